Context: an optimization exercise on an open-source flow, tuned for small area, a short achievable clock period and few clock cycles per item. The choices shown serve that exercise and are no tape-out recipe. In this exercise RTL edits were held to simulation tests only and were not proved equivalent to the original. Runs are listed by start time; runs that overlapped did not see each other's results, and the first one shown may already differ from the original design. Some runs may be left out. An edit can pass the tests and still lose a function that they never use.

--- design.v ---
module ALU #(parameter W = 32) (
    input  [W-1:0] x,
    input  [W-1:0] y,
    input          ci,
    output [W-1:0] s,
    output         co
);
    wire [W:0] c;
    assign c[0] = ci;
    genvar j;
    generate for (j = 0; j < W; j = j + 1) begin : g
        assign s[j]   = x[j] ^ y[j] ^ c[j];
        assign c[j+1] = (x[j] & y[j]) | (c[j] & (x[j] ^ y[j]));
    end endgenerate
    assign co = c[W];
endmodule
module alu_unit (
    input             clk,
    input             rst,
    input             in_valid,
    output            in_ready,
    input      [3:0]  op,
    input      [31:0] a,
    input      [31:0] b,
    output            out_valid,
    output     [63:0] result
);
    localparam OP_AND = 4'd0, OP_OR = 4'd1, OP_ADD = 4'd2, OP_SUB = 4'd3,
               OP_NEG = 4'd4, OP_NOT = 4'd5, OP_SHL = 4'd6, OP_SHR = 4'd7,
               OP_ROL = 4'd8, OP_ROR = 4'd9, OP_MUL = 4'd10, OP_DIV = 4'd11;
    localparam ST_IDLE = 3'd0, ST_FIRST = 3'd1, ST_MUL = 3'd2, ST_DALIGN = 3'd3,
               ST_DITER = 3'd4, ST_DFIXR = 3'd5, ST_DFIXQ = 3'd6;
    reg [31:0] ra, rb;
    reg [3:0]  rop;
    reg [2:0]  st;
    reg [5:0]  cnt;
    reg        rdy, ov;
    reg [63:0] rr;
    reg        bprev, sgn_a, sgn_q, sgn_b;
    assign in_ready  = rdy;
    assign out_valid = ov;
    assign result    = rr;
    wire accept = in_valid & rdy & ~rst;
    wire first  = (st == ST_FIRST);
    wire is_mul = first & (rop == OP_MUL);
    wire is_div = first & (rop == OP_DIV);
    wire inv_a = first ? ra[31] : 1'b0;
    wire inv_b = first ? rb[31] : 1'b1;
    wire [31:0] a1 = ra ^ {32{inv_a}};
    wire [31:0] b1 = rb ^ {32{inv_b}};
    reg  [5:0] clz_a, clz_b;
    integer k;
    always @(*) begin
        clz_a = 6'd32;
        for (k = 0; k < 32; k = k + 1)
            if (a1[k]) clz_a = 6'd31 - k[5:0];
        clz_b = 6'd32;
        for (k = 0; k < 32; k = k + 1)
            if (b1[k]) clz_b = 6'd31 - k[5:0];
    end
    wire [6:0] nq0 = {1'b0, clz_b} - {1'b0, clz_a} + {6'd0, inv_a} + 7'd1;
    wire       nq_le0 = nq0[6] | (nq0 == 7'd0);
    wire [6:0] nq = (!nq0[6] && nq0 > 7'd32) ? 7'd32 : nq0;
    wire       b_zero = (rb == 32'd0);
    wire in_diter = (st == ST_DITER);
    wire [31:0] rprime = {rr[62:32], rr[31]};
    reg  [31:0] ax, ay;
    reg         acin;
    always @(*) begin
        ax = 32'd0; ay = ~rb; acin = 1'b1;
        case (st)
            ST_DITER:  begin ax = rprime; ay = rb;        acin = ~sgn_b; end
            ST_DFIXR:  begin ay = ~rr[63:32]; end
            ST_DFIXQ:  begin ay = ~rr[31:0]; end
            default: begin
                if (rop == OP_DIV)      begin ay = ~ra; end
                else if (rop == OP_ADD) begin ax = ra; ay = rb; acin = 1'b0; end
                else if (rop == OP_SUB) begin ax = ra; end
            end
        endcase
    end
    wire [31:0] asum;
    wire        aco;
    ALU #(32) add0 (.x(ax), .y(ay), .ci(acin), .s(asum), .co(aco));
    wire       sh_div = (rop == OP_DIV);
    wire [4:0] amt    = sh_div ? nq[4:0] : rb[4:0];
    wire       rneg   = sh_div | (rop == OP_ROR) | (rop == OP_SHR);
    wire [4:0] rot    = rneg ? (5'd0 - amt) : amt;
    wire [63:0] rot2  = {ra, ra} << rot;
    wire [31:0] rotv  = rot2[63:32];
    wire [5:0] mk     = ((rop == OP_SHR) && (rb[4:0] == 5'd0)) ? 6'd32 : {1'b0, rot};
    wire [31:0] m     = 32'hFFFFFFFF << mk;
    reg  [31:0] sh_lo, sh_hi;
    always @(*) begin
        sh_lo = 32'd0; sh_hi = 32'd0;
        case (rop)
            OP_SHL: if (rb[31:6] == 26'd0) begin
                        if (rb[5]) sh_hi = rotv & m;
                        else begin sh_lo = rotv & m; sh_hi = rotv & ~m; end
                    end
            OP_SHR: if (rb[31:5] == 27'd0) sh_lo = rotv & ~m;
            OP_ROL, OP_ROR: sh_lo = rotv;
            default: begin sh_lo = rotv & m; sh_hi = rotv & ~m; end
        endcase
    end
    wire [31:0] mult = first ? ra : rr[31:0];
    wire [31:0] acc  = first ? 32'd0 : rr[63:32];
    wire [8:0]  mb   = {mult[7:0], first ? 1'b0 : bprev};
    wire [32:0] mext = {rb[31], rb};
    function [39:0] booth_row;
        input [2:0]  bits;    
        input [32:0] m;
        reg one, two;
        reg [32:0] mag;
        begin
            one = bits[1] ^ bits[0];
            two = (bits[2] & ~bits[1] & ~bits[0]) | (~bits[2] & bits[1] & bits[0]);
            mag = ({33{one}} & m) | ({33{two}} & {m[31:0], 1'b0});
            booth_row = {{7{mag[32] ^ bits[2]}}, mag ^ {33{bits[2]}}};
        end
    endfunction
    wire [39:0] pp0 = booth_row(mb[2:0], mext);
    wire [39:0] pp1 = booth_row(mb[4:2], mext) << 2;
    wire [39:0] pp2 = booth_row(mb[6:4], mext) << 4;
    wire [39:0] pp3 = booth_row(mb[8:6], mext) << 6;
    wire [3:0]  pneg = {mb[8], mb[6], mb[4], mb[2]};
    wire [39:0] accx = {{8{acc[31]}}, acc};
    wire [39:0] negv = {33'd0, pneg[3], 1'b0, pneg[2], 1'b0, pneg[1], 1'b0, pneg[0]};
    wire [39:0] s1 = accx ^ pp0 ^ pp1;
    wire [39:0] c1 = ((accx & pp0) | (accx & pp1) | (pp0 & pp1)) << 1;
    wire [39:0] s2 = pp2 ^ pp3 ^ negv;
    wire [39:0] c2 = ((pp2 & pp3) | (pp2 & negv) | (pp3 & negv)) << 1;
    wire [39:0] s3 = s1 ^ c1 ^ s2;
    wire [39:0] c3 = ((s1 & c1) | (s1 & s2) | (c1 & s2)) << 1;
    wire [39:0] s4 = s3 ^ c3 ^ c2;
    wire [39:0] c4 = ((s3 & c3) | (s3 & c2) | (c3 & c2)) << 1;
    wire [39:0] msum;
    wire        mco;
    ALU #(40) add1 (.x(s4), .y(c4), .ci(1'b0), .s(msum), .co(mco));
    reg [2:0]  st_n;
    reg [5:0]  cnt_n;
    reg        fin;         
    reg [63:0] rr_n;
    reg [31:0] ra_n, rb_n;
    reg        sa_n, sq_n, sb_n;
    always @(*) begin
        st_n = st; cnt_n = cnt; fin = 1'b0; rr_n = rr;
        ra_n = ra; rb_n = rb;
        sa_n = sgn_a; sq_n = sgn_q; sb_n = sgn_b;
        case (st)
            ST_FIRST: begin
                fin = 1'b1;
                case (rop)
                    OP_AND: rr_n = {32'd0, ra & rb};
                    OP_OR:  rr_n = {32'd0, ra | rb};
                    OP_ADD: rr_n = {31'd0, aco, asum};
                    OP_SUB, OP_NEG: rr_n = {{32{~aco}}, asum};
                    OP_NOT: rr_n = {32'd0, ~rb};
                    OP_SHL, OP_SHR, OP_ROL, OP_ROR: rr_n = {sh_hi, sh_lo};
                    OP_MUL: begin
                        fin = 1'b0;
                        rr_n = {msum[39:8], msum[7:0], mult[31:8]};
                        st_n = ST_MUL; cnt_n = 6'd3;
                    end
                    OP_DIV: begin
                        sa_n = ra[31]; sb_n = rb[31]; sq_n = ra[31] ^ rb[31];
                        if (b_zero)      rr_n = {ra, 32'hFFFFFFFF};
                        else if (nq_le0) rr_n = {ra, 32'd0};
                        else begin
                            fin = 1'b0;
                            rb_n = rb ^ {32{~rb[31]}};
                            cnt_n = nq[5:0];
                            if (ra[31]) begin
                                ra_n = asum;
                                st_n = ST_DALIGN;
                            end else begin
                                rr_n = {sh_hi, sh_lo};
                                st_n = ST_DITER;
                            end
                        end
                    end
                    default: rr_n = 64'd0;
                endcase
            end
            ST_MUL: begin
                rr_n = {msum[39:8], msum[7:0], mult[31:8]};
                cnt_n = cnt - 6'd1;
                if (cnt == 6'd1) fin = 1'b1;
            end
            ST_DALIGN: begin
                cnt_n = nq[5:0];
                if (nq_le0) begin
                    rr_n = {ra, 32'd0};
                    st_n = ST_DFIXR;
                end else begin
                    rr_n = {sh_hi, sh_lo};
                    st_n = ST_DITER;
                end
            end
            ST_DITER: begin
                rr_n = {aco ? asum : rprime, rr[30:0], aco};
                cnt_n = cnt - 6'd1;
                if (cnt == 6'd1) begin
                    if (sgn_a)      st_n = ST_DFIXR;
                    else if (sgn_q) st_n = ST_DFIXQ;
                    else            fin = 1'b1;
                end
            end
            ST_DFIXR: begin
                rr_n = {asum, rr[31:0]};
                if (sgn_q) st_n = ST_DFIXQ;
                else       fin = 1'b1;
            end
            ST_DFIXQ: begin
                rr_n = {rr[63:32], asum};
                fin = 1'b1;
            end
            default: ;
        endcase
        if (fin) st_n = ST_IDLE;
        if (accept) st_n = ST_FIRST;
    end
    reg rdy_n;
    always @(*) begin
        case (st_n)
            ST_IDLE:   rdy_n = 1'b1;
            ST_FIRST:  rdy_n = accept ? ((op != OP_MUL) && (op != OP_DIV))
                                      : ((rop != OP_MUL) && (rop != OP_DIV));
            ST_MUL:    rdy_n = (cnt_n == 6'd1);
            ST_DITER:  rdy_n = (cnt_n == 6'd1) && !sa_n && !sq_n;
            ST_DFIXR:  rdy_n = !sq_n;
            ST_DFIXQ:  rdy_n = 1'b1;
            default:   rdy_n = 1'b0;
        endcase
    end
    always @(posedge clk) begin
        if (rst) begin
            st  <= ST_IDLE;
            rdy <= 1'b1;
            ov  <= 1'b0;
        end else begin
            st  <= st_n;
            rdy <= rdy_n;
            ov  <= fin;
        end
        if (accept) begin
            rop <= op;
            ra  <= a;
            rb  <= b;
        end else begin
            ra  <= ra_n;
            rb  <= rb_n;
        end
        rr    <= rr_n;
        cnt   <= cnt_n;
        bprev <= mult[7];
        sgn_a <= sa_n;
        sgn_q <= sq_n;
        sgn_b <= sb_n;
    end
endmodule
--- run.sh ---
#!/bin/bash
# synth_recipe.tcl (not shown) runs the flow's synth.tcl, then flattens the netlist and writes it again
# the make line also repeats each setting of config.mk as NAME=value (left out here)
make -C /OpenROAD-flow-scripts/flow DESIGN_CONFIG=/design/flow/config.mk WORK_HOME=/design/flow/orfs CLKGATE_MAP_FILE= SYNTH_SCRIPT=/design/flow/synth_recipe.tcl finish
--- config.mk ---
export PLATFORM = sky130hd
export DESIGN_NAME = alu_unit
export DESIGN_NICKNAME = alu_unit
export VERILOG_FILES = /design/flow/design.v
export SDC_FILE = /design/flow/constraint.sdc
export NUM_CORES = 4
export LEC_CHECK = 0
export CAP_MARGIN = 20
export CORE_MARGIN = 2
export CORE_UTILIZATION = 40
export SLEW_MARGIN = 20
--- constraint.sdc ---
create_clock -name core_clock -period 85.0 [get_ports {clk}]
set_input_delay 17.0000 -clock core_clock [delete_from_list [all_inputs] [get_ports {clk}]]
set_output_delay 17.0000 -clock core_clock [all_outputs]
set_load 0.01 [all_outputs]
==> results.cfg, run 1 <==
[cts]
cts_buffers = 17
cts_root_buf = clkbuf_16
clkTransAtPathRegs_ns = 0.08
post_cts_buffers = 0
cts_htree_levels = 4
cts.sinks = 147
cts_max_path_buffers = 2
cts_hold_buf = 0
post_cts_resized = 0
cts_tree = done
clock_latency_ns = 0.53

[place]
placed_cells = 4143
gp_congestion = 1.15
portBuffers = 136
dp_hpwl_um = 97500
placement.cell_area_mm2 = 0.0281

[global_route]
antenna_found_initial = 7
grt_usage_pct = 40.2
grt-ovfl-total = 0
grt_pass1_wl_um = 197000
grt_pass1_vias = 26900
grt_max_degree = 63

[yosys]
synthesis.nets = 3725
synth_edf_count = 133
synth_ff_type = edfxtp_1
synthArstFlopShare_pct = 0
ys_top_cells_by_area = edfxtp_1 (15%), fa_1 (13%), a21oi_1 (6.1%), nand2_1 (5.9%), o21ai_0 (5.2%)
synthCells = 3422
ys_seq_area_share_pct = 16.4
yosysTopAreaCell = edfxtp_1
synth_top_area_share_pct = 15.3
ys_ff_latch = 147
avgSynthCellArea_um2 = 7.63
post-synth-top-count-cell = nand2_1
synth_cell_types = 93
synth_commonest_cells = nand2_1 (408), a21oi_1 (318), clkbuf_1 (313), nor2_1 (305), o21ai_0 (273)
synth_area_mm2 = 0.0261
yosys_warnings = 1

[setup_path]
critPathMaxFanout = 57
startpoint_type = flip-flop
r2r_slack_ns = 62.31
arrival_ns = 22.95
required_ns = 85.25
crit_type = reg -> reg
r2r-start = st[0]$_SDFF_PP0_
cp_top_family = adder cells
cp_slowest_cell = dfxtp_4
reg2regPathDepth = 54
reg2reg_to = rr[63]$_DFFE_PP_
slowest_delay_ns = 0.86
crit_buf_inv = 2
cp_common_cell = fa_1
end_kind = flip-flop

[final_layout]
post-route-util_pct = 44.5
final_cells = 4180
final_nets = 3610
synthToLayoutAreaGrowth_pct = 9.90
drive_above_1_share_pct = 9.28
fin_area_mm2 = 0.0287
fill_cells = 6575

[timing]
period_needed_ns = 22.69
fin_crit_sh_pct = 26.7
fin_setup_tns_ns = 0
finalSetupViolations = 0
rsz0062_at_grt = no
tightest_slew_ns = 1.22
relSlewSlack_pct = 18.4
fmax_ghz = 0.0441
fin_skew_ns = 0.0234
finalHoldViolations = 0
drv_slew = 0

[worst_hold_path]
hold_class = reg -> reg
min_to = sgn_a$_DFF_P_
holdPathStages = 1
min_from = sgn_a$_DFF_P_

[detailed_routing]
drcViolationCount = 0
drt_pass1_iterations = 10
drt_iter0_markers = 5315
ant_nets = 0
drt-total-wl_um = 138000
wire_per_inst_um = 33.0
vias_per_cell = 7.00
vias = 29300

[floorplanning]
ios = 137
die_y_um = 259
die_w_um = 259
initial_core_util_pct = 40.5
coreArea_mm2 = 0.0645
rows = 93
dieArea_mm2 = 0.0673

[job]
drv_cap = 0

[outcome]
status = no timing/DRC/antenna violations
[state kept, by name (all words and copies together) (netlist names)]
signal and count:
sgn_a 1, sgn_b 1, rb 32, rr 64
sgn_q 1, st 3, rdy 1, ra 32
bprev 1, ov 1, cnt 6, rop 4
[layout make-up]
cell class | instances | area [um2] | area share [%]
multi-input cells | 2766 | 20000 | 69.9
diodes | 5 | 12.5 | 0.0436
well taps | 855 | 1070 | 3.73
repair buffers | 256 | 2260 | 7.89
inverters | 119 | 447 | 1.56
flip-flops and latches | 147 | 4290 | 14.9
clock buffers | 18 | 429 | 1.50
clock inverters | 14 | 126 | 0.441
[layout by cell type, fill, tap and decap left out, types with 19 or more instances in the layout]
master and instances:
fa_1 172, nor3_1 70, mux2i_1 111, inv_1 106, ha_1 60, o221ai_1 26
o22ai_1 45, a221oi_1 79, a22oi_1 105, a22o_1 34, and3_1 19, xor2_1 41
a21oi_1 314, a2111oi_0 36, edfxtp_1 133, buf_4 120, a211oi_1 67, nand2_1 408
o31ai_1 23, mux2_2 56, a31oi_1 25, nor2_1 294, and2_1 19, nand3_1 79
o21ai_0 271, a222oi_1 31, clkdlybuf4s50_1 136, xnor2_1 106
[per-layer routing]
metal / GRT usage, % / vias up / part of all wire (%)
met1: 50.5 / 14100 / 37
met5: 0 / - / 0.029
li1: - / 12300 / -
met4: 24.9 / 8 / 7.8
met3: 15.9 / 562 / 15
met2: 57.4 / 2357 / 41
[metrics by stage]
stage	setup slack, ns	hold WS (ns)
3_3_place_gp	62.34	0.522
2_1_floorplan	63.86	0.487
4_1_cts	62.27	0.548
3_5_place_dp	62.29	0.536
5_1_grt	61.43	0.575
6_report	62.31	0.555
[logic make-up (layout without fill, tap and decap cells)]
group	count (synthesis)	after routing	synth area share, %
AO/OA/AOI/OAI	1189	1189	29.9
AND/OR/NAND/NOR	1012	1012	17.0
buffers and inverters	509	407	7.65
adder cells (fa/ha/maj)	233	233	16.1
multiplexers	185	185	7.99
XOR/XNOR	147	147	4.93
flip-flops	147	147	16.4
other	0	5	0
[worst reg2reg max path, delay by kind of cell (launching register included)]
kind	cells	cell delay [ns]
adder cells (fa/ha/maj)	39	17.54
AND/OR/NAND/NOR	4	1.56
flip-flops	1	0.86
buffers and inverters	2	0.59
AO/OA/AOI/OAI	6	1.43
XOR/XNOR	3	0.47
[worst max-delay path by stage]
stage               cells past startpoint              from          endpoint  slack [ns]
detailed placement                     54  st[0]$_SDFF_PP0_  rr[63]$_DFFE_PP_       62.29
global route                           54  st[0]$_SDFF_PP0_  rr[63]$_DFFE_PP_       61.43
global placement                       54  st[0]$_SDFF_PP0_  rr[63]$_DFFE_PP_       62.34
floorplan                              56  st[2]$_SDFF_PP0_  rr[63]$_DFFE_PP_       63.86
CTS                                    54  st[0]$_SDFF_PP0_  rr[63]$_DFFE_PP_       62.27
finish                                 54  st[0]$_SDFF_PP0_  rr[63]$_DFFE_PP_       62.31
Testbench counts, summed over its fixed seeds: cycles 40,837, items 24,000.
Power of run 1 is not shown: the default activity estimate is doubtful for this run.
==> run 2: changes to the inputs <==
==> design.v (replaced) <==
module ALU #(parameter W = 32) (
    input  [W-1:0] x,
    input  [W-1:0] y,
    input          ci,
    output [W-1:0] s,
    output         co
);
    wire [W:0] c;
    assign c[0] = ci;
    genvar j;
    generate for (j = 0; j < W; j = j + 1) begin : g
        assign s[j]   = x[j] ^ y[j] ^ c[j];
        assign c[j+1] = (x[j] & y[j]) | (c[j] & (x[j] ^ y[j]));
    end endgenerate
    assign co = c[W];
endmodule
module alu_unit (
    input             clk,
    input             rst,
    input             in_valid,
    output            in_ready,
    input      [3:0]  op,
    input      [31:0] a,
    input      [31:0] b,
    output            out_valid,
    output     [63:0] result
);
    localparam OP_AND = 4'd0, OP_OR = 4'd1, OP_ADD = 4'd2, OP_SUB = 4'd3,
               OP_NEG = 4'd4, OP_NOT = 4'd5, OP_SHL = 4'd6, OP_SHR = 4'd7,
               OP_ROL = 4'd8, OP_ROR = 4'd9, OP_MUL = 4'd10, OP_DIV = 4'd11;
    reg [31:0] ra, rb;
    reg [63:0] rr;
    reg [5:0]  cnt;
    reg        rdy, ov;
    reg        bprev, sgn_a, sgn_q;
    reg s_first, s_mul, s_dalign, s_diter, s_dfixr, s_dfixq;
    reg f_and, f_or, f_not, f_add, f_subneg, f_shl, f_shr, f_rot, f_rneg,
        f_mul, f_div;
    reg xs_acc, xs_rp, xs_a, xs_lo, xinv, xsgn_a, mm_mul, mm_p1, mm_m1,
        m_signed, m_first;
    assign in_ready  = rdy;
    assign out_valid = ov;
    assign result    = rr;
    wire accept = in_valid & rdy & ~rst;
    function [5:0] lzc32;
        input [31:0] x;
        reg [1:0] c2 [0:15]; reg z2 [0:15];
        reg [2:0] c4 [0:7];  reg z4 [0:7];
        reg [3:0] c8 [0:3];  reg z8 [0:3];
        reg [4:0] c16 [0:1]; reg z16 [0:1];
        integer i;
        begin
            for (i = 0; i < 16; i = i + 1) begin
                z2[i] = ~(x[2*i+1] | x[2*i]);
                c2[i] = {1'b0, ~x[2*i+1]};
            end
            for (i = 0; i < 8; i = i + 1) begin
                z4[i] = z2[2*i+1] & z2[2*i];
                c4[i] = z2[2*i+1] ? {1'b1, c2[2*i][0:0]} : {1'b0, c2[2*i+1][0:0]};
            end
            for (i = 0; i < 4; i = i + 1) begin
                z8[i] = z4[2*i+1] & z4[2*i];
                c8[i] = z4[2*i+1] ? {1'b1, c4[2*i][1:0]} : {1'b0, c4[2*i+1][1:0]};
            end
            for (i = 0; i < 2; i = i + 1) begin
                z16[i] = z8[2*i+1] & z8[2*i];
                c16[i] = z8[2*i+1] ? {1'b1, c8[2*i][2:0]} : {1'b0, c8[2*i+1][2:0]};
            end
            lzc32 = (z16[1] & z16[0]) ? 6'd32 :
                    z16[1] ? {2'b01, c16[0][3:0]} : {2'b00, c16[1][3:0]};
        end
    endfunction
    wire inv_a = s_first & ra[31];
    wire [5:0] clz_a = lzc32(ra ^ {32{inv_a}});
    wire [5:0] clz_b = lzc32(rb ^ {32{rb[31]}});
    wire [6:0] nq0 = {1'b0, clz_b} - {1'b0, clz_a} + {6'd0, inv_a} + 7'd1;
    wire       nq_le0 = nq0[6] | (nq0 == 7'd0);
    wire [5:0] nq = (!nq0[6] && nq0 > 7'd32) ? 6'd32 : nq0[5:0];
    wire       b_zero = (rb == 32'd0);
    wire       d_quick = f_div & (b_zero | nq_le0);    
    wire       d_abs   = f_div & ~d_quick & ra[31];    
    wire       d_go    = f_div & ~d_quick & ~ra[31];   
    wire [31:0] rprime = {rr[62:32], rr[31]};
    wire [32:0] xop = (({33{xs_acc}} & {rr[63], rr[63:32]})
                     | ({33{xs_rp}}  & {1'b0, rprime})
                     | ({33{xs_a}}   & {ra[31] & xsgn_a, ra})
                     | ({33{xs_lo}}  & {1'b0, rr[31:0]})) ^ {33{xinv}};
    wire        cin = xinv;
    wire [31:0] mult = m_first ? ra : rr[31:0];
    wire [8:0]  mb = mm_mul ? {mult[7:0], bprev & ~m_first} : {{8{mm_m1}}, mm_p1};
    wire [32:0] mext = {rb[31] & m_signed, rb};
    function [33:0] booth_row;
        input [2:0]  bits;    
        input [32:0] m;
        reg one, two;
        reg [33:0] mag;
        begin
            one = bits[1] ^ bits[0];
            two = (bits[2] & ~bits[1] & ~bits[0]) | (~bits[2] & bits[1] & bits[0]);
            mag = ({34{one}} & {m[32], m}) | ({34{two}} & {m, 1'b0});
            booth_row = mag ^ {34{bits[2]}};
        end
    endfunction
    wire [33:0] pp0 = booth_row(mb[2:0], mext);
    wire [33:0] pp1 = booth_row(mb[4:2], mext);
    wire [33:0] pp2 = booth_row(mb[6:4], mext);
    wire [33:0] pp3 = booth_row(mb[8:6], mext);
    wire [3:0]  pneg = {mb[8], mb[6], mb[4], mb[2]};
    wire [39:0] msum;
    wire t0_s = xop[4] ^ pp0[4];
    wire t0_c = xop[4] & pp0[4];
    wire t1_s = xop[5] ^ pp0[5];
    wire t1_c = xop[5] & pp0[5];
    wire t2_s = xop[6] ^ pp0[6] ^ pp1[4];
    wire t2_c = (xop[6] & pp0[6]) | (xop[6] & pp1[4]) | (pp0[6] & pp1[4]);
    wire t3_s = pp2[2] ^ pp3[0];
    wire t3_c = pp2[2] & pp3[0];
    wire t4_s = xop[7] ^ pp0[7] ^ pp1[5];
    wire t4_c = (xop[7] & pp0[7]) | (xop[7] & pp1[5]) | (pp0[7] & pp1[5]);
    wire t5_s = pp2[3] ^ pp3[1];
    wire t5_c = pp2[3] & pp3[1];
    wire t6_s = xop[8] ^ pp0[8] ^ pp1[6];
    wire t6_c = (xop[8] & pp0[8]) | (xop[8] & pp1[6]) | (pp0[8] & pp1[6]);
    wire t7_s = pp2[4] ^ pp3[2];
    wire t7_c = pp2[4] & pp3[2];
    wire t8_s = xop[9] ^ pp0[9] ^ pp1[7];
    wire t8_c = (xop[9] & pp0[9]) | (xop[9] & pp1[7]) | (pp0[9] & pp1[7]);
    wire t9_s = pp2[5] ^ pp3[3];
    wire t9_c = pp2[5] & pp3[3];
    wire t10_s = xop[10] ^ pp0[10] ^ pp1[8];
    wire t10_c = (xop[10] & pp0[10]) | (xop[10] & pp1[8]) | (pp0[10] & pp1[8]);
    wire t11_s = pp2[6] ^ pp3[4];
    wire t11_c = pp2[6] & pp3[4];
    wire t12_s = xop[11] ^ pp0[11] ^ pp1[9];
    wire t12_c = (xop[11] & pp0[11]) | (xop[11] & pp1[9]) | (pp0[11] & pp1[9]);
    wire t13_s = pp2[7] ^ pp3[5];
    wire t13_c = pp2[7] & pp3[5];
    wire t14_s = xop[12] ^ pp0[12] ^ pp1[10];
    wire t14_c = (xop[12] & pp0[12]) | (xop[12] & pp1[10]) | (pp0[12] & pp1[10]);
    wire t15_s = pp2[8] ^ pp3[6];
    wire t15_c = pp2[8] & pp3[6];
    wire t16_s = xop[13] ^ pp0[13] ^ pp1[11];
    wire t16_c = (xop[13] & pp0[13]) | (xop[13] & pp1[11]) | (pp0[13] & pp1[11]);
    wire t17_s = pp2[9] ^ pp3[7];
    wire t17_c = pp2[9] & pp3[7];
    wire t18_s = xop[14] ^ pp0[14] ^ pp1[12];
    wire t18_c = (xop[14] & pp0[14]) | (xop[14] & pp1[12]) | (pp0[14] & pp1[12]);
    wire t19_s = pp2[10] ^ pp3[8];
    wire t19_c = pp2[10] & pp3[8];
    wire t20_s = xop[15] ^ pp0[15] ^ pp1[13];
    wire t20_c = (xop[15] & pp0[15]) | (xop[15] & pp1[13]) | (pp0[15] & pp1[13]);
    wire t21_s = pp2[11] ^ pp3[9];
    wire t21_c = pp2[11] & pp3[9];
    wire t22_s = xop[16] ^ pp0[16] ^ pp1[14];
    wire t22_c = (xop[16] & pp0[16]) | (xop[16] & pp1[14]) | (pp0[16] & pp1[14]);
    wire t23_s = pp2[12] ^ pp3[10];
    wire t23_c = pp2[12] & pp3[10];
    wire t24_s = xop[17] ^ pp0[17] ^ pp1[15];
    wire t24_c = (xop[17] & pp0[17]) | (xop[17] & pp1[15]) | (pp0[17] & pp1[15]);
    wire t25_s = pp2[13] ^ pp3[11];
    wire t25_c = pp2[13] & pp3[11];
    wire t26_s = xop[18] ^ pp0[18] ^ pp1[16];
    wire t26_c = (xop[18] & pp0[18]) | (xop[18] & pp1[16]) | (pp0[18] & pp1[16]);
    wire t27_s = pp2[14] ^ pp3[12];
    wire t27_c = pp2[14] & pp3[12];
    wire t28_s = xop[19] ^ pp0[19] ^ pp1[17];
    wire t28_c = (xop[19] & pp0[19]) | (xop[19] & pp1[17]) | (pp0[19] & pp1[17]);
    wire t29_s = pp2[15] ^ pp3[13];
    wire t29_c = pp2[15] & pp3[13];
    wire t30_s = xop[20] ^ pp0[20] ^ pp1[18];
    wire t30_c = (xop[20] & pp0[20]) | (xop[20] & pp1[18]) | (pp0[20] & pp1[18]);
    wire t31_s = pp2[16] ^ pp3[14];
    wire t31_c = pp2[16] & pp3[14];
    wire t32_s = xop[21] ^ pp0[21] ^ pp1[19];
    wire t32_c = (xop[21] & pp0[21]) | (xop[21] & pp1[19]) | (pp0[21] & pp1[19]);
    wire t33_s = pp2[17] ^ pp3[15];
    wire t33_c = pp2[17] & pp3[15];
    wire t34_s = xop[22] ^ pp0[22] ^ pp1[20];
    wire t34_c = (xop[22] & pp0[22]) | (xop[22] & pp1[20]) | (pp0[22] & pp1[20]);
    wire t35_s = pp2[18] ^ pp3[16];
    wire t35_c = pp2[18] & pp3[16];
    wire t36_s = xop[23] ^ pp0[23] ^ pp1[21];
    wire t36_c = (xop[23] & pp0[23]) | (xop[23] & pp1[21]) | (pp0[23] & pp1[21]);
    wire t37_s = pp2[19] ^ pp3[17];
    wire t37_c = pp2[19] & pp3[17];
    wire t38_s = xop[24] ^ pp0[24] ^ pp1[22];
    wire t38_c = (xop[24] & pp0[24]) | (xop[24] & pp1[22]) | (pp0[24] & pp1[22]);
    wire t39_s = pp2[20] ^ pp3[18];
    wire t39_c = pp2[20] & pp3[18];
    wire t40_s = xop[25] ^ pp0[25] ^ pp1[23];
    wire t40_c = (xop[25] & pp0[25]) | (xop[25] & pp1[23]) | (pp0[25] & pp1[23]);
    wire t41_s = pp2[21] ^ pp3[19];
    wire t41_c = pp2[21] & pp3[19];
    wire t42_s = xop[26] ^ pp0[26] ^ pp1[24];
    wire t42_c = (xop[26] & pp0[26]) | (xop[26] & pp1[24]) | (pp0[26] & pp1[24]);
    wire t43_s = pp2[22] ^ pp3[20];
    wire t43_c = pp2[22] & pp3[20];
    wire t44_s = xop[27] ^ pp0[27] ^ pp1[25];
    wire t44_c = (xop[27] & pp0[27]) | (xop[27] & pp1[25]) | (pp0[27] & pp1[25]);
    wire t45_s = pp2[23] ^ pp3[21];
    wire t45_c = pp2[23] & pp3[21];
    wire t46_s = xop[28] ^ pp0[28] ^ pp1[26];
    wire t46_c = (xop[28] & pp0[28]) | (xop[28] & pp1[26]) | (pp0[28] & pp1[26]);
    wire t47_s = pp2[24] ^ pp3[22];
    wire t47_c = pp2[24] & pp3[22];
    wire t48_s = xop[29] ^ pp0[29] ^ pp1[27];
    wire t48_c = (xop[29] & pp0[29]) | (xop[29] & pp1[27]) | (pp0[29] & pp1[27]);
    wire t49_s = pp2[25] ^ pp3[23];
    wire t49_c = pp2[25] & pp3[23];
    wire t50_s = xop[30] ^ pp0[30] ^ pp1[28];
    wire t50_c = (xop[30] & pp0[30]) | (xop[30] & pp1[28]) | (pp0[30] & pp1[28]);
    wire t51_s = pp2[26] ^ pp3[24];
    wire t51_c = pp2[26] & pp3[24];
    wire t52_s = xop[31] ^ pp0[31] ^ pp1[29];
    wire t52_c = (xop[31] & pp0[31]) | (xop[31] & pp1[29]) | (pp0[31] & pp1[29]);
    wire t53_s = pp2[27] ^ pp3[25];
    wire t53_c = pp2[27] & pp3[25];
    wire t54_s = ~xop[32] ^ pp0[32] ^ pp1[30];
    wire t54_c = (~xop[32] & pp0[32]) | (~xop[32] & pp1[30]) | (pp0[32] & pp1[30]);
    wire t55_s = pp2[28] ^ pp3[26] ^ 1'b1;
    wire t55_c = (pp2[28] & pp3[26]) | (pp2[28] & 1'b1) | (pp3[26] & 1'b1);
    wire t56_s = ~pp0[33] ^ pp1[31] ^ pp2[29];
    wire t56_c = (~pp0[33] & pp1[31]) | (~pp0[33] & pp2[29]) | (pp1[31] & pp2[29]);
    wire t57_s = pp1[32] ^ pp2[30];
    wire t57_c = pp1[32] & pp2[30];
    wire t58_s = xop[0] ^ pp0[0];
    wire t58_c = xop[0] & pp0[0];
    wire t59_s = xop[2] ^ pp0[2];
    wire t59_c = xop[2] & pp0[2];
    wire t60_s = xop[3] ^ pp0[3];
    wire t60_c = xop[3] & pp0[3];
    wire t61_s = pp1[2] ^ pp2[0] ^ pneg[2];
    wire t61_c = (pp1[2] & pp2[0]) | (pp1[2] & pneg[2]) | (pp2[0] & pneg[2]);
    wire t62_s = pp1[3] ^ pp2[1] ^ t1_s;
    wire t62_c = (pp1[3] & pp2[1]) | (pp1[3] & t1_s) | (pp2[1] & t1_s);
    wire t63_s = pneg[3] ^ t2_s ^ t3_s;
    wire t63_c = (pneg[3] & t2_s) | (pneg[3] & t3_s) | (t2_s & t3_s);
    wire t64_s = t4_s ^ t5_s ^ t2_c;
    wire t64_c = (t4_s & t5_s) | (t4_s & t2_c) | (t5_s & t2_c);
    wire t65_s = t6_s ^ t7_s ^ t4_c;
    wire t65_c = (t6_s & t7_s) | (t6_s & t4_c) | (t7_s & t4_c);
    wire t66_s = t8_s ^ t9_s ^ t6_c;
    wire t66_c = (t8_s & t9_s) | (t8_s & t6_c) | (t9_s & t6_c);
    wire t67_s = t10_s ^ t11_s ^ t8_c;
    wire t67_c = (t10_s & t11_s) | (t10_s & t8_c) | (t11_s & t8_c);
    wire t68_s = t12_s ^ t13_s ^ t10_c;
    wire t68_c = (t12_s & t13_s) | (t12_s & t10_c) | (t13_s & t10_c);
    wire t69_s = t14_s ^ t15_s ^ t12_c;
    wire t69_c = (t14_s & t15_s) | (t14_s & t12_c) | (t15_s & t12_c);
    wire t70_s = t16_s ^ t17_s ^ t14_c;
    wire t70_c = (t16_s & t17_s) | (t16_s & t14_c) | (t17_s & t14_c);
    wire t71_s = t18_s ^ t19_s ^ t16_c;
    wire t71_c = (t18_s & t19_s) | (t18_s & t16_c) | (t19_s & t16_c);
    wire t72_s = t20_s ^ t21_s ^ t18_c;
    wire t72_c = (t20_s & t21_s) | (t20_s & t18_c) | (t21_s & t18_c);
    wire t73_s = t22_s ^ t23_s ^ t20_c;
    wire t73_c = (t22_s & t23_s) | (t22_s & t20_c) | (t23_s & t20_c);
    wire t74_s = t24_s ^ t25_s ^ t22_c;
    wire t74_c = (t24_s & t25_s) | (t24_s & t22_c) | (t25_s & t22_c);
    wire t75_s = t26_s ^ t27_s ^ t24_c;
    wire t75_c = (t26_s & t27_s) | (t26_s & t24_c) | (t27_s & t24_c);
    wire t76_s = t28_s ^ t29_s ^ t26_c;
    wire t76_c = (t28_s & t29_s) | (t28_s & t26_c) | (t29_s & t26_c);
    wire t77_s = t30_s ^ t31_s ^ t28_c;
    wire t77_c = (t30_s & t31_s) | (t30_s & t28_c) | (t31_s & t28_c);
    wire t78_s = t32_s ^ t33_s ^ t30_c;
    wire t78_c = (t32_s & t33_s) | (t32_s & t30_c) | (t33_s & t30_c);
    wire t79_s = t34_s ^ t35_s ^ t32_c;
    wire t79_c = (t34_s & t35_s) | (t34_s & t32_c) | (t35_s & t32_c);
    wire t80_s = t36_s ^ t37_s ^ t34_c;
    wire t80_c = (t36_s & t37_s) | (t36_s & t34_c) | (t37_s & t34_c);
    wire t81_s = t38_s ^ t39_s ^ t36_c;
    wire t81_c = (t38_s & t39_s) | (t38_s & t36_c) | (t39_s & t36_c);
    wire t82_s = t40_s ^ t41_s ^ t38_c;
    wire t82_c = (t40_s & t41_s) | (t40_s & t38_c) | (t41_s & t38_c);
    wire t83_s = t42_s ^ t43_s ^ t40_c;
    wire t83_c = (t42_s & t43_s) | (t42_s & t40_c) | (t43_s & t40_c);
    wire t84_s = t44_s ^ t45_s ^ t42_c;
    wire t84_c = (t44_s & t45_s) | (t44_s & t42_c) | (t45_s & t42_c);
    wire t85_s = t46_s ^ t47_s ^ t44_c;
    wire t85_c = (t46_s & t47_s) | (t46_s & t44_c) | (t47_s & t44_c);
    wire t86_s = t48_s ^ t49_s ^ t46_c;
    wire t86_c = (t48_s & t49_s) | (t48_s & t46_c) | (t49_s & t46_c);
    wire t87_s = t50_s ^ t51_s ^ t48_c;
    wire t87_c = (t50_s & t51_s) | (t50_s & t48_c) | (t51_s & t48_c);
    wire t88_s = t52_s ^ t53_s ^ t50_c;
    wire t88_c = (t52_s & t53_s) | (t52_s & t50_c) | (t53_s & t50_c);
    wire t89_s = t54_s ^ t55_s ^ t52_c;
    wire t89_c = (t54_s & t55_s) | (t54_s & t52_c) | (t55_s & t52_c);
    wire t90_s = pp3[27] ^ t56_s ^ t54_c;
    wire t90_c = (pp3[27] & t56_s) | (pp3[27] & t54_c) | (t56_s & t54_c);
    wire t91_s = pp3[28] ^ 1'b1 ^ t57_s;
    wire t91_c = (pp3[28] & 1'b1) | (pp3[28] & t57_s) | (1'b1 & t57_s);
    wire t92_s = ~pp1[33] ^ pp2[31] ^ pp3[29];
    wire t92_c = (~pp1[33] & pp2[31]) | (~pp1[33] & pp3[29]) | (pp2[31] & pp3[29]);
    wire t93_s = pp2[32] ^ pp3[30];
    wire t93_c = pp2[32] & pp3[30];
    wire t94_s = pneg[0] ^ cin;
    wire t94_c = pneg[0] & cin;
    wire t95_s = xop[1] ^ pp0[1] ^ t58_c;
    wire t95_c = (xop[1] & pp0[1]) | (xop[1] & t58_c) | (pp0[1] & t58_c);
    wire t96_s = pp1[0] ^ pneg[1] ^ t59_s;
    wire t96_c = (pp1[0] & pneg[1]) | (pp1[0] & t59_s) | (pneg[1] & t59_s);
    wire t97_s = pp1[1] ^ t60_s ^ t59_c;
    wire t97_c = (pp1[1] & t60_s) | (pp1[1] & t59_c) | (t60_s & t59_c);
    wire t98_s = t0_s ^ t61_s ^ t60_c;
    wire t98_c = (t0_s & t61_s) | (t0_s & t60_c) | (t61_s & t60_c);
    wire t99_s = t0_c ^ t62_s ^ t61_c;
    wire t99_c = (t0_c & t62_s) | (t0_c & t61_c) | (t62_s & t61_c);
    wire t100_s = t1_c ^ t63_s ^ t62_c;
    wire t100_c = (t1_c & t63_s) | (t1_c & t62_c) | (t63_s & t62_c);
    wire t101_s = t3_c ^ t64_s ^ t63_c;
    wire t101_c = (t3_c & t64_s) | (t3_c & t63_c) | (t64_s & t63_c);
    wire t102_s = t5_c ^ t65_s ^ t64_c;
    wire t102_c = (t5_c & t65_s) | (t5_c & t64_c) | (t65_s & t64_c);
    wire t103_s = t7_c ^ t66_s ^ t65_c;
    wire t103_c = (t7_c & t66_s) | (t7_c & t65_c) | (t66_s & t65_c);
    wire t104_s = t9_c ^ t67_s ^ t66_c;
    wire t104_c = (t9_c & t67_s) | (t9_c & t66_c) | (t67_s & t66_c);
    wire t105_s = t11_c ^ t68_s ^ t67_c;
    wire t105_c = (t11_c & t68_s) | (t11_c & t67_c) | (t68_s & t67_c);
    wire t106_s = t13_c ^ t69_s ^ t68_c;
    wire t106_c = (t13_c & t69_s) | (t13_c & t68_c) | (t69_s & t68_c);
    wire t107_s = t15_c ^ t70_s ^ t69_c;
    wire t107_c = (t15_c & t70_s) | (t15_c & t69_c) | (t70_s & t69_c);
    wire t108_s = t17_c ^ t71_s ^ t70_c;
    wire t108_c = (t17_c & t71_s) | (t17_c & t70_c) | (t71_s & t70_c);
    wire t109_s = t19_c ^ t72_s ^ t71_c;
    wire t109_c = (t19_c & t72_s) | (t19_c & t71_c) | (t72_s & t71_c);
    wire t110_s = t21_c ^ t73_s ^ t72_c;
    wire t110_c = (t21_c & t73_s) | (t21_c & t72_c) | (t73_s & t72_c);
    wire t111_s = t23_c ^ t74_s ^ t73_c;
    wire t111_c = (t23_c & t74_s) | (t23_c & t73_c) | (t74_s & t73_c);
    wire t112_s = t25_c ^ t75_s ^ t74_c;
    wire t112_c = (t25_c & t75_s) | (t25_c & t74_c) | (t75_s & t74_c);
    wire t113_s = t27_c ^ t76_s ^ t75_c;
    wire t113_c = (t27_c & t76_s) | (t27_c & t75_c) | (t76_s & t75_c);
    wire t114_s = t29_c ^ t77_s ^ t76_c;
    wire t114_c = (t29_c & t77_s) | (t29_c & t76_c) | (t77_s & t76_c);
    wire t115_s = t31_c ^ t78_s ^ t77_c;
    wire t115_c = (t31_c & t78_s) | (t31_c & t77_c) | (t78_s & t77_c);
    wire t116_s = t33_c ^ t79_s ^ t78_c;
    wire t116_c = (t33_c & t79_s) | (t33_c & t78_c) | (t79_s & t78_c);
    wire t117_s = t35_c ^ t80_s ^ t79_c;
    wire t117_c = (t35_c & t80_s) | (t35_c & t79_c) | (t80_s & t79_c);
    wire t118_s = t37_c ^ t81_s ^ t80_c;
    wire t118_c = (t37_c & t81_s) | (t37_c & t80_c) | (t81_s & t80_c);
    wire t119_s = t39_c ^ t82_s ^ t81_c;
    wire t119_c = (t39_c & t82_s) | (t39_c & t81_c) | (t82_s & t81_c);
    wire t120_s = t41_c ^ t83_s ^ t82_c;
    wire t120_c = (t41_c & t83_s) | (t41_c & t82_c) | (t83_s & t82_c);
    wire t121_s = t43_c ^ t84_s ^ t83_c;
    wire t121_c = (t43_c & t84_s) | (t43_c & t83_c) | (t84_s & t83_c);
    wire t122_s = t45_c ^ t85_s ^ t84_c;
    wire t122_c = (t45_c & t85_s) | (t45_c & t84_c) | (t85_s & t84_c);
    wire t123_s = t47_c ^ t86_s ^ t85_c;
    wire t123_c = (t47_c & t86_s) | (t47_c & t85_c) | (t86_s & t85_c);
    wire t124_s = t49_c ^ t87_s ^ t86_c;
    wire t124_c = (t49_c & t87_s) | (t49_c & t86_c) | (t87_s & t86_c);
    wire t125_s = t51_c ^ t88_s ^ t87_c;
    wire t125_c = (t51_c & t88_s) | (t51_c & t87_c) | (t88_s & t87_c);
    wire t126_s = t53_c ^ t89_s ^ t88_c;
    wire t126_c = (t53_c & t89_s) | (t53_c & t88_c) | (t89_s & t88_c);
    wire t127_s = t55_c ^ t90_s ^ t89_c;
    wire t127_c = (t55_c & t90_s) | (t55_c & t89_c) | (t90_s & t89_c);
    wire t128_s = t56_c ^ t91_s ^ t90_c;
    wire t128_c = (t56_c & t91_s) | (t56_c & t90_c) | (t91_s & t90_c);
    wire t129_s = t57_c ^ t92_s ^ t91_c;
    wire t129_c = (t57_c & t92_s) | (t57_c & t91_c) | (t92_s & t91_c);
    wire t130_s = 1'b1 ^ t93_s ^ t92_c;
    wire t130_c = (1'b1 & t93_s) | (1'b1 & t92_c) | (t93_s & t92_c);
    wire t131_s = ~pp2[33] ^ pp3[31] ^ t93_c;
    wire t131_c = (~pp2[33] & pp3[31]) | (~pp2[33] & t93_c) | (pp3[31] & t93_c);
    wire t132_s = pp3[32] ^ 1'b1;
    wire t132_c = pp3[32] & 1'b1;
    wire [39:0] csa_a = {~pp3[33], t132_s, t131_s, t130_s, t129_s, t128_s, t127_s, t126_s, t125_s, t124_s, t123_s, t122_s, t121_s, t120_s, t119_s, t118_s, t117_s, t116_s, t115_s, t114_s, t113_s, t112_s, t111_s, t110_s, t109_s, t108_s, t107_s, t106_s, t105_s, t104_s, t103_s, t102_s, t101_s, t100_s, t99_s, t98_s, t97_s, t96_s, t95_s, t58_s};
    wire [39:0] csa_b = {t132_c, t131_c, t130_c, t129_c, t128_c, t127_c, t126_c, t125_c, t124_c, t123_c, t122_c, t121_c, t120_c, t119_c, t118_c, t117_c, t116_c, t115_c, t114_c, t113_c, t112_c, t111_c, t110_c, t109_c, t108_c, t107_c, t106_c, t105_c, t104_c, t103_c, t102_c, t101_c, t100_c, t99_c, t98_c, t97_c, t96_c, t95_c, t94_c, t94_s};
    wire [24:0] rc;
    assign rc[0] = 1'b0;
    genvar gj;
    generate for (gj = 0; gj < 24; gj = gj + 1) begin : g_cpa
        assign msum[gj] = csa_a[gj] ^ csa_b[gj] ^ rc[gj];
        assign rc[gj+1] = (csa_a[gj] & csa_b[gj]) | (rc[gj] & (csa_a[gj] ^ csa_b[gj]));
    end endgenerate
    wire [40-24:0] hsum = {csa_a[39:24], 1'b1} + {csa_b[39:24], rc[24]};
    assign msum[39:24] = hsum[40-24:1];
    wire       sh_div = f_div | s_dalign;
    wire [4:0] amt  = sh_div ? nq[4:0] : rb[4:0];
    wire [4:0] rot  = (sh_div | f_rneg) ? (5'd0 - amt) : amt;
    wire [31:0] r1 = rot[0] ? {ra[30:0], ra[31]}    : ra;
    wire [31:0] r2 = rot[1] ? {r1[29:0], r1[31:30]} : r1;
    wire [31:0] r3 = rot[2] ? {r2[27:0], r2[31:28]} : r2;
    wire [31:0] r4 = rot[3] ? {r3[23:0], r3[31:24]} : r3;
    wire [31:0] rotv = rot[4] ? {r4[15:0], r4[31:16]} : r4;
    wire       mk32 = f_shr && (rb[4:0] == 5'd0);
    reg  [31:0] m;
    integer mj;
    always @(*)
        for (mj = 0; mj < 32; mj = mj + 1)
            m[mj] = !mk32 && (mj[4:0] >= rot);
    wire shl_ok = (rb[31:6] == 26'd0);
    wire shr_ok = (rb[31:5] == 27'd0);
    wire lo_m  = (f_shl & shl_ok & ~rb[5]) | sh_div;         
    wire lo_nm = f_shr & shr_ok;                             
    wire hi_nm = (f_shl & shl_ok & ~rb[5]) | sh_div;         
    wire hi_m  = f_shl & shl_ok & rb[5];                     
    wire [31:0] sh_lo = rotv & (({32{lo_m}} & m) | ({32{lo_nm}} & ~m) | {32{f_rot}});
    wire [31:0] sh_hi = rotv & (({32{hi_nm}} & ~m) | ({32{hi_m}} & m));
    wire qbit = ~msum[32];
    wire t_shift = f_shl | f_shr | f_rot | d_go | (s_dalign & ~nq_le0);
    wire t_mul   = f_mul | s_mul;
    wire t_ra    = d_quick | (s_dalign & nq_le0);    
    wire [63:0] rr_n =
          ({64{f_and}}    & {32'd0, ra & rb})
        | ({64{f_or}}     & {32'd0, ra | rb})
        | ({64{f_not}}    & {32'd0, ~rb})
        | ({64{f_add}}    & {31'd0, msum[32:0]})
        | ({64{f_subneg}} & {{32{msum[32]}}, msum[31:0]})
        | ({64{t_shift}}  & {sh_hi, sh_lo})
        | ({64{t_mul}}    & {msum[39:8], msum[7:0], mult[31:8]})
        | ({64{t_ra}}     & {ra, {32{b_zero & f_div}}})
        | ({64{s_diter}}  & {qbit ? msum[31:0] : rprime, rr[30:0], qbit})
        | ({64{s_dfixr}}  & {msum[31:0], rr[31:0]})
        | ({64{s_dfixq}}  & {rr[63:32], msum[31:0]});
    wire last_mul  = (cnt == 6'd1);
    wire first_end = s_first & ~f_mul & ~(f_div & ~d_quick);
    wire fin = first_end | (s_mul & last_mul)
             | (s_diter & last_mul & ~sgn_a & ~sgn_q)
             | (s_dfixr & ~sgn_q) | s_dfixq;
    wire sa_n = f_div ? ra[31] : sgn_a;
    wire sq_n = f_div ? (ra[31] ^ rb[31]) : sgn_q;
    wire n_mul    = (s_first & f_mul) | (s_mul & ~last_mul);
    wire n_dalign = d_abs;
    wire n_diter  = d_go | (s_dalign & ~nq_le0) | (s_diter & ~last_mul);
    wire n_dfixr  = (s_dalign & nq_le0) | (s_diter & last_mul & sgn_a);
    wire n_dfixq  = (s_diter & last_mul & ~sgn_a & sgn_q) | (s_dfixr & sgn_q);
    wire [5:0] cnt_n = (f_mul) ? 6'd3 :
                       (d_go | s_dalign) ? nq : cnt - 6'd1;
    wire busy_n = (n_mul & (cnt_n != 6'd1)) | n_dalign
                | (n_diter & ~((cnt_n == 6'd1) & ~sa_n & ~sq_n))
                | (n_dfixr & sq_n);
    wire op_multi = (op == OP_MUL) || (op == OP_DIV);
    always @(posedge clk) begin
        if (rst) begin
            rdy <= 1'b1; ov <= 1'b0;
            s_first <= 1'b0; s_mul <= 1'b0; s_dalign <= 1'b0;
            s_diter <= 1'b0; s_dfixr <= 1'b0; s_dfixq <= 1'b0;
        end else begin
            rdy <= accept ? ~op_multi : ~busy_n;
            ov  <= fin;
            s_first  <= accept;
            s_mul    <= n_mul;
            s_dalign <= n_dalign;
            s_diter  <= n_diter;
            s_dfixr  <= n_dfixr;
            s_dfixq  <= n_dfixq;
        end
        f_and    <= accept & (op == OP_AND);
        f_or     <= accept & (op == OP_OR);
        f_not    <= accept & (op == OP_NOT);
        f_add    <= accept & (op == OP_ADD);
        f_subneg <= accept & ((op == OP_SUB) | (op == OP_NEG));
        f_shl    <= accept & (op == OP_SHL);
        f_shr    <= accept & (op == OP_SHR);
        f_rot    <= accept & ((op == OP_ROL) | (op == OP_ROR));
        f_rneg   <= accept & ((op == OP_ROR) | (op == OP_SHR));
        f_mul    <= accept & (op == OP_MUL);
        f_div    <= accept & (op == OP_DIV);
        xs_acc   <= n_mul | n_dfixr;
        xs_rp    <= n_diter;
        xs_a     <= accept & ((op == OP_ADD) | (op == OP_SUB) | (op == OP_DIV));
        xs_lo    <= n_dfixq;
        xinv     <= (accept & (op == OP_DIV)) | n_dfixr | n_dfixq;
        xsgn_a   <= accept & (op == OP_DIV);
        mm_mul   <= (accept & (op == OP_MUL)) | n_mul;
        mm_p1    <= (accept & (op == OP_ADD)) | (n_diter & rb[31]);
        mm_m1    <= (accept & ((op == OP_SUB) | (op == OP_NEG))) | (n_diter & ~rb[31]);
        m_signed <= (accept & ((op == OP_MUL) | (op == OP_DIV))) | n_mul | n_diter;
        m_first  <= accept & (op == OP_MUL);
        if (rdy) begin
            ra <= a;
            rb <= b;
        end else if (d_abs) begin
            ra <= msum[31:0];
        end
        rr    <= rr_n;
        cnt   <= cnt_n;
        bprev <= mult[7];
        sgn_a <= sa_n;
        sgn_q <= sq_n;
    end
endmodule
==> results.cfg, run 2 <==
[cts]
cts_tree = done
cts_max_path_buffers = 2
clkTransAtPathRegs_ns = 0.08
cts.sinks = 165
cts_htree_levels = 4
cts_root_buf = clkbuf_16
clock_latency_ns = 0.52
post_cts_buffers = 0
cts_buffers = 17
cts_hold_buf = 0
post_cts_resized = 0

[global_route]
antenna_found_initial = 8
grt_pass1_wl_um = 155000
grt_pass1_vias = 21800
grt_max_degree = 71
grt-ovfl-total = 0
grt_usage_pct = 37.9

[yosys]
synth_fa_ha_area_share_pct = 15.1
synthMuxAreaShare_pct = 9.12
synthArstFlopShare_pct = 0
yosys_warnings = 17
synth_simple_gate_area_share_pct = 13.4
yosysTopAreaCell = fa_1
ys_ff_latch = 165
synth_commonest_cells = clkbuf_1 (238), nand2_1 (224), nor2_1 (202), inv_1 (181), a21oi_1 (169)
avgSynthCellArea_um2 = 8.02
synthCells = 2699
synth_cell_types = 94
synth_area_mm2 = 0.0217
synthXorXnorAreaFrac_pct = 6.59
ys_top_cells_by_area = fa_1 (11%), dfxtp_1 (9.3%), edfxtp_1 (8.9%), mux2i_1 (5.4%), a22oi_1 (4.3%)
post-synth-top-count-cell = clkbuf_1
synth_top_area_share_pct = 11.0
synth_edf_count = 64
synthesis.nets = 2960
ys_seq_area_share_pct = 18.2
synth_compound_area_share_pct = 29.5
synth_ff_type = dfxtp_1
synth_top_family_by_area = compound AO/OA/AOI/OAI gates

[place]
placement.cell_area_mm2 = 0.0236
dp_hpwl_um = 78000
gp_congestion = 1.02
portBuffers = 136
placed_cells = 3347
pre_cts_slack_ns = 66.11

[final_layout]
final_common_cell = nand2_1
fill_cells = 5297
final_cell_mix = nand2_1 (224), nor2_1 (198), inv_1 (181)
drive_above_1_share_pct = 9.02
final_cells = 3380
fin_area_mm2 = 0.0242
multi_input_area_mm2 = 0.0161
final_nets = 2931
reg_top3 = rr: 64 flops, ra: 32 flops, rb: 32 flops
ff_latch_area_mm2 = 0.00395
top_register = rr
synthToLayoutAreaGrowth_pct = 11.6
largest_reg_flops = 64

[detailed_routing]
ant_nets = 0
drt-total-wl_um = 108000
wl_met2_um = 45000
drcViolationCount = 0
vias_per_cell = 6.89
vias = 23300
drt_iter0_markers = 4028
dr.max_layer_used = met5
drt_pass1_iterations = 13
met3_length_um = 13400
wl_met1_um = 43100
wire_per_inst_um = 32.0

[setup_path]
startpoint_type = flip-flop
path_cells = clkdlybuf4s50_1
end_kind = output port
critPathMaxFanout = 6
crit_type = reg -> out
cp_slowest_cell = clkdlybuf4s50_1
crit_buf_inv = 1
arrival_ns = 1.78
cp_top_family = buffers and inverters
slowest_delay_ns = 0.64
required_ns = 68.00

[timing]
period_needed_ns = 18.78
fin_skew_ns = 0.0196
finalHoldViolations = 0
drv_slew = 0
tightest_slew_ns = 1.28
relSlewSlack_pct = 14.5
rsz0062_at_grt = no
fin_crit_sh_pct = 22.1
finalWorstSetupSlack_ns = 66.22
fin_setup_tns_ns = 0
finalSetupViolations = 0
fmax_ghz = 0.0532

[job]
drv_cap = 0

[worst_hold_path]
hold_class = reg -> reg

[floorplanning]
die_w_um = 237
coreArea_mm2 = 0.0537
initial_core_util_pct = 40.3
ios = 137
dieArea_mm2 = 0.0560
die_y_um = 237
rows = 85

[outcome]
status = no timing/DRC/antenna violations
-- run 2: cell count changes in the layout (fill, tap and decap cells not counted), sizes merged, moves of 39 or more --
cell	before	now
inv	117	191
nor2	306	202
a211oi	68	27
a21oi	323	169
fa	172	119
o21ai	288	168
a222oi	31	70
dfxtp	14	101
edfxtp	133	64
nand2	410	225
-- run 2: kinds of logic (layout without fill, tap and decap cells) --
family,after synthesis,in the layout
AOI/OAI and AO/OA,900,900
and+or+nand+nor,643,643
buffers and inverters,453,437
adders and majority gates,190,190
muxes,186,186
DFF,165,165
xor gates and xnor gates,162,162
other,0,1
-- run 2: metal layers --
metal	up-vias	track usage, %
li1	9882	-
met1	11300	50.1
met2	1727	55.5
met3	336	11.3
met4	12	20.2
met5	-	0
-- run 2: final cells by class --
type,count,share of cell area (%)
clock inverter,13,0.549
multi-input combinational,2081,66.5
timing repair buffer,221,8.30
antenna,1,0.0104
tap,696,3.60
sequential,165,16.4
clock buffer,19,1.83
inverter,184,2.86
-- run 2: through the flow --
step                      util (%)  hold WS (ns)
after detailed placement      43.9         0.517
after global placement        43.9         0.504
final                         45.0         0.551
after global routing          45.0         0.579
after CTS                     45.0         0.529
after floorplan                  -         0.471
-- run 2: worst paths after layout --
| path | start | to | slack (ns) | cells after the start |
|---|---|---|---|---|
| setup / recovery | rr[31]$_DFF_P_ | result[31] | 66.22 | 1 |
| hold / removal | sgn_q$_DFF_P_ | xs_lo$_DFF_P_ | 0.55 | 2 |
| setup reg to reg | f_mul$_DFF_P_ | rr[59]$_DFF_P_ | 67.25 | 47 |
| hold reg to reg | sgn_q$_DFF_P_ | xs_lo$_DFF_P_ | 0.55 | 2 |
Testbench counts for the RTL of run 2, summed over its fixed seeds: cycles 40,837, items 24,000.
Power of run 2 is not shown: the default activity estimate is doubtful for this run.
==> run 3: changes to the inputs <==
==> flow/run.sh (new file) <==
#!/bin/bash
set -euo pipefail
export BUFFER_PORTS_ARGS="-buffer_cell sky130_fd_sc_hd__buf_2"
bash standard.sh synth > synth.log 2>&1
bash standard.sh floorplan > floorplan.log 2>&1
bash standard.sh place > place.log 2>&1
bash standard.sh cts > cts.log 2>&1
bash standard.sh route > route.log 2>&1
bash standard.sh finish > finish.log 2>&1
==> standard.sh (new file) <==
#!/bin/bash
# synth_recipe.tcl (not shown) runs the flow's synth.tcl, then flattens the netlist and writes it again
# the make line also repeats each setting of config.mk as NAME=value (left out here)
make -C /OpenROAD-flow-scripts/flow DESIGN_CONFIG=/design/flow/config.mk WORK_HOME=/design/flow/orfs CLKGATE_MAP_FILE= SYNTH_SCRIPT=/design/flow/synth_recipe.tcl "${@:-finish}"
removed: run.sh
==> results.cfg, run 3 <==
[outcome]
status = no timing/DRC/antenna violations

[global_route]
grt-ovfl-total = 0
grt_max_degree = 70
grt_pass1_vias = 21400
grt_usage_pct = 36.9
antenna_found_initial = 8
grt_pass1_wl_um = 152000

[cts]
post_cts_resized = 0
clock_latency_ns = 0.50
clkTransAtPathRegs_ns = 0.08
cts_max_path_buffers = 2
cts_buffers = 17
cts_tree = done
cts_root_buf = clkbuf_16
cts_htree_levels = 4
cts_hold_buf = 0
cts.sinks = 165
post_cts_buffers = 0

[yosys]
synth_cell_types = 94
synthCells = 2699
synth_edf_count = 64
ys_seq_area_share_pct = 18.2
yosysTopAreaCell = fa_1
synthesis.nets = 2960
ys_ff_latch = 165
ys_top_cells_by_area = fa_1 (11%), dfxtp_1 (9.3%), edfxtp_1 (8.9%), mux2i_1 (5.4%), a22oi_1 (4.3%)
synth_top_area_share_pct = 11.0
avgSynthCellArea_um2 = 8.02
synth_area_mm2 = 0.0217
synth_commonest_cells = clkbuf_1 (238), nand2_1 (224), nor2_1 (202), inv_1 (181), a21oi_1 (169)
synth_ff_type = dfxtp_1
post-synth-top-count-cell = clkbuf_1
yosys_warnings = 17
synthArstFlopShare_pct = 0

[setup_path]
startpoint_type = flip-flop
required_ns = 68.00
cp_top_family = flip-flops
startpoint = rr[31]$_DFF_P_
r2r-start = f_mul$_DFF_P_
path_cells = buf_2
crit_buf_inv = 1
cp_slowest_cell = dfxtp_1
crit_type = reg -> out
critPathMaxFanout = 6
end_kind = output port
slowest_delay_ns = 0.65
arrival_ns = 1.39

[timing]
period_needed_ns = 18.39
fin_hold_ws_ns = 0.561
fin_crit_sh_pct = 21.6
fin_setup_tns_ns = 0
fmax_ghz = 0.0544
drv_slew = 0
finalHoldViolations = 0
rsz0062_at_grt = no
tightest_slew_ns = 1.20
relSlewSlack_pct = 20.1
fin_skew_ns = 0.0135
finalSetupViolations = 0

[job]
drv_cap = 0

[floorplanning]
die_y_um = 237
ios = 137
die_w_um = 237
dieArea_mm2 = 0.0560
rows = 85
coreArea_mm2 = 0.0537
initial_core_util_pct = 40.3

[detailed_routing]
drcViolationCount = 0
wire_per_inst_um = 31.2
drt_iter0_markers = 3811
drt-total-wl_um = 106000
vias = 23100
vias_per_cell = 6.84
ant_nets = 0
drt_pass1_iterations = 10

[final_layout]
synthToLayoutAreaGrowth_pct = 8.67
drive_above_1_share_pct = 14.1
reg_top3 = rr: 64 flops, ra: 32 flops, rb: 32 flops
post-route-util_pct = 43.8
final_cell_mix = nand2_1 (224), nor2_1 (198), inv_1 (181)
top_register = rr
final_common_cell = nand2_1
final_nets = 2933
largest_reg_flops = 64
final_cells = 3382

[worst_hold_path]
hold_class = reg -> reg
min_from = sgn_a$_DFF_P_

[place]
placed_cells = 3347
gp_congestion = 1.01
portBuffers = 136
dp_hpwl_um = 77000
-- run 3: cell counts after synthesis --
Identical to the previous run, type by type.
-- run 3: cells by family after synthesis --
kind of cell    Yosys count  synth area share [%]
compound gates          900                  29.5
flops                   165                  18.2
fa+ha+maj               190                  15.1
mux                     186                  9.12
buf+inv                 453                  8.06
simple gates            643                  13.4
xor+xnor                162                  6.59
-- run 3: per-stage QoR --
step	cell area, um2	setup slack, ns
6_report	23500	66.61
5_1_grt	23500	66.66
4_1_cts	23500	66.69
3_5_place_dp	22900	66.59
3_3_place_gp	22900	66.64
2_1_floorplan	21700	66.63
-- run 3: final cells by class --
cell class                      count  area, um2
Fill cell                        5331      30200
Multi-Input combinational cell   2081      16100
Sequential cell                   165       3950
Timing Repair Buffer              223       1340
Tap cell                          696        871
Inverter                          184        691
Clock buffer                       20        458
Clock inverter                     12        143
Antenna cell                        1       2.50
-- run 3: worst paths after layout --
| kind | to | slack (ns) | cells after the start |
|---|---|---|---|
| min | sgn_a$_DFF_P_ | 0.56 | 2 |
| max | result[31] | 66.61 | 1 |
| min reg2reg | sgn_a$_DFF_P_ | 0.56 | 2 |
| max reg2reg | rr[52]$_DFF_P_ | 67.75 | 47 |
-- run 3: metal layers --
metal / up-vias / global-route usage (%) / share of wire [%]
li1: 9899 / - / -
met5: - / 0 / 0.065
met3: 297 / 11.2 / 13
met1: 11200 / 50.0 / 40
met2: 1712 / 51.8 / 40
met4: 10 / 21.1 / 6.3
Power of run 3 is not shown: the default activity estimate is doubtful for this run.
==> run 4: changes to the inputs <==
--- a/config.mk
+++ b/config.mk
@@ -5,7 +5,8 @@
 export SDC_FILE = /design/flow/constraint.sdc
 export NUM_CORES = 4
 export LEC_CHECK = 0
-export CAP_MARGIN = 20
+export ABC_AREA = 1
+export CAP_MARGIN = 0
 export CORE_MARGIN = 2
 export CORE_UTILIZATION = 40
-export SLEW_MARGIN = 20
+export SLEW_MARGIN = 0
==> results.cfg, run 4 <==
[cts]
clock_latency_ns = 0.51
cts_hold_buf = 0
cts_buffers = 17
cts_tree = done
cts_htree_levels = 4
clkTransAtPathRegs_ns = 0.08
cts_max_path_buffers = 2
post_cts_buffers = 0
post_cts_resized = 0
cts.sinks = 165
cts_root_buf = clkbuf_16

[detailed_routing]
vias = 24900
drt_iter0_markers = 3934
drt_pass1_iterations = 8
vias_per_cell = 6.40
drcViolationCount = 0
wire_per_inst_um = 30.8
ant_nets = 0
drt-total-wl_um = 120000

[floorplanning]
initial_core_util_pct = 40.4
rows = 84
ios = 137
dieArea_mm2 = 0.0548
die_w_um = 234
coreArea_mm2 = 0.0524
die_y_um = 234

[setup_path]
cp_slowest_cell = dfxtp_4
cp_top_family = flip-flops
path_cells = buf_2
crit_type = reg -> out
startpoint_type = flip-flop
crit_buf_inv = 1
arrival_ns = 1.37
critPathMaxFanout = 34
required_ns = 68.00
end_kind = output port
slowest_delay_ns = 0.63

[timing]
finalHoldViolations = 0
fin_setup_tns_ns = 0
period_needed_ns = 18.37
drv_slew = 0
fmax_ghz = 0.0544
finalSetupViolations = 0
fin_skew_ns = 0.0167
tightest_slew_ns = 1.18
fin_crit_sh_pct = 21.6
finalWorstSetupSlack_ns = 66.63
rsz0062_at_grt = no
relSlewSlack_pct = 19.2

[final_layout]
reg_top3 = rr: 64 flops, ra: 32 flops, rb: 32 flops
final_common_cell = nand2_1
final_cell_mix = nand2_1 (743), inv_1 (374), o22ai_1 (232)
final_nets = 3441
synthToLayoutAreaGrowth_pct = 8.52
drive_above_1_share_pct = 8.64
ff_latch_area_mm2 = 0.00395
top_register = rr
multi_input_area_mm2 = 0.0149
largest_reg_flops = 64
fill_cells = 5595

[worst_hold_path]
hold_class = reg -> reg

[yosys]
ys_ff_latch = 165
synth_ff_type = dfxtp_1
post-synth-top-count-cell = nand2_1
yosysTopAreaCell = nand2_1
ys_top_cells_by_area = nand2_1 (13%), fa_1 (11%), dfxtp_1 (9.5%), edfxtp_1 (9.1%), xor2_1 (8.0%)
synthCells = 3162
avgSynthCellArea_um2 = 6.70
synth_commonest_cells = nand2_1 (744), inv_1 (374), o22ai_1 (233), nand3_1 (216), xor2_1 (194)
synthesis.nets = 3423
synth_edf_count = 64
synthArstFlopShare_pct = 0
synth_area_mm2 = 0.0212
yosys_warnings = 17
synth_cell_types = 57
ys_seq_area_share_pct = 18.6
synth_top_area_share_pct = 13.2

[place]
dp_hpwl_um = 92700
portBuffers = 136
pre_cts_slack_ns = 66.95
gp_congestion = 1.05

[outcome]
status = no timing/DRC/antenna violations

[global_route]
grt_max_degree = 67
antenna_found_initial = 10
grt_pass1_wl_um = 165000
grt_pass1_vias = 22600
grt-ovfl-total = 0
grt_usage_pct = 42.9

[job]
drv_cap = 0
==> run 4: cell count changes in the layout (fill, tap and decap cells not counted), moves of 48 or more <==
cell | previous run | this run
nand2_1 | 224 | 743
inv_1 | 181 | 374
o22ai_1 | 43 | 232
nand3_1 | 58 | 216
xor2_1 | 69 | 194
a22oi_1 | 125 | 11
mux2i_1 | 115 | 1
xnor2_1 | 89 | 7
a222oi_1 | 70 | 0
mux2_2 | 66 | 0
a221oi_1 | 83 | 35
==> run 4: kinds of logic after synthesis <==
group,share of synthesized area (%)
AO/OA/AOI/OAI,21.3
buffers and inverters,11.2
XOR/XNOR,8.31
multiplexers,0.0473
flip-flops,18.6
adder cells (fa/ha/maj),15.4
AND/OR/NAND/NOR,25.1
==> run 4: cell type report <==
type	count	area share (%)
multi-input combinational	2393	64.9
sequential	165	17.2
inverter	409	6.68
timing repair buffer	194	4.86
tap	688	3.75
clock buffer	19	1.94
clock inverter	13	0.680
antenna	3	0.0327
==> run 4: metal layers <==
layer	vias up	part of all wire, %	global-route usage [%]
met4	6	7.2	26.9
li1	10700	-	-
met3	378	12	11.5
met5	-	0.18	1.70
met1	11900	39	56.5
met2	1845	41	62.0
==> run 4: final timing paths <==
check / from / slack [ns] / depth (start not counted) / end
max reg2reg: ra[1]$_DFFE_PP_ / 67.50 / 48 / rr[43]$_DFF_P_
min reg2reg: sgn_q$_DFF_P_ / 0.52 / 2 / xs_lo$_DFF_P_
min: sgn_q$_DFF_P_ / 0.52 / 2 / xs_lo$_DFF_P_
max: rdy$_SDFF_PP1_ / 66.63 / 1 / in_ready
==> run 4: per-stage QoR <==
step,util (%),hold WS [ns],cell area [um2],std cells
global placement,42.7,0.496,22400,3849
floorplan,-,0.450,21200,3162
finish,43.8,0.516,23000,3884
CTS,43.8,0.513,23000,3881
global route,43.8,0.534,23000,3881
detailed placement,42.7,0.499,22400,3849
==> run 4: worst reg2reg max path: cells and delay by family, from the launching register on <==
| kind | cells | cell delay, ns |
|---|---|---|
| flops | 1 | 0.76 |
| simple gates | 12 | 1.63 |
| fa+ha+maj | 24 | 11.18 |
| compound gates | 3 | 0.74 |
| buf+inv | 8 | 2.86 |
| xor+xnor | 1 | 0.20 |
Power of run 4 is not shown: the default activity estimate is doubtful for this run.
==> run 5: changes to the inputs <==
--- a/design.v
+++ b/design.v
@@ -410,18 +410,29 @@
     wire t_shift = f_shl | f_shr | f_rot | d_go | (s_dalign & ~nq_le0);
     wire t_mul   = f_mul | s_mul;
     wire t_ra    = d_quick | (s_dalign & nq_le0);    
-    wire [63:0] rr_n =
-          ({64{f_and}}    & {32'd0, ra & rb})
-        | ({64{f_or}}     & {32'd0, ra | rb})
-        | ({64{f_not}}    & {32'd0, ~rb})
-        | ({64{f_add}}    & {31'd0, msum[32:0]})
-        | ({64{f_subneg}} & {{32{msum[32]}}, msum[31:0]})
-        | ({64{t_shift}}  & {sh_hi, sh_lo})
-        | ({64{t_mul}}    & {msum[39:8], msum[7:0], mult[31:8]})
-        | ({64{t_ra}}     & {ra, {32{b_zero & f_div}}})
-        | ({64{s_diter}}  & {qbit ? msum[31:0] : rprime, rr[30:0], qbit})
-        | ({64{s_dfixr}}  & {msum[31:0], rr[31:0]})
-        | ({64{s_dfixq}}  & {rr[63:32], msum[31:0]});
+    wire l_sum  = f_add | f_subneg | s_dfixq;
+    wire h_msum = s_dfixr | (s_diter & qbit);
+    wire h_rp   = s_diter & ~qbit;
+    wire [31:0] rr_lo_n =
+          ({32{f_and}}   & (ra & rb))
+        | ({32{f_or}}    & (ra | rb))
+        | ({32{f_not}}   & ~rb)
+        | ({32{l_sum}}   & msum[31:0])
+        | ({32{t_shift}} & sh_lo)
+        | ({32{t_mul}}   & {msum[7:0], mult[31:8]})
+        | ({32{t_ra & b_zero & f_div}})
+        | ({32{s_diter}} & {rr[30:0], qbit})
+        | ({32{s_dfixr}} & rr[31:0]);
+    wire [31:0] rr_hi_n =
+          ({32{f_add}}    & {31'd0, msum[32]})
+        | ({32{f_subneg}} & {32{msum[32]}})
+        | ({32{t_shift}}  & sh_hi)
+        | ({32{t_mul}}    & msum[39:8])
+        | ({32{t_ra}}     & ra)
+        | ({32{h_msum}}   & msum[31:0])
+        | ({32{h_rp}}     & rprime)
+        | ({32{s_dfixq}}  & rr[63:32]);
+    wire [63:0] rr_n = {rr_hi_n, rr_lo_n};
     wire last_mul  = (cnt == 6'd1);
     wire first_end = s_first & ~f_mul & ~(f_div & ~d_quick);
     wire fin = first_end | (s_mul & last_mul)
@@ -477,12 +488,8 @@
         mm_m1    <= (accept & ((op == OP_SUB) | (op == OP_NEG))) | (n_diter & ~rb[31]);
         m_signed <= (accept & ((op == OP_MUL) | (op == OP_DIV))) | n_mul | n_diter;
         m_first  <= accept & (op == OP_MUL);
-        if (rdy) begin
-            ra <= a;
-            rb <= b;
-        end else if (d_abs) begin
-            ra <= msum[31:0];
-        end
+        ra <= rdy ? a : msum[31:0];
+        if (rdy) rb <= b;
         rr    <= rr_n;
         cnt   <= cnt_n;
         bprev <= mult[7];
==> flow/run.sh (replaced) <==
#!/bin/bash
# The standard layout (standard synthesis and ORFS steps unchanged) with
# two differences: the port buffers are buf_2 cells instead of the default
# delay buffer, and after the floorplan the flip-flops that drive the result
# port get the next drive strength of the same cell (dfxtp_1 -> dfxtp_2).
set -euo pipefail
export BUFFER_PORTS_ARGS="-buffer_cell sky130_fd_sc_hd__buf_2"
RES=orfs/results/${FLOW_PLATFORM}/alu_unit/base
bash standard.sh synth > synth.log 2>&1
bash standard.sh floorplan > floorplan.log 2>&1
cat > upsize.tcl <<EOS
read_liberty $FLOW_HOME/platforms/$FLOW_PLATFORM/lib/sky130_fd_sc_hd__tt_025C_1v80.lib
read_db $RES/2_floorplan.odb
set n 0
foreach inst [get_cells rr*] {
  set m [get_property \$inst ref_name]
  if {\$m eq "sky130_fd_sc_hd__dfxtp_1"} {
    replace_cell \$inst sky130_fd_sc_hd__dfxtp_2
    incr n
  }
}
puts "upsized \$n result flip-flops"
write_db $RES/2_floorplan.odb
EOS
openroad -no_init -exit upsize.tcl > upsize.log 2>&1
bash standard.sh place > place.log 2>&1
bash standard.sh cts > cts.log 2>&1
bash standard.sh route > route.log 2>&1
bash standard.sh finish > finish.log 2>&1
==> results.cfg, run 5 <==
[detailed_routing]
drt-total-wl_um = 103000
vias_per_cell = 6.24
ant_nets = 0
drcViolationCount = 0
wire_per_inst_um = 27.0
drt_pass1_iterations = 7
vias = 23800
drt_iter0_markers = 3387

[global_route]
antenna_found_initial = 3
grt_pass1_vias = 22200
grt_max_degree = 62
grt_usage_pct = 37.9
grt-ovfl-total = 0
grt_pass1_wl_um = 148000

[setup_path]
crit_buf_inv = 1
cp_slowest_cell = dfxtp_4
end_kind = output port
path_cells = buf_2
crit_type = reg -> out
worst-path-stages = 1
reg2regPathDepth = 49
r2r-start = f_mul$_DFF_P_
critPathMaxFanout = 49
r2r_slack_ns = 68.98
arrival_ns = 1.51
reg2reg_to = rr[63]$_DFF_P_
startpoint_type = flip-flop
required_ns = 68.00
slowest_delay_ns = 0.76
cp_top_family = flip-flops

[floorplanning]
die_y_um = 231
rows = 83
coreArea_mm2 = 0.0512
initial_core_util_pct = 40.3
ios = 137
die_w_um = 231
dieArea_mm2 = 0.0535

[cts]
clkTransAtPathRegs_ns = 0.08
post_cts_resized = 0
cts_root_buf = clkbuf_16
cts_hold_buf = 0
cts.sinks = 165
cts_buffers = 17
post_cts_buffers = 0
clock_latency_ns = 0.50
cts_max_path_buffers = 2
cts_tree = done
cts_htree_levels = 4

[worst_hold_path]
min_to = sgn_a$_DFF_P_
min_from = sgn_a$_DFF_P_
holdPathStages = 2
hold_class = reg -> reg

[yosys]
post-synth-top-count-cell = nand2_1
synth_edf_count = 32
ys_ff_latch = 165
ys_seq_area_share_pct = 17.5
synthArstFlopShare_pct = 0
synth_top_area_share_pct = 12.9
synthesis.nets = 3379
ys_top_cells_by_area = dfxtp_1 (13%), nand2_1 (13%), fa_1 (12%), xor2_1 (8.2%), inv_1 (6.8%)
yosys_warnings = 17
synth_cell_types = 55
synthCells = 3118
synth_area_mm2 = 0.0207
avgSynthCellArea_um2 = 6.62
synth_ff_type = dfxtp_1
yosysTopAreaCell = dfxtp_1
synth_commonest_cells = nand2_1 (709), inv_1 (373), nor2_1 (225), nand3_1 (214)

[final_layout]
final_nets = 3385
reg_top3 = rr: 64 flops, ra: 32 flops, rb: 32 flops
fin_area_mm2 = 0.0224
synthToLayoutAreaGrowth_pct = 8.50
final_cell_mix = nand2_1 (709), inv_1 (373), nor2_1 (220)
largest_reg_flops = 64
fill_cells = 5386
final_common_cell = nand2_1
final_cells = 3819
drive_above_1_share_pct = 10.6
top_register = rr

[timing]
drv_slew = 0
fin_skew_ns = 0.0223
finalHoldViolations = 0
finalSetupViolations = 0
fin_crit_sh_pct = 21.8
fin_setup_tns_ns = 0
finalWorstSetupSlack_ns = 66.49
period_needed_ns = 18.51
tightest_slew_ns = 1.22
fmax_ghz = 0.0540
rsz0062_at_grt = no
relSlewSlack_pct = 18.3

[place]
placement.cell_area_mm2 = 0.0218
placed_cells = 3785
dp_hpwl_um = 79500
portBuffers = 136
gp_congestion = 1.05
pre_cts_slack_ns = 66.77

[outcome]
status = no timing/DRC/antenna violations

[job]
drv_cap = 0
run 5: cell types whose count changed after synthesis, moves of 24 or more:
| cell | change |
|---|---|
| dfxtp_1 | +32 |
| nand2_1 | -35 |
| nor4_1 | -27 |
| edfxtp_1 | -32 |
| o22ai_1 | -40 |
| a221oi_1 | +24 |
| nor2_1 | +35 |
run 5: area by class of cell:
class / count / area [um2] / share of cell area (%)
timing repair buffer: 181 / 1020 / 4.54
multi-input combinational: 2352 / 14700 / 65.6
antenna: 2 / 5.00 / 0.0223
clock inverter: 15 / 175 / 0.782
tap: 680 / 851 / 3.80
clock buffer: 17 / 425 / 1.90
inverter: 407 / 1530 / 6.82
sequential: 165 / 3710 / 16.5
run 5: stage by stage:
stage,util [%],hold WS [ns]
floorplan,-,0.450
global placement,42.6,0.500
detailed placement,42.6,0.503
CTS,43.8,0.521
global route,43.8,0.561
finish,43.8,0.536
run 5: cells by family after synthesis:
family                     share of synthesized area, %
AOI/OAI and AO/OA                                  21.5
DFF                                                17.5
and+or+nand+nor                                    25.0
muxes                                             0.212
xor gates and xnor gates                           8.40
buffers and inverters                              11.5
adders and majority gates                          15.8
run 5: worst max-delay path by stage:
stage                   start           end  slack, ns
3_5_place_dp              rst  xinv$_DFF_P_      66.77
4_1_cts        rdy$_SDFF_PP1_      in_ready      66.49
2_1_floorplan  rdy$_SDFF_PP1_      in_ready      66.95
6_report       rdy$_SDFF_PP1_      in_ready      66.49
5_1_grt        rdy$_SDFF_PP1_      in_ready      66.47
3_3_place_gp              rst  xs_a$_DFF_P_      66.78
run 5: metal layers:
metal  GRT usage (%)  share of wire (%)  wire length [um]
met5               0                  0                 0
met4            24.0                7.0              7200
met3            9.42                 12             12300
met2            56.4                 43             43900
met1            49.0                 38             39600
Power of run 5 is not shown: the default activity estimate is doubtful for this run.
==> run 6: changes to the inputs <==
--- a/design.v
+++ b/design.v
@@ -385,27 +385,26 @@
     wire [40-24:0] hsum = {csa_a[39:24], 1'b1} + {csa_b[39:24], rc[24]};
     assign msum[39:24] = hsum[40-24:1];
     wire       sh_div = f_div | s_dalign;
-    wire [4:0] amt  = sh_div ? nq[4:0] : rb[4:0];
-    wire [4:0] rot  = (sh_div | f_rneg) ? (5'd0 - amt) : amt;
-    wire [31:0] r1 = rot[0] ? {ra[30:0], ra[31]}    : ra;
-    wire [31:0] r2 = rot[1] ? {r1[29:0], r1[31:30]} : r1;
-    wire [31:0] r3 = rot[2] ? {r2[27:0], r2[31:28]} : r2;
-    wire [31:0] r4 = rot[3] ? {r3[23:0], r3[31:24]} : r3;
-    wire [31:0] rotv = rot[4] ? {r4[15:0], r4[31:16]} : r4;
-    wire       mk32 = f_shr && (rb[4:0] == 5'd0);
-    reg  [31:0] m;
-    integer mj;
-    always @(*)
-        for (mj = 0; mj < 32; mj = mj + 1)
-            m[mj] = !mk32 && (mj[4:0] >= rot);
+    wire       kneg = sh_div | f_rneg;
+    wire [5:0] amt6 = sh_div ? nq : {1'b0, rb[4:0]};
+    wire [5:0] k    = f_shl ? rb[5:0] : kneg ? (6'd32 - amt6) : amt6;
+    wire [63:0] s0 = {32'd0, ra};
+    wire [63:0] s1 = k[0] ? {s0[62:0], 1'b0}  : s0;
+    wire [63:0] s2 = k[1] ? {s1[61:0], 2'b0}  : s1;
+    wire [63:0] s3 = k[2] ? {s2[59:0], 4'b0}  : s2;
+    wire [63:0] s4 = k[3] ? {s3[55:0], 8'b0}  : s3;
+    wire [63:0] s5 = k[4] ? {s4[47:0], 16'b0} : s4;
+    wire [31:0] s5l = s5[31:0], s5h = s5[63:32];
     wire shl_ok = (rb[31:6] == 26'd0);
     wire shr_ok = (rb[31:5] == 27'd0);
-    wire lo_m  = (f_shl & shl_ok & ~rb[5]) | sh_div;         
-    wire lo_nm = f_shr & shr_ok;                             
-    wire hi_nm = (f_shl & shl_ok & ~rb[5]) | sh_div;         
-    wire hi_m  = f_shl & shl_ok & rb[5];                     
-    wire [31:0] sh_lo = rotv & (({32{lo_m}} & m) | ({32{lo_nm}} & ~m) | {32{f_rot}});
-    wire [31:0] sh_hi = rotv & (({32{hi_nm}} & ~m) | ({32{hi_m}} & m));
+    wire both = (f_shl & shl_ok) | sh_div;
+    wire shr  = f_shr & shr_ok;
+    wire g1 = (both & ~k[5]) | f_rot | (shr & k[5]);
+    wire g2 = f_rot | (shr & ~k[5]);
+    wire g3 = both & k[5];
+    wire g4 = both & ~k[5];
+    wire [31:0] sh_lo = ({32{g1}} & s5l) | ({32{g2}} & s5h);
+    wire [31:0] sh_hi = ({32{g3}} & s5l) | ({32{g4}} & s5h);
     wire qbit = ~msum[32];
     wire t_shift = f_shl | f_shr | f_rot | d_go | (s_dalign & ~nq_le0);
     wire t_mul   = f_mul | s_mul;
==> flow/run.sh (replaced) <==
#!/bin/bash
set -euo pipefail
export BUFFER_PORTS_ARGS="-buffer_cell sky130_fd_sc_hd__buf_2"
bash standard.sh synth > synth.log 2>&1
bash standard.sh floorplan > floorplan.log 2>&1
bash standard.sh place > place.log 2>&1
bash standard.sh cts > cts.log 2>&1
bash standard.sh route > route.log 2>&1
bash standard.sh finish > finish.log 2>&1
--- a/config.mk
+++ b/config.mk
@@ -6,7 +6,7 @@
 export NUM_CORES = 4
 export LEC_CHECK = 0
 export ABC_AREA = 1
-export CAP_MARGIN = 0
+export CAP_MARGIN = 10
 export CORE_MARGIN = 2
 export CORE_UTILIZATION = 40
-export SLEW_MARGIN = 0
+export SLEW_MARGIN = 10
==> results.cfg, run 6 <==
[outcome]
status = no timing/DRC/antenna violations

[global_route]
grt_pass1_vias = 21400
grt_pass1_wl_um = 153000
grt_max_degree = 81
antenna_found_initial = 2
grt-ovfl-total = 0
grt_usage_pct = 41.6

[timing]
period_needed_ns = 18.36
drv_slew = 0
fin_crit_sh_pct = 21.6
rsz0062_at_grt = no
tightest_slew_ns = 1.23
fin_skew_ns = 0.0143
fmax_ghz = 0.0545
relSlewSlack_pct = 15.9
finalHoldViolations = 0
finalSetupViolations = 0
fin_setup_tns_ns = 0

[detailed_routing]
vias_per_cell = 6.48
drt-total-wl_um = 109000
vias = 23400
drcViolationCount = 0
drt_iter0_markers = 3799
ant_nets = 0
drt_pass1_iterations = 7
wire_per_inst_um = 30.1

[final_layout]
final_nets = 3195
fill_cells = 5211
synthToLayoutAreaGrowth_pct = 8.43
reg_top3 = rr: 64 flops, ra: 32 flops, rb: 32 flops
largest_reg_flops = 64
top_register = rr
post-route-util_pct = 44.1
final_cell_mix = nand2_1 (591), nand3_1 (341), inv_1 (292)
drive_above_1_share_pct = 9.09
final_common_cell = nand2_1

[setup_path]
end_kind = output port
crit_type = reg -> out
arrival_ns = 1.36
cp_top_family = flip-flops
cp_slowest_cell = dfxtp_1
required_ns = 68.00
crit_buf_inv = 1
path_cells = buf_2
startpoint_type = flip-flop
slowest_delay_ns = 0.65
critPathMaxFanout = 5

[floorplanning]
dieArea_mm2 = 0.0517
ios = 137
initial_core_util_pct = 40.6
die_w_um = 227
coreArea_mm2 = 0.0492
die_y_um = 227
rows = 81

[yosys]
synth_cell_types = 59
yosysTopAreaCell = dfxtp_1
ys_ff_latch = 165
yosys_warnings = 17
synth_edf_count = 32
synthesis.nets = 3178
synth_commonest_cells = nand2_1 (592), nand3_1 (341), inv_1 (292), xor2_1 (198), o21ai_0 (172)
avgSynthCellArea_um2 = 6.84
synth_area_mm2 = 0.0200
synth_ff_type = dfxtp_1
ys_top_cells_by_area = dfxtp_1 (13%), fa_1 (12%), nand2_1 (11%), xor2_1 (8.7%), nand3_1 (8.5%)
post-synth-top-count-cell = nand2_1
synthCells = 2919
synth_top_area_share_pct = 13.3
ys_seq_area_share_pct = 18.1
synthArstFlopShare_pct = 0

[cts]
cts_hold_buf = 0
cts_htree_levels = 4
post_cts_buffers = 0
post_cts_resized = 0
cts_max_path_buffers = 2
clock_latency_ns = 0.48
cts_root_buf = clkbuf_16
cts.sinks = 165
cts_buffers = 17
cts_tree = done
clkTransAtPathRegs_ns = 0.08

[place]
portBuffers = 136
dp_hpwl_um = 83200
gp_congestion = 1.07

[job]
drv_cap = 0

[worst_hold_path]
hold_class = reg -> reg
run 6: changes by cell type after synthesis, sizes merged, moves of 10 or more:
cell / change
nand2: -116
a22oi: -12
o22ai: -25
a221oi: -19
a2111oi: +17
clkbuf: -10
inv: -80
nand3: +133
nor2: -73
run 6: metal layers:
| metal | vias to the layer above | GRT usage (%) | part of all wire [%] |
|---|---|---|---|
| met5 | - | 0.474 | 0 |
| met4 | 0 | 25.7 | 7.7 |
| met3 | 388 | 12.4 | 13 |
| met2 | 1944 | 58.5 | 40 |
| met1 | 11100 | 55.5 | 39 |
| li1 | 10100 | - | - |
run 6: worst paths after layout:
kind	start	to	slack (ns)	cells past startpoint
worst max-delay path	rr[22]$_DFF_P_	result[22]	66.64	1
worst min-delay path	sgn_a$_DFF_P_	sgn_a$_DFF_P_	0.53	2
worst max register to register	f_mul$_DFF_P_	rr[53]$_DFF_P_	68.30	52
worst min register to register	sgn_a$_DFF_P_	sgn_a$_DFF_P_	0.53	2
run 6: stage by stage:
stage / worst slack [ns] / hold WS [ns] / cell area [um2] / cells
after floorplan: 66.95 / 0.450 / 20000 / 2919
after global placement: 66.93 / 0.500 / 21100 / 3581
after detailed placement: 66.90 / 0.505 / 21100 / 3581
after CTS: 66.71 / 0.516 / 21600 / 3613
after global routing: 66.70 / 0.582 / 21600 / 3613
final: 66.64 / 0.525 / 21700 / 3619
run 6: final cells by class:
type                       count  area, um2  area share, %
multi-input combinational   2249      14400           66.4
inverter                     324       1220           5.61
timing repair buffer         179       1000           4.63
clock inverter                12        144          0.664
tap                          664        831           3.84
sequential                   165       3630           16.8
clock buffer                  20        437           2.02
antenna                        6       15.0         0.0693
run 6: logic make-up (layout without fill, tap and decap cells):
group           count (synthesis)  in the layout  share of synthesized area [%]
other cells                     0              6                              0
buf+inv                       505            535                           10.1
mux                             1              1                         0.0501
simple gates                 1187           1187                           25.8
xor+xnor                      204            204                           8.94
flops                         165            165                           18.1
compound gates                669            669                           20.7
fa+ha+maj                     188            188                           16.2
Testbench counts for the RTL of run 6, summed over its fixed seeds: cycles 40,837, items 24,000.
Power of run 6 is not shown: the default activity estimate is doubtful for this run.
==> run 7: changes to the inputs <==
--- a/design.v
+++ b/design.v
@@ -31,17 +31,17 @@
     reg [31:0] ra, rb;
     reg [63:0] rr;
     reg [5:0]  cnt;
-    reg        rdy, ov;
+    reg        rdy, rdy_o, ov;
     reg        bprev, sgn_a, sgn_q;
     reg s_first, s_mul, s_dalign, s_diter, s_dfixr, s_dfixq;
     reg f_and, f_or, f_not, f_add, f_subneg, f_shl, f_shr, f_rot, f_rneg,
         f_mul, f_div;
     reg xs_acc, xs_rp, xs_a, xs_lo, xinv, xsgn_a, mm_mul, mm_p1, mm_m1,
         m_signed, m_first;
-    assign in_ready  = rdy;
+    assign in_ready  = rdy_o;
     assign out_valid = ov;
     assign result    = rr;
-    wire accept = in_valid & rdy & ~rst;
+    wire accept = in_valid & rdy;
     function [5:0] lzc32;
         input [31:0] x;
         reg [1:0] c2 [0:15]; reg z2 [0:15];
@@ -77,9 +77,10 @@
     wire       nq_le0 = nq0[6] | (nq0 == 7'd0);
     wire [5:0] nq = (!nq0[6] && nq0 > 7'd32) ? 6'd32 : nq0[5:0];
     wire       b_zero = (rb == 32'd0);
-    wire       d_quick = f_div & (b_zero | nq_le0);    
-    wire       d_abs   = f_div & ~d_quick & ra[31];    
-    wire       d_go    = f_div & ~d_quick & ~ra[31];   
+    wire       d_first = s_first & f_div;
+    wire       d_quick = d_first & (b_zero | nq_le0);    
+    wire       d_abs   = d_first & ~d_quick & ra[31];    
+    wire       d_go    = d_first & ~d_quick & ~ra[31];   
     wire [31:0] rprime = {rr[62:32], rr[31]};
     wire [32:0] xop = (({33{xs_acc}} & {rr[63], rr[63:32]})
                      | ({33{xs_rp}}  & {1'b0, rprime})
@@ -437,8 +438,8 @@
     wire fin = first_end | (s_mul & last_mul)
              | (s_diter & last_mul & ~sgn_a & ~sgn_q)
              | (s_dfixr & ~sgn_q) | s_dfixq;
-    wire sa_n = f_div ? ra[31] : sgn_a;
-    wire sq_n = f_div ? (ra[31] ^ rb[31]) : sgn_q;
+    wire sa_n = d_first ? ra[31] : sgn_a;
+    wire sq_n = d_first ? (ra[31] ^ rb[31]) : sgn_q;
     wire n_mul    = (s_first & f_mul) | (s_mul & ~last_mul);
     wire n_dalign = d_abs;
     wire n_diter  = d_go | (s_dalign & ~nq_le0) | (s_diter & ~last_mul);
@@ -449,14 +450,19 @@
     wire busy_n = (n_mul & (cnt_n != 6'd1)) | n_dalign
                 | (n_diter & ~((cnt_n == 6'd1) & ~sa_n & ~sq_n))
                 | (n_dfixr & sq_n);
+    wire busy_o_n = (n_mul & cnt_n[1]) | n_dalign
+                  | (n_diter & ~((cnt_n == 6'd1) & ~sa_n & ~sq_n))
+                  | (n_dfixr & sq_n);
     wire op_multi = (op == OP_MUL) || (op == OP_DIV);
+    wire rb_ld = ~(n_mul | n_dalign | n_diter);
     always @(posedge clk) begin
         if (rst) begin
-            rdy <= 1'b1; ov <= 1'b0;
+            rdy <= 1'b1; rdy_o <= 1'b1; ov <= 1'b0;
             s_first <= 1'b0; s_mul <= 1'b0; s_dalign <= 1'b0;
             s_diter <= 1'b0; s_dfixr <= 1'b0; s_dfixq <= 1'b0;
         end else begin
             rdy <= accept ? ~op_multi : ~busy_n;
+            rdy_o <= accept ? ~op_multi : ~busy_o_n;
             ov  <= fin;
             s_first  <= accept;
             s_mul    <= n_mul;
@@ -487,8 +493,8 @@
         mm_m1    <= (accept & ((op == OP_SUB) | (op == OP_NEG))) | (n_diter & ~rb[31]);
         m_signed <= (accept & ((op == OP_MUL) | (op == OP_DIV))) | n_mul | n_diter;
         m_first  <= accept & (op == OP_MUL);
-        ra <= rdy ? a : msum[31:0];
-        if (rdy) rb <= b;
+        ra <= d_abs ? msum[31:0] : a;
+        if (rb_ld) rb <= b;
         rr    <= rr_n;
         cnt   <= cnt_n;
         bprev <= mult[7];
==> flow/run.sh (replaced) <==
#!/bin/bash
# The standard layout (standard synthesis and ORFS steps unchanged) with
# two differences: the port buffers are buf_2 cells instead of the default
# delay buffer, and after the floorplan the flip-flops that drive the result
# port get the next drive strength of the same cell (dfxtp_1 -> dfxtp_2).
set -euo pipefail
export BUFFER_PORTS_ARGS="-buffer_cell sky130_fd_sc_hd__buf_2"
RES=orfs/results/${FLOW_PLATFORM}/alu_unit/base
bash standard.sh synth > synth.log 2>&1
bash standard.sh floorplan > floorplan.log 2>&1
cat > upsize.tcl <<EOS
read_liberty $FLOW_HOME/platforms/$FLOW_PLATFORM/lib/sky130_fd_sc_hd__tt_025C_1v80.lib
read_db $RES/2_floorplan.odb
set n 0
foreach inst [get_cells rr*] {
  set m [get_property \$inst ref_name]
  if {\$m eq "sky130_fd_sc_hd__dfxtp_1"} {
    replace_cell \$inst sky130_fd_sc_hd__dfxtp_2
    incr n
  }
}
puts "upsized \$n result flip-flops"
write_db $RES/2_floorplan.odb
EOS
openroad -no_init -exit upsize.tcl > upsize.log 2>&1
bash standard.sh place > place.log 2>&1
bash standard.sh cts > cts.log 2>&1
bash standard.sh route > route.log 2>&1
bash standard.sh finish > finish.log 2>&1
==> results.cfg, run 7 <==
[setup_path]
startpoint = rr[7]$_DFF_P_
path_cells = buf_2
slowest_delay_ns = 0.48
crit_type = reg -> out
reg2reg_to = rr[60]$_DFF_P_
cp_top_family = flip-flops
crit_end = result[7]
end_kind = output port
r2r-start = ra[1]$_DFF_P_
crit_buf_inv = 1
r2r_slack_ns = 68.57
arrival_ns = 1.17
startpoint_type = flip-flop
critPathMaxFanout = 5
reg2regPathDepth = 53
required_ns = 68.00
cp_slowest_cell = dfxtp_2
worst-path-stages = 1

[yosys]
yosysTopAreaCell = dfxtp_1
avgSynthCellArea_um2 = 6.93
synthesis.nets = 3160
yosys_warnings = 17
synth_ff_type = dfxtp_1
synthCells = 2901
ys_top_cells_by_area = dfxtp_1 (13%), fa_1 (12%), nand2_1 (9.4%), nand3_1 (9.1%), xor2_1 (8.6%)
synth_top_area_share_pct = 13.3
synth_area_mm2 = 0.0201
ys_seq_area_share_pct = 18.1
synth_edf_count = 32
synth_commonest_cells = nand2_1 (506), nand3_1 (365), inv_1 (315), xor2_1 (197), o22ai_1 (187)
synth_cell_types = 62
post-synth-top-count-cell = nand2_1
ys_ff_latch = 166
synthArstFlopShare_pct = 0

[job]
drv_cap = 0

[global_route]
antenna_found_initial = 1
grt_pass1_wl_um = 151000
grt_usage_pct = 39.8
grt_pass1_vias = 21800
grt_max_degree = 65
grt-ovfl-total = 0

[timing]
tightest_slew_ns = 1.27
rsz0062_at_grt = no
finalHoldViolations = 0
fin_hold_ws_ns = 0.546
fmax_ghz = 0.0550
finalSetupViolations = 0
fin_crit_sh_pct = 21.4
relSlewSlack_pct = 13.0
fin_skew_ns = 0.0180
period_needed_ns = 18.17
fin_setup_tns_ns = 0
drv_slew = 0

[detailed_routing]
wire_per_inst_um = 29.5
ant_nets = 0
drt-total-wl_um = 106000
drcViolationCount = 0
drt_pass1_iterations = 8
drt_iter0_markers = 3317
vias_per_cell = 6.42
vias = 23100

[place]
gp_congestion = 1.05
dp_hpwl_um = 82000
portBuffers = 136

[final_layout]
final_cell_mix = nand2_1 (506), nand3_1 (365), inv_1 (314)
largest_reg_flops = 64
reg_top3 = rr: 64 flops, ra: 32 flops, rb: 32 flops
drive_above_1_share_pct = 11.9
top_register = rr
final_common_cell = nand2_1
synthToLayoutAreaGrowth_pct = 8.50
final_nets = 3173

[floorplanning]
initial_core_util_pct = 40.3
ios = 137
die_w_um = 228
coreArea_mm2 = 0.0499
rows = 82
die_y_um = 228
dieArea_mm2 = 0.0521

[cts]
clock_latency_ns = 0.51
cts_max_path_buffers = 2
cts.sinks = 166
post_cts_buffers = 0
cts_buffers = 17
cts_htree_levels = 4
post_cts_resized = 0
cts_tree = done
cts_hold_buf = 0
cts_root_buf = clkbuf_16
clkTransAtPathRegs_ns = 0.08

[outcome]
status = no timing/DRC/antenna violations

[worst_hold_path]
hold_class = reg -> reg
run 7: changes by cell type after synthesis, sizes merged, moves of 13 or more:
| cell | before | now |
|---|---|---|
| buf | 70 | 83 |
| o22ai | 168 | 188 |
| inv | 303 | 330 |
| nand3 | 349 | 371 |
| nand2 | 603 | 524 |
| o21ai | 188 | 148 |
run 7: cells by family (layout without fill, tap and decap cells):
kind of cell	after synthesis	count (layout)	share of synthesized area [%]
and+or+nand+nor	1132	1132	25.0
AOI/OAI and AO/OA	677	677	21.0
buffers and inverters	535	561	10.9
xor gates and xnor gates	202	202	8.80
adders and majority gates	188	188	16.1
DFF	166	166	18.1
muxes	1	1	0.0498
other	0	1	0
run 7: area by class of cell:
cell class                      instances  area, um2
Antenna cell                            1       2.50
Multi-Input combinational cell       2200      14300
Clock inverter                         15        176
Timing Repair Buffer                  183       1030
Sequential cell                       166       3720
Clock buffer                           17        425
Inverter                              346       1300
Tap cell                              672        841
Fill cell                            5314      28000
run 7: per-stage QoR:
stage / area, um2 / setup slack, ns / util (%) / instances
detailed placement: 21200 / 67.02 / 42.5 / 3566
floorplan: 20100 / 67.29 / - / 2901
finish: 21800 / 66.83 / 43.8 / 3600
global route: 21800 / 66.85 / 43.8 / 3599
CTS: 21800 / 66.82 / 43.8 / 3598
global placement: 21200 / 67.03 / 42.5 / 3566
run 7: routing by layer:
| metal | share of wire [%] | GRT usage, % | up-vias |
|---|---|---|---|
| li1 | - | - | 9982 |
| met2 | 42 | 58.4 | 1467 |
| met1 | 41 | 53.0 | 11300 |
| met5 | 0.010 | 0 | - |
| met3 | 11 | 10.4 | 331 |
| met4 | 6.3 | 21.9 | 2 |
run 7: worst min-delay path by stage:
stage | startpoint | end | slack, ns | depth (start not counted)
2_1_floorplan | sgn_q$_DFF_P_ | s_dfixq$_SDFF_PP0_ | 0.47 | 2
3_3_place_gp | rr[32]$_DFF_P_ | rr[33]$_DFF_P_ | 0.50 | 2
3_5_place_dp | rr[32]$_DFF_P_ | rr[33]$_DFF_P_ | 0.52 | 2
4_1_cts | rr[32]$_DFF_P_ | rr[33]$_DFF_P_ | 0.54 | 2
5_1_grt | rr[32]$_DFF_P_ | rr[33]$_DFF_P_ | 0.56 | 2
6_report | cnt[0]$_DFF_P_ | cnt[0]$_DFF_P_ | 0.55 | 1
Testbench counts for the RTL of run 7, summed over its fixed seeds: cycles 40,837, items 24,000.
Power of run 7 is not shown: the default activity estimate is doubtful for this run.
==> run 8: changes to the inputs <==
--- a/config.mk
+++ b/config.mk
@@ -8,5 +8,7 @@
 export ABC_AREA = 1
 export CAP_MARGIN = 10
 export CORE_MARGIN = 2
-export CORE_UTILIZATION = 40
+export CORE_UTILIZATION = 50
+export CTS_BUF_LIST = sky130_fd_sc_hd__clkbuf_8
+export CTS_CLUSTER_SIZE = 30
 export SLEW_MARGIN = 10
==> results.cfg, run 8 <==
[final_layout]
reg_top3 = rr: 64 flops, ra: 32 flops, rb: 32 flops
drive_above_1_share_pct = 11.7
final_cell_mix = nand2_1 (506), nand3_1 (365), inv_1 (316)
final_common_cell = nand2_1
fill_cells = 4031
top_register = rr
final_nets = 3168
largest_reg_flops = 64
synthToLayoutAreaGrowth_pct = 6.52

[floorplanning]
dieArea_mm2 = 0.0418
coreArea_mm2 = 0.0397
die_y_um = 205
ios = 137
initial_core_util_pct = 50.6
rows = 73
die_w_um = 205

[place]
portBuffers = 136
dp_hpwl_um = 79200
gp_congestion = 1.07

[yosys]
synth_commonest_cells = nand2_1 (506), nand3_1 (365), inv_1 (315), xor2_1 (197), o22ai_1 (187)
avgSynthCellArea_um2 = 6.93
ys_seq_area_share_pct = 18.1
synth_edf_count = 32
post-synth-top-count-cell = nand2_1
ys_top_cells_by_area = dfxtp_1 (13%), fa_1 (12%), nand2_1 (9.4%), nand3_1 (9.1%), xor2_1 (8.6%)
synthCells = 2901
yosys_warnings = 17
synthArstFlopShare_pct = 0
ys_ff_latch = 166
synth_ff_type = dfxtp_1
synth_cell_types = 62
synth_top_area_share_pct = 13.3
synthesis.nets = 3160
yosysTopAreaCell = dfxtp_1
synth_area_mm2 = 0.0201

[timing]
finalHoldViolations = 0
drv_slew = 0
fin_skew_ns = 0.0274
fin_setup_tns_ns = 0
finalSetupViolations = 0
period_needed_ns = 18.28
fin_hold_ws_ns = 0.545
fin_crit_sh_pct = 21.5
relSlewSlack_pct = 14.5
tightest_slew_ns = 1.25
fmax_ghz = 0.0547
rsz0062_at_grt = no

[setup_path]
crit_buf_inv = 1
crit_type = reg -> out
r2r_slack_ns = 67.59
cp_top_family = flip-flops
reg2reg_to = rr[46]$_DFF_P_
path_cells = buf_2
arrival_ns = 1.28
startpoint_type = flip-flop
required_ns = 68.00
cp_slowest_cell = dfxtp_2
end_kind = output port
slowest_delay_ns = 0.44
reg2regPathDepth = 53
critPathMaxFanout = 4
r2r-start = f_mul$_DFF_P_

[global_route]
grt_usage_pct = 48.9
grt-ovfl-total = 0
antenna_found_initial = 3
grt_max_degree = 65
grt_pass1_wl_um = 149000
grt_pass1_vias = 21900

[outcome]
status = no timing/DRC/antenna violations

[worst_hold_path]
min_from = sgn_q$_DFF_P_
min_to = xs_lo$_DFF_P_
holdPathStages = 2
hold_class = reg -> reg

[cts]
cts.sinks = 166
cts_max_path_buffers = 2
cts_buffers = 17
cts_root_buf = clkbuf_8
cts_htree_levels = 4
clkTransAtPathRegs_ns = 0.13
post_cts_resized = 0
cts_hold_buf = 0
post_cts_buffers = 0
cts_tree = done
clock_latency_ns = 0.58

[detailed_routing]
drt-total-wl_um = 103000
vias = 23600
vias_per_cell = 6.83
drcViolationCount = 0
ant_nets = 0
wire_per_inst_um = 29.9
drt_iter0_markers = 3706
drt_pass1_iterations = 9

[job]
drv_cap = 0
==> run 8: how the worst max path moves through the flow <==
stage | from | to | slack (ns) | depth (start not counted)
6_report | rr[35]$_DFF_P_ | result[35] | 66.72 | 1
5_1_grt | rr[35]$_DFF_P_ | result[35] | 66.73 | 1
4_1_cts | rr[35]$_DFF_P_ | result[35] | 66.78 | 1
3_5_place_dp | in_valid | rdy$_SDFF_PP1_ | 67.05 | 7
3_3_place_gp | in_valid | rdy_o$_SDFF_PP1_ | 67.04 | 7
2_1_floorplan | in_valid | rdy$_SDFF_PP1_ | 67.29 | 6
==> run 8: area by class of cell <==
type,count,area (um2),area share (%)
Clock buffer,17,234,1.09
Antenna cell,2,5.00,0.0234
Timing Repair Buffer,178,996,4.65
Sequential cell,166,3720,17.4
Inverter,346,1300,6.06
Tap cell,525,657,3.07
Clock inverter,15,186,0.870
Multi-Input combinational cell,2200,14300,66.9
==> run 8: metal layers <==
layer,global-route usage [%],up-vias,share of wire (%)
met3,17.3,507,14
li1,-,9971,-
met5,0.595,-,0.023
met2,71.0,1856,41
met1,61.5,11200,37
met4,30.6,4,8.0
==> run 8: cell families after synthesis <==
group	share of synthesized area [%]
simple gates	25.0
buf+inv	10.9
mux	0.0498
flops	18.1
xor+xnor	8.80
fa+ha+maj	16.1
compound gates	21.0
==> run 8: metrics by stage <==
| stage | area, um2 | instances | setup slack [ns] | utilization, % |
|---|---|---|---|---|
| CTS | 21400 | 3446 | 66.78 | 53.9 |
| global route | 21400 | 3448 | 66.73 | 53.9 |
| floorplan | 20100 | 2901 | 67.29 | - |
| detailed placement | 21000 | 3414 | 67.05 | 52.8 |
| finish | 21400 | 3449 | 66.72 | 53.9 |
| global placement | 21000 | 3414 | 67.04 | 52.8 |
Power of run 8 is not shown: the default activity estimate is doubtful for this run.
==> run 9: changes to the inputs <==
--- a/design.v
+++ b/design.v
@@ -37,7 +37,7 @@
     reg f_and, f_or, f_not, f_add, f_subneg, f_shl, f_shr, f_rot, f_rneg,
         f_mul, f_div;
     reg xs_acc, xs_rp, xs_a, xs_lo, xinv, xsgn_a, mm_mul, mm_p1, mm_m1,
-        m_signed, m_first;
+        m_signed, m_first, xs_one;
     assign in_ready  = rdy_o;
     assign out_valid = ov;
     assign result    = rr;
@@ -85,7 +85,8 @@
     wire [32:0] xop = (({33{xs_acc}} & {rr[63], rr[63:32]})
                      | ({33{xs_rp}}  & {1'b0, rprime})
                      | ({33{xs_a}}   & {ra[31] & xsgn_a, ra})
-                     | ({33{xs_lo}}  & {1'b0, rr[31:0]})) ^ {33{xinv}};
+                     | ({33{xs_lo}}  & {1'b0, rr[31:0]})
+                     | {32'd0, xs_one}) ^ {33{xinv}};
     wire        cin = xinv;
     wire [31:0] mult = m_first ? ra : rr[31:0];
     wire [8:0]  mb = mm_mul ? {mult[7:0], bprev & ~m_first} : {{8{mm_m1}}, mm_p1};
@@ -410,13 +411,12 @@
     wire t_shift = f_shl | f_shr | f_rot | d_go | (s_dalign & ~nq_le0);
     wire t_mul   = f_mul | s_mul;
     wire t_ra    = d_quick | (s_dalign & nq_le0);    
-    wire l_sum  = f_add | f_subneg | s_dfixq;
+    wire l_sum  = f_add | f_subneg | f_not | s_dfixq;
     wire h_msum = s_dfixr | (s_diter & qbit);
     wire h_rp   = s_diter & ~qbit;
     wire [31:0] rr_lo_n =
           ({32{f_and}}   & (ra & rb))
         | ({32{f_or}}    & (ra | rb))
-        | ({32{f_not}}   & ~rb)
         | ({32{l_sum}}   & msum[31:0])
         | ({32{t_shift}} & sh_lo)
         | ({32{t_mul}}   & {msum[7:0], mult[31:8]})
@@ -486,11 +486,12 @@
         xs_rp    <= n_diter;
         xs_a     <= accept & ((op == OP_ADD) | (op == OP_SUB) | (op == OP_DIV));
         xs_lo    <= n_dfixq;
-        xinv     <= (accept & (op == OP_DIV)) | n_dfixr | n_dfixq;
+        xinv     <= (accept & ((op == OP_DIV) | (op == OP_NOT))) | n_dfixr | n_dfixq;
+        xs_one   <= accept & (op == OP_NOT);
         xsgn_a   <= accept & (op == OP_DIV);
         mm_mul   <= (accept & (op == OP_MUL)) | n_mul;
         mm_p1    <= (accept & (op == OP_ADD)) | (n_diter & rb[31]);
-        mm_m1    <= (accept & ((op == OP_SUB) | (op == OP_NEG))) | (n_diter & ~rb[31]);
+        mm_m1    <= (accept & ((op == OP_SUB) | (op == OP_NEG) | (op == OP_NOT))) | (n_diter & ~rb[31]);
         m_signed <= (accept & ((op == OP_MUL) | (op == OP_DIV))) | n_mul | n_diter;
         m_first  <= accept & (op == OP_MUL);
         ra <= d_abs ? msum[31:0] : a;
--- a/config.mk
+++ b/config.mk
@@ -8,7 +8,5 @@
 export ABC_AREA = 1
 export CAP_MARGIN = 10
 export CORE_MARGIN = 2
-export CORE_UTILIZATION = 50
-export CTS_BUF_LIST = sky130_fd_sc_hd__clkbuf_8
-export CTS_CLUSTER_SIZE = 30
+export CORE_UTILIZATION = 40
 export SLEW_MARGIN = 10
==> results.cfg, run 9 <==
[floorplanning]
coreArea_mm2 = 0.0491
die_w_um = 227
initial_core_util_pct = 40.7
ios = 137
dieArea_mm2 = 0.0517
rows = 81
die_y_um = 227

[setup_path]
startpoint_type = flip-flop
slowest_delay_ns = 0.48
cp_slowest_cell = dfxtp_2
critPathMaxFanout = 5
path_cells = buf_2
crit_buf_inv = 1
cp_top_family = flip-flops
end_kind = output port
crit_type = reg -> out
arrival_ns = 1.22
required_ns = 68.00

[global_route]
antenna_found_initial = 5
grt_max_degree = 61
grt-ovfl-total = 0
grt_pass1_vias = 21500
grt_pass1_wl_um = 154000
grt_usage_pct = 42.0

[timing]
fin_skew_ns = 0.0232
fin_setup_tns_ns = 0
finalSetupViolations = 0
fmax_ghz = 0.0549
tightest_slew_ns = 1.28
finalWorstSetupSlack_ns = 66.78
rsz0062_at_grt = no
fin_crit_sh_pct = 21.4
drv_slew = 0
period_needed_ns = 18.22
relSlewSlack_pct = 13.9
finalHoldViolations = 0

[worst_hold_path]
hold_class = reg -> reg

[cts]
post_cts_resized = 0
cts_htree_levels = 4
cts_root_buf = clkbuf_16
cts_max_path_buffers = 2
post_cts_buffers = 0
clock_latency_ns = 0.51
clkTransAtPathRegs_ns = 0.08
cts_hold_buf = 0
cts_buffers = 17
cts.sinks = 166
cts_tree = done

[yosys]
synth_commonest_cells = nand2_1 (552), nand3_1 (356), inv_1 (305), xor2_1 (194), nor2_1 (193)
avgSynthCellArea_um2 = 6.83
ys_top_cells_by_area = dfxtp_1 (13%), fa_1 (12%), nand2_1 (10%), nand3_1 (8.9%), xor2_1 (8.5%)
synth_ff_type = dfxtp_1
synth_cell_types = 61
post-synth-top-count-cell = nand2_1
synthXorXnorAreaFrac_pct = 8.69
synth_top_area_share_pct = 13.4
ys_seq_area_share_pct = 18.3
synth_simple_gate_area_share_pct = 26.2
synthArstFlopShare_pct = 0
synthCells = 2920
synth_top_family_by_area = simple AND/OR/NAND/NOR gates
synthMuxAreaShare_pct = 0.0502
synth_edf_count = 32
ys_ff_latch = 166
yosys_warnings = 17
synthesis.nets = 3179
synth_area_mm2 = 0.0200
synth_fa_ha_area_share_pct = 16.3
yosysTopAreaCell = dfxtp_1
synth_compound_area_share_pct = 20.0

[detailed_routing]
drt_iter0_markers = 3364
drcViolationCount = 0
wire_per_inst_um = 30.0
vias = 23200
drt_pass1_iterations = 13
drt-total-wl_um = 109000
ant_nets = 0
vias_per_cell = 6.38

[final_layout]
drive_above_1_share_pct = 11.9
final_nets = 3214
final_common_cell = nand2_1
ff_latch_area_mm2 = 0.00372
synthToLayoutAreaGrowth_pct = 9.29
top_register = rr
final_cells = 3634
reg_top3 = rr: 64 flops, ra: 32 flops, rb: 32 flops
final_cell_mix = nand2_1 (552), nand3_1 (356), inv_1 (304)
fill_cells = 5233
post-route-util_pct = 44.5
largest_reg_flops = 64
multi_input_area_mm2 = 0.0143

[place]
portBuffers = 136
gp_congestion = 1.08
placed_cells = 3600
pre_cts_slack_ns = 67.06
dp_hpwl_um = 84900

[outcome]
status = no timing/DRC/antenna violations

[job]
drv_cap = 0
run 9: cell count changes in the layout (fill, tap and decap cells not counted), sizes merged, moves of 6 or more:
cell,delta
o221ai,-6
o21ai,-6
a21oi,+16
inv,-12
o311ai,+16
o2111ai,-10
o211ai,-16
a221oi,-7
o21bai,-6
nand3,-10
nand2,+43
buf,+18
nor2,+29
o22ai,-14
run 9: worst paths after layout:
path                       start                  to  slack, ns  cells after the start
setup reg to reg   ra[1]$_DFF_P_      rr[54]$_DFF_P_      68.39                     49
hold reg to reg   rdy$_SDFF_PP1_  s_first$_SDFF_PP0_       0.51                      2
setup / recovery  rr[32]$_DFF_P_          result[32]      66.78                      1
hold / removal    rdy$_SDFF_PP1_  s_first$_SDFF_PP0_       0.51                      2
run 9: through the flow:
step	instance area [um2]	hold slack, ns
3_3_place_gp	21200	0.487
6_report	21800	0.512
3_5_place_dp	21200	0.487
4_1_cts	21800	0.510
2_1_floorplan	20000	0.439
5_1_grt	21800	0.546
run 9: routing by layer:
layer	global-route usage, %	part of all wire (%)
met1	54.7	40
met2	60.2	41
met3	10.5	11
met4	30.4	8.3
met5	0	0.021
run 9: cell families (layout without fill, tap and decap cells):
family | after synthesis | after routing
buffers and inverters | 518 | 566
muxes | 1 | 1
adders and majority gates | 188 | 188
xor gates and xnor gates | 198 | 198
and+or+nand+nor | 1201 | 1201
other | 0 | 2
DFF | 166 | 166
AOI/OAI and AO/OA | 648 | 648
run 9: layout make-up:
type | count | share of cell area [%]
well taps | 664 | 3.81
repair buffers | 195 | 5.15
inverters | 339 | 5.84
clock inverters | 13 | 0.654
clock buffers | 19 | 2.03
multi-input cells | 2236 | 65.4
flip-flops and latches | 166 | 17.1
diodes | 2 | 0.0230
Testbench counts for the RTL of run 9, summed over its fixed seeds: cycles 40,837, items 24,000.
Power of run 9 is not shown: the default activity estimate is doubtful for this run.
==> run 10: changes to the inputs <==
--- a/flow/run.sh
+++ b/flow/run.sh
@@ -1,10 +1,10 @@
 #!/bin/bash
 # The standard layout (standard synthesis and ORFS steps unchanged) with
-# two differences: the port buffers are buf_2 cells instead of the default
+# two differences: the port buffers are buf_1 cells instead of the default
 # delay buffer, and after the floorplan the flip-flops that drive the result
 # port get the next drive strength of the same cell (dfxtp_1 -> dfxtp_2).
 set -euo pipefail
-export BUFFER_PORTS_ARGS="-buffer_cell sky130_fd_sc_hd__buf_2"
+export BUFFER_PORTS_ARGS="-buffer_cell sky130_fd_sc_hd__buf_1"
 RES=orfs/results/${FLOW_PLATFORM}/alu_unit/base
 bash standard.sh synth > synth.log 2>&1
 bash standard.sh floorplan > floorplan.log 2>&1
--- a/config.mk
+++ b/config.mk
@@ -8,5 +8,5 @@
 export ABC_AREA = 1
 export CAP_MARGIN = 10
 export CORE_MARGIN = 2
-export CORE_UTILIZATION = 40
+export CORE_UTILIZATION = 50
 export SLEW_MARGIN = 10
==> results.cfg, run 10 <==
[timing]
fin_setup_tns_ns = 0
fin_skew_ns = 0.0201
tightest_slew_ns = 1.21
period_needed_ns = 18.16
finalSetupViolations = 0
fin_crit_sh_pct = 21.4
relSlewSlack_pct = 17.5
fmax_ghz = 0.0551
rsz0062_at_grt = no
fin_hold_ws_ns = 0.514
drv_slew = 0
finalHoldViolations = 0

[setup_path]
arrival_ns = 1.16
cp_top_family = flip-flops
required_ns = 68.00
crit_type = reg -> out
critPathMaxFanout = 6
crit_buf_inv = 1
cp_slowest_cell = dfxtp_2
end_kind = output port
path_cells = buf_1
slowest_delay_ns = 0.43
startpoint_type = flip-flop

[detailed_routing]
ant_nets = 0
vias = 23800
drt_pass1_iterations = 19
drcViolationCount = 0
drt_iter0_markers = 3990
met3_length_um = 14200
wire_per_inst_um = 30.5
dr.max_layer_used = met5
drt-total-wl_um = 106000
wl_met2_um = 43100
wl_met1_um = 38600
vias_per_cell = 6.80

[floorplanning]
rows = 73
die_w_um = 204
die_y_um = 204
initial_core_util_pct = 50.4
coreArea_mm2 = 0.0395
ios = 137
dieArea_mm2 = 0.0415

[place]
dp_hpwl_um = 79400
placed_cells = 3459
portBuffers = 136
placement.cell_area_mm2 = 0.0209
gp_congestion = 1.12

[outcome]
status = no timing/DRC/antenna violations

[worst_hold_path]
hold_class = reg -> reg

[global_route]
antenna_found_initial = 7
grt_usage_pct = 50.8
grt_pass1_wl_um = 151000
grt_max_degree = 61
grt_pass1_vias = 22100
grt-ovfl-total = 0

[cts]
cts_max_path_buffers = 2
post_cts_resized = 0
clock_latency_ns = 0.51
cts_htree_levels = 4
post_cts_buffers = 0
cts.sinks = 166
cts_hold_buf = 0
clkTransAtPathRegs_ns = 0.09
cts_root_buf = clkbuf_16
cts_tree = done
cts_buffers = 17

[final_layout]
fill_cells = 3959
drive_above_1_share_pct = 7.41
synthToLayoutAreaGrowth_pct = 7.60
final_cells = 3494
multi_input_area_mm2 = 0.0143
top_register = rr
largest_reg_flops = 64
final_nets = 3213
reg_top3 = rr: 64 flops, ra: 32 flops, rb: 32 flops
final_cell_mix = nand2_1 (552), nand3_1 (356), inv_1 (304)
ff_latch_area_mm2 = 0.00373
final_common_cell = nand2_1
fin_area_mm2 = 0.0215

[yosys]
ys_ff_latch = 166
avgSynthCellArea_um2 = 6.83
ys_seq_area_share_pct = 18.3
ys_top_cells_by_area = dfxtp_1 (13%), fa_1 (12%), nand2_1 (10%), nand3_1 (8.9%), xor2_1 (8.5%)
synthesis.nets = 3179
synthCells = 2920
synth_edf_count = 32
yosys_warnings = 17
synth_cell_types = 61
synth_commonest_cells = nand2_1 (552), nand3_1 (356), inv_1 (305), xor2_1 (194), nor2_1 (193)
synth_ff_type = dfxtp_1
synthArstFlopShare_pct = 0
synth_top_area_share_pct = 13.4
synth_area_mm2 = 0.0200
yosysTopAreaCell = dfxtp_1
post-synth-top-count-cell = nand2_1

[job]
drv_cap = 0
[run 10: cell counts after synthesis]
Identical to the previous run, type by type.
[run 10: final cells by class]
type	instances	share of cell area (%)
diodes	2	0.0233
multi-input cells	2236	66.4
clock buffers	17	1.98
repair buffers	194	4.39
clock inverters	15	0.833
well taps	525	3.06
inverters	339	5.93
flip-flops and latches	166	17.4
[run 10: metrics by stage]
step                worst slack (ns)  util (%)
finish                         66.84      54.3
global route                   66.83      54.3
CTS                            66.84      54.3
detailed placement             67.10      52.7
global placement               67.09      52.7
floorplan                      67.34         -
[run 10: layer usage]
metal,track usage (%),up-vias
met5,1.67,-
met4,39.0,6
met3,17.5,552
met2,73.2,2054
met1,62.0,11100
li1,-,10000
[run 10: logic make-up (layout without fill, tap and decap cells)]
logic type	Yosys count	after routing	share of synthesized area (%)
AND/OR/NAND/NOR	1201	1201	26.2
multiplexers	1	1	0.0502
flip-flops	166	166	18.3
AO/OA/AOI/OAI	648	648	20.0
buffers and inverters	518	565	10.5
adder cells (fa/ha/maj)	188	188	16.3
XOR/XNOR	198	198	8.69
other	0	2	0
[run 10: worst paths after layout]
kind / start / end / slack, ns / depth (start not counted)
setup / recovery: rr[31]$_DFF_P_ / result[31] / 66.84 / 1
hold reg to reg: sgn_q$_DFF_P_ / s_dfixq$_SDFF_PP0_ / 0.51 / 2
setup reg to reg: f_mul$_DFF_P_ / rr[48]$_DFF_P_ / 67.56 / 51
hold / removal: sgn_q$_DFF_P_ / s_dfixq$_SDFF_PP0_ / 0.51 / 2
Power of run 10 is not shown: the default activity estimate is doubtful for this run.
==> run 11: changes to the inputs <==
--- a/design.v
+++ b/design.v
@@ -103,10 +103,14 @@
             booth_row = mag ^ {34{bits[2]}};
         end
     endfunction
-    wire [33:0] pp0 = booth_row(mb[2:0], mext);
-    wire [33:0] pp1 = booth_row(mb[4:2], mext);
-    wire [33:0] pp2 = booth_row(mb[6:4], mext);
-    wire [33:0] pp3 = booth_row(mb[8:6], mext);
+    wire [33:0] pp0w = booth_row(mb[2:0], mext);
+    wire [33:0] pp1w = booth_row(mb[4:2], mext);
+    wire [33:0] pp2w = booth_row(mb[6:4], mext);
+    wire [33:0] pp3w = booth_row(mb[8:6], mext);
+    wire [32:0] pp0 = pp0w[32:0];
+    wire [32:0] pp1 = pp1w[32:0];
+    wire [32:0] pp2 = pp2w[32:0];
+    wire [32:0] pp3 = pp3w[32:0];
     wire [3:0]  pneg = {mb[8], mb[6], mb[4], mb[2]};
     wire [39:0] msum;
     wire t0_s = xop[4] ^ pp0[4];
@@ -217,166 +221,160 @@
     wire t52_c = (xop[31] & pp0[31]) | (xop[31] & pp1[29]) | (pp0[31] & pp1[29]);
     wire t53_s = pp2[27] ^ pp3[25];
     wire t53_c = pp2[27] & pp3[25];
-    wire t54_s = ~xop[32] ^ pp0[32] ^ pp1[30];
-    wire t54_c = (~xop[32] & pp0[32]) | (~xop[32] & pp1[30]) | (pp0[32] & pp1[30]);
-    wire t55_s = pp2[28] ^ pp3[26] ^ 1'b1;
-    wire t55_c = (pp2[28] & pp3[26]) | (pp2[28] & 1'b1) | (pp3[26] & 1'b1);
-    wire t56_s = ~pp0[33] ^ pp1[31] ^ pp2[29];
-    wire t56_c = (~pp0[33] & pp1[31]) | (~pp0[33] & pp2[29]) | (pp1[31] & pp2[29]);
-    wire t57_s = pp1[32] ^ pp2[30];
-    wire t57_c = pp1[32] & pp2[30];
-    wire t58_s = xop[0] ^ pp0[0];
-    wire t58_c = xop[0] & pp0[0];
-    wire t59_s = xop[2] ^ pp0[2];
-    wire t59_c = xop[2] & pp0[2];
-    wire t60_s = xop[3] ^ pp0[3];
-    wire t60_c = xop[3] & pp0[3];
-    wire t61_s = pp1[2] ^ pp2[0] ^ pneg[2];
-    wire t61_c = (pp1[2] & pp2[0]) | (pp1[2] & pneg[2]) | (pp2[0] & pneg[2]);
-    wire t62_s = pp1[3] ^ pp2[1] ^ t1_s;
-    wire t62_c = (pp1[3] & pp2[1]) | (pp1[3] & t1_s) | (pp2[1] & t1_s);
-    wire t63_s = pneg[3] ^ t2_s ^ t3_s;
-    wire t63_c = (pneg[3] & t2_s) | (pneg[3] & t3_s) | (t2_s & t3_s);
-    wire t64_s = t4_s ^ t5_s ^ t2_c;
-    wire t64_c = (t4_s & t5_s) | (t4_s & t2_c) | (t5_s & t2_c);
-    wire t65_s = t6_s ^ t7_s ^ t4_c;
-    wire t65_c = (t6_s & t7_s) | (t6_s & t4_c) | (t7_s & t4_c);
-    wire t66_s = t8_s ^ t9_s ^ t6_c;
-    wire t66_c = (t8_s & t9_s) | (t8_s & t6_c) | (t9_s & t6_c);
-    wire t67_s = t10_s ^ t11_s ^ t8_c;
-    wire t67_c = (t10_s & t11_s) | (t10_s & t8_c) | (t11_s & t8_c);
-    wire t68_s = t12_s ^ t13_s ^ t10_c;
-    wire t68_c = (t12_s & t13_s) | (t12_s & t10_c) | (t13_s & t10_c);
-    wire t69_s = t14_s ^ t15_s ^ t12_c;
-    wire t69_c = (t14_s & t15_s) | (t14_s & t12_c) | (t15_s & t12_c);
-    wire t70_s = t16_s ^ t17_s ^ t14_c;
-    wire t70_c = (t16_s & t17_s) | (t16_s & t14_c) | (t17_s & t14_c);
-    wire t71_s = t18_s ^ t19_s ^ t16_c;
-    wire t71_c = (t18_s & t19_s) | (t18_s & t16_c) | (t19_s & t16_c);
-    wire t72_s = t20_s ^ t21_s ^ t18_c;
-    wire t72_c = (t20_s & t21_s) | (t20_s & t18_c) | (t21_s & t18_c);
-    wire t73_s = t22_s ^ t23_s ^ t20_c;
-    wire t73_c = (t22_s & t23_s) | (t22_s & t20_c) | (t23_s & t20_c);
-    wire t74_s = t24_s ^ t25_s ^ t22_c;
-    wire t74_c = (t24_s & t25_s) | (t24_s & t22_c) | (t25_s & t22_c);
-    wire t75_s = t26_s ^ t27_s ^ t24_c;
-    wire t75_c = (t26_s & t27_s) | (t26_s & t24_c) | (t27_s & t24_c);
-    wire t76_s = t28_s ^ t29_s ^ t26_c;
-    wire t76_c = (t28_s & t29_s) | (t28_s & t26_c) | (t29_s & t26_c);
-    wire t77_s = t30_s ^ t31_s ^ t28_c;
-    wire t77_c = (t30_s & t31_s) | (t30_s & t28_c) | (t31_s & t28_c);
-    wire t78_s = t32_s ^ t33_s ^ t30_c;
-    wire t78_c = (t32_s & t33_s) | (t32_s & t30_c) | (t33_s & t30_c);
-    wire t79_s = t34_s ^ t35_s ^ t32_c;
-    wire t79_c = (t34_s & t35_s) | (t34_s & t32_c) | (t35_s & t32_c);
-    wire t80_s = t36_s ^ t37_s ^ t34_c;
-    wire t80_c = (t36_s & t37_s) | (t36_s & t34_c) | (t37_s & t34_c);
-    wire t81_s = t38_s ^ t39_s ^ t36_c;
-    wire t81_c = (t38_s & t39_s) | (t38_s & t36_c) | (t39_s & t36_c);
-    wire t82_s = t40_s ^ t41_s ^ t38_c;
-    wire t82_c = (t40_s & t41_s) | (t40_s & t38_c) | (t41_s & t38_c);
-    wire t83_s = t42_s ^ t43_s ^ t40_c;
-    wire t83_c = (t42_s & t43_s) | (t42_s & t40_c) | (t43_s & t40_c);
-    wire t84_s = t44_s ^ t45_s ^ t42_c;
-    wire t84_c = (t44_s & t45_s) | (t44_s & t42_c) | (t45_s & t42_c);
-    wire t85_s = t46_s ^ t47_s ^ t44_c;
-    wire t85_c = (t46_s & t47_s) | (t46_s & t44_c) | (t47_s & t44_c);
-    wire t86_s = t48_s ^ t49_s ^ t46_c;
-    wire t86_c = (t48_s & t49_s) | (t48_s & t46_c) | (t49_s & t46_c);
-    wire t87_s = t50_s ^ t51_s ^ t48_c;
-    wire t87_c = (t50_s & t51_s) | (t50_s & t48_c) | (t51_s & t48_c);
-    wire t88_s = t52_s ^ t53_s ^ t50_c;
-    wire t88_c = (t52_s & t53_s) | (t52_s & t50_c) | (t53_s & t50_c);
-    wire t89_s = t54_s ^ t55_s ^ t52_c;
-    wire t89_c = (t54_s & t55_s) | (t54_s & t52_c) | (t55_s & t52_c);
-    wire t90_s = pp3[27] ^ t56_s ^ t54_c;
-    wire t90_c = (pp3[27] & t56_s) | (pp3[27] & t54_c) | (t56_s & t54_c);
-    wire t91_s = pp3[28] ^ 1'b1 ^ t57_s;
-    wire t91_c = (pp3[28] & 1'b1) | (pp3[28] & t57_s) | (1'b1 & t57_s);
-    wire t92_s = ~pp1[33] ^ pp2[31] ^ pp3[29];
-    wire t92_c = (~pp1[33] & pp2[31]) | (~pp1[33] & pp3[29]) | (pp2[31] & pp3[29]);
-    wire t93_s = pp2[32] ^ pp3[30];
-    wire t93_c = pp2[32] & pp3[30];
-    wire t94_s = pneg[0] ^ cin;
-    wire t94_c = pneg[0] & cin;
-    wire t95_s = xop[1] ^ pp0[1] ^ t58_c;
-    wire t95_c = (xop[1] & pp0[1]) | (xop[1] & t58_c) | (pp0[1] & t58_c);
-    wire t96_s = pp1[0] ^ pneg[1] ^ t59_s;
-    wire t96_c = (pp1[0] & pneg[1]) | (pp1[0] & t59_s) | (pneg[1] & t59_s);
-    wire t97_s = pp1[1] ^ t60_s ^ t59_c;
-    wire t97_c = (pp1[1] & t60_s) | (pp1[1] & t59_c) | (t60_s & t59_c);
-    wire t98_s = t0_s ^ t61_s ^ t60_c;
-    wire t98_c = (t0_s & t61_s) | (t0_s & t60_c) | (t61_s & t60_c);
-    wire t99_s = t0_c ^ t62_s ^ t61_c;
-    wire t99_c = (t0_c & t62_s) | (t0_c & t61_c) | (t62_s & t61_c);
-    wire t100_s = t1_c ^ t63_s ^ t62_c;
-    wire t100_c = (t1_c & t63_s) | (t1_c & t62_c) | (t63_s & t62_c);
-    wire t101_s = t3_c ^ t64_s ^ t63_c;
-    wire t101_c = (t3_c & t64_s) | (t3_c & t63_c) | (t64_s & t63_c);
-    wire t102_s = t5_c ^ t65_s ^ t64_c;
-    wire t102_c = (t5_c & t65_s) | (t5_c & t64_c) | (t65_s & t64_c);
-    wire t103_s = t7_c ^ t66_s ^ t65_c;
-    wire t103_c = (t7_c & t66_s) | (t7_c & t65_c) | (t66_s & t65_c);
-    wire t104_s = t9_c ^ t67_s ^ t66_c;
-    wire t104_c = (t9_c & t67_s) | (t9_c & t66_c) | (t67_s & t66_c);
-    wire t105_s = t11_c ^ t68_s ^ t67_c;
-    wire t105_c = (t11_c & t68_s) | (t11_c & t67_c) | (t68_s & t67_c);
-    wire t106_s = t13_c ^ t69_s ^ t68_c;
-    wire t106_c = (t13_c & t69_s) | (t13_c & t68_c) | (t69_s & t68_c);
-    wire t107_s = t15_c ^ t70_s ^ t69_c;
-    wire t107_c = (t15_c & t70_s) | (t15_c & t69_c) | (t70_s & t69_c);
-    wire t108_s = t17_c ^ t71_s ^ t70_c;
-    wire t108_c = (t17_c & t71_s) | (t17_c & t70_c) | (t71_s & t70_c);
-    wire t109_s = t19_c ^ t72_s ^ t71_c;
-    wire t109_c = (t19_c & t72_s) | (t19_c & t71_c) | (t72_s & t71_c);
-    wire t110_s = t21_c ^ t73_s ^ t72_c;
-    wire t110_c = (t21_c & t73_s) | (t21_c & t72_c) | (t73_s & t72_c);
-    wire t111_s = t23_c ^ t74_s ^ t73_c;
-    wire t111_c = (t23_c & t74_s) | (t23_c & t73_c) | (t74_s & t73_c);
-    wire t112_s = t25_c ^ t75_s ^ t74_c;
-    wire t112_c = (t25_c & t75_s) | (t25_c & t74_c) | (t75_s & t74_c);
-    wire t113_s = t27_c ^ t76_s ^ t75_c;
-    wire t113_c = (t27_c & t76_s) | (t27_c & t75_c) | (t76_s & t75_c);
-    wire t114_s = t29_c ^ t77_s ^ t76_c;
-    wire t114_c = (t29_c & t77_s) | (t29_c & t76_c) | (t77_s & t76_c);
-    wire t115_s = t31_c ^ t78_s ^ t77_c;
-    wire t115_c = (t31_c & t78_s) | (t31_c & t77_c) | (t78_s & t77_c);
-    wire t116_s = t33_c ^ t79_s ^ t78_c;
-    wire t116_c = (t33_c & t79_s) | (t33_c & t78_c) | (t79_s & t78_c);
-    wire t117_s = t35_c ^ t80_s ^ t79_c;
-    wire t117_c = (t35_c & t80_s) | (t35_c & t79_c) | (t80_s & t79_c);
-    wire t118_s = t37_c ^ t81_s ^ t80_c;
-    wire t118_c = (t37_c & t81_s) | (t37_c & t80_c) | (t81_s & t80_c);
-    wire t119_s = t39_c ^ t82_s ^ t81_c;
-    wire t119_c = (t39_c & t82_s) | (t39_c & t81_c) | (t82_s & t81_c);
-    wire t120_s = t41_c ^ t83_s ^ t82_c;
-    wire t120_c = (t41_c & t83_s) | (t41_c & t82_c) | (t83_s & t82_c);
-    wire t121_s = t43_c ^ t84_s ^ t83_c;
-    wire t121_c = (t43_c & t84_s) | (t43_c & t83_c) | (t84_s & t83_c);
-    wire t122_s = t45_c ^ t85_s ^ t84_c;
-    wire t122_c = (t45_c & t85_s) | (t45_c & t84_c) | (t85_s & t84_c);
-    wire t123_s = t47_c ^ t86_s ^ t85_c;
-    wire t123_c = (t47_c & t86_s) | (t47_c & t85_c) | (t86_s & t85_c);
-    wire t124_s = t49_c ^ t87_s ^ t86_c;
-    wire t124_c = (t49_c & t87_s) | (t49_c & t86_c) | (t87_s & t86_c);
-    wire t125_s = t51_c ^ t88_s ^ t87_c;
-    wire t125_c = (t51_c & t88_s) | (t51_c & t87_c) | (t88_s & t87_c);
-    wire t126_s = t53_c ^ t89_s ^ t88_c;
-    wire t126_c = (t53_c & t89_s) | (t53_c & t88_c) | (t89_s & t88_c);
-    wire t127_s = t55_c ^ t90_s ^ t89_c;
-    wire t127_c = (t55_c & t90_s) | (t55_c & t89_c) | (t90_s & t89_c);
-    wire t128_s = t56_c ^ t91_s ^ t90_c;
-    wire t128_c = (t56_c & t91_s) | (t56_c & t90_c) | (t91_s & t90_c);
-    wire t129_s = t57_c ^ t92_s ^ t91_c;
-    wire t129_c = (t57_c & t92_s) | (t57_c & t91_c) | (t92_s & t91_c);
-    wire t130_s = 1'b1 ^ t93_s ^ t92_c;
-    wire t130_c = (1'b1 & t93_s) | (1'b1 & t92_c) | (t93_s & t92_c);
-    wire t131_s = ~pp2[33] ^ pp3[31] ^ t93_c;
-    wire t131_c = (~pp2[33] & pp3[31]) | (~pp2[33] & t93_c) | (pp3[31] & t93_c);
-    wire t132_s = pp3[32] ^ 1'b1;
-    wire t132_c = pp3[32] & 1'b1;
-    wire [39:0] csa_a = {~pp3[33], t132_s, t131_s, t130_s, t129_s, t128_s, t127_s, t126_s, t125_s, t124_s, t123_s, t122_s, t121_s, t120_s, t119_s, t118_s, t117_s, t116_s, t115_s, t114_s, t113_s, t112_s, t111_s, t110_s, t109_s, t108_s, t107_s, t106_s, t105_s, t104_s, t103_s, t102_s, t101_s, t100_s, t99_s, t98_s, t97_s, t96_s, t95_s, t58_s};
-    wire [39:0] csa_b = {t132_c, t131_c, t130_c, t129_c, t128_c, t127_c, t126_c, t125_c, t124_c, t123_c, t122_c, t121_c, t120_c, t119_c, t118_c, t117_c, t116_c, t115_c, t114_c, t113_c, t112_c, t111_c, t110_c, t109_c, t108_c, t107_c, t106_c, t105_c, t104_c, t103_c, t102_c, t101_c, t100_c, t99_c, t98_c, t97_c, t96_c, t95_c, t94_c, t94_s};
+    wire t54_s = ~xop[32] ^ ~pp0[32] ^ pp1[30];
+    wire t54_c = (~xop[32] & ~pp0[32]) | (~xop[32] & pp1[30]) | (~pp0[32] & pp1[30]);
+    wire t55_s = pp2[28] ^ pp3[26];
+    wire t55_c = pp2[28] & pp3[26];
+    wire t56_s = pp1[31] ^ pp2[29] ^ pp3[27];
+    wire t56_c = (pp1[31] & pp2[29]) | (pp1[31] & pp3[27]) | (pp2[29] & pp3[27]);
+    wire t57_s = xop[0] ^ pp0[0];
+    wire t57_c = xop[0] & pp0[0];
+    wire t58_s = xop[2] ^ pp0[2];
+    wire t58_c = xop[2] & pp0[2];
+    wire t59_s = xop[3] ^ pp0[3];
+    wire t59_c = xop[3] & pp0[3];
+    wire t60_s = pp1[2] ^ pp2[0] ^ pneg[2];
+    wire t60_c = (pp1[2] & pp2[0]) | (pp1[2] & pneg[2]) | (pp2[0] & pneg[2]);
+    wire t61_s = pp1[3] ^ pp2[1] ^ t1_s;
+    wire t61_c = (pp1[3] & pp2[1]) | (pp1[3] & t1_s) | (pp2[1] & t1_s);
+    wire t62_s = pneg[3] ^ t2_s ^ t3_s;
+    wire t62_c = (pneg[3] & t2_s) | (pneg[3] & t3_s) | (t2_s & t3_s);
+    wire t63_s = t4_s ^ t5_s ^ t2_c;
+    wire t63_c = (t4_s & t5_s) | (t4_s & t2_c) | (t5_s & t2_c);
+    wire t64_s = t6_s ^ t7_s ^ t4_c;
+    wire t64_c = (t6_s & t7_s) | (t6_s & t4_c) | (t7_s & t4_c);
+    wire t65_s = t8_s ^ t9_s ^ t6_c;
+    wire t65_c = (t8_s & t9_s) | (t8_s & t6_c) | (t9_s & t6_c);
+    wire t66_s = t10_s ^ t11_s ^ t8_c;
+    wire t66_c = (t10_s & t11_s) | (t10_s & t8_c) | (t11_s & t8_c);
+    wire t67_s = t12_s ^ t13_s ^ t10_c;
+    wire t67_c = (t12_s & t13_s) | (t12_s & t10_c) | (t13_s & t10_c);
+    wire t68_s = t14_s ^ t15_s ^ t12_c;
+    wire t68_c = (t14_s & t15_s) | (t14_s & t12_c) | (t15_s & t12_c);
+    wire t69_s = t16_s ^ t17_s ^ t14_c;
+    wire t69_c = (t16_s & t17_s) | (t16_s & t14_c) | (t17_s & t14_c);
+    wire t70_s = t18_s ^ t19_s ^ t16_c;
+    wire t70_c = (t18_s & t19_s) | (t18_s & t16_c) | (t19_s & t16_c);
+    wire t71_s = t20_s ^ t21_s ^ t18_c;
+    wire t71_c = (t20_s & t21_s) | (t20_s & t18_c) | (t21_s & t18_c);
+    wire t72_s = t22_s ^ t23_s ^ t20_c;
+    wire t72_c = (t22_s & t23_s) | (t22_s & t20_c) | (t23_s & t20_c);
+    wire t73_s = t24_s ^ t25_s ^ t22_c;
+    wire t73_c = (t24_s & t25_s) | (t24_s & t22_c) | (t25_s & t22_c);
+    wire t74_s = t26_s ^ t27_s ^ t24_c;
+    wire t74_c = (t26_s & t27_s) | (t26_s & t24_c) | (t27_s & t24_c);
+    wire t75_s = t28_s ^ t29_s ^ t26_c;
+    wire t75_c = (t28_s & t29_s) | (t28_s & t26_c) | (t29_s & t26_c);
+    wire t76_s = t30_s ^ t31_s ^ t28_c;
+    wire t76_c = (t30_s & t31_s) | (t30_s & t28_c) | (t31_s & t28_c);
+    wire t77_s = t32_s ^ t33_s ^ t30_c;
+    wire t77_c = (t32_s & t33_s) | (t32_s & t30_c) | (t33_s & t30_c);
+    wire t78_s = t34_s ^ t35_s ^ t32_c;
+    wire t78_c = (t34_s & t35_s) | (t34_s & t32_c) | (t35_s & t32_c);
+    wire t79_s = t36_s ^ t37_s ^ t34_c;
+    wire t79_c = (t36_s & t37_s) | (t36_s & t34_c) | (t37_s & t34_c);
+    wire t80_s = t38_s ^ t39_s ^ t36_c;
+    wire t80_c = (t38_s & t39_s) | (t38_s & t36_c) | (t39_s & t36_c);
+    wire t81_s = t40_s ^ t41_s ^ t38_c;
+    wire t81_c = (t40_s & t41_s) | (t40_s & t38_c) | (t41_s & t38_c);
+    wire t82_s = t42_s ^ t43_s ^ t40_c;
+    wire t82_c = (t42_s & t43_s) | (t42_s & t40_c) | (t43_s & t40_c);
+    wire t83_s = t44_s ^ t45_s ^ t42_c;
+    wire t83_c = (t44_s & t45_s) | (t44_s & t42_c) | (t45_s & t42_c);
+    wire t84_s = t46_s ^ t47_s ^ t44_c;
+    wire t84_c = (t46_s & t47_s) | (t46_s & t44_c) | (t47_s & t44_c);
+    wire t85_s = t48_s ^ t49_s ^ t46_c;
+    wire t85_c = (t48_s & t49_s) | (t48_s & t46_c) | (t49_s & t46_c);
+    wire t86_s = t50_s ^ t51_s ^ t48_c;
+    wire t86_c = (t50_s & t51_s) | (t50_s & t48_c) | (t51_s & t48_c);
+    wire t87_s = t52_s ^ t53_s ^ t50_c;
+    wire t87_c = (t52_s & t53_s) | (t52_s & t50_c) | (t53_s & t50_c);
+    wire t88_s = t54_s ^ t55_s ^ t52_c;
+    wire t88_c = (t54_s & t55_s) | (t54_s & t52_c) | (t55_s & t52_c);
+    wire t89_s = 1'b1 ^ t56_s ^ t54_c;
+    wire t89_c = (1'b1 & t56_s) | (1'b1 & t54_c) | (t56_s & t54_c);
+    wire t90_s = ~pp1[32] ^ pp2[30] ^ pp3[28];
+    wire t90_c = (~pp1[32] & pp2[30]) | (~pp1[32] & pp3[28]) | (pp2[30] & pp3[28]);
+    wire t91_s = pp2[31] ^ pp3[29];
+    wire t91_c = pp2[31] & pp3[29];
+    wire t92_s = pneg[0] ^ cin;
+    wire t92_c = pneg[0] & cin;
+    wire t93_s = xop[1] ^ pp0[1] ^ t57_c;
+    wire t93_c = (xop[1] & pp0[1]) | (xop[1] & t57_c) | (pp0[1] & t57_c);
+    wire t94_s = pp1[0] ^ pneg[1] ^ t58_s;
+    wire t94_c = (pp1[0] & pneg[1]) | (pp1[0] & t58_s) | (pneg[1] & t58_s);
+    wire t95_s = pp1[1] ^ t59_s ^ t58_c;
+    wire t95_c = (pp1[1] & t59_s) | (pp1[1] & t58_c) | (t59_s & t58_c);
+    wire t96_s = t0_s ^ t60_s ^ t59_c;
+    wire t96_c = (t0_s & t60_s) | (t0_s & t59_c) | (t60_s & t59_c);
+    wire t97_s = t0_c ^ t61_s ^ t60_c;
+    wire t97_c = (t0_c & t61_s) | (t0_c & t60_c) | (t61_s & t60_c);
+    wire t98_s = t1_c ^ t62_s ^ t61_c;
+    wire t98_c = (t1_c & t62_s) | (t1_c & t61_c) | (t62_s & t61_c);
+    wire t99_s = t3_c ^ t63_s ^ t62_c;
+    wire t99_c = (t3_c & t63_s) | (t3_c & t62_c) | (t63_s & t62_c);
+    wire t100_s = t5_c ^ t64_s ^ t63_c;
+    wire t100_c = (t5_c & t64_s) | (t5_c & t63_c) | (t64_s & t63_c);
+    wire t101_s = t7_c ^ t65_s ^ t64_c;
+    wire t101_c = (t7_c & t65_s) | (t7_c & t64_c) | (t65_s & t64_c);
+    wire t102_s = t9_c ^ t66_s ^ t65_c;
+    wire t102_c = (t9_c & t66_s) | (t9_c & t65_c) | (t66_s & t65_c);
+    wire t103_s = t11_c ^ t67_s ^ t66_c;
+    wire t103_c = (t11_c & t67_s) | (t11_c & t66_c) | (t67_s & t66_c);
+    wire t104_s = t13_c ^ t68_s ^ t67_c;
+    wire t104_c = (t13_c & t68_s) | (t13_c & t67_c) | (t68_s & t67_c);
+    wire t105_s = t15_c ^ t69_s ^ t68_c;
+    wire t105_c = (t15_c & t69_s) | (t15_c & t68_c) | (t69_s & t68_c);
+    wire t106_s = t17_c ^ t70_s ^ t69_c;
+    wire t106_c = (t17_c & t70_s) | (t17_c & t69_c) | (t70_s & t69_c);
+    wire t107_s = t19_c ^ t71_s ^ t70_c;
+    wire t107_c = (t19_c & t71_s) | (t19_c & t70_c) | (t71_s & t70_c);
+    wire t108_s = t21_c ^ t72_s ^ t71_c;
+    wire t108_c = (t21_c & t72_s) | (t21_c & t71_c) | (t72_s & t71_c);
+    wire t109_s = t23_c ^ t73_s ^ t72_c;
+    wire t109_c = (t23_c & t73_s) | (t23_c & t72_c) | (t73_s & t72_c);
+    wire t110_s = t25_c ^ t74_s ^ t73_c;
+    wire t110_c = (t25_c & t74_s) | (t25_c & t73_c) | (t74_s & t73_c);
+    wire t111_s = t27_c ^ t75_s ^ t74_c;
+    wire t111_c = (t27_c & t75_s) | (t27_c & t74_c) | (t75_s & t74_c);
+    wire t112_s = t29_c ^ t76_s ^ t75_c;
+    wire t112_c = (t29_c & t76_s) | (t29_c & t75_c) | (t76_s & t75_c);
+    wire t113_s = t31_c ^ t77_s ^ t76_c;
+    wire t113_c = (t31_c & t77_s) | (t31_c & t76_c) | (t77_s & t76_c);
+    wire t114_s = t33_c ^ t78_s ^ t77_c;
+    wire t114_c = (t33_c & t78_s) | (t33_c & t77_c) | (t78_s & t77_c);
+    wire t115_s = t35_c ^ t79_s ^ t78_c;
+    wire t115_c = (t35_c & t79_s) | (t35_c & t78_c) | (t79_s & t78_c);
+    wire t116_s = t37_c ^ t80_s ^ t79_c;
+    wire t116_c = (t37_c & t80_s) | (t37_c & t79_c) | (t80_s & t79_c);
+    wire t117_s = t39_c ^ t81_s ^ t80_c;
+    wire t117_c = (t39_c & t81_s) | (t39_c & t80_c) | (t81_s & t80_c);
+    wire t118_s = t41_c ^ t82_s ^ t81_c;
+    wire t118_c = (t41_c & t82_s) | (t41_c & t81_c) | (t82_s & t81_c);
+    wire t119_s = t43_c ^ t83_s ^ t82_c;
+    wire t119_c = (t43_c & t83_s) | (t43_c & t82_c) | (t83_s & t82_c);
+    wire t120_s = t45_c ^ t84_s ^ t83_c;
+    wire t120_c = (t45_c & t84_s) | (t45_c & t83_c) | (t84_s & t83_c);
+    wire t121_s = t47_c ^ t85_s ^ t84_c;
+    wire t121_c = (t47_c & t85_s) | (t47_c & t84_c) | (t85_s & t84_c);
+    wire t122_s = t49_c ^ t86_s ^ t85_c;
+    wire t122_c = (t49_c & t86_s) | (t49_c & t85_c) | (t86_s & t85_c);
+    wire t123_s = t51_c ^ t87_s ^ t86_c;
+    wire t123_c = (t51_c & t87_s) | (t51_c & t86_c) | (t87_s & t86_c);
+    wire t124_s = t53_c ^ t88_s ^ t87_c;
+    wire t124_c = (t53_c & t88_s) | (t53_c & t87_c) | (t88_s & t87_c);
+    wire t125_s = t55_c ^ t89_s ^ t88_c;
+    wire t125_c = (t55_c & t89_s) | (t55_c & t88_c) | (t89_s & t88_c);
+    wire t126_s = t56_c ^ t90_s ^ t89_c;
+    wire t126_c = (t56_c & t90_s) | (t56_c & t89_c) | (t90_s & t89_c);
+    wire t127_s = 1'b1 ^ t91_s ^ t90_c;
+    wire t127_c = (1'b1 & t91_s) | (1'b1 & t90_c) | (t91_s & t90_c);
+    wire t128_s = ~pp2[32] ^ pp3[30] ^ t91_c;
+    wire t128_c = (~pp2[32] & pp3[30]) | (~pp2[32] & t91_c) | (pp3[30] & t91_c);
+    wire t129_s = pp3[31] ^ 1'b1;
+    wire t129_c = pp3[31] & 1'b1;
+    wire [39:0] csa_a = {1'b1, ~pp3[32], t129_s, t128_s, t127_s, t126_s, t125_s, t124_s, t123_s, t122_s, t121_s, t120_s, t119_s, t118_s, t117_s, t116_s, t115_s, t114_s, t113_s, t112_s, t111_s, t110_s, t109_s, t108_s, t107_s, t106_s, t105_s, t104_s, t103_s, t102_s, t101_s, t100_s, t99_s, t98_s, t97_s, t96_s, t95_s, t94_s, t93_s, t57_s};
+    wire [39:0] csa_b = {1'b0, t129_c, t128_c, t127_c, t126_c, t125_c, t124_c, t123_c, t122_c, t121_c, t120_c, t119_c, t118_c, t117_c, t116_c, t115_c, t114_c, t113_c, t112_c, t111_c, t110_c, t109_c, t108_c, t107_c, t106_c, t105_c, t104_c, t103_c, t102_c, t101_c, t100_c, t99_c, t98_c, t97_c, t96_c, t95_c, t94_c, t93_c, t92_c, t92_s};
     wire [24:0] rc;
     assign rc[0] = 1'b0;
     genvar gj;
==> results.cfg, run 11 <==
[floorplanning]
dieArea_mm2 = 0.0408
rows = 72
ios = 137
die_w_um = 202
die_y_um = 202
initial_core_util_pct = 50.7
coreArea_mm2 = 0.0386

[yosys]
yosysTopAreaCell = dfxtp_1
ys_seq_area_share_pct = 18.6
synth_top_area_share_pct = 13.7
synth_ff_type = dfxtp_1
avgSynthCellArea_um2 = 6.90
synth_commonest_cells = nand2_1 (554), inv_1 (316), nand3_1 (305), xor2_1 (190), o22ai_1 (179)
post-synth-top-count-cell = nand2_1
ys_ff_latch = 166
synth_edf_count = 32
synth_cell_types = 59
synth_area_mm2 = 0.0196
yosys_warnings = 17
synthCells = 2841
synthesis.nets = 3096
synthArstFlopShare_pct = 0
ys_top_cells_by_area = dfxtp_1 (14%), fa_1 (12%), nand2_1 (11%), xor2_1 (8.5%), nand3_1 (7.8%)

[timing]
finalWorstSetupSlack_ns = 66.84
period_needed_ns = 18.16
tightest_slew_ns = 1.36
fmax_ghz = 0.0551
relSlewSlack_pct = 8.84
drv_slew = 0
fin_setup_tns_ns = 0
finalHoldViolations = 0
rsz0062_at_grt = no
finalSetupViolations = 0
fin_skew_ns = 0.0191
fin_crit_sh_pct = 21.4
fin_hold_ws_ns = 0.498

[detailed_routing]
wire_per_inst_um = 31.1
vias = 23300
ant_nets = 0
drt-total-wl_um = 106000
vias_per_cell = 6.84
drcViolationCount = 0
drt_pass1_iterations = 9
drt_iter0_markers = 3949

[cts]
post_cts_resized = 0
cts_htree_levels = 4
cts_buffers = 17
cts.sinks = 166
cts_root_buf = clkbuf_16
post_cts_buffers = 0
cts_max_path_buffers = 2
cts_hold_buf = 0
clkTransAtPathRegs_ns = 0.07
cts_tree = done
clock_latency_ns = 0.48

[place]
placed_cells = 3372
pre_cts_slack_ns = 67.01
portBuffers = 136
gp_congestion = 1.09
dp_hpwl_um = 79700

[setup_path]
r2r-start = f_mul$_DFF_P_
startpoint_type = flip-flop
slowest_delay_ns = 0.50
r2r_slack_ns = 68.51
startpoint = rr[23]$_DFF_P_
required_ns = 68.00
worst-path-stages = 1
reg2regPathDepth = 49
path_cells = buf_1
crit_type = reg -> out
cp_slowest_cell = dfxtp_2
critPathMaxFanout = 5
arrival_ns = 1.16
end_kind = output port
crit_buf_inv = 1
reg2reg_to = rr[48]$_DFF_P_
cp_top_family = flip-flops
crit_end = result[23]

[global_route]
gr-usage-met3_pct = 20.8
grt.busiest_layer = met2
grt_pass1_wl_um = 150000
grt_usage_pct = 51.1
grt_use_met2_pct = 71.2
grt_pass1_vias = 21700
grt_max_degree = 60
antenna_found_initial = 7
grt-ovfl-total = 0
use_met1_pct = 62.7

[final_layout]
drive_above_1_share_pct = 7.31
synthToLayoutAreaGrowth_pct = 7.92
final_common_cell = nand2_1
final_cells = 3406
reg_top3 = rr: 64 flops, ra: 32 flops, rb: 32 flops
final_cell_mix = nand2_1 (553), inv_1 (315), nand3_1 (305)
top_register = rr
largest_reg_flops = 64
final_nets = 3128

[worst_hold_path]
holdPathStages = 2
hold_class = reg -> reg

[job]
drv_cap = 0

[outcome]
status = no timing/DRC/antenna violations
==> run 11: kinds of logic (layout without fill, tap and decap cells) <==
| kind of cell | count (synthesis) | in the layout | synth area share [%] |
|---|---|---|---|
| AO/OA/AOI/OAI | 668 | 668 | 21.5 |
| XOR/XNOR | 196 | 196 | 8.75 |
| adder cells (fa/ha/maj) | 184 | 184 | 16.2 |
| buffers and inverters | 527 | 572 | 10.9 |
| flip-flops | 166 | 166 | 18.6 |
| multiplexers | 1 | 1 | 0.0510 |
| other | 0 | 2 | 0 |
| AND/OR/NAND/NOR | 1099 | 1099 | 24.1 |
==> run 11: how the worst min path moves through the flow <==
stage,startpoint,end,slack (ns)
3_3_place_gp,sgn_q$_DFF_P_,s_dfixq$_SDFF_PP0_,0.47
2_1_floorplan,rdy$_SDFF_PP1_,s_first$_SDFF_PP0_,0.44
5_1_grt,sgn_q$_DFF_P_,s_dfixq$_SDFF_PP0_,0.53
4_1_cts,rdy$_SDFF_PP1_,s_first$_SDFF_PP0_,0.49
6_report,rdy$_SDFF_PP1_,s_first$_SDFF_PP0_,0.50
3_5_place_dp,rdy$_SDFF_PP1_,s_first$_SDFF_PP0_,0.48
==> run 11: area by class of cell <==
type,count,area [um2]
Sequential cell,166,3730
Clock inverter,13,206
Clock buffer,19,454
Timing Repair Buffer,190,916
Tap cell,518,648
Antenna cell,2,5.00
Multi-Input combinational cell,2148,13900
Inverter,350,1310
Fill cell,3827,17500
==> run 11: per-stage QoR <==
stage                     instance area, um2  utilization, %
after floorplan                        19600               -
after global placement                 20500            53.0
after detailed placement               20500            53.0
after CTS                              21200            54.8
after global routing                   21200            54.8
final                                  21200            54.8
==> run 11: metal layers <==
layer,vias up,share of wire (%)
li1,9780,-
met1,10800,35
met2,2148,39
met3,617,16
met4,8,10
met5,-,0.051
Testbench counts for the RTL of run 11, summed over its fixed seeds: cycles 40,837, items 24,000.
Power of run 11 is not shown: the default activity estimate is doubtful for this run.
==> run 12: changes to the inputs <==
--- a/config.mk
+++ b/config.mk
@@ -9,4 +9,5 @@
 export CAP_MARGIN = 10
 export CORE_MARGIN = 2
 export CORE_UTILIZATION = 50
+export GPL_TIMING_DRIVEN = 0
 export SLEW_MARGIN = 10
==> results.cfg, run 12 <==
[setup_path]
path_cells = buf_1
startpoint_type = flip-flop
r2r-start = ra[1]$_DFF_P_
critPathMaxFanout = 5
slowest_delay_ns = 0.59
cp_slowest_cell = dfxtp_2
crit_buf_inv = 1
end_kind = output port
required_ns = 68.00
startpoint = rr[23]$_DFF_P_
arrival_ns = 1.27
crit_type = reg -> out
cp_top_family = flip-flops

[detailed_routing]
drt_pass1_iterations = 12
wire_per_inst_um = 31.6
vias_per_cell = 6.88
drt_iter0_markers = 5023
ant_nets = 0
drcViolationCount = 0
drt-total-wl_um = 112000
vias = 24300

[global_route]
grt_pass1_vias = 22200
grt_pass1_wl_um = 156000
grt-ovfl-total = 0
grt_max_degree = 17
grt_usage_pct = 53.9
antenna_found_initial = 6

[yosys]
synthArstFlopShare_pct = 0
synth_compound_area_share_pct = 21.5
synth_cell_types = 59
post-synth-top-count-cell = nand2_1
synth_top_family_by_area = simple AND/OR/NAND/NOR gates
ys_ff_latch = 166
synth_fa_ha_area_share_pct = 16.2
synthesis.nets = 3096
synth_edf_count = 32
ys_seq_area_share_pct = 18.6
synth_simple_gate_area_share_pct = 24.1
synth_area_mm2 = 0.0196
synthXorXnorAreaFrac_pct = 8.75
synth_top_area_share_pct = 13.7
ys_top_cells_by_area = dfxtp_1 (14%), fa_1 (12%), nand2_1 (11%), xor2_1 (8.5%), nand3_1 (7.8%)
synthMuxAreaShare_pct = 0.0510
synthCells = 2841
synth_commonest_cells = nand2_1 (554), inv_1 (316), nand3_1 (305), xor2_1 (190), o22ai_1 (179)
avgSynthCellArea_um2 = 6.90
synth_ff_type = dfxtp_1
yosys_warnings = 17
yosysTopAreaCell = dfxtp_1

[final_layout]
final_nets = 3253
final_cells = 3533
final_common_cell = nand2_1
top_register = rr
drive_above_1_share_pct = 6.81
synthToLayoutAreaGrowth_pct = 9.66
largest_reg_flops = 64
final_cell_mix = nand2_1 (554), inv_1 (316), nand3_1 (305)
post-route-util_pct = 55.6
reg_top3 = rr: 64 flops, ra: 32 flops, rb: 32 flops

[floorplanning]
ios = 137
coreArea_mm2 = 0.0386
rows = 72
die_y_um = 202
die_w_um = 202
initial_core_util_pct = 50.7
dieArea_mm2 = 0.0408

[timing]
fin_skew_ns = 0.0248
period_needed_ns = 18.27
relSlewSlack_pct = -11.0
fmax_ghz = 0.0547
rsz0062_at_grt = no
finalHoldViolations = 0
tightest_slew_ns = 1.62
drv_slew = 2
fin_crit_sh_pct = 21.5
fin_setup_tns_ns = 0
finalSetupViolations = 0

[cts]
clock_latency_ns = 0.49
cts_htree_levels = 4
post_cts_buffers = 0
cts_hold_buf = 0
cts_root_buf = clkbuf_16
cts_buffers = 17
cts.sinks = 166
post_cts_resized = 0
clkTransAtPathRegs_ns = 0.07
cts_max_path_buffers = 2
cts_tree = done

[job]
drv_cap = 1

[place]
placed_cells = 3497
gp_congestion = 1.18
portBuffers = 135
dp_hpwl_um = 87400

[worst_hold_path]
min_from = sgn_q$_DFF_P_
hold_class = reg -> reg

[outcome]
violations = max-capacitance violations, max-slew violations
status = failed layout checks
[run 12: path summary, 6_finish.rpt]
kind	slack [ns]	end	depth (start not counted)
worst max-delay path	66.73	result[23]	1
worst min-delay path	0.54	s_dfixq$_SDFF_PP0_	2
worst max register to register	68.34	rr[48]$_DFF_P_	45
worst min register to register	0.54	s_dfixq$_SDFF_PP0_	2
[run 12: stage by stage]
step                      instance area [um2]  worst slack [ns]  hold WS [ns]
after CTS                               21500             66.79         0.519
after global placement                  20800             67.01         0.487
final                                   21500             66.73         0.538
after global routing                    21500             66.75         0.543
after floorplan                         19600             67.34         0.439
after detailed placement                20900             66.96         0.503
[run 12: tightest hold or removal path, stage by stage, from the launching register on]
cell and delay (ns):
dfxtp_1 0.33, nand2_1 0.10, nor2_1 0.05
[run 12: cells by family after synthesis]
kind of cell | count (synthesis)
mux | 1
compound gates | 668
flops | 166
simple gates | 1099
fa+ha+maj | 184
buf+inv | 527
xor+xnor | 196
[run 12: final cells by class]
cell class	instances	area [um2]
clock buffers	21	483
diodes	4	10.0
clock inverters	11	109
multi-input cells	2148	13900
flip-flops and latches	166	3720
well taps	518	648
fillers	3854	17100
inverters	350	1310
repair buffers	138	536
plain buffers	177	823
[run 12: layer usage]
| layer | part of all wire, % | wire (um) | vias to the layer above | GRT usage, % |
|---|---|---|---|---|
| met2 | 38 | 42200 | 2398 | 73.7 |
| met3 | 18 | 20000 | 635 | 26.1 |
| met1 | 34 | 38000 | 11200 | 64.4 |
| li1 | - | - | 10000 | - |
| met5 | 0.089 | 99 | - | 1.43 |
| met4 | 10 | 11300 | 6 | 41.6 |
Power of run 12 is not shown: the default activity estimate is doubtful for this run.
==> run 13: changes to the inputs <==
--- a/config.mk
+++ b/config.mk
@@ -6,8 +6,8 @@
 export NUM_CORES = 4
 export LEC_CHECK = 0
 export ABC_AREA = 1
-export CAP_MARGIN = 10
+export CAP_MARGIN = 15
 export CORE_MARGIN = 2
 export CORE_UTILIZATION = 50
-export GPL_TIMING_DRIVEN = 0
+export PLACE_DENSITY = 0.75
 export SLEW_MARGIN = 10
==> results.cfg, run 13 <==
[cts]
cts_max_path_buffers = 2
cts_htree_levels = 4
clock_latency_ns = 0.48
cts_hold_buf = 0
post_cts_resized = 0
cts_root_buf = clkbuf_16
post_cts_buffers = 0
cts_tree = done
cts_buffers = 17
clkTransAtPathRegs_ns = 0.07
cts.sinks = 166

[place]
portBuffers = 136
dp_hpwl_um = 79700
gp_congestion = 1.11
placement.cell_area_mm2 = 0.0205

[detailed_routing]
drt_pass1_iterations = 8
ant_nets = 0
wire_per_inst_um = 31.3
wl_met2_um = 41700
met3_length_um = 16800
dr.max_layer_used = met5
drt_iter0_markers = 4203
vias = 23500
wl_met1_um = 37600
drt-total-wl_um = 107000
drcViolationCount = 0
vias_per_cell = 6.90

[setup_path]
path_cells = buf_1
cp_top_family = flip-flops
slowest_delay_ns = 0.56
startpoint_type = flip-flop
cp_slowest_cell = dfxtp_2
critPathMaxFanout = 5
end_kind = output port
crit_type = reg -> out
arrival_ns = 1.23
crit_buf_inv = 1
required_ns = 68.00

[global_route]
grt-ovfl-total = 0
grt_pass1_vias = 22000
grt_usage_pct = 51.6
grt_max_degree = 59
antenna_found_initial = 4
grt_pass1_wl_um = 152000

[timing]
drv_slew = 0
tightest_slew_ns = 1.37
fmax_ghz = 0.0549
period_needed_ns = 18.23
rsz0062_at_grt = no
finalHoldViolations = 0
fin_setup_tns_ns = 0
fin_crit_sh_pct = 21.4
fin_skew_ns = 0.0193
relSlewSlack_pct = 7.52
finalSetupViolations = 0

[outcome]
status = no timing/DRC/antenna violations

[yosys]
synthesis.nets = 3096
synthCells = 2841
ys_seq_area_share_pct = 18.6
ys_top_cells_by_area = dfxtp_1 (14%), fa_1 (12%), nand2_1 (11%), xor2_1 (8.5%), nand3_1 (7.8%)
synthArstFlopShare_pct = 0
synth_edf_count = 32
synth_commonest_cells = nand2_1 (554), inv_1 (316), nand3_1 (305), xor2_1 (190), o22ai_1 (179)
synth_ff_type = dfxtp_1
synth_cell_types = 59
avgSynthCellArea_um2 = 6.90
ys_ff_latch = 166
post-synth-top-count-cell = nand2_1
yosysTopAreaCell = dfxtp_1
synth_area_mm2 = 0.0196
synth_top_area_share_pct = 13.7
yosys_warnings = 17

[floorplanning]
ios = 137
coreArea_mm2 = 0.0386
initial_core_util_pct = 50.7
dieArea_mm2 = 0.0408
die_w_um = 202
die_y_um = 202
rows = 72

[final_layout]
synthToLayoutAreaGrowth_pct = 7.46
largest_reg_flops = 64
fin_area_mm2 = 0.0211
top_register = rr
final_nets = 3128
reg_top3 = rr: 64 flops, ra: 32 flops, rb: 32 flops
final_cell_mix = nand2_1 (554), inv_1 (315), nand3_1 (305)
multi_input_area_mm2 = 0.0139
fill_cells = 3756
drive_above_1_share_pct = 7.28
final_common_cell = nand2_1
ff_latch_area_mm2 = 0.00373

[worst_hold_path]
hold_class = reg -> reg

[job]
drv_cap = 0
-- run 13: cell types whose count changed in the layout (fill, tap and decap cells not counted), sizes merged, moves of 2 or more --
| cell | before | now |
|---|---|---|
| clkbuf | 123 | 17 |
| buf | 212 | 190 |
| inv | 333 | 336 |
| clkinvlp | 1 | 3 |
-- run 13: kinds of logic (layout without fill, tap and decap cells) --
family	Yosys count	after routing	share of synthesized area (%)
AOI/OAI and AO/OA	668	668	21.5
xor gates and xnor gates	196	196	8.75
adders and majority gates	184	184	16.2
buffers and inverters	527	572	10.9
DFF	166	166	18.6
muxes	1	1	0.0510
other	0	3	0
and+or+nand+nor	1099	1099	24.1
-- run 13: stage by stage --
stage          utilization [%]  setup WS (ns)  hold WS (ns)  std cells
2_1_floorplan                -          67.34         0.439       2841
3_5_place_dp              53.0          67.09         0.481       3371
3_3_place_gp              53.0          67.08         0.480       3371
4_1_cts                   54.5          66.82         0.495       3403
5_1_grt                   54.5          66.78         0.518       3404
6_report                  54.5          66.77         0.498       3407
-- run 13: worst paths after layout --
kind                        from  slack, ns  depth (start not counted)            endpoint
setup / recovery  rr[17]$_DFF_P_      66.77                          1          result[17]
hold / removal    rdy$_SDFF_PP1_       0.50                          2  s_first$_SDFF_PP0_
setup reg to reg   f_mul$_DFF_P_      69.16                         47      rr[54]$_DFF_P_
hold reg to reg   rdy$_SDFF_PP1_       0.50                          2  s_first$_SDFF_PP0_
-- run 13: area by class of cell --
cell class              instances  area share, %
clock inverters                15          0.665
flip-flops and latches        166           17.7
repair buffers                190           4.33
well taps                     518           3.08
multi-input cells            2148           66.0
diodes                          3         0.0356
clock buffers                  17           2.02
inverters                     350           6.23
-- run 13: layer usage --
metal	vias up	global-route usage (%)
met1	10900	62.6
li1	9761	-
met5	-	0.238
met4	4	38.1
met3	592	22.2
met2	2237	72.2
Power of run 13 is not shown: the default activity estimate is doubtful for this run.
==> run 14: changes to the inputs <==
--- a/config.mk
+++ b/config.mk
@@ -6,8 +6,8 @@
 export NUM_CORES = 4
 export LEC_CHECK = 0
 export ABC_AREA = 1
-export CAP_MARGIN = 15
+export CAP_MARGIN = 20
 export CORE_MARGIN = 2
-export CORE_UTILIZATION = 50
-export PLACE_DENSITY = 0.75
+export CORE_UTILIZATION = 55
+export PLACE_DENSITY = 0.7
 export SLEW_MARGIN = 10
==> results.cfg, run 14 <==
[outcome]
status = no timing/DRC/antenna violations

[setup_path]
cp_slowest_cell = dfxtp_2
startpoint_type = flip-flop
arrival_ns = 1.21
crit_buf_inv = 1
end_kind = output port
slowest_delay_ns = 0.39
path_cells = buf_1
cp_top_family = flip-flops
r2r_slack_ns = 67.78
required_ns = 68.00
critPathMaxFanout = 5
crit_type = reg -> out

[timing]
fin_skew_ns = 0.0212
fmax_ghz = 0.0549
fin_crit_sh_pct = 21.4
period_needed_ns = 18.21
tightest_slew_ns = 1.21
finalSetupViolations = 0
finalHoldViolations = 0
fin_setup_tns_ns = 0
drv_slew = 0
rsz0062_at_grt = no
relSlewSlack_pct = 18.4

[yosys]
synth_top_area_share_pct = 13.7
synthCells = 2841
synth_edf_count = 32
synthesis.nets = 3096
synth_area_mm2 = 0.0196
post-synth-top-count-cell = nand2_1
yosysTopAreaCell = dfxtp_1
synthArstFlopShare_pct = 0
ys_top_cells_by_area = dfxtp_1 (14%), fa_1 (12%), nand2_1 (11%), xor2_1 (8.5%), nand3_1 (7.8%)
ys_seq_area_share_pct = 18.6
synth_commonest_cells = nand2_1 (554), inv_1 (316), nand3_1 (305), xor2_1 (190), o22ai_1 (179)
avgSynthCellArea_um2 = 6.90
ys_ff_latch = 166
synth_ff_type = dfxtp_1
yosys_warnings = 17
synth_cell_types = 59

[detailed_routing]
ant_nets = 0
vias_per_cell = 7.08
drcViolationCount = 0
drt_pass1_iterations = 28
drt_iter0_markers = 4870
drt-total-wl_um = 104000
vias = 23700
wire_per_inst_um = 31.1

[floorplanning]
dieArea_mm2 = 0.0372
die_y_um = 193
initial_core_util_pct = 55.5
rows = 69
die_w_um = 193
ios = 137
coreArea_mm2 = 0.0353

[final_layout]
fill_cells = 3168
final_cell_mix = nand2_1 (554), inv_1 (315), nand3_1 (305)
final_nets = 3129
synthToLayoutAreaGrowth_pct = 7.46
multi_input_area_mm2 = 0.0139
drive_above_1_share_pct = 7.34
ff_latch_area_mm2 = 0.00373
reg_top3 = rr: 64 flops, ra: 32 flops, rb: 32 flops
top_register = rr
largest_reg_flops = 64
final_common_cell = nand2_1

[cts]
post_cts_resized = 0
cts_root_buf = clkbuf_16
clkTransAtPathRegs_ns = 0.08
post_cts_buffers = 0
cts_tree = done
cts.sinks = 166
clock_latency_ns = 0.48
cts_max_path_buffers = 2
cts_buffers = 17
cts_hold_buf = 0
cts_htree_levels = 4

[global_route]
grt_pass1_vias = 21700
grt-ovfl-total = 0
grt_usage_pct = 55.9
antenna_found_initial = 5
grt_pass1_wl_um = 148000
grt_max_degree = 60

[job]
drv_cap = 0

[place]
gp_congestion = 1.15
dp_hpwl_um = 78500
portBuffers = 136

[worst_hold_path]
hold_class = reg -> reg
==> run 14: cell count changes in the layout (fill, tap and decap cells not counted), moves of 2 or more <==
| cell | change |
|---|---|
| clkinvlp_4 | -3 |
| a2111oi_0 | +2 |
| clkinv_8 | +5 |
| a2111oi_1 | -2 |
==> run 14: through the flow <==
stage | instance area [um2] | utilization [%] | hold slack (ns) | worst slack, ns | std cells
2_1_floorplan | 19600 | - | 0.439 | 67.34 | 2841
3_3_place_gp | 20400 | 57.8 | 0.477 | 67.07 | 3314
3_5_place_dp | 20400 | 57.8 | 0.462 | 67.07 | 3314
4_1_cts | 21100 | 59.6 | 0.473 | 66.85 | 3346
5_1_grt | 21100 | 59.7 | 0.502 | 66.81 | 3349
6_report | 21100 | 59.7 | 0.467 | 66.79 | 3351
==> run 14: path summary, 6_finish.rpt <==
| kind | from | to | depth (start not counted) |
|---|---|---|---|
| max | rr[24]$_DFF_P_ | result[24] | 1 |
| min | rdy$_SDFF_PP1_ | s_first$_SDFF_PP0_ | 2 |
| max reg2reg | f_mul$_DFF_P_ | rr[48]$_DFF_P_ | 49 |
| min reg2reg | rdy$_SDFF_PP1_ | s_first$_SDFF_PP0_ | 2 |
==> run 14: cell type report <==
cell class / instances / area share [%]
inverters: 350 / 6.23
repair buffers: 191 / 4.39
clock buffers: 18 / 2.14
flip-flops and latches: 166 / 17.7
well taps: 461 / 2.74
diodes: 3 / 0.0356
clock inverters: 14 / 0.831
multi-input cells: 2148 / 65.9
==> run 14: cells by family (layout without fill, tap and decap cells) <==
| group | count (synthesis) | in the layout | synth area share, % |
|---|---|---|---|
| compound gates | 668 | 668 | 21.5 |
| flops | 166 | 166 | 18.6 |
| xor+xnor | 196 | 196 | 8.75 |
| simple gates | 1099 | 1099 | 24.1 |
| buf+inv | 527 | 573 | 10.9 |
| fa+ha+maj | 184 | 184 | 16.2 |
| other cells | 0 | 3 | 0 |
| mux | 1 | 1 | 0.0510 |
==> run 14: per-layer routing <==
layer,track usage (%),routed length (um),vias up
met4,45.9,11500,8
met2,76.0,39700,2361
met1,66.8,35700,10800
met3,25.1,17200,721
li1,-,-,9788
met5,3.57,138,-
Power of run 14 is not shown: the default activity estimate is doubtful for this run.

[what the ideal ports hide]
The results above use ideal ports. As a check the final layouts listed here were re-extracted and re-timed, cells and wires unchanged.
Step 1, drivers: a clkbuf_16 drives clk and a buf_2 each remaining input, both assumed.
Step 2 moves the port delays by t, midway between the first and last clock arrival at a register: inputs arrive t later, outputs are due t later. That takes back most of the time a late clock gives input paths.
Slacks: no drivers / after step 1 / after step 2; pairs: no drivers / after step 1.
run | t, ns | setup slack, ns | hold WS [ns] | worst setup path after step 2 | latest minus earliest clock arrival (ns)
run 1 | 0.583 | 62.306 / 62.306 / 62.306 | 0.555 / 0.555 / 0.555 | register to register | 0.024 / 0.023
run 2 | 0.572 | 66.218 / 66.152 / 66.055 | 0.551 / 0.551 / 0.551 | input to register | 0.020 / 0.020
run 3 | 0.556 | 66.607 / 66.546 / 66.582 | 0.561 / 0.561 / 0.561 | input to register | 0.014 / 0.013
run 4 | 0.565 | 66.628 / 66.566 / 66.931 | 0.516 / 0.516 / 0.516 | input to register | 0.016 / 0.017
run 5 | 0.545 | 66.492 / 66.433 / 66.734 | 0.536 / 0.536 / 0.536 | input to register | 0.023 / 0.022
run 6 | 0.524 | 66.639 / 66.584 / 66.862 | 0.525 / 0.525 / 0.525 | input to register | 0.014 / 0.015
run 7 | 0.561 | 66.826 / 66.766 / 67.004 | 0.546 / 0.546 / 0.546 | input to register | 0.018 / 0.018
run 8 | 0.633 | 66.724 / 66.662 / 66.997 | 0.545 / 0.545 / 0.545 | input to register | 0.028 / 0.027
run 9 | 0.555 | 66.777 / 66.724 / 67.032 | 0.512 / 0.512 / 0.512 | input to register | 0.023 / 0.024
run 10 | 0.560 | 66.836 / 66.779 / 67.037 | 0.514 / 0.514 / 0.514 | input to register | 0.020 / 0.020
run 11 | 0.528 | 66.837 / 66.783 / 66.973 | 0.498 / 0.498 / 0.498 | input to register | 0.019 / 0.019
run 12 | 0.533 | 66.731 / 66.677 / 66.918 | 0.538 / 0.538 / 0.538 | input to register | 0.025 / 0.024
run 13 | 0.528 | 66.770 / 66.712 / 67.009 | 0.498 / 0.498 / 0.498 | input to register | 0.019 / 0.019
run 14 | 0.530 | 66.793 / 66.736 / 66.986 | 0.467 / 0.467 / 0.467 | input to register | 0.021 / 0.022
The setup slack of run 2, which loses most, moves by -0.066 ns with the drivers and by -0.163 ns with both steps.
